Source: an optimization exercise on an open RTL-to-GDS flow (aim: small area and a short achievable clock period). Production flows keep margins and buffers that such runs may drop. Where RTL was checked, it was by simulation tests only, not by an equivalence proof against the original. Order is by start time. A run may have started before the one above it ended, and the first run may already hold edits. Some runs may be left out. An edit can pass the tests and still lose a function that they never use. For runs 4 to 7, 13 and 14, only the layout was checked, not whether the RTL still works.

## flow/design.v

```verilog
module alu
    ( input wire[7:0] a
    , input wire[7:0] b
    , output wire[7:0] y
    );
assign y = a + b;
endmodule
module id
    ( input wire reset
    , input wire[4:0] pc
    , input wire[7:0] inst
    , input wire[7:0] resreg
    , input wire[7:0] val_i
    , output reg[7:0] val1
    , output reg[7:0] val2
    , output reg wmem
    , output reg[4:0] wmemaddr
    , output reg wresreg
    , output reg wpc
    , output reg[4:0] pc_o
    , output reg rmem
    , output reg[4:0] rmemaddr
    );
always @(*) begin
    if (reset == 1) begin
        val1 <= 0;
        val2 <= 0;
        wmem <= 0;
        wmemaddr <= 0;
        wresreg <= 0;
        wpc <= 0;
        pc_o <= 0;
        rmem <= 0;
        rmemaddr <= 0;
    end else if (inst[7] == 0) begin
        case (inst[6:4])
            3'b001: begin  
                val1 <= 0;
                val2 <= {4'b0000, inst[3:0]};
                wmem <= 0;
                wmemaddr <= 0;
                wresreg <= 1;
                wpc <= 0;
                pc_o <= 0;
                rmem <= 0;
                rmemaddr <= 0;
            end
            3'b010: begin  
                val1 <= resreg;
                val2 <= {4'b0000, inst[3:0]};
                wmem <= 0;
                wmemaddr <= 0;
                wresreg <= 1;
                wpc <= 0;
                pc_o <= 0;
                rmem <= 0;
                rmemaddr <= 0;   
            end
            default: begin  
                val1 <= 0;
                val2 <= 0;
                wmem <= 0;
                wmemaddr <= 0;
                wresreg <= 0;
                wpc <= 0;
                pc_o <= 0;
                rmem <= 0;
                rmemaddr <= 0;    
            end
        endcase
    end else begin
        case (inst[6:5])
            2'b00: begin  
                val1 <= resreg;
                val2 <= val_i;
                wmem <= 0;
                wmemaddr <= 0;
                wresreg <= 1;
                wpc <= 0;
                pc_o <= 0;
                rmem <= 1;
                rmemaddr <= inst[4:0];
            end
            2'b01: begin
                val1 <= 0;
                val2 <= val_i;
                wmem <= 0;
                wmemaddr <= 0;
                wresreg <= 1;
                wpc <= 0;
                pc_o <= 0;
                rmem <= 1;
                rmemaddr <= inst[4:0]; 
            end
            2'b10: begin
                val1 <= 0;
                val2 <= resreg;
                wmem <= 1;
                wmemaddr <= inst[4:0];
                wresreg <= 0;
                wpc <= 0;
                pc_o <= 0;
                rmem <= 0;
                rmemaddr <= 0; 
            end
            2'b11: begin
                val1 <= 0;
                val2 <= 0;
                wmem <= 0;
                wmemaddr <= 0;
                wresreg <= 0;
                wpc <= 1;
                pc_o <= inst[4:0];
                rmem <= 0;
                rmemaddr <= 0; 
            end
            default: begin
                val1 <= 0;
                val2 <= 0;
                wmem <= 0;
                wmemaddr <= 0;
                wresreg <= 0;
                wpc <= 0;
                pc_o <= 0;
                rmem <= 0;
                rmemaddr <= 0;  
            end
        endcase
    end
end
endmodule
module pc
    ( input wire clock
    , input wire reset
    , input wire load
    , input wire[4:0] pc_i
    , output wire rmem
    , output wire[4:0] pc
    );
reg[7:0] q;
assign rmem = !reset;
assign pc = q;
always @(posedge clock) begin
    if (reset == 1) begin
        q <= 0;
    end else if (load == 1) begin
        q <= pc_i;
    end else begin
        q <= q + 1;
    end
end
endmodule
module pc_reg
    ( input wire clock
    , input wire reset
    , input wire[4:0] pc_i
    , input wire rmem_i
    , output wire[4:0] pc_o
    , output wire rmem_o
    );
reg[4:0] pc_q;
reg rmem_q;
assign pc_o = reset == 1 ? 0 : pc_q;
assign rmem_o = reset == 1 ? 0 : rmem_q;
always @(posedge clock) begin
    if (reset == 1) begin
        pc_q <= 0;
        rmem_q <= 0;
    end else begin
        pc_q <= pc_i;
        rmem_q <= rmem_i;
    end
end
endmodule
module ram
    ( input wire clock
    , input wire re1
    , input wire[4:0] raddr1
    , input wire re2
    , input wire[4:0] raddr2
    , input wire we
    , input wire[4:0] waddr
    , input wire[7:0] wdata
    , input wire pwe
    , input wire[4:0] paddr
    , input wire[7:0] pdata
    , output wire[7:0] rdata1
    , output wire[7:0] rdata2
    );
reg[7:0] data[0:31];
assign rdata1 = re1 == 0 ? 0 : data[raddr1];
assign rdata2 = re2 == 0 ? 0 : data[raddr2];
always @(posedge clock) begin
    if (we == 1) begin
        data[waddr] = wdata;
    end else if (pwe == 1) begin
        data[paddr] = pdata;
    end
end
endmodule
module reg8 
    ( input wire clock
    , input wire reset
    , input wire load
    , input wire[7:0] data
    , output wire[7:0] y
    );
reg[7:0] value;
assign y = reset == 1 ? 0 : value;
always @(posedge clock) begin
    if (reset == 1) begin
        value <= 0;
    end else if (load == 1) begin
        value <= data;
    end
end
endmodule
module addmachine
    ( input wire clock
    , input wire reset
    , input wire prog_we
    , input wire[4:0] prog_addr
    , input wire[7:0] prog_data
    , output wire[7:0] res
    );
wire[4:0] pc_o;
wire pc_rmem_o;
wire[4:0] pc_reg_o;
wire pc_reg_rmem_o;
wire[7:0] id_val1_o;
wire[7:0] id_val2_o;
wire id_wmem_o;
wire[4:0] id_wmemaddr_o;
wire id_wresreg_o;
wire id_wpc_o;
wire[4:0] id_pc_o;
wire id_rmem_o;
wire[4:0] id_rmemaddr_o;
wire[7:0] ram_rdata1_o;
wire[7:0] ram_rdata2_o;
wire[7:0] resreg_o;
wire[7:0] alu_o;
pc pc0 (
    .clock(clock),
    .reset(reset),
    .load(id_wpc_o),
    .pc_i(id_pc_o),
    .rmem(pc_rmem_o),
    .pc(pc_o)
);
pc_reg pc_reg0 (
    .clock(clock),
    .reset(reset),
    .pc_i(pc_o),
    .rmem_i(pc_rmem_o),
    .pc_o(pc_reg_o),
    .rmem_o(pc_reg_rmem_o)
);
ram ram0 (
    .clock(clock),
    .re1(pc_reg_rmem_o),
    .raddr1(pc_reg_o),
    .re2(id_rmem_o),
    .raddr2(id_rmemaddr_o),
    .we(id_wmem_o),
    .waddr(id_wmemaddr_o),
    .wdata(resreg_o),
    .pwe(reset & prog_we),
    .paddr(prog_addr),
    .pdata(prog_data),
    .rdata1(ram_rdata1_o),
    .rdata2(ram_rdata2_o)
);
id id0 (
    .reset(reset),
    .pc(pc_reg_o),
    .inst(ram_rdata1_o),
    .resreg(resreg_o),
    .val_i(ram_rdata2_o),
    .val1(id_val1_o),
    .val2(id_val2_o),
    .wmem(id_wmem_o),
    .wmemaddr(id_wmemaddr_o),
    .wresreg(id_wresreg_o),
    .wpc(id_wpc_o),
    .pc_o(id_pc_o),
    .rmem(id_rmem_o),
    .rmemaddr(id_rmemaddr_o)
);
reg8 resreg (
    .clock(clock),
    .reset(reset),
    .load(id_wresreg_o),
    .data(alu_o),
    .y(resreg_o)
);
alu alu0 (
    .a(id_val1_o),
    .b(id_val2_o),
    .y(alu_o)
);
assign res = resreg_o;
endmodule
```

## flow/run.sh

```bash
#!/bin/bash
# synth_recipe.tcl (not shown) runs the flow's synth.tcl, then flattens the netlist and writes it again
# the make line also repeats each setting of config.mk as NAME=value (left out here)
make -C /OpenROAD-flow-scripts/flow DESIGN_CONFIG=/design/flow/config.mk WORK_HOME=/design/flow/orfs CLKGATE_MAP_FILE= SYNTH_SCRIPT=/design/flow/synth_recipe.tcl finish
```

## flow/config.mk

```make
export PLATFORM = sky130hd
export DESIGN_NAME = addmachine
export DESIGN_NICKNAME = addmachine
export VERILOG_FILES = /design/flow/design.v
export SDC_FILE = /design/flow/constraint.sdc
export NUM_CORES = 4
export LEC_CHECK = 0
export CAP_MARGIN = 20
export CORE_MARGIN = 2
export CORE_UTILIZATION = 30
export PLACE_DENSITY = 0.5
export SETUP_SLACK_MARGIN = 0.3
export SLEW_MARGIN = 20
```

## flow/constraint.sdc

```tcl
create_clock -name core_clock -period 6.0 [get_ports {clock}]
set_input_delay 1.2000 -clock core_clock [delete_from_list [all_inputs] [get_ports {clock}]]
set_output_delay 1.2000 -clock core_clock [all_outputs]
set_load 0.01 [all_outputs]
```

==> impl_metrics.env, run 1 <==
export IMPL_cts_hold_buf=0
export IMPL_final_core_util_pct=38.8
export IMPL_grt_first_pass_wirelength_um=82600
export IMPL_path_buf_inv=4
export IMPL_synthSimpleGateAreaFrac_pct=12.5
export IMPL_synth_cells_most_frequent="edfxtp_1, nand2_1, mux2i_1"
export IMPL_synthXorXnorAreaFrac_pct=0.613
export IMPL_required_ns=6.51
export IMPL_synthTopCellsByArea="edfxtp_1, mux2i_1, nand2_1"
export IMPL_slew_violations=0
export IMPL_wl_per_cell_um=28.0
export IMPL_grt_pass1_vias=11500
export IMPL_synth_top_area_share_pct=53.8
export IMPL_vias=11900
export IMPL_ys_async_sr_fraction_pct=0
export IMPL_post_place_ws_ns=-0.522
export IMPL_path_max_fanout=18
export IMPL_cp_top_family="compound AO/OA/AOI/OAI gates"
export IMPL_final_hold_violation_count=0
export IMPL_ys_ff_latch=275
export IMPL_fin_cells=2068
export IMPL_cts_tree="built"
export IMPL_crit_path_top_delay_cell="a222oi_1"
export IMPL_tightest_slew_ns=1.02
export IMPL_synth_cells=1206
export IMPL_rsz0062_at_grt="no"
export IMPL_period_needed_ns=5.54
export IMPL_syn_to_final_growth_pct=26.9
export IMPL_setup_worst_path_class="primary input to flop"
export IMPL_synth_main_ff_cell="edfxtp_1"
export IMPL_core_area_um2=46800
export IMPL_synth_distinct_cells=88
export IMPL_htree_num_levels=1
export IMPL_placed_area_um2=16800
export IMPL_layout_setup_ws_ns=0.455
export IMPL_start_util_pct=30.6
export IMPL_numClockSinks=275
export IMPL_relSlewSlack_pct=31.8
export IMPL_max_freq_mhz=180
export IMPL_fin_nets=1460
export IMPL_wirelength_um=57900
export IMPL_synthesis_area_um2=14300
export IMPL_critPathCaptureType="flop"
export IMPL_clk_latency_ns=0.58
export IMPL_synth_compound_area_share_pct=16.1
export IMPL_drive_above_1_share_pct=28.4
export IMPL_rows=79
export IMPL_dr_pass1_iters=7
export IMPL_fin_worst_skew_ns=0.0211
export IMPL_max_stage_delay_ns=0.46
export IMPL_clockRootBuffer="clkbuf_16"
export IMPL_dp_cells=1997
export IMPL_clock_path_buffers=3
export IMPL_dieArea_um2=49400
export IMPL_antenna_found_initial=2
export IMPL_final_area_um2=18100
export IMPL_dp_hpwl_um=42500
export IMPL_gp_congestion=1.00
export IMPL_cts_clk_slew_worst_paths_ns=0.06
export IMPL_vias_per_cell=5.76
export IMPL_synth_edff_count=256
export IMPL_yosys_area_top_type="edfxtp_1"
export IMPL_worst_setup_path_start_kind="primary input"
export IMPL_dieWidth_um=222
export IMPL_drv_cap=0
export IMPL_hold_class="flop to flop"
export IMPL_grt_usage_pct=22.9
export IMPL_io_pins=24
export IMPL_synth_most_common_cell="edfxtp_1"
export IMPL_drc=0
export IMPL_grt_overflow=0
export IMPL_cts_inserted_buffers=30
export IMPL_synth_top_family_by_area="compound AO/OA/AOI/OAI gates"
export IMPL_path_cells="buf_8 > or3b_4 > buf_4 > o22a_1 > a211oi_2 > a41oi_2 > nand2_2 > buf_4 > nor2_1 > a222oi_1 > mux2i_1 > buf_4 > o211ai_1 > a211oi_2 > ha_1 > a21o_1 > a21o_1 > a21o_1 > a21oi_2 > o21bai_1 > a21oi_1 > xor2_1 > or3_1 > nand3_1"
export IMPL_avgSynthCellArea_um2=11.8
export IMPL_finalSetupViolCount=0
export IMPL_yosysSeqAreaShare_pct=56.5
export IMPL_fin_crit_sh_pct=92.4
export IMPL_muxShareOfSynthArea_pct=8.88
export IMPL_synthAdderAreaFrac_pct=0.841
export IMPL_die_h_um=222
export IMPL_ys_warn_count=5
export IMPL_drtIter0Drc=1726
export IMPL_grt_max_degree=33
export IMPL_crit_arrival_ns=6.06
export IMPL_ant_nets=0
export IMPL_port_buffers=23
export IMPL_outcome="complete, no violations"
-- cell usage in the layout (no fill, tap or decap), types with 17 or more instances in the layout --
master	instances
edfxtp_1	256
buf_4	243
nand2_1	136
mux2i_1	82
nor2_1	81
nand3_1	72
a221oi_1	36
o22ai_1	32
clkbuf_16	31
inv_1	29
a21oi_1	27
o21ai_0	26
clkdlybuf4s50_1	22
mux2_2	17
-- what timing repair did --
action,CTS,global route
gates cloned,0,1
setup buffers,1,11
setup endpoints to repair,2,2
gates resized for setup,8,44
endpoints found under the hold margin,0,0
pin swaps,1,11
-- state kept, by name, indices dropped and copies added, names as in the netlist --
signal	count
resreg.value	8
pc_reg0.rmem_q	1
pc0.q	5
pc_reg0.pc_q	5
ram0.data	256
-- metal layers --
metal	part of all wire (%)	routed length [µm]	GRT usage, %	up-vias
met4	3.3	1940	7.41	0
met5	0	0	0	-
met2	44	25500	34.9	644
met1	45	25800	33.3	5985
li1	-	-	-	5191
met3	8.1	4720	3.45	85
-- layout make-up --
cell class / count / area [µm²]
diodes: 2 / 5.00
clock buffers: 42 / 857
clock inverters: 14 / 124
fillers: 4547 / 28600
inverters: 30 / 113
multi-input cells: 815 / 5800
flip-flops and latches: 275 / 8080
well taps: 607 / 759
repair buffers: 283 / 2390
-- cells by family after synthesis --
logic type               count (synthesis)
AO/OA/AOI/OAI                          301
XOR/XNOR                                10
adder cells (fa/ha/maj)                  9
buffers and inverters                  117
flip-flops                             275
multiplexers                           112
AND/OR/NAND/NOR                        382
-- through the flow --
step / TNS [ns] / hold slack [ns]
after floorplan: 0 / 0.459
after global placement: -1.23 / 0.469
after detailed placement: -1.18 / 0.475
after CTS: 0 / 0.483
after global routing: 0 / 0.509
final: 0 / 0.481
-- path summary, 6_finish.rpt --
check	start	end	slack, ns	cells after the start
max	reset	resreg.value[7]	0.46	24
min	pc0.q[1]	pc_reg0.pc_q[1]	0.48	1
max reg2reg	pc_reg0.pc_q[0]	resreg.value[7]	0.59	24
min reg2reg	pc0.q[1]	pc_reg0.pc_q[1]	0.48	1
Power of run 1 is not shown: the default activity estimate is doubtful for this run.
==> inputs of run 2 (changes only) <==
==> flow/design.v (replaced) <==
module addmachine
    ( input wire clock
    , input wire reset
    , input wire prog_we
    , input wire[4:0] prog_addr
    , input wire[7:0] prog_data
    , output wire[7:0] res
    );
reg [7:0] acc;    
reg [7:0] ir;     
reg [4:0] pc;     
wire is_loadi = ir[7:4] == 4'b0001;
wire is_addi  = ir[7:4] == 4'b0010;
wire is_add   = ir[7:5] == 3'b100;
wire is_load  = ir[7:5] == 3'b101;
wire is_store = ir[7:5] == 3'b110;
wire is_jump  = ir[7:5] == 3'b111;
wire [4:0] waddr = reset ? prog_addr : ir[4:0];
wire [7:0] wdata = reset ? prog_data : acc;
wire       we    = reset ? prog_we : is_store;
wire [7:0] rd [0:31];
genvar i;
generate
    for (i = 0; i < 32; i = i + 1) begin : m
        reg [7:0] b;
        always @(posedge clock)
            if (we && waddr == i)
                b <= wdata;
        assign rd[i] = b;
    end
endgenerate
wire [7:0] opnd  = rd[ir[4:0]];
wire [7:0] fetch = (is_store && ir[4:0] == pc) ? acc : rd[pc];
always @(posedge clock) begin
    if (reset) begin
        ir <= 8'd0;
        pc <= 5'd0;
        acc <= 8'd0;
    end else begin
        ir <= fetch;
        pc <= is_jump ? ir[4:0] : pc + 5'd1;
        if (is_loadi)
            acc <= {4'b0000, ir[3:0]};
        else if (is_addi)
            acc <= acc + {4'b0000, ir[3:0]};
        else if (is_add)
            acc <= acc + opnd;
        else if (is_load)
            acc <= opnd;
    end
end
assign res = reset ? 8'd0 : acc;
endmodule
==> run 2 against run 1 <==
- still clean on timing, DRC and antenna
- fmax is 2.8% higher
- synthesized cell count is 3.4% lower
- cell count is 11% lower
- first-iteration DRC count is 26% higher
- worst hold slack better by 0.11 ns
- core utilization is 3.3 points lower
==> impl_metrics.env, run 2 <==
export IMPL_outcome="complete, no violations"
export IMPL_synth_distinct_cells=77
export IMPL_gp_congestion=1.07
export IMPL_min_path_cells=2
export IMPL_postCtsSetupBuffers=0
export IMPL_r2r_start="ir[2]"
export IMPL_grt_usage_pct=36.2
export IMPL_critPathCaptureType="flop"
export IMPL_port_buffers=23
export IMPL_critical_path_startpoint="ir[2]"
export IMPL_grt_max_degree=55
export IMPL_cp_endpoint="acc[6]"
export IMPL_numClockSinks=277
export IMPL_synth_cells=1165
export IMPL_setup_worst_path_class="flop to flop"
export IMPL_maxUsedRoutingLayer="met5"
export IMPL_largest_reg_flops=256
export IMPL_nFillCells=4459
export IMPL_clock_path_buffers=3
export IMPL_rows=78
export IMPL_grt_overflow=0
export IMPL_hold_class="flop to flop"
export IMPL_reg2reg_slack_ns=0.60
export IMPL_synth_edff_count=256
export IMPL_wl_per_cell_um=47.7
export IMPL_synth_main_ff_cell="edfxtp_1"
export IMPL_ys_ff_latch=277
export IMPL_multi_input_area_um2=5510
export IMPL_finalSetupViolCount=0
export IMPL_worst_setup_path_start_kind="flop"
export IMPL_drv_cap=0
export IMPL_cts_resized=0
export IMPL_synth_top_area_share_pct=55.2
export IMPL_dieWidth_um=220
export IMPL_finalSetupTns_ns=0
export IMPL_ys_async_sr_fraction_pct=0
export IMPL_fin_nets=1245
export IMPL_io_pins=24
export IMPL_core_area_um2=45600
export IMPL_dp_hpwl_um=66400
export IMPL_path_max_fanout=23
export IMPL_final_common_cell="edfxtp_1"
export IMPL_timing_rr_end="acc[6]"
export IMPL_fin_crit_sh_pct=89.9
export IMPL_drtIter0Drc=2168
export IMPL_max_freq_mhz=185
export IMPL_vias=12400
export IMPL_fin_worst_skew_ns=0.0288
export IMPL_ant_nets=0
export IMPL_vias_per_cell=6.78
export IMPL_yosys_area_top_type="edfxtp_1"
export IMPL_slew_violations=0
export IMPL_min_from="acc[3]"
export IMPL_tightest_slew_ns=1.19
export IMPL_grt_pass1_vias=11700
export IMPL_dr_pass1_iters=6
export IMPL_avgSynthCellArea_um2=12.0
export IMPL_ys_warn_count=1
export IMPL_drc=0
export IMPL_synth_most_common_cell="edfxtp_1"
export IMPL_dieArea_um2=48200
export IMPL_clockRootBuffer="clkbuf_16"
export IMPL_layout_common_cells="edfxtp_1, nor2_1, a22oi_1, nand2_1, buf_4"
export IMPL_die_h_um=220
export IMPL_start_util_pct=30.6
export IMPL_final_core_util_pct=35.5
export IMPL_period_needed_ns=5.40
export IMPL_relSlewSlack_pct=20.4
export IMPL_synthesis_area_um2=13900
export IMPL_wirelength_um=87400
export IMPL_grt_first_pass_wirelength_um=114000
export IMPL_cts_tree="built"
export IMPL_htree_num_levels=1
export IMPL_synthTopCellsByArea="edfxtp_1, a22oi_1, dfxtp_1"
export IMPL_clk_latency_ns=0.60
export IMPL_cts_clk_slew_worst_paths_ns=0.06
export IMPL_synth_cells_most_frequent="edfxtp_1, nor2_1, a22oi_1"
export IMPL_yosysSeqAreaShare_pct=58.2
export IMPL_antenna_found_initial=7
export IMPL_drt_met1_wl_um=34800
export IMPL_cts_hold_buf=0
export IMPL_regArea_um2=8110
export IMPL_required_ns=6.48
export IMPL_cts_inserted_buffers=31
export IMPL_rsz0062_at_grt="no"
export IMPL_crit_arrival_ns=5.87
export IMPL_syn_to_final_growth_pct=16.1
export IMPL_wl_met2_um=37300
export IMPL_drive_above_1_share_pct=14.8
export IMPL_route_met3_wl_um=8810
export IMPL_r2r_cells=16
export IMPL_final_hold_violation_count=0
## run 2: worst min path at each step
stage,to
final,ir[3]
after global routing,ir[3]
after CTS,ir[3]
after detailed placement,ir[3]
after global placement,pc[0]
after floorplan,ir[7]
## run 2: area by class of cell
class / instances / share of cell area (%)
clock inverters: 23 / 1.79
diodes: 1 / 0.0155
clock buffers: 33 / 4.84
flip-flops and latches: 277 / 50.2
multi-input cells: 803 / 34.1
repair buffers: 82 / 4.13
inverters: 15 / 0.348
well taps: 600 / 4.64
## run 2: cell families (layout without fill, tap and decap cells)
logic type	after synthesis	count (layout)	synth area share (%)
AND/OR/NAND/NOR	391	391	14.4
AO/OA/AOI/OAI	331	331	18.0
flip-flops	277	277	58.2
buffers and inverters	85	153	2.92
multiplexers	46	46	3.69
adder cells (fa/ha/maj)	19	19	1.81
XOR/XNOR	16	16	1.01
other	0	1	0
## run 2: metal layers
metal  up-vias  track usage [%]
met4        10             20.7
met1      6359             47.7
met2      1013             54.6
met5         -                0
met3       267             8.49
li1       4778                -
## run 2: worst max-delay path: stages, from the launching register on
cell and delay [ns]:
dfxtp_1 1.07, buf_4 0.39, nor3b_4 0.62, and2_1 0.54, a222oi_1 0.20, and3_1 0.26, a31oi_1 0.54, ha_1 0.30
inv_1 0.07, fa_1 0.43, nor2b_1 0.12, o21ai_0 0.08, nand2b_1 0.12, a31oi_1 0.12, xnor2_1 0.14, a22oi_1 0.18
a21oi_1 0.09
## run 2: metrics by stage
stage,std cells,worst slack [ns],area [µm²],hold slack [ns]
6_report,1834,0.604,16200,0.589
4_1_cts,1832,0.930,16100,0.595
5_1_grt,1833,0.619,16200,0.625
3_3_place_gp,1776,0.876,15100,0.574
3_5_place_dp,1776,0.961,15100,0.584
2_1_floorplan,1165,2.61,13900,0.511
Power of run 2 is not shown: the default activity estimate is doubtful for this run.
==> inputs of run 3 (changes only) <==
==> flow/config.mk (replaced) <==
export PLATFORM = sky130hd
export DESIGN_NAME = addmachine
export DESIGN_NICKNAME = addmachine
export VERILOG_FILES = /design/flow/design.v
export SDC_FILE = /design/flow/constraint.sdc
export NUM_CORES = 4
export LEC_CHECK = 0
export ABC_CLOCK_PERIOD_IN_PS = 3000
export CAP_MARGIN = 20
export CORE_MARGIN = 2
export CORE_UTILIZATION = 50
export PLACE_DENSITY = 0.6
export SETUP_SLACK_MARGIN = 3.0
export SLEW_MARGIN = 20
==> run 3 against run 2 <==
- synthesized cell count unchanged
- register-to-register slack improved by 1.5 ns
- fmax grew 40%
- critical path depth unchanged
- critical path type unchanged
- largest cell class unchanged
==> impl_metrics.env, run 3 <==
export IMPL_yosys_area_top_type="edfxtp_1"
export IMPL_synth_most_common_cell="edfxtp_1"
export IMPL_grt_first_pass_wirelength_um=103000
export IMPL_timing_rr_end="acc[7]"
export IMPL_finalSetupViolCount=0
export IMPL_numClockSinks=277
export IMPL_period_needed_ns=3.87
export IMPL_rsz0062_at_grt="yes"
export IMPL_htree_num_levels=1
export IMPL_core_area_um2=27600
export IMPL_fin_nets=1296
export IMPL_gp_congestion=1.19
export IMPL_synth_edff_count=256
export IMPL_r2r_cells=16
export IMPL_slew_violations=0
export IMPL_r2r_start="ir[0]"
export IMPL_setup_worst_path_class="flop to flop"
export IMPL_clockRootBuffer="clkbuf_16"
export IMPL_whs_endpoint="pc[0]"
export IMPL_grt_usage_pct=53.1
export IMPL_ys_async_sr_fraction_pct=0
export IMPL_fin_worst_skew_ns=0.0377
export IMPL_dieArea_um2=29200
export IMPL_max_freq_mhz=259
export IMPL_critPathCaptureType="flop"
export IMPL_ys_ff_latch=277
export IMPL_clk_latency_ns=0.60
export IMPL_synthTopCellsByArea="edfxtp_1, a22oi_1, dfxtp_1"
export IMPL_nFillCells=2176
export IMPL_required_ns=6.52
export IMPL_ys_warn_count=1
export IMPL_largest_reg_flops=256
export IMPL_crit_arrival_ns=4.38
export IMPL_final_hold_violation_count=0
export IMPL_relSlewSlack_pct=17.7
export IMPL_fin_crit_sh_pct=64.4
export IMPL_vias_per_cell=8.25
export IMPL_synth_cells=1165
export IMPL_antenna_found_initial=7
export IMPL_min_from="pc[0]"
export IMPL_dieWidth_um=171
export IMPL_start_util_pct=50.4
export IMPL_clock_path_buffers=3
export IMPL_yosysSeqAreaShare_pct=58.2
export IMPL_avgSynthCellArea_um2=12.0
export IMPL_cts_clk_slew_worst_paths_ns=0.07
export IMPL_hold_class="flop to flop"
export IMPL_finalSetupTns_ns=0
export IMPL_vias=13800
export IMPL_io_pins=24
export IMPL_syn_to_final_growth_pct=22.7
export IMPL_tightest_slew_ns=1.23
export IMPL_layout_common_cells="edfxtp_1, buf_4, nor2_1, a22oi_1, nand2_1"
export IMPL_grt_max_degree=34
export IMPL_wirelength_um=78700
export IMPL_port_buffers=23
export IMPL_drc=0
export IMPL_outcome="complete, no violations"
export IMPL_dp_hpwl_um=54400
export IMPL_synth_distinct_cells=77
export IMPL_rows=61
export IMPL_synth_top_area_share_pct=55.2
export IMPL_drv_cap=0
export IMPL_cts_inserted_buffers=29
export IMPL_drtIter0Drc=3226
export IMPL_drive_above_1_share_pct=25.9
export IMPL_synthesis_area_um2=13900
export IMPL_cts_hold_buf=0
export IMPL_wl_per_cell_um=47.2
export IMPL_synth_main_ff_cell="edfxtp_1"
export IMPL_worst_setup_path_start_kind="flop"
export IMPL_dr_pass1_iters=9
export IMPL_die_h_um=171
export IMPL_path_max_fanout=6
export IMPL_final_common_cell="edfxtp_1"
export IMPL_cts_tree="built"
export IMPL_reg2reg_slack_ns=2.13
export IMPL_grt_pass1_vias=12300
export IMPL_synth_cells_most_frequent="edfxtp_1, nor2_1, a22oi_1"
export IMPL_ant_nets=0
export IMPL_min_path_cells=1
export IMPL_grt_overflow=0
## run 3: cell count changes in the layout (fill, tap and decap cells not counted), sizes merged
cell,previous run,this run
clkinvlp,0,1
inv,18,15
clkinv,14,12
bufbuf,0,1
dlygate4sd2,0,1
diode,1,7
clkdlybuf4s50,22,14
buf,60,114
clkdlybuf4s15,0,1
clkbuf,33,40
bufinv,6,4
## run 3: cell families (layout without fill, tap and decap cells)
group                      after synthesis  count (layout)  synth area share [%]
buffers and inverters                   85             203                  2.92
and+or+nand+nor                        391             391                  14.4
muxes                                   46              46                  3.69
adders and majority gates               19              19                  1.81
DFF                                    277             277                  58.2
xor gates and xnor gates                16              16                  1.01
AOI/OAI and AO/OA                      331             331                  18.0
other                                    0               7                     0
## run 3: area by class of cell
| type | count | area [µm²] | share of cell area, % |
|---|---|---|---|
| Clock inverter | 17 | 204 | 1.19 |
| Multi-Input combinational cell | 803 | 6160 | 36.1 |
| Clock buffer | 36 | 772 | 4.52 |
| Inverter | 15 | 56.3 | 0.329 |
| Sequential cell | 277 | 8140 | 47.6 |
| Timing Repair Buffer | 135 | 1270 | 7.42 |
| Antenna cell | 7 | 17.5 | 0.102 |
| Tap cell | 378 | 473 | 2.77 |
## run 3: repair_timing
action,CTS,global route
pin swaps,27,32
gates cloned,1,2
setup endpoints to repair,174,105
gates resized for setup,132,86
setup buffers,36,19
## run 3: routing by layer
metal	track usage (%)	routed length [µm]	vias up
met4	38.4	8990	8
met2	72.3	29900	1754
met5	2.96	120	-
met3	28.2	14000	593
met1	63.5	25700	6519
li1	-	-	4883
## run 3: critical path, cell delays in order (launching register included)
cell and delay [ns]:
dfxtp_4 0.43, buf_12 0.14, buf_4 0.12, mux2i_2 0.46, nor3_1 0.22, a21oi_1 0.18, nand4_1 0.11, or3_4 0.44
o21a_1 0.17, ha_4 0.26, nand3_1 0.09, o211ai_1 0.14, o41ai_2 0.26, xor2_1 0.17, nor2_1 0.06, or4b_1 0.47
nand3_1 0.08
## run 3: how the worst max path moves through the flow
stage,start,end,slack [ns],cells past startpoint
floorplan,ir[0],acc[7],2.69,15
global placement,ir[3],acc[7],1.24,13
detailed placement,ir[4],acc[7],1.40,14
CTS,ir[0],acc[7],2.11,14
global route,ir[0],acc[7],2.14,14
finish,ir[0],acc[7],2.13,16
## run 3: stage by stage
step	utilization, %	hold WS [ns]	instance area [µm²]	std cells	setup WS, ns
finish	61.9	0.521	17100	1668	2.13
detailed placement	53.4	0.587	14700	1550	1.40
global placement	53.3	0.579	14700	1550	1.24
global route	61.8	0.564	17100	1663	2.14
CTS	59.7	0.610	16500	1640	2.11
floorplan	-	0.511	14000	1165	2.69
Power of run 3 is not shown: the default activity estimate is doubtful for this run.
==> inputs of run 4 (changes only) <==
--- a/flow/design.v
+++ b/flow/design.v
@@ -1,3 +1,36 @@
+module ao3n
+    ( input wire a0, input wire s0
+    , input wire a1, input wire s1
+    , input wire a2, input wire s2
+    , output wire yn
+    );
+assign yn = ~((a0 & s0) | (a1 & s1) | (a2 & s2));
+endmodule
+module rdbit
+    ( input wire[31:0] a
+    , input wire[31:0] s
+    , output wire y
+    );
+wire [10:0] t;
+genvar i;
+generate
+    for (i = 0; i < 10; i = i + 1) begin : g
+        ao3n u (.a0(a[3*i]), .s0(s[3*i]), .a1(a[3*i+1]), .s1(s[3*i+1]),
+                .a2(a[3*i+2]), .s2(s[3*i+2]), .yn(t[i]));
+    end
+endgenerate
+assign t[10] = ~((a[30] & s[30]) | (a[31] & s[31]));
+assign y = ~&t;
+endmodule
+module wbit
+    ( input wire q
+    , input wire d
+    , input wire we
+    , input wire hold
+    , output wire y
+    );
+assign y = (we & d) | (hold & q);
+endmodule
 module addmachine
     ( input wire clock
     , input wire reset
@@ -15,22 +48,40 @@
 wire is_load  = ir[7:5] == 3'b101;
 wire is_store = ir[7:5] == 3'b110;
 wire is_jump  = ir[7:5] == 3'b111;
-wire [4:0] waddr = reset ? prog_addr : ir[4:0];
+reg [31:0] sel_op, sel_f;
+integer k;
+always @(*)
+    for (k = 0; k < 32; k = k + 1) begin
+        sel_op[k] = ir[4:0] == k;
+        sel_f[k]  = pc == k;
+    end
 wire [7:0] wdata = reset ? prog_data : acc;
-wire       we    = reset ? prog_we : is_store;
-wire [7:0] rd [0:31];
-genvar i;
+reg [31:0] we;
+always @(*)
+    for (k = 0; k < 32; k = k + 1)
+        we[k] = reset ? (prog_we && prog_addr == k) : (is_store && sel_op[k]);
+reg [7:0] mem [0:31];
+wire [7:0] opnd, fetch_m;
+genvar i, j;
 generate
     for (i = 0; i < 32; i = i + 1) begin : m
-        reg [7:0] b;
+        wire [7:0] nxt;
+        for (j = 0; j < 8; j = j + 1) begin : b
+            wbit w (.q(mem[i][j]), .d(wdata[j]), .we(we[i]), .hold(~we[i]), .y(nxt[j]));
+        end
         always @(posedge clock)
-            if (we && waddr == i)
-                b <= wdata;
-        assign rd[i] = b;
+            mem[i] <= nxt;
+    end
+    for (j = 0; j < 8; j = j + 1) begin : r
+        wire [31:0] col;
+        for (i = 0; i < 32; i = i + 1) begin : c
+            assign col[i] = mem[i][j];
+        end
+        rdbit rop (.a(col), .s(sel_op), .y(opnd[j]));
+        rdbit rf  (.a(col), .s(sel_f),  .y(fetch_m[j]));
     end
 endgenerate
-wire [7:0] opnd  = rd[ir[4:0]];
-wire [7:0] fetch = (is_store && ir[4:0] == pc) ? acc : rd[pc];
+wire [7:0] fetch = (is_store && ir[4:0] == pc) ? acc : fetch_m;
 always @(posedge clock) begin
     if (reset) begin
         ir <= 8'd0;
--- a/flow/config.mk
+++ b/flow/config.mk
@@ -12,3 +12,5 @@
 export PLACE_DENSITY = 0.6
 export SETUP_SLACK_MARGIN = 3.0
 export SLEW_MARGIN = 20
+export SYNTH_HIERARCHICAL = 1
+export SYNTH_MINIMUM_KEEP_SIZE = 0
==> run 4 against run 3 <==
- critical path depth down 3
- non-clock buffer count down 55
- setup slack better by 0.093 ns
- critical path type unchanged
==> impl_metrics.env, run 4 <==
export IMPL_outcome="complete, no violations"
export IMPL_grt_pass1_vias=11400
export IMPL_synthesis_area_um2=12400
export IMPL_dr_pass1_iters=17
export IMPL_cpMostUsedCell="nor2_2"
export IMPL_max_stage_delay_ns=0.61
export IMPL_rsz0062_at_grt="yes"
export IMPL_drc=0
export IMPL_tightest_slew_ns=1.17
export IMPL_rows=57
export IMPL_ys_ff_latch=277
export IMPL_drv_cap=0
export IMPL_finalSetupTns_ns=0
export IMPL_grt_overflow=0
export IMPL_synth_edff_count=0
export IMPL_cts_inserted_buffers=29
export IMPL_grt_first_pass_wirelength_um=73100
export IMPL_ys_async_sr_fraction_pct=0
export IMPL_grt_max_degree=46
export IMPL_ant_nets=0
export IMPL_avgSynthCellArea_um2=10.5
export IMPL_cts_tree="built"
export IMPL_synth_distinct_cells=60
export IMPL_path_cells="buf_4 > nor2_2 > nand2_2 > nor2_2 > a222oi_1 > nand4_1 > or4_4 > ha_4 > a211oi_4 > o2111ai_2 > nand2_1 > and4b_1 > or4_1"
export IMPL_critPathCaptureType="flop"
export IMPL_die_h_um=162
export IMPL_synthTopCellsByArea="dfxtp_1, a22o_1, a222oi_1"
export IMPL_syn_to_final_growth_pct=20.5
export IMPL_clockRootBuffer="clkbuf_16"
export IMPL_hold_class="flop to flop"
export IMPL_grt_usage_pct=36.6
export IMPL_cp_top_family="simple AND/OR/NAND/NOR gates"
export IMPL_crit_path_top_delay_cell="or4_4"
export IMPL_dp_cells=1518
export IMPL_final_hold_violation_count=0
export IMPL_synth_main_ff_cell="dfxtp_1"
export IMPL_ys_warn_count=9
export IMPL_finalSetupViolCount=0
export IMPL_drive_above_1_share_pct=18.1
export IMPL_wirelength_um=49200
export IMPL_start_util_pct=51.0
export IMPL_fin_nets=1305
export IMPL_largest_reg_flops=256
export IMPL_required_ns=6.43
export IMPL_fin_crit_sh_pct=62.9
export IMPL_nFillCells=2051
export IMPL_io_pins=24
export IMPL_cts_clk_slew_worst_paths_ns=0.06
export IMPL_wl_per_cell_um=30.5
export IMPL_fin_worst_skew_ns=0.0127
export IMPL_max_freq_mhz=265
export IMPL_synth_top_area_share_pct=44.7
export IMPL_synth_cells=1184
export IMPL_diodes=0
export IMPL_vias=12400
export IMPL_final_common_cell="a22o_1"
export IMPL_drtIter0Drc=2465
export IMPL_period_needed_ns=3.77
export IMPL_setup_worst_path_class="flop to flop"
export IMPL_dp_hpwl_um=33600
export IMPL_dieWidth_um=162
export IMPL_synth_cells_most_frequent="a22o_1, dfxtp_1, a222oi_1"
export IMPL_htree_num_levels=1
export IMPL_dieArea_um2=26100
export IMPL_port_buffers=23
export IMPL_worst_setup_path_start_kind="flop"
export IMPL_core_area_um2=24300
export IMPL_slew_violations=0
export IMPL_gp_congestion=1.02
export IMPL_vias_per_cell=7.69
export IMPL_path_max_fanout=8
export IMPL_relSlewSlack_pct=21.6
export IMPL_clock_path_buffers=3
export IMPL_clk_latency_ns=0.56
export IMPL_layout_common_cells="a22o_1, dfxtp_1, a222oi_1, nor2_1, buf_4"
export IMPL_yosysSeqAreaShare_pct=44.7
export IMPL_crit_arrival_ns=4.20
export IMPL_numClockSinks=277
export IMPL_path_buf_inv=1
export IMPL_yosys_area_top_type="dfxtp_1"
export IMPL_antenna_found_initial=0
export IMPL_fin_cells=1617
run 4: changes by cell type after synthesis, sizes merged, moves of 20 or more:
cell / change
a22o: +256
dfxtp: +256
edfxtp: -256
a222oi: +150
a22oi: -79
nor2: -38
buf: -35
a32oi: -30
nand3: -28
and3: -24
o21ai: -21
mux2: -20
run 4: cell families (layout without fill, tap and decap cells):
| family | Yosys count | count (layout) | share of synthesized area [%] |
|---|---|---|---|
| xor gates and xnor gates | 14 | 14 | 0.989 |
| buffers and inverters | 56 | 164 | 1.79 |
| muxes | 10 | 10 | 0.807 |
| DFF | 277 | 277 | 44.7 |
| adders and majority gates | 19 | 19 | 2.04 |
| AOI/OAI and AO/OA | 537 | 537 | 38.0 |
| and+or+nand+nor | 271 | 272 | 11.7 |
run 4: final cells by class:
class / instances / area (µm²) / area share, %
Tap cell: 324 / 405 / 2.71
Sequential cell: 277 / 5570 / 37.3
Multi-Input combinational cell: 852 / 7160 / 47.9
Timing Repair Buffer: 80 / 707 / 4.73
Clock inverter: 16 / 174 / 1.16
Clock buffer: 38 / 810 / 5.42
Inverter: 30 / 118 / 0.787
run 4: per-module statistics from Yosys (local to each module, per instance):
| module | copies in the design | flip-flops and latches | cells |
|---|---|---|---|
| wbit | 256 | 0 | 1 |
| ao3n | 160 | 0 | 1 |
| rdbit | 16 | 0 | 5 |
| addmachine | 1 | 277 | 688 |
run 4: final timing paths:
path	start	endpoint	slack, ns	depth (start not counted)
min	mem[8][0]	mem[8][0]	0.51	1
max	ir[3]	acc[7]	2.23	13
min reg2reg	mem[8][0]	mem[8][0]	0.51	1
max reg2reg	ir[3]	acc[7]	2.23	13
run 4: metrics by stage:
| step | utilization (%) | hold WS [ns] | instance area [µm²] | setup WS [ns] |
|---|---|---|---|---|
| floorplan | - | 0.461 | 12600 | 2.71 |
| global placement | 54.1 | 0.481 | 13100 | 1.58 |
| finish | 61.5 | 0.506 | 14900 | 2.23 |
| CTS | 60.5 | 0.503 | 14700 | 2.40 |
| detailed placement | 54.1 | 0.484 | 13200 | 1.81 |
| global route | 61.5 | 0.520 | 14900 | 2.19 |
run 4: layer usage:
layer  wire, µm  global-route usage (%)  vias to the layer above  part of all wire, %
met2      20200                    53.6                      934                   41
li1           -                       -                     5301                    -
met5          0                       0                        -                    0
met4       2620                    15.4                        0                  5.3
met1      20800                    53.6                     6020                   42
met3       5600                    5.57                      172                   11
run 4: timing repair:
action / in CTS / in global routing
hold buffers: 0 / 0
pin swaps: 36 / 38
setup endpoints to repair: 181 / 79
gates cloned: 1 / 0
buffers inserted: 29 / 15
resized for setup: 106 / 31
Power of run 4 is not shown: the default activity estimate is doubtful for this run.
==> inputs of run 5 (changes only) <==
==> flow/design.v (replaced) <==
module ao3n
    ( input wire a0, input wire s0
    , input wire a1, input wire s1
    , input wire a2, input wire s2
    , output wire yn
    );
assign yn = ~((a0 & s0) | (a1 & s1) | (a2 & s2));
endmodule
module rdbit
    ( input wire[31:0] a
    , input wire[31:0] s
    , output wire y
    );
wire [10:0] t;
genvar i;
generate
    for (i = 0; i < 10; i = i + 1) begin : g
        ao3n u (.a0(a[3*i]), .s0(s[3*i]), .a1(a[3*i+1]), .s1(s[3*i+1]),
                .a2(a[3*i+2]), .s2(s[3*i+2]), .yn(t[i]));
    end
endgenerate
assign t[10] = ~((a[30] & s[30]) | (a[31] & s[31]));
assign y = ~&t;
endmodule
module wbit
    ( input wire q
    , input wire d
    , input wire we
    , input wire hold
    , output wire y
    );
assign y = (we & d) | (hold & q);
endmodule
module addmachine
    ( input wire clock
    , input wire reset
    , input wire prog_we
    , input wire[4:0] prog_addr
    , input wire[7:0] prog_data
    , output wire[7:0] res
    );
reg [7:0] acc;
reg [7:0] ex;
reg [7:0] opr;
reg [7:0] fi;
reg       fwd;
reg       jmp;
reg [4:0] fa1;
wire is_loadi = ex[7:4] == 4'b0001;
wire is_addi  = ex[7:4] == 4'b0010;
wire is_load  = ex[7:5] == 3'b101;
wire is_store = ex[7:5] == 3'b110;
wire rd_mem   = ex[7:6] == 2'b10;            
wire keep_acc = ~(is_loadi | is_load);       
wire [7:0] wdata = reset ? prog_data : acc;
wire [4:0] waddr = reset ? prog_addr : ex[4:0];
wire       wen   = reset ? prog_we : is_store;
reg [31:0] we;
integer k;
always @(*)
    for (k = 0; k < 32; k = k + 1)
        we[k] = wen && waddr == k;
wire [7:0] nx    = fwd ? acc : fi;
wire [4:0] oaddr = nx[4:0];
wire [4:0] faddr = jmp ? ex[4:0] : fa1;
wire       fwd_o = is_store && ex[4:0] == oaddr;
wire       fwd_f = is_store && ex[4:0] == fa1;
reg [31:0] sel_op, sel_f;
always @(*)
    for (k = 0; k < 32; k = k + 1) begin
        sel_op[k] = oaddr == k;
        sel_f[k]  = faddr == k;
    end
reg [7:0] mem [0:31];
wire [7:0] mem0_nxt;
wire [7:0] rd_o, rd_f;
genvar i, j;
generate
    for (i = 0; i < 32; i = i + 1) begin : m
        wire [7:0] nxt;
        for (j = 0; j < 8; j = j + 1) begin : b
            wbit w (.q(mem[i][j]), .d(wdata[j]), .we(we[i]), .hold(~we[i]), .y(nxt[j]));
        end
        always @(posedge clock)
            mem[i] <= nxt;
    end
    for (j = 0; j < 8; j = j + 1) begin : r
        wire [31:0] col;
        for (i = 0; i < 32; i = i + 1) begin : c
            assign col[i] = mem[i][j];
        end
        rdbit rop (.a(col), .s(sel_op), .y(rd_o[j]));
        rdbit rf  (.a(col), .s(sel_f),  .y(rd_f[j]));
    end
endgenerate
assign mem0_nxt = m[0].nxt;
wire [7:0] imm = (is_loadi | is_addi) ? {4'b0000, ex[3:0]} : 8'd0;
wire [7:0] opv = rd_mem ? opr : 8'd0;
wire [7:0] sum = (keep_acc ? acc : 8'd0) + (opv | imm);
wire [7:0] fi_nxt = fwd_f ? acc : rd_f;
always @(posedge clock) begin
    opr <= fwd_o ? acc : rd_o;
    if (reset) begin
        ex  <= 8'd0;
        acc <= 8'd0;
        fi  <= mem0_nxt;
        fwd <= 1'b0;
        jmp <= 1'b0;
        fa1 <= 5'd1;
    end else begin
        ex  <= nx;
        acc <= sum;
        fi  <= fi_nxt;
        fwd <= nx[7:5] == 3'b110 && nx[4:0] == faddr;
        jmp <= nx[7:5] == 3'b111;
        fa1 <= faddr + 5'd1;
    end
end
assign res = reset ? 8'd0 : acc;
endmodule
==> flow/config.mk (replaced) <==
export PLATFORM = sky130hd
export DESIGN_NAME = addmachine
export DESIGN_NICKNAME = addmachine
export VERILOG_FILES = /design/flow/design.v
export SDC_FILE = /design/flow/constraint.sdc
export NUM_CORES = 4
export LEC_CHECK = 0
export ABC_CLOCK_PERIOD_IN_PS = 2800
export CAP_MARGIN = 20
export CORE_MARGIN = 2
export CORE_UTILIZATION = 35
export CTS_BUF_LIST = sky130_fd_sc_hd__clkbuf_4 sky130_fd_sc_hd__clkbuf_8
export PLACE_DENSITY = 0.5
export SETUP_SLACK_MARGIN = 3.2
export SLEW_MARGIN = 20
export SYNTH_HIERARCHICAL = 1
export SYNTH_MINIMUM_KEEP_SIZE = 0
==> run 5 against run 4 <==
- non-clock buffer count is the same
- synthesized area increased by 3.1%
- flip-flop and latch count increased by 18
- sequential share of layout area is 0.062 points higher
- cell count up 14%
- worst hold slack worse by 0.0086 ns
- critical path depth is 1 lower
- first-iteration DRC count fell by 6.4%
- final area increased by 6.3%
- core utilization shrank 18 points
- die area is 46% higher
- largest cell class unchanged
- highest routed layer unchanged
==> impl_metrics.env, run 5 <==
export IMPL_outcome="complete, no violations"
export IMPL_cts_clk_slew_worst_paths_ns=0.06
export IMPL_wl_per_cell_um=28.8
export IMPL_synth_edff_count=0
export IMPL_drv_cap=0
export IMPL_slew_violations=0
export IMPL_wirelength_um=53100
export IMPL_synth_cells_most_frequent="dfxtp_1, a22o_1, a222oi_1"
export IMPL_period_needed_ns=3.18
export IMPL_syn_to_final_growth_pct=24.2
export IMPL_io_pins=24
export IMPL_dieArea_um2=38100
export IMPL_start_util_pct=35.3
export IMPL_reg2reg_slack_ns=2.82
export IMPL_path_max_fanout=8
export IMPL_clockRootBuffer="clkbuf_8"
export IMPL_post_place_ws_ns=1.94
export IMPL_timing_rr_end="fi[3]"
export IMPL_grt_pass1_vias=11600
export IMPL_numClockSinks=295
export IMPL_final_hold_violation_count=0
export IMPL_hold_class="flop to flop"
export IMPL_finalSetupViolCount=0
export IMPL_rows=70
export IMPL_dp_cells=1695
export IMPL_cts_inserted_buffers=52
export IMPL_grt_overflow=0
export IMPL_drc=0
export IMPL_largest_reg_flops=256
export IMPL_ant_nets=0
export IMPL_synthesis_area_um2=12800
export IMPL_drtIter0Drc=2307
export IMPL_grt_usage_pct=27.0
export IMPL_grt_max_degree=33
export IMPL_core_area_um2=36300
export IMPL_dr_pass1_iters=14
export IMPL_whs_ns=0.497
export IMPL_critical_path_startpoint="jmp"
export IMPL_setup_worst_path_class="flop to flop"
export IMPL_r2r_start="jmp"
export IMPL_relSlewSlack_pct=28.4
export IMPL_grt_first_pass_wirelength_um=77200
export IMPL_cts_tree="built"
export IMPL_cp_endpoint="fi[3]"
export IMPL_fin_crit_sh_pct=53.0
export IMPL_yosysSeqAreaShare_pct=46.2
export IMPL_critPathCaptureType="flop"
export IMPL_final_common_cell="dfxtp_1"
export IMPL_finalSetupTns_ns=0
export IMPL_synth_most_common_cell="dfxtp_1"
export IMPL_dieWidth_um=195
export IMPL_diodes=0
export IMPL_vias_per_cell=6.71
export IMPL_synth_distinct_cells=44
export IMPL_synth_main_ff_cell="dfxtp_1"
export IMPL_fin_worst_skew_ns=0.0324
export IMPL_r2r_cells=12
export IMPL_antenna_found_initial=0
export IMPL_synth_cells=1222
export IMPL_avgSynthCellArea_um2=10.5
export IMPL_fin_nets=1362
export IMPL_yosys_area_top_type="dfxtp_1"
export IMPL_nFillCells=3468
export IMPL_cts_hold_buf=0
export IMPL_gp_congestion=0.969
export IMPL_drive_above_1_share_pct=22.9
export IMPL_tightest_slew_ns=1.07
export IMPL_required_ns=6.51
export IMPL_synthTopCellsByArea="dfxtp_1, a22o_1, a222oi_1"
export IMPL_worst_setup_path_start_kind="flop"
export IMPL_layout_setup_ws_ns=2.82
export IMPL_dp_hpwl_um=35300
export IMPL_regArea_um2=5930
export IMPL_vias=12400
export IMPL_ys_ff_latch=295
export IMPL_port_buffers=23
export IMPL_crit_arrival_ns=3.69
export IMPL_ys_warn_count=9
export IMPL_ys_async_sr_fraction_pct=0
export IMPL_synth_top_area_share_pct=46.2
export IMPL_clk_latency_ns=0.64
export IMPL_layout_common_cells="dfxtp_1, a22o_1, a222oi_1, nor2_1, nand2_1"
export IMPL_multi_input_area_um2=7370
export IMPL_die_h_um=195
export IMPL_htree_num_levels=2
export IMPL_rsz0062_at_grt="yes"
export IMPL_clock_path_buffers=3
export IMPL_fin_cells=1841
export IMPL_max_freq_mhz=315
run 5: cell types whose count changed after synthesis, sizes merged, moves of 13 or more:
cell / before / now
inv: 29 / 10
dfxtp: 277 / 295
mux2i: 10 / 23
nand2: 53 / 92
nor2: 83 / 133
o22ai: 25 / 0
run 5: how the worst min path moves through the flow:
stage / startpoint / to / slack [ns] / cells after the start
2_1_floorplan: fi[6] / ex[6] / 0.46 / 2
3_3_place_gp: mem[3][7] / mem[3][7] / 0.48 / 1
3_5_place_dp: mem[21][6] / mem[21][6] / 0.48 / 1
4_1_cts: fi[6] / ex[6] / 0.50 / 2
5_1_grt: mem[1][5] / mem[1][5] / 0.51 / 1
6_report: fi[6] / ex[6] / 0.50 / 2
run 5: modules after synthesis (local to each module, per instance):
| module | flops+latches | cells |
|---|---|---|
| rdbit | 0 | 5 |
| addmachine | 295 | 726 |
| ao3n | 0 | 1 |
| wbit | 0 | 1 |
run 5: final cells by class:
class                      count  share of cell area, %
tap                          468                   3.69
inverter                      10                  0.252
clock buffer                  80                   6.26
clock inverter                15                   1.13
multi-input combinational    893                   46.4
sequential                   295                   37.3
timing repair buffer          80                   4.94
run 5: routing by layer:
metal	global-route usage, %	share of wire, %
met1	37.9	44
met2	39.8	43
met4	10.7	3.8
met3	6.27	9.7
met5	0	0
run 5: cells by family (layout without fill, tap and decap cells):
group                      Yosys count  after routing  share of synthesized area (%)
xor gates and xnor gates            20             20                           1.37
muxes                               33             33                           3.17
DFF                                295            295                           46.2
buffers and inverters               34            185                           1.12
adders and majority gates           14             14                           1.43
AOI/OAI and AO/OA                  487            487                           34.0
and+or+nand+nor                    339            339                           12.8
run 5: what timing repair did:
action,CTS,global route
endpoints found under the setup margin,282,114
pin swaps,68,54
hold endpoints to repair,0,0
cloned,1,1
resized for setup,176,36
buffers inserted,34,15
run 5: through the flow:
stage / utilization, % / area [µm²]
after global placement: 37.5 / 13600
after floorplan: - / 12900
after global routing: 43.8 / 15900
after CTS: 43.1 / 15600
after detailed placement: 37.5 / 13600
final: 43.8 / 15900
run 5: worst max-delay path: stages (launching register included):
cell and delay, ns:
dfxtp_4 0.40, mux2i_4 0.21, buf_4 0.15, buf_4 0.17
ha_4 0.19, nand2_4 0.11, buf_4 0.12, nor2_2 0.07
a222oi_1 0.55, nand4_1 0.36, or4_4 0.49, mux2i_1 0.15
o21ai_1 0.07
Power of run 5 is not shown: the default activity estimate is doubtful for this run.
==> inputs of run 6 (changes only) <==
==> flow/design.v (replaced) <==
module ao3n
    ( input wire a0, input wire s0
    , input wire a1, input wire s1
    , input wire a2, input wire s2
    , output wire yn
    );
assign yn = ~((a0 & s0) | (a1 & s1) | (a2 & s2));
endmodule
module wbit
    ( input wire q
    , input wire d
    , input wire we
    , input wire hold
    , output wire y
    );
assign y = (we & d) | (hold & q);
endmodule
module predec #(parameter W = 2)
    ( input wire[W-1:0] a
    , input wire en
    , output reg[(1<<W)-1:0] p
    , output reg[(1<<W)-1:0] pn
    );
integer k;
always @(*)
    for (k = 0; k < (1 << W); k = k + 1) begin
        p[k]  = en && a == k;
        pn[k] = !(en && a == k);
    end
endmodule
module nor2m (input wire a, input wire b, output wire y);
assign y = ~(a | b);
endmodule
module nand2m (input wire a, input wire b, output wire y);
assign y = ~(a & b);
endmodule
module dec5
    ( input wire[4:0] a
    , input wire en
    , output reg[31:0] y
    );
integer k;
always @(*)
    for (k = 0; k < 32; k = k + 1)
        y[k] = en && a == k;
endmodule
module dec5c
    ( input wire[4:0] a
    , input wire en
    , output wire[31:0] y
    , output wire[31:0] yn
    );
wire [3:0] lo, lon;
wire [7:0] hi, hin;
predec #(.W(2)) pl (.a(a[1:0]), .en(en), .p(lo), .pn(lon));
predec #(.W(3)) ph (.a(a[4:2]), .en(1'b1), .p(hi), .pn(hin));
genvar k;
generate
    for (k = 0; k < 32; k = k + 1) begin : g
        nor2m  u (.a(lon[k % 4]), .b(hin[k / 4]), .y(y[k]));
        nand2m v (.a(lo[k % 4]), .b(hi[k / 4]), .y(yn[k]));
    end
endgenerate
endmodule
module or11n
    ( input wire[10:0] tn
    , output wire y
    );
assign y = ~&tn;
endmodule
module addmachine
    ( input wire clock
    , input wire reset
    , input wire prog_we
    , input wire[4:0] prog_addr
    , input wire[7:0] prog_data
    , output wire[7:0] res
    );
reg [7:0] acc;
reg [7:0] ex;
reg [7:0] opr;
reg       opf;
reg [7:0] fi;
reg       fwd;
reg [4:0] fad;
wire is_loadi = ex[7:4] == 4'b0001;
wire is_addi  = ex[7:4] == 4'b0010;
wire is_load  = ex[7:5] == 3'b101;
wire is_store = ex[7:5] == 3'b110;
wire rd_mem   = ex[7:6] == 2'b10;            
wire keep_acc = ~(is_loadi | is_load);       
wire [7:0] wdata = reset ? prog_data : acc;
wire [4:0] waddr = reset ? prog_addr : ex[4:0];
wire       wen   = reset ? prog_we : is_store;
wire [31:0] we, hold;
dec5c dw (.a(waddr), .en(wen), .y(we), .yn(hold));
wire [7:0] nx    = fwd ? acc : fi;
wire [4:0] oaddr = nx[4:0];
wire       fwd_o = is_store && ex[4:0] == oaddr;
wire       fwd_f = is_store && ex[4:0] == fad;
wire [31:0] sel_op, sel_f;
dec5 dop (.a(oaddr), .en(1'b1), .y(sel_op));
dec5 df  (.a(fad), .en(!reset), .y(sel_f));
reg [7:0] mem [0:31];
wire [7:0] mem0_nxt;
wire [7:0] opr_nxt, fi_nxt;
genvar i, j;
generate
    for (i = 0; i < 32; i = i + 1) begin : m
        wire [7:0] nxt;
        for (j = 0; j < 8; j = j + 1) begin : b
            wbit w (.q(mem[i][j]), .d(wdata[j]), .we(we[i]), .hold(hold[i]), .y(nxt[j]));
        end
        always @(posedge clock)
            mem[i] <= nxt;
    end
    for (j = 0; j < 8; j = j + 1) begin : r
        wire [10:0] to, tf;
        for (i = 0; i < 10; i = i + 1) begin : g
            ao3n uo (.a0(mem[3*i][j]), .s0(sel_op[3*i]), .a1(mem[3*i+1][j]), .s1(sel_op[3*i+1]),
                     .a2(mem[3*i+2][j]), .s2(sel_op[3*i+2]), .yn(to[i]));
            ao3n uf (.a0(mem[3*i][j]), .s0(sel_f[3*i]), .a1(mem[3*i+1][j]), .s1(sel_f[3*i+1]),
                     .a2(mem[3*i+2][j]), .s2(sel_f[3*i+2]), .yn(tf[i]));
        end
        assign to[10] = ~((mem[30][j] & sel_op[30]) | (mem[31][j] & sel_op[31]));
        assign tf[10] = ~((mem[30][j] & sel_f[30]) | (mem[31][j] & sel_f[31])
                          | (reset & mem0_nxt[j]));
        or11n co (.tn(to), .y(opr_nxt[j]));
        or11n cf (.tn(tf), .y(fi_nxt[j]));
    end
endgenerate
assign mem0_nxt = m[0].nxt;
wire [7:0] imm = (is_loadi | is_addi) ? {4'b0000, ex[3:0]} : 8'd0;
wire [7:0] opv = rd_mem ? (opf ? acc : opr) : 8'd0;
wire [7:0] sum = (keep_acc ? acc : 8'd0) + (opv | imm);
always @(posedge clock) begin
    opr <= opr_nxt;
    opf <= fwd_o;
    fi  <= fi_nxt;
    if (reset) begin
        ex  <= 8'd0;
        acc <= 8'd0;
        fwd <= 1'b0;
        fad <= 5'd1;
    end else begin
        ex  <= nx;
        acc <= sum;
        fwd <= (nx[7:5] == 3'b110 && nx[4:0] == fad) || fwd_f;
        fad <= nx[7:5] == 3'b111 ? nx[4:0] : fad + 5'd1;
    end
end
assign res = reset ? 8'd0 : acc;
endmodule
==> flow/flow/run.sh (new file) <==
#!/bin/bash
# The standard layout, with two changes: the ports get plain buf_2 buffers
# (which timing repair may resize), and clock tree synthesis adds no dummy
# loads and clusters more flip-flops per leaf buffer.
set -euo pipefail
export BUFFER_PORTS_ARGS="-buffer_cell sky130_fd_sc_hd__buf_2"
export CTS_ARGS="-sink_clustering_enable -repair_clock_nets -buf_list {sky130_fd_sc_hd__clkbuf_4 sky130_fd_sc_hd__clkbuf_8} -sink_clustering_size 14 -sink_clustering_max_diameter 60 -dont_use_dummy_load"
bash standard.sh > standard.log 2>&1
==> flow/standard.sh (new file) <==
#!/bin/bash
# synth_recipe.tcl (not shown) runs the flow's synth.tcl, then flattens the netlist and writes it again
# the make line also repeats each setting of config.mk as NAME=value (left out here)
make -C /OpenROAD-flow-scripts/flow DESIGN_CONFIG=/design/flow/config.mk WORK_HOME=/design/flow/orfs CLKGATE_MAP_FILE= SYNTH_SCRIPT=/design/flow/synth_recipe.tcl "${@:-finish}"
--- a/flow/config.mk
+++ b/flow/config.mk
@@ -7,11 +7,13 @@
 export LEC_CHECK = 0
 export ABC_CLOCK_PERIOD_IN_PS = 2800
 export CAP_MARGIN = 20
+export CELL_PAD_IN_SITES_DETAIL_PLACEMENT = 1
+export CELL_PAD_IN_SITES_GLOBAL_PLACEMENT = 2
 export CORE_MARGIN = 2
-export CORE_UTILIZATION = 35
-export CTS_BUF_LIST = sky130_fd_sc_hd__clkbuf_4 sky130_fd_sc_hd__clkbuf_8
+export CORE_UTILIZATION = 30
 export PLACE_DENSITY = 0.5
 export SETUP_SLACK_MARGIN = 3.2
 export SLEW_MARGIN = 20
 export SYNTH_HIERARCHICAL = 1
 export SYNTH_MINIMUM_KEEP_SIZE = 0
+export TNS_END_PERCENT = 5
removed: flow/run.sh
==> run 6 against run 5 <==
- critical path depth fell by 5
- via count decreased by 2.2%
- highest routed layer is now met5
- non-clock buffer count increased by 1
- fmax grew 3.7%
- flip-flop and latch count did not move
- final area is 8.4% lower
- setup slack improved by 0.11 ns
- count of clock-buffer cells in the layout decreased by 46
- synthesized cell count down 4.7%
- sequential share of layout area is 3.3 points higher
==> impl_metrics.env, run 6 <==
export IMPL_cts_tree="built"
export IMPL_clock_path_buffers=3
export IMPL_dieArea_um2=43400
export IMPL_gp_congestion=0.946
export IMPL_numClockSinks=295
export IMPL_syn_to_final_growth_pct=16.2
export IMPL_synth_main_ff_cell="dfxtp_1"
export IMPL_cts_clk_slew_worst_paths_ns=0.07
export IMPL_setup_worst_path_class="primary input to flop"
export IMPL_required_ns=6.49
export IMPL_grt_max_degree=33
export IMPL_synthTopCellsByArea="dfxtp_1, a22o_1, a222oi_1"
export IMPL_crit_cells=7
export IMPL_clk_latency_ns=0.62
export IMPL_synth_cells_most_frequent="dfxtp_1, a22o_1, a222oi_1"
export IMPL_path_buf_inv=3
export IMPL_synth_most_common_cell="dfxtp_1"
export IMPL_port_buffers=23
export IMPL_drc=0
export IMPL_grt_pass1_vias=11500
export IMPL_period_needed_ns=3.06
export IMPL_ant_nets=0
export IMPL_avgSynthCellArea_um2=10.8
export IMPL_cts_hold_buf=0
export IMPL_synth_edff_count=0
export IMPL_grt_usage_pct=28.4
export IMPL_ys_warn_count=12
export IMPL_whs_endpoint="mem[1][7]"
export IMPL_critPathCaptureType="flop"
export IMPL_tightest_slew_ns=0.927
export IMPL_crit_arrival_ns=3.55
export IMPL_dp_cells=1717
export IMPL_grt_first_pass_wirelength_um=89800
export IMPL_io_pins=24
export IMPL_reg2reg_slack_ns=3.05
export IMPL_wl_per_cell_um=34.8
export IMPL_fin_nets=1294
export IMPL_antenna_found_initial=3
export IMPL_vias=12100
export IMPL_r2r_cells=7
export IMPL_vias_per_cell=6.71
export IMPL_slew_violations=0
export IMPL_clockRootBuffer="clkbuf_8"
export IMPL_cp_top_family="simple AND/OR/NAND/NOR gates"
export IMPL_final_common_cell="dfxtp_1"
export IMPL_dp_hpwl_um=43700
export IMPL_fin_crit_sh_pct=51.1
export IMPL_drtIter0Drc=1935
export IMPL_min_path_cells=1
export IMPL_synth_top_area_share_pct=47.2
export IMPL_ys_ff_latch=295
export IMPL_yosysSeqAreaShare_pct=47.2
export IMPL_fin_cells=1800
export IMPL_nFillCells=4513
export IMPL_dieWidth_um=208
export IMPL_finalSetupViolCount=0
export IMPL_htree_num_levels=2
export IMPL_rows=74
export IMPL_start_util_pct=30.5
export IMPL_cts_inserted_buffers=34
export IMPL_dr_pass1_iters=14
export IMPL_max_stage_delay_ns=0.84
export IMPL_final_core_util_pct=35.5
export IMPL_worst_setup_path_start_kind="primary input"
export IMPL_rsz0062_at_grt="yes"
export IMPL_largest_reg_flops=256
export IMPL_path_max_fanout=8
export IMPL_max_freq_mhz=326
export IMPL_die_h_um=208
export IMPL_ys_async_sr_fraction_pct=0
export IMPL_yosys_area_top_type="dfxtp_1"
export IMPL_synth_cells=1164
export IMPL_relSlewSlack_pct=37.9
export IMPL_final_hold_violation_count=0
export IMPL_outcome="complete, no violations"
export IMPL_drive_above_1_share_pct=14.9
export IMPL_synth_distinct_cells=58
export IMPL_drv_cap=0
export IMPL_path_cells="buf_16 > buf_6 > mux2_4 > buf_4 > nand3_1 > nor2_1 > a22o_1"
export IMPL_finalSetupTns_ns=0
export IMPL_min_from="mem[1][7]"
export IMPL_synthesis_area_um2=12500
export IMPL_hold_class="flop to flop"
export IMPL_grt_overflow=0
export IMPL_wirelength_um=62600
export IMPL_layout_common_cells="dfxtp_1, a22o_1, a222oi_1, nor2_1, buf_4"
export IMPL_r2r_start="acc[1]"
export IMPL_fin_worst_skew_ns=0.0801
export IMPL_core_area_um2=41000
export IMPL_timing_rr_end="opr[7]"
export IMPL_crit_path_top_delay_cell="nor2_1"
==> run 6: cell count changes in the layout (fill, tap and decap cells not counted), moves of 14 or more <==
| cell | change |
|---|---|
| nand2_1 | -39 |
| clkbuf_8 | -29 |
| buf_2 | +22 |
| clkbuf_4 | -17 |
| a22o_1 | -16 |
| nor2_2 | -16 |
| nor2_4 | -16 |
| or4_4 | -16 |
| conb_1 | +15 |
| clkdlybuf4s50_1 | -14 |
| nor2_1 | +14 |
==> run 6: worst max path at each step <==
stage	slack (ns)	start	endpoint
detailed placement	1.50	reset	fi[5]
floorplan	2.66	reset	fi[0]
global placement	1.45	reset	fi[0]
finish	2.94	reset	mem[27][0]
global route	2.99	reset	res[4]
CTS	3.03	reset	res[4]
==> run 6: per-module statistics from Yosys, one instance, submodules excluded, excerpt <==
module / cells inside / times used
wbit: 1 / 256
or11n: 4 / 16
nand2m: 1 / 32
addmachine: 497 / 1
dec5: 47 / 2
ao3n: 1 / 160
dec5c: 1 / 1
nor2m: 1 / 32
==> run 6: area by class of cell <==
type / count / area, µm² / area share [%]
antenna: 1 / 2.50 / 0.0172
clock buffer: 34 / 468 / 3.22
inverter: 8 / 33.8 / 0.232
multi-input combinational: 849 / 6800 / 46.7
sequential: 295 / 5910 / 40.6
tap: 532 / 666 / 4.57
timing repair buffer: 81 / 672 / 4.62
==> run 6: logic make-up (layout without fill, tap and decap cells) <==
kind of cell,Yosys count,after routing,share of synthesized area [%]
DFF,295,295,47.2
AOI/OAI and AO/OA,472,472,34.1
adders and majority gates,9,9,0.960
muxes,24,24,2.00
other,2,16,0.0600
buffers and inverters,33,123,1.07
xor gates and xnor gates,19,19,1.33
and+or+nand+nor,310,310,13.3
==> run 6: metal layers <==
metal	vias up	GRT usage [%]	part of all wire, %
li1	5190	-	-
met1	6166	40.4	46
met2	615	44.0	43
met3	113	4.02	7.2
met4	2	9.30	3.2
met5	-	0	0.021
==> run 6: per-stage QoR <==
step	setup slack (ns)	hold slack (ns)	area (µm²)
detailed placement	1.50	0.486	13400
floorplan	2.66	0.461	12700
global placement	1.45	0.478	13400
finish	2.94	0.506	14600
global route	2.99	0.517	14500
CTS	3.03	0.505	14500
==> run 6: timing repair <==
| action | 4_1_cts | 5_1_grt |
|---|---|---|
| gates resized for setup | 67 | 9 |
| gates cloned | 3 | 0 |
| pin swaps | 24 | 2 |
| setup endpoints to repair | 282 | 151 |
| setup buffers | 42 | 3 |
Power of run 6 is not shown: the default activity estimate is doubtful for this run.
==> inputs of run 7 (changes only) <==
--- a/flow/config.mk
+++ b/flow/config.mk
@@ -12,8 +12,8 @@
 export CORE_MARGIN = 2
 export CORE_UTILIZATION = 30
 export PLACE_DENSITY = 0.5
-export SETUP_SLACK_MARGIN = 3.2
+export SETUP_SLACK_MARGIN = 3.4
 export SLEW_MARGIN = 20
 export SYNTH_HIERARCHICAL = 1
 export SYNTH_MINIMUM_KEEP_SIZE = 0
-export TNS_END_PERCENT = 5
+export TNS_END_PERCENT = 20
==> run 7 against run 6 <==
- highest routed layer unchanged
- synthesized area unchanged
- global-route usage increased by 0.47 points
- count of clock-buffer cells in the layout increased by 1
- register-to-register slack about the same
==> impl_metrics.env, run 7 <==
export IMPL_worst_setup_path_start_kind="primary input"
export IMPL_final_common_cell="dfxtp_1"
export IMPL_cts_tree="built"
export IMPL_vias=12300
export IMPL_gp_congestion=0.902
export IMPL_ys_async_sr_fraction_pct=0
export IMPL_finalSetupTns_ns=0
export IMPL_finalSetupViolCount=0
export IMPL_synthTopCellsByArea="dfxtp_1, a22o_1, a222oi_1"
export IMPL_vias_per_cell=6.75
export IMPL_drive_above_1_share_pct=18.6
export IMPL_clk_latency_ns=0.63
export IMPL_dp_hpwl_um=44100
export IMPL_die_h_um=208
export IMPL_drc=0
export IMPL_slew_violations=0
export IMPL_largest_reg_flops=256
export IMPL_setup_worst_path_class="primary input to flop"
export IMPL_numClockSinks=295
export IMPL_rsz0062_at_grt="yes"
export IMPL_drv_cap=0
export IMPL_ys_ff_latch=295
export IMPL_cts_inserted_buffers=35
export IMPL_cts_clk_slew_worst_paths_ns=0.09
export IMPL_period_needed_ns=3.06
export IMPL_fin_worst_skew_ns=0.0629
export IMPL_grt_pass1_vias=11800
export IMPL_yosysSeqAreaShare_pct=47.2
export IMPL_htree_num_levels=2
export IMPL_wirelength_um=63600
export IMPL_start_util_pct=30.5
export IMPL_port_buffers=23
export IMPL_synth_cells=1164
export IMPL_synth_most_common_cell="dfxtp_1"
export IMPL_antenna_found_initial=3
export IMPL_ys_warn_count=12
export IMPL_synth_top_area_share_pct=47.2
export IMPL_critPathCaptureType="flop"
export IMPL_synth_edff_count=0
export IMPL_outcome="complete, no violations"
export IMPL_synth_main_ff_cell="dfxtp_1"
export IMPL_yosys_area_top_type="dfxtp_1"
export IMPL_grt_usage_pct=28.8
export IMPL_synthesis_area_um2=12500
export IMPL_crit_arrival_ns=3.53
export IMPL_ant_nets=0
export IMPL_layout_common_cells="dfxtp_1, a22o_1, a222oi_1, nor2_1, buf_4"
export IMPL_fin_crit_sh_pct=51.0
export IMPL_dieArea_um2=43400
export IMPL_grt_overflow=0
export IMPL_required_ns=6.47
export IMPL_rows=74
export IMPL_nFillCells=4531
export IMPL_relSlewSlack_pct=37.2
export IMPL_io_pins=24
export IMPL_avgSynthCellArea_um2=10.8
export IMPL_core_area_um2=41000
export IMPL_max_freq_mhz=327
export IMPL_final_hold_violation_count=0
export IMPL_synth_cells_most_frequent="dfxtp_1, a22o_1, a222oi_1"
export IMPL_wl_per_cell_um=35.1
export IMPL_grt_max_degree=33
export IMPL_syn_to_final_growth_pct=20.2
export IMPL_path_max_fanout=8
export IMPL_hold_class="flop to flop"
export IMPL_dr_pass1_iters=14
export IMPL_clockRootBuffer="clkbuf_8"
export IMPL_dieWidth_um=208
export IMPL_synth_distinct_cells=58
export IMPL_fin_nets=1308
export IMPL_drtIter0Drc=1957
export IMPL_clock_path_buffers=3
export IMPL_tightest_slew_ns=0.938
export IMPL_grt_first_pass_wirelength_um=91500
[run 7: cell type report]
class	count	area (µm²)	share of cell area, %
diodes	1	2.50	0.0166
clock buffers	35	482	3.20
inverters	8	40.0	0.266
multi-input cells	849	7050	46.9
flip-flops and latches	295	5910	39.3
well taps	532	666	4.42
repair buffers	94	893	5.94
[run 7: per-stage QoR]
| stage | cells | worst slack, ns | hold slack, ns | instance area [µm²] | utilization [%] |
|---|---|---|---|---|---|
| 3_3_place_gp | 1716 | 1.25 | 0.481 | 13400 | 32.7 |
| 4_1_cts | 1801 | 2.98 | 0.504 | 14800 | 36.2 |
| 3_5_place_dp | 1716 | 1.28 | 0.484 | 13400 | 32.7 |
| 5_1_grt | 1813 | 2.93 | 0.529 | 15000 | 36.7 |
| 6_report | 1814 | 2.94 | 0.505 | 15000 | 36.7 |
| 2_1_floorplan | 1177 | 2.66 | 0.461 | 12700 | - |
[run 7: logic make-up after synthesis]
family | Yosys count | synth area share [%]
muxes | 24 | 2.00
and+or+nand+nor | 310 | 13.3
xor gates and xnor gates | 19 | 1.33
AOI/OAI and AO/OA | 472 | 34.1
buffers and inverters | 33 | 1.07
DFF | 295 | 47.2
other | 2 | 0.0600
adders and majority gates | 9 | 0.960
[run 7: per-layer routing]
layer	vias up	global-route usage (%)	wire, µm
met3	106	5.03	4310
met2	564	46.5	28800
li1	5218	-	-
met1	6363	39.5	28700
met4	2	8.09	1850
met5	-	0	13
[run 7: worst max-delay path: stages]
cell and delay (ns):
buf_16 0.14, mux2_4 0.36, nor4b_4 0.34, nand2_2 0.16, a22o_1 0.24, a222oi_1 0.39, nand3_2 0.28, or3_1 0.40
[run 7: timing repair]
item	4_1_cts	5_1_grt
hold buffers	0	0
setup buffers	46	12
gates resized for setup	110	29
setup endpoints to repair	284	177
gates cloned	4	0
pin swaps	54	28
[run 7: worst paths after layout]
check             start    endpoint  slack, ns  cells after the start
max               reset       fi[5]       2.94                      8
min          mem[24][2]  mem[24][2]       0.51                      1
max reg2reg         fwd      opr[3]       3.05                      8
min reg2reg  mem[24][2]  mem[24][2]       0.51                      1
[run 7: modules after synthesis, one instance, submodules excluded, a selection]
module,flops+latches,times used,area [µm²]
ao3n,0,160,10.0
nor2m,0,32,3.75
dec5c,0,1,3.75
dec5,0,2,234
or11n,0,16,23.8
addmachine,295,1,7330
wbit,0,256,8.76
nand2m,0,32,3.75
Power of run 7 is not shown: the default activity estimate is doubtful for this run.
==> inputs of run 8 (changes only) <==
--- a/flow/design.v
+++ b/flow/design.v
@@ -15,17 +15,29 @@
     );
 assign y = (we & d) | (hold & q);
 endmodule
-module predec #(parameter W = 2)
-    ( input wire[W-1:0] a
+module predec2
+    ( input wire[1:0] a
     , input wire en
-    , output reg[(1<<W)-1:0] p
-    , output reg[(1<<W)-1:0] pn
+    , output reg[3:0] p
+    , output reg[3:0] pn
     );
 integer k;
 always @(*)
-    for (k = 0; k < (1 << W); k = k + 1) begin
+    for (k = 0; k < 4; k = k + 1) begin
         p[k]  = en && a == k;
         pn[k] = !(en && a == k);
+    end
+endmodule
+module predec3
+    ( input wire[2:0] a
+    , output reg[7:0] p
+    , output reg[7:0] pn
+    );
+integer k;
+always @(*)
+    for (k = 0; k < 8; k = k + 1) begin
+        p[k]  = a == k;
+        pn[k] = a != k;
     end
 endmodule
 module nor2m (input wire a, input wire b, output wire y);
@@ -35,6 +47,15 @@
 assign y = ~(a & b);
 endmodule
 module dec5
+    ( input wire[4:0] a
+    , output reg[31:0] y
+    );
+integer k;
+always @(*)
+    for (k = 0; k < 32; k = k + 1)
+        y[k] = a == k;
+endmodule
+module dec5e
     ( input wire[4:0] a
     , input wire en
     , output reg[31:0] y
@@ -52,8 +73,8 @@
     );
 wire [3:0] lo, lon;
 wire [7:0] hi, hin;
-predec #(.W(2)) pl (.a(a[1:0]), .en(en), .p(lo), .pn(lon));
-predec #(.W(3)) ph (.a(a[4:2]), .en(1'b1), .p(hi), .pn(hin));
+predec2 pl (.a(a[1:0]), .en(en), .p(lo), .pn(lon));
+predec3 ph (.a(a[4:2]), .p(hi), .pn(hin));
 genvar k;
 generate
     for (k = 0; k < 32; k = k + 1) begin : g
@@ -99,8 +120,8 @@
 wire       fwd_o = is_store && ex[4:0] == oaddr;
 wire       fwd_f = is_store && ex[4:0] == fad;
 wire [31:0] sel_op, sel_f;
-dec5 dop (.a(oaddr), .en(1'b1), .y(sel_op));
-dec5 df  (.a(fad), .en(!reset), .y(sel_f));
+dec5  dop (.a(oaddr), .y(sel_op));
+dec5e df  (.a(fad), .en(!reset), .y(sel_f));
 reg [7:0] mem [0:31];
 wire [7:0] mem0_nxt;
 wire [7:0] opr_nxt, fi_nxt;
--- a/flow/config.mk
+++ b/flow/config.mk
@@ -12,8 +12,8 @@
 export CORE_MARGIN = 2
 export CORE_UTILIZATION = 30
 export PLACE_DENSITY = 0.5
-export SETUP_SLACK_MARGIN = 3.4
+export SETUP_SLACK_MARGIN = 3.2
 export SLEW_MARGIN = 20
 export SYNTH_HIERARCHICAL = 1
 export SYNTH_MINIMUM_KEEP_SIZE = 0
-export TNS_END_PERCENT = 20
+export TNS_END_PERCENT = 5
==> run 8 against run 7 <==
- via count fell by 3.4%
- clock skew fell by 0.015 ns
- count of clock-buffer cells in the layout did not move
- cell count fell by 1.3%
- global-route usage fell by 1.5 points
- sequential share of layout area rose by 1.1 points
- highest routed layer unchanged
- fmax rose by 3.2%
==> impl_metrics.env, run 8 <==
export IMPL_clockRootBuffer="clkbuf_8"
export IMPL_dieArea_um2=43200
export IMPL_path_max_fanout=8
export IMPL_grt_first_pass_wirelength_um=86700
export IMPL_setup_worst_path_class="primary input to flop"
export IMPL_synthesis_area_um2=12500
export IMPL_worst_setup_path_start_kind="primary input"
export IMPL_path_cells="buf_16 > buf_12 > mux2_4 > nand3b_1 > nor2_1 > a22o_1"
export IMPL_vias=11800
export IMPL_min_from="mem[1][2]"
export IMPL_drc=0
export IMPL_core_area_um2=40900
export IMPL_dr_pass1_iters=12
export IMPL_outcome="complete, no violations"
export IMPL_clk_latency_ns=0.61
export IMPL_post_place_ws_ns=1.43
export IMPL_synth_main_ff_cell="dfxtp_1"
export IMPL_ys_warn_count=13
export IMPL_finalSetupViolCount=0
export IMPL_wirelength_um=60700
export IMPL_synth_most_common_cell="dfxtp_1"
export IMPL_r2r_cells=5
export IMPL_synth_top_area_share_pct=47.4
export IMPL_hold_class="flop to flop"
export IMPL_start_util_pct=30.5
export IMPL_synthTopCellsByArea="dfxtp_1, a22o_1, a222oi_1"
export IMPL_route_met3_wl_um=4280
export IMPL_synth_distinct_cells=56
export IMPL_syn_to_final_growth_pct=17.4
export IMPL_numClockSinks=295
export IMPL_regArea_um2=5910
export IMPL_period_needed_ns=2.97
export IMPL_yosysSeqAreaShare_pct=47.4
export IMPL_yosys_area_top_type="dfxtp_1"
export IMPL_finalSetupTns_ns=0
export IMPL_io_pins=24
export IMPL_htree_num_levels=2
export IMPL_multi_input_area_um2=6790
export IMPL_dp_hpwl_um=42200
export IMPL_avgSynthCellArea_um2=10.7
export IMPL_relSlewSlack_pct=35.3
export IMPL_whs_ns=0.505
export IMPL_ys_ff_latch=295
export IMPL_critPathCaptureType="flop"
export IMPL_clock_path_buffers=3
export IMPL_cts_tree="built"
export IMPL_dieWidth_um=208
export IMPL_gp_congestion=0.847
export IMPL_layout_common_cells="dfxtp_1, a22o_1, a222oi_1, nor2_1, buf_4"
export IMPL_ys_async_sr_fraction_pct=0
export IMPL_timing_rr_end="fi[6]"
export IMPL_required_ns=6.56
export IMPL_cts_inserted_buffers=35
export IMPL_drt_met1_wl_um=27500
export IMPL_tightest_slew_ns=0.967
export IMPL_cts_clk_slew_worst_paths_ns=0.08
export IMPL_ant_nets=0
export IMPL_fin_worst_skew_ns=0.0477
export IMPL_largest_reg_flops=256
export IMPL_fin_crit_sh_pct=49.5
export IMPL_min_path_cells=1
export IMPL_antenna_found_initial=3
export IMPL_grt_max_degree=33
export IMPL_vias_per_cell=6.61
export IMPL_nFillCells=4521
export IMPL_layout_setup_ws_ns=3.03
export IMPL_grt_usage_pct=27.3
export IMPL_fin_cells=1790
export IMPL_fin_nets=1283
export IMPL_rsz0062_at_grt="yes"
export IMPL_grt_overflow=0
export IMPL_wl_met2_um=26500
export IMPL_r2r_start="fad[0]"
export IMPL_drtIter0Drc=1728
export IMPL_dp_cells=1701
export IMPL_crit_arrival_ns=3.52
export IMPL_cts_hold_buf=0
export IMPL_whs_endpoint="mem[1][2]"
export IMPL_maxUsedRoutingLayer="met5"
export IMPL_synth_cells_most_frequent="dfxtp_1, a22o_1, a222oi_1"
export IMPL_reg2reg_slack_ns=3.08
export IMPL_die_h_um=208
export IMPL_max_stage_delay_ns=0.83
export IMPL_drive_above_1_share_pct=17.4
export IMPL_drv_cap=0
export IMPL_max_freq_mhz=337
export IMPL_rows=74
export IMPL_wl_per_cell_um=33.9
export IMPL_final_common_cell="dfxtp_1"
export IMPL_final_hold_violation_count=0
export IMPL_grt_pass1_vias=11300
export IMPL_port_buffers=23
export IMPL_crit_path_top_delay_cell="nor2_1"
export IMPL_slew_violations=0
export IMPL_synth_cells=1161
export IMPL_synth_edff_count=0
[run 8: cell count changes in the layout (fill, tap and decap cells not counted), sizes merged, moves of 6 or more]
cell	before	now
nand4bb	9	3
nand4b	9	3
nand3b	5	11
or3b	1	7
buf	92	82
conb	15	0
[run 8: modules after synthesis, one instance, submodules excluded, a selection]
| module | cells inside | area [µm²] | flops+latches | copies in the design |
|---|---|---|---|---|
| or11n | 4 | 23.8 | 0 | 16 |
| wbit | 1 | 8.76 | 0 | 256 |
| dec5 | 47 | 221 | 0 | 1 |
| dec5e | 47 | 234 | 0 | 1 |
| predec2 | 8 | 63.8 | 0 | 1 |
| predec3 | 19 | 158 | 0 | 1 |
| addmachine | 496 | 7330 | 295 | 1 |
| nand2m | 1 | 3.75 | 0 | 32 |
| nor2m | 1 | 3.75 | 0 | 32 |
| ao3n | 1 | 10.0 | 0 | 160 |
[run 8: how the worst max path moves through the flow]
stage          start         end  slack, ns  cells past startpoint
2_1_floorplan  reset       fi[0]       2.79                     10
3_5_place_dp   reset       fi[3]       1.43                      9
4_1_cts        reset       fi[3]       3.13                      9
5_1_grt        reset       fi[3]       2.99                      9
6_report       reset  mem[13][2]       3.03                      6
3_3_place_gp   reset       fi[3]       1.54                      9
[run 8: critical path, delay by kind of cell]
| kind | cells | cell delay (ns) |
|---|---|---|
| AO/OA/AOI/OAI | 1 | 0.25 |
| buffers and inverters | 2 | 0.26 |
| AND/OR/NAND/NOR | 2 | 1.44 |
| multiplexers | 1 | 0.35 |
[run 8: routing by layer]
| metal | vias to the layer above | track usage, % |
|---|---|---|
| met1 | 6033 | 38.1 |
| met5 | - | 0 |
| met2 | 524 | 41.9 |
| met4 | 2 | 10.7 |
| li1 | 5153 | - |
| met3 | 119 | 4.92 |
[run 8: kinds of logic (layout without fill, tap and decap cells)]
kind of cell,Yosys count,count (layout),synth area share (%)
other,0,2,0
and+or+nand+nor,310,310,13.1
DFF,295,295,47.4
muxes,24,24,2.01
AOI/OAI and AO/OA,472,472,34.2
xor gates and xnor gates,19,19,1.33
buffers and inverters,32,127,1.07
adders and majority gates,9,9,0.963
[run 8: what timing repair did]
action                                  in CTS  in global routing
resized for setup                          102                  9
gates cloned                                 3                  0
endpoints found under the setup margin     282                196
setup buffers                               40                  9
pin swaps                                   48                  9
[run 8: area by class of cell]
type / instances / area share, %
timing repair buffer: 84 / 5.10
antenna: 2 / 0.0342
clock buffer: 35 / 3.29
sequential: 295 / 40.4
multi-input combinational: 834 / 46.4
inverter: 8 / 0.265
tap: 532 / 4.55
[run 8: stage by stage]
step / cell area [µm²] / util (%)
finish: 14600 / 35.8
global route: 14600 / 35.8
CTS: 14500 / 35.5
detailed placement: 13300 / 32.4
global placement: 13300 / 32.4
floorplan: 12600 / -
Power of run 8 is not shown: the default activity estimate is doubtful for this run.
==> inputs of run 9 (changes only) <==
--- a/flow/config.mk
+++ b/flow/config.mk
@@ -10,8 +10,8 @@
 export CELL_PAD_IN_SITES_DETAIL_PLACEMENT = 1
 export CELL_PAD_IN_SITES_GLOBAL_PLACEMENT = 2
 export CORE_MARGIN = 2
-export CORE_UTILIZATION = 30
-export PLACE_DENSITY = 0.5
+export CORE_UTILIZATION = 45
+export PLACE_DENSITY = 0.65
 export SETUP_SLACK_MARGIN = 3.2
 export SLEW_MARGIN = 20
 export SYNTH_HIERARCHICAL = 1
==> run 9 against run 8 <==
- first-iteration DRC count increased by 33%
- still clean on timing, DRC and antenna
- routed wire length decreased by 13%
- core utilization increased by 16 points
- register-to-register slack got worse by 0.07 ns
- largest cell class unchanged
- count of clock-buffer cells in the layout decreased by 7
==> impl_metrics.env, run 9 <==
export IMPL_outcome="complete, no violations"
export IMPL_fin_worst_skew_ns=0.0665
export IMPL_finalSetupViolCount=0
export IMPL_dr_pass1_iters=13
export IMPL_clock_path_buffers=3
export IMPL_max_stage_delay_ns=0.79
export IMPL_gp_congestion=0.966
export IMPL_syn_to_final_growth_pct=11.7
export IMPL_grt_pass1_vias=11400
export IMPL_cts_hold_buf=0
export IMPL_path_cells="buf_12 > bufbuf_16 > o21ai_4 > buf_4 > nand3b_1 > nor2_1 > a22o_1"
export IMPL_slew_violations=0
export IMPL_rsz0062_at_grt="yes"
export IMPL_synth_distinct_cells=56
export IMPL_crit_path_top_delay_cell="nor2_1"
export IMPL_setup_worst_path_class="primary input to flop"
export IMPL_layout_common_cells="dfxtp_1, a22o_1, a222oi_1, nor2_1, nand2_1"
export IMPL_post_place_ws_ns=1.69
export IMPL_required_ns=6.56
export IMPL_final_core_util_pct=51.4
export IMPL_wl_per_cell_um=33.1
export IMPL_port_buffers=23
export IMPL_drc=0
export IMPL_synthTopCellsByArea="dfxtp_1, a22o_1, a222oi_1"
export IMPL_vias_per_cell=7.50
export IMPL_htree_num_levels=1
export IMPL_start_util_pct=46.0
export IMPL_worst_setup_path_start_kind="primary input"
export IMPL_rows=60
export IMPL_dieWidth_um=170
export IMPL_ys_ff_latch=295
export IMPL_whs_ns=0.509
export IMPL_synth_cells_most_frequent="dfxtp_1, a22o_1, a222oi_1"
export IMPL_drv_cap=0
export IMPL_vias=12000
export IMPL_io_pins=24
export IMPL_drive_above_1_share_pct=10.9
export IMPL_crit_arrival_ns=3.59
export IMPL_dp_hpwl_um=35800
export IMPL_drtIter0Drc=2291
export IMPL_clk_latency_ns=0.62
export IMPL_path_max_fanout=13
export IMPL_fin_nets=1248
export IMPL_layout_setup_ws_ns=2.98
export IMPL_yosysSeqAreaShare_pct=47.4
export IMPL_ys_async_sr_fraction_pct=0
export IMPL_relSlewSlack_pct=43.0
export IMPL_yosys_area_top_type="dfxtp_1"
export IMPL_final_common_cell="dfxtp_1"
export IMPL_synth_edff_count=0
export IMPL_ys_warn_count=13
export IMPL_period_needed_ns=3.02
export IMPL_grt_first_pass_wirelength_um=77300
export IMPL_wirelength_um=52800
export IMPL_antenna_found_initial=3
export IMPL_synthesis_area_um2=12500
export IMPL_dieArea_um2=29100
export IMPL_final_hold_violation_count=0
export IMPL_critPathCaptureType="flop"
export IMPL_synth_most_common_cell="dfxtp_1"
export IMPL_avgSynthCellArea_um2=10.7
export IMPL_die_h_um=170
export IMPL_reg2reg_slack_ns=3.01
export IMPL_grt_usage_pct=35.8
export IMPL_clockRootBuffer="clkbuf_8"
export IMPL_tightest_slew_ns=0.852
export IMPL_fin_crit_sh_pct=50.4
export IMPL_synth_cells=1161
export IMPL_cts_inserted_buffers=28
export IMPL_cts_clk_slew_worst_paths_ns=0.09
export IMPL_ant_nets=0
export IMPL_hold_class="flop to flop"
export IMPL_core_area_um2=27100
export IMPL_largest_reg_flops=256
export IMPL_synth_top_area_share_pct=47.4
export IMPL_cts_tree="built"
export IMPL_grt_overflow=0
export IMPL_synth_main_ff_cell="dfxtp_1"
export IMPL_numClockSinks=295
export IMPL_grt_max_degree=33
export IMPL_finalSetupTns_ns=0
export IMPL_nFillCells=2938
export IMPL_max_freq_mhz=331
==> run 9: routing by layer <==
layer	track usage [%]	share of wire, %	vias up
met4	15.4	4.8	4
met1	50.4	42	5963
met3	6.47	10	151
met5	0	0.051	-
met2	53.8	43	748
li1	-	-	5094
==> run 9: logic make-up after synthesis <==
group,synth area share [%]
AO/OA/AOI/OAI,34.2
buffers and inverters,1.07
AND/OR/NAND/NOR,13.1
XOR/XNOR,1.33
multiplexers,2.01
adder cells (fa/ha/maj),0.963
flip-flops,47.4
==> run 9: final cells by class <==
type / count / area (µm²) / area share, %
sequential: 295 / 5910 / 42.4
inverter: 8 / 33.8 / 0.243
timing repair buffer: 56 / 477 / 3.42
antenna: 1 / 2.50 / 0.0180
tap: 372 / 465 / 3.34
multi-input combinational: 834 / 6650 / 47.8
clock buffer: 28 / 385 / 2.77
==> run 9: final timing paths <==
kind                  start         end  cells past startpoint
hold / removal    mem[3][1]   mem[3][1]                      1
setup / recovery      reset  mem[22][6]                      7
setup reg to reg     fad[0]       fi[1]                      5
hold reg to reg   mem[3][1]   mem[3][1]                      1
==> run 9: modules after synthesis (local to each module, per instance), a selection <==
module	times used	flip-flops and latches
ao3n	160	0
nor2m	32	0
nand2m	32	0
dec5e	1	0
or11n	16	0
dec5	1	0
==> run 9: repair_timing <==
action	in CTS	in global routing
pin swaps	20	8
gates resized for setup	42	5
buffers inserted	17	4
gates cloned	3	0
endpoints found under the setup margin	282	175
==> run 9: worst max-delay path: cells and delay by family <==
kind | cells | cell delay [ns]
AO/OA/AOI/OAI | 2 | 0.43
buffers and inverters | 3 | 0.55
AND/OR/NAND/NOR | 2 | 1.38
==> run 9: metrics by stage <==
step / std cells / cell area [µm²]
2_1_floorplan: 1161 / 12600
3_3_place_gp: 1541 / 13100
3_5_place_dp: 1541 / 13100
4_1_cts: 1589 / 13900
5_1_grt: 1593 / 13900
6_report: 1594 / 13900
Power of run 9 is not shown: the default activity estimate is doubtful for this run.
==> inputs of run 10 (changes only) <==
--- a/flow/design.v
+++ b/flow/design.v
@@ -55,16 +55,6 @@
     for (k = 0; k < 32; k = k + 1)
         y[k] = a == k;
 endmodule
-module dec5e
-    ( input wire[4:0] a
-    , input wire en
-    , output reg[31:0] y
-    );
-integer k;
-always @(*)
-    for (k = 0; k < 32; k = k + 1)
-        y[k] = en && a == k;
-endmodule
 module dec5c
     ( input wire[4:0] a
     , input wire en
@@ -102,7 +92,7 @@
 reg [7:0] opr;
 reg       opf;
 reg [7:0] fi;
-reg       fwd;
+reg       nfi, nacc, nm0;
 reg [4:0] fad;
 wire is_loadi = ex[7:4] == 4'b0001;
 wire is_addi  = ex[7:4] == 4'b0010;
@@ -115,15 +105,14 @@
 wire       wen   = reset ? prog_we : is_store;
 wire [31:0] we, hold;
 dec5c dw (.a(waddr), .en(wen), .y(we), .yn(hold));
-wire [7:0] nx    = fwd ? acc : fi;
+wire [7:0] nx    = ({8{nfi}} & fi) | ({8{nacc}} & acc) | ({8{nm0}} & mem[0]);
 wire [4:0] oaddr = nx[4:0];
 wire       fwd_o = is_store && ex[4:0] == oaddr;
 wire       fwd_f = is_store && ex[4:0] == fad;
 wire [31:0] sel_op, sel_f;
-dec5  dop (.a(oaddr), .y(sel_op));
-dec5e df  (.a(fad), .en(!reset), .y(sel_f));
+dec5 dop (.a(oaddr), .y(sel_op));
+dec5 df  (.a(fad), .y(sel_f));
 reg [7:0] mem [0:31];
-wire [7:0] mem0_nxt;
 wire [7:0] opr_nxt, fi_nxt;
 genvar i, j;
 generate
@@ -144,13 +133,11 @@
                      .a2(mem[3*i+2][j]), .s2(sel_f[3*i+2]), .yn(tf[i]));
         end
         assign to[10] = ~((mem[30][j] & sel_op[30]) | (mem[31][j] & sel_op[31]));
-        assign tf[10] = ~((mem[30][j] & sel_f[30]) | (mem[31][j] & sel_f[31])
-                          | (reset & mem0_nxt[j]));
+        assign tf[10] = ~((mem[30][j] & sel_f[30]) | (mem[31][j] & sel_f[31]));
         or11n co (.tn(to), .y(opr_nxt[j]));
         or11n cf (.tn(tf), .y(fi_nxt[j]));
     end
 endgenerate
-assign mem0_nxt = m[0].nxt;
 wire [7:0] imm = (is_loadi | is_addi) ? {4'b0000, ex[3:0]} : 8'd0;
 wire [7:0] opv = rd_mem ? (opf ? acc : opr) : 8'd0;
 wire [7:0] sum = (keep_acc ? acc : 8'd0) + (opv | imm);
@@ -159,15 +146,19 @@
     opf <= fwd_o;
     fi  <= fi_nxt;
     if (reset) begin
-        ex  <= 8'd0;
-        acc <= 8'd0;
-        fwd <= 1'b0;
-        fad <= 5'd1;
+        ex   <= 8'd0;
+        acc  <= 8'd0;
+        nfi  <= 1'b0;
+        nacc <= 1'b0;
+        nm0  <= 1'b1;
+        fad  <= 5'd1;
     end else begin
-        ex  <= nx;
-        acc <= sum;
-        fwd <= (nx[7:5] == 3'b110 && nx[4:0] == fad) || fwd_f;
-        fad <= nx[7:5] == 3'b111 ? nx[4:0] : fad + 5'd1;
+        ex   <= nx;
+        acc  <= sum;
+        nacc <= (nx[7:5] == 3'b110 && nx[4:0] == fad) || fwd_f;
+        nfi  <= !((nx[7:5] == 3'b110 && nx[4:0] == fad) || fwd_f);
+        nm0  <= 1'b0;
+        fad  <= nx[7:5] == 3'b111 ? nx[4:0] : fad + 5'd1;
     end
 end
 assign res = reset ? 8'd0 : acc;
--- a/flow/config.mk
+++ b/flow/config.mk
@@ -10,8 +10,8 @@
 export CELL_PAD_IN_SITES_DETAIL_PLACEMENT = 1
 export CELL_PAD_IN_SITES_GLOBAL_PLACEMENT = 2
 export CORE_MARGIN = 2
-export CORE_UTILIZATION = 45
-export PLACE_DENSITY = 0.65
+export CORE_UTILIZATION = 30
+export PLACE_DENSITY = 0.5
 export SETUP_SLACK_MARGIN = 3.2
 export SLEW_MARGIN = 20
 export SYNTH_HIERARCHICAL = 1
==> run 10 against run 9 <==
- synthesized cell count up 0.17%
- register-to-register slack worse by 0.13 ns
- still clean on timing, DRC and antenna
- die area is 48% higher
- fmax decreased by 3.0%
- flip-flop and latch count up 2
- critical path depth is 2 lower
- core utilization down 16 points
- sequential share of layout area is 0.89 points lower
- first-iteration DRC count is 20% lower
- setup slack got worse by 0.093 ns
- non-clock buffer count rose by 9
- cell count up 11%
==> impl_metrics.env, run 10 <==
export IMPL_outcome="complete, no violations"
export IMPL_setup_worst_path_class="flop to flop"
export IMPL_fin_worst_skew_ns=0.0643
export IMPL_path_buf_inv=0
export IMPL_layout_common_cells="dfxtp_1, a22o_1, a222oi_1, nor2_1, nand2_1"
export IMPL_tightest_slew_ns=1.04
export IMPL_slew_violations=0
export IMPL_crit_arrival_ns=3.55
export IMPL_vias_per_cell=6.58
export IMPL_dr_pass1_iters=13
export IMPL_crit_path_top_delay_cell="a222oi_1"
export IMPL_critPathCaptureType="flop"
export IMPL_largest_reg_flops=256
export IMPL_avgSynthCellArea_um2=10.7
export IMPL_drtIter0Drc=1823
export IMPL_grt_first_pass_wirelength_um=86900
export IMPL_final_hold_violation_count=0
export IMPL_yosysSeqAreaShare_pct=47.8
export IMPL_crit_cells=5
export IMPL_synth_edff_count=0
export IMPL_fin_nets=1266
export IMPL_yosys_area_top_type="dfxtp_1"
export IMPL_dieWidth_um=208
export IMPL_grt_overflow=0
export IMPL_vias=11700
export IMPL_drc=0
export IMPL_core_area_um2=40900
export IMPL_period_needed_ns=3.12
export IMPL_numClockSinks=297
export IMPL_synthTopCellsByArea="dfxtp_1, a22o_1, a222oi_1"
export IMPL_synth_top_area_share_pct=47.8
export IMPL_cts_clk_slew_worst_paths_ns=0.06
export IMPL_max_freq_mhz=321
export IMPL_port_buffers=23
export IMPL_drive_above_1_share_pct=15.7
export IMPL_synth_main_ff_cell="dfxtp_1"
export IMPL_syn_to_final_growth_pct=15.2
export IMPL_antenna_found_initial=5
export IMPL_io_pins=24
export IMPL_path_max_fanout=9
export IMPL_ys_warn_count=12
export IMPL_die_h_um=208
export IMPL_clock_path_buffers=3
export IMPL_clockRootBuffer="clkbuf_8"
export IMPL_clk_latency_ns=0.62
export IMPL_max_stage_delay_ns=0.69
export IMPL_cts_tree="built"
export IMPL_finalSetupViolCount=0
export IMPL_cts_inserted_buffers=35
export IMPL_worst_setup_path_start_kind="flop"
export IMPL_fin_crit_sh_pct=51.9
export IMPL_synth_cells_most_frequent="dfxtp_1, a22o_1, a222oi_1"
export IMPL_cp_top_family="simple AND/OR/NAND/NOR gates"
export IMPL_wl_per_cell_um=34.0
export IMPL_start_util_pct=30.4
export IMPL_ant_nets=0
export IMPL_required_ns=6.44
export IMPL_relSlewSlack_pct=30.7
export IMPL_synth_distinct_cells=45
export IMPL_cts_hold_buf=0
export IMPL_grt_pass1_vias=11400
export IMPL_drv_cap=0
export IMPL_synthesis_area_um2=12400
export IMPL_grt_max_degree=33
export IMPL_dp_hpwl_um=42300
export IMPL_dieArea_um2=43100
export IMPL_gp_congestion=0.858
export IMPL_finalSetupTns_ns=0
export IMPL_grt_usage_pct=27.4
export IMPL_min_path_cells=1
export IMPL_ys_ff_latch=297
export IMPL_synth_most_common_cell="dfxtp_1"
export IMPL_final_common_cell="dfxtp_1"
export IMPL_rows=74
export IMPL_path_cells="nand2b_1 > nor2_1 > a222oi_1 > nand4_1 > or3_1"
export IMPL_hold_class="flop to flop"
export IMPL_htree_num_levels=2
export IMPL_wirelength_um=60200
export IMPL_r2r_cells=5
export IMPL_rsz0062_at_grt="yes"
export IMPL_ys_async_sr_fraction_pct=0
export IMPL_synth_cells=1163
==> run 10: cell count changes after synthesis, moves of 4 or more <==
cell | previous run | this run
and2_1 | 1 | 8
mux2i_1 | 16 | 7
a22oi_1 | 8 | 16
and3_1 | 9 | 1
o21ai_0 | 7 | 12
nor2_1 | 115 | 119
==> run 10: worst paths after layout <==
path	startpoint	end	slack (ns)
worst max-delay path	fad[2]	fi[3]	2.88
worst min register to register	mem[13][5]	mem[13][5]	0.50
worst max register to register	fad[2]	fi[3]	2.88
worst min-delay path	mem[13][5]	mem[13][5]	0.50
==> run 10: layout make-up <==
class                   count  area, µm²
flip-flops and latches    297       5960
well taps                 532        666
repair buffers             65        532
diodes                      1       2.50
inverters                  10       37.5
clock buffers              35        482
multi-input cells         832       6660
fillers                  4542      26600
==> run 10: layer usage <==
metal  GRT usage (%)  vias up  share of wire [%]
met1            38.1     5959                 45
met4            9.61        4                3.5
met5               0        -              0.038
li1                -     5094                  -
met2            43.1      497                 45
met3            3.95      108                6.5
==> run 10: logic make-up (layout without fill, tap and decap cells) <==
kind of cell,Yosys count,after routing,share of synthesized area (%)
adders and majority gates,9,9,0.965
DFF,297,297,47.8
buffers and inverters,34,110,1.25
muxes,13,13,1.11
xor gates and xnor gates,20,20,1.41
AOI/OAI and AO/OA,477,477,34.4
and+or+nand+nor,313,313,13.0
other,0,1,0
==> run 10: Yosys stat by module (local to each module, per instance), excerpt <==
module      times used  cells inside  flip-flops and latches
predec2              1             8                       0
nand2m              32             1                       0
nor2m               32             1                       0
wbit               256             1                       0
ao3n               160             1                       0
or11n               16             4                       0
dec5                 2            47                       0
predec3              1            19                       0
addmachine           1           498                     297
==> run 10: timing repair <==
action                     4_1_cts  5_1_grt
gates resized for setup         47        9
hold endpoints to repair         0        0
pin swaps                       22       12
cloned                           3        0
setup endpoints to repair      151       99
setup buffers                   25        2
==> run 10: through the flow <==
step	worst slack (ns)	hold WS, ns	utilization (%)	std cells	cell area (µm²)
global placement	2.17	0.480	32.7	1706	13400
floorplan	3.00	0.461	-	1163	12700
global route	2.91	0.522	35.0	1771	14300
detailed placement	2.13	0.483	32.7	1706	13400
finish	2.88	0.502	35.0	1772	14300
CTS	3.03	0.501	34.9	1769	14300
==> run 10: worst reg2reg max path, stage by stage (launching register included) <==
cell,delay (ns)
dfxtp_1,0.56
nand2b_1,0.52
nor2_1,0.31
a222oi_1,0.69
nand4_1,0.38
or3_1,0.51
Power of run 10 is not shown: the default activity estimate is doubtful for this run.
==> inputs of run 11 (changes only) <==
--- a/flow/config.mk
+++ b/flow/config.mk
@@ -10,8 +10,8 @@
 export CELL_PAD_IN_SITES_DETAIL_PLACEMENT = 1
 export CELL_PAD_IN_SITES_GLOBAL_PLACEMENT = 2
 export CORE_MARGIN = 2
-export CORE_UTILIZATION = 30
-export PLACE_DENSITY = 0.5
+export CORE_UTILIZATION = 45
+export PLACE_DENSITY = 0.65
 export SETUP_SLACK_MARGIN = 3.2
 export SLEW_MARGIN = 20
 export SYNTH_HIERARCHICAL = 1
==> run 11 against run 10 <==
- worst hold slack improved by 0.0086 ns
- final area decreased by 2.0%
- via count increased by 4.2%
- synthesized cell count unchanged
- synthesized area unchanged
- flip-flop and latch count unchanged
- critical endpoint is now opr[7]
- clock skew decreased by 0.012 ns
- routed wire length decreased by 9.3%
- non-clock buffer count increased by 1
- highest routed layer is now met4
==> impl_metrics.env, run 11 <==
export IMPL_outcome="complete, no violations"
export IMPL_rsz0062_at_grt="yes"
export IMPL_synth_cells=1163
export IMPL_slew_violations=0
export IMPL_antenna_found_initial=1
export IMPL_final_common_cell="dfxtp_1"
export IMPL_synthesis_area_um2=12400
export IMPL_timing_rr_end="opr[7]"
export IMPL_ant_nets=0
export IMPL_largest_reg_flops=256
export IMPL_required_ns=6.53
export IMPL_fin_crit_sh_pct=50.1
export IMPL_yosysSeqAreaShare_pct=47.8
export IMPL_ys_warn_count=12
export IMPL_grt_max_degree=33
export IMPL_dp_hpwl_um=37900
export IMPL_avgSynthCellArea_um2=10.7
export IMPL_r2r_cells=8
export IMPL_wl_met2_um=23900
export IMPL_whs_ns=0.510
export IMPL_critical_path_startpoint="nacc"
export IMPL_port_buffers=23
export IMPL_grt_overflow=0
export IMPL_reg2reg_slack_ns=3.00
export IMPL_layout_common_cells="dfxtp_1, a22o_1, a222oi_1, nor2_1, nand2_1"
export IMPL_synth_edff_count=0
export IMPL_wl_per_cell_um=34.7
export IMPL_crit_arrival_ns=3.54
export IMPL_synth_main_ff_cell="dfxtp_1"
export IMPL_final_core_util_pct=52.0
export IMPL_setup_worst_path_class="flop to flop"
export IMPL_finalSetupViolCount=0
export IMPL_min_from="mem[10][2]"
export IMPL_numClockSinks=297
export IMPL_cts_clk_slew_worst_paths_ns=0.09
export IMPL_die_h_um=170
export IMPL_synth_cells_most_frequent="dfxtp_1, a22o_1, a222oi_1"
export IMPL_drv_cap=0
export IMPL_hold_class="flop to flop"
export IMPL_dr_pass1_iters=11
export IMPL_clock_path_buffers=3
export IMPL_cts_hold_buf=0
export IMPL_cp_endpoint="opr[7]"
export IMPL_r2r_start="nacc"
export IMPL_grt_first_pass_wirelength_um=79600
export IMPL_synthTopCellsByArea="dfxtp_1, a22o_1, a222oi_1"
export IMPL_muxShareOfSynthArea_pct=1.11
export IMPL_start_util_pct=46.0
export IMPL_syn_to_final_growth_pct=12.9
export IMPL_finalSetupTns_ns=0
export IMPL_drc=0
export IMPL_wirelength_um=54600
export IMPL_rows=60
export IMPL_period_needed_ns=3.00
export IMPL_synth_top_family_by_area="compound AO/OA/AOI/OAI gates"
export IMPL_max_freq_mhz=333
export IMPL_route_met3_wl_um=5220
export IMPL_synthXorXnorAreaFrac_pct=1.41
export IMPL_worst_setup_path_start_kind="flop"
export IMPL_vias_per_cell=7.71
export IMPL_fin_nets=1261
export IMPL_synth_top_area_share_pct=47.8
export IMPL_path_max_fanout=8
export IMPL_drtIter0Drc=2453
export IMPL_critPathCaptureType="flop"
export IMPL_drt_met1_wl_um=22800
export IMPL_dieWidth_um=170
export IMPL_synth_most_common_cell="dfxtp_1"
export IMPL_final_hold_violation_count=0
export IMPL_cts_inserted_buffers=29
export IMPL_cts_tree="built"
export IMPL_synth_distinct_cells=45
export IMPL_drive_above_1_share_pct=15.4
export IMPL_grt_usage_pct=37.0
export IMPL_core_area_um2=27000
export IMPL_clockRootBuffer="clkbuf_8"
export IMPL_fin_worst_skew_ns=0.0519
export IMPL_clk_latency_ns=0.62
export IMPL_synthSimpleGateAreaFrac_pct=13.0
export IMPL_ys_async_sr_fraction_pct=0
export IMPL_maxUsedRoutingLayer="met4"
export IMPL_relSlewSlack_pct=27.9
export IMPL_gp_congestion=1.08
export IMPL_synthAdderAreaFrac_pct=0.965
export IMPL_io_pins=24
export IMPL_dieArea_um2=29000
export IMPL_synth_compound_area_share_pct=34.4
export IMPL_ys_ff_latch=297
export IMPL_vias=12100
export IMPL_yosys_area_top_type="dfxtp_1"
export IMPL_htree_num_levels=1
export IMPL_grt_pass1_vias=11500
export IMPL_tightest_slew_ns=1.07
run 11: cell counts after synthesis:
Identical to the previous run, type by type.
run 11: worst min-delay path by stage:
stage | to | cells after the start | slack, ns
6_report | mem[10][2] | 1 | 0.51
5_1_grt | mem[13][4] | 1 | 0.54
4_1_cts | mem[14][4] | 1 | 0.51
3_5_place_dp | mem[5][2] | 1 | 0.48
3_3_place_gp | mem[10][4] | 1 | 0.48
2_1_floorplan | mem[12][0] | 1 | 0.46
run 11: layout make-up:
cell class / count / area (µm²)
fillers: 2888 / 13000
flip-flops and latches: 297 / 5960
repair buffers: 66 / 541
clock buffers: 29 / 399
multi-input cells: 832 / 6690
well taps: 341 / 427
diodes: 1 / 2.50
inverters: 10 / 37.5
run 11: critical path, stage by stage (launching register included):
cell	delay, ns
dfxtp_4	0.38
a222oi_1	0.47
inv_1	0.20
buf_4	0.20
nand3b_1	0.27
nor2_1	0.71
a222oi_1	0.23
nand3_1	0.31
or3_1	0.17
run 11: per-stage QoR:
stage                     cells  cell area [µm²]  setup slack [ns]
after floorplan            1163            12700              3.00
after global placement     1515            13100              2.35
after detailed placement   1515            13100              2.30
after CTS                  1567            13900              3.07
after global routing       1575            14000              3.03
final                      1576            14000              3.00
run 11: cells by family (layout without fill, tap and decap cells):
kind of cell / Yosys count / after routing
and+or+nand+nor: 313 / 313
DFF: 297 / 297
muxes: 13 / 13
xor gates and xnor gates: 20 / 20
AOI/OAI and AO/OA: 477 / 477
buffers and inverters: 34 / 105
adders and majority gates: 9 / 9
other: 0 / 1
run 11: per-module statistics from Yosys, one instance, submodules excluded, excerpt:
| module | copies in the design | flops+latches | area (µm²) | cells |
|---|---|---|---|---|
| nand2m | 32 | 0 | 3.75 | 1 |
| dec5 | 2 | 0 | 221 | 47 |
| predec3 | 1 | 0 | 158 | 19 |
| addmachine | 1 | 297 | 7310 | 498 |
| nor2m | 32 | 0 | 3.75 | 1 |
| or11n | 16 | 0 | 23.8 | 4 |
| ao3n | 160 | 0 | 10.0 | 1 |
| predec2 | 1 | 0 | 63.8 | 8 |
| wbit | 256 | 0 | 8.76 | 1 |
run 11: metal layers:
| metal | vias up | GRT usage, % |
|---|---|---|
| met5 | - | 0 |
| met1 | 6136 | 50.4 |
| li1 | 5082 | - |
| met3 | 162 | 7.26 |
| met4 | 0 | 15.8 |
| met2 | 766 | 57.1 |
run 11: timing repair:
| item | in CTS | in global routing |
|---|---|---|
| setup endpoints to repair | 154 | 84 |
| cloned | 2 | 0 |
| pin swaps | 10 | 18 |
| resized for setup | 35 | 33 |
| buffers inserted | 21 | 8 |
Power of run 11 is not shown: the default activity estimate is doubtful for this run.
==> inputs of run 12 (changes only) <==
--- a/flow/config.mk
+++ b/flow/config.mk
@@ -12,8 +12,8 @@
 export CORE_MARGIN = 2
 export CORE_UTILIZATION = 45
 export PLACE_DENSITY = 0.65
-export SETUP_SLACK_MARGIN = 3.2
+export SETUP_SLACK_MARGIN = 3.05
 export SLEW_MARGIN = 20
 export SYNTH_HIERARCHICAL = 1
 export SYNTH_MINIMUM_KEEP_SIZE = 0
-export TNS_END_PERCENT = 5
+export TNS_END_PERCENT = 100
==> run 12 against run 11 <==
- synthesized area stayed put
- core utilization is 0.54 points lower
- clock skew hardly changed
- setup slack better by 0.046 ns
- critical endpoint is now opr[4]
- highest routed layer unchanged
==> impl_metrics.env, run 12 <==
export IMPL_layout_setup_ws_ns=3.04
export IMPL_dieWidth_um=170
export IMPL_layout_common_cells="dfxtp_1, a22o_1, a222oi_1, nor2_1, nand2_1"
export IMPL_yosysSeqAreaShare_pct=47.8
export IMPL_reg2reg_slack_ns=3.04
export IMPL_rsz0062_at_grt="yes"
export IMPL_synth_edff_count=0
export IMPL_avgSynthCellArea_um2=10.7
export IMPL_synth_cells_most_frequent="dfxtp_1, a22o_1, a222oi_1"
export IMPL_clk_latency_ns=0.63
export IMPL_grt_overflow=0
export IMPL_cpMostUsedCell="a222oi_1"
export IMPL_vias_per_cell=7.66
export IMPL_path_cells="a222oi_1 > buf_4 > inv_1 > or2_2 > nor2_1 > a222oi_1 > nand4_1 > or3_1"
export IMPL_required_ns=6.47
export IMPL_synth_main_ff_cell="dfxtp_1"
export IMPL_outcome="complete, no violations"
export IMPL_drv_cap=0
export IMPL_min_from="mem[10][2]"
export IMPL_path_max_fanout=8
export IMPL_post_place_ws_ns=2.30
export IMPL_slew_violations=0
export IMPL_period_needed_ns=2.96
export IMPL_relSlewSlack_pct=28.5
export IMPL_final_area_um2=13900
export IMPL_synth_cells=1163
export IMPL_setup_worst_path_class="flop to flop"
export IMPL_cp_top_family="simple AND/OR/NAND/NOR gates"
export IMPL_clockRootBuffer="clkbuf_8"
export IMPL_r2r_cells=8
export IMPL_cts_clk_slew_worst_paths_ns=0.09
export IMPL_ys_ff_latch=297
export IMPL_drc=0
export IMPL_finalSetupTns_ns=0
export IMPL_cts_hold_buf=0
export IMPL_ys_async_sr_fraction_pct=0
export IMPL_cts_inserted_buffers=29
export IMPL_port_buffers=23
export IMPL_final_hold_violation_count=0
export IMPL_max_freq_mhz=338
export IMPL_critPathCaptureType="flop"
export IMPL_final_common_cell="dfxtp_1"
export IMPL_io_pins=24
export IMPL_cts_tree="built"
export IMPL_fin_worst_skew_ns=0.0523
export IMPL_grt_max_degree=33
export IMPL_syn_to_final_growth_pct=11.7
export IMPL_htree_num_levels=1
export IMPL_vias=12000
export IMPL_rows=60
export IMPL_dp_hpwl_um=37900
export IMPL_critical_path_startpoint="acc[2]"
export IMPL_grt_first_pass_wirelength_um=79500
export IMPL_fin_nets=1250
export IMPL_wirelength_um=54200
export IMPL_hold_class="flop to flop"
export IMPL_core_area_um2=27000
export IMPL_path_buf_inv=2
export IMPL_synth_distinct_cells=45
export IMPL_dieArea_um2=29000
export IMPL_synth_top_area_share_pct=47.8
export IMPL_whs_endpoint="mem[10][2]"
export IMPL_crit_arrival_ns=3.43
export IMPL_tightest_slew_ns=1.06
export IMPL_start_util_pct=46.0
export IMPL_drtIter0Drc=2632
export IMPL_ant_nets=0
export IMPL_largest_reg_flops=256
export IMPL_synth_most_common_cell="dfxtp_1"
export IMPL_ys_warn_count=12
export IMPL_antenna_found_initial=1
export IMPL_dr_pass1_iters=14
export IMPL_worst_setup_path_start_kind="flop"
export IMPL_synthesis_area_um2=12400
export IMPL_gp_congestion=1.08
export IMPL_drive_above_1_share_pct=13.3
export IMPL_die_h_um=170
export IMPL_grt_usage_pct=36.8
export IMPL_timing_rr_end="opr[4]"
export IMPL_synthTopCellsByArea="dfxtp_1, a22o_1, a222oi_1"
export IMPL_clock_path_buffers=3
export IMPL_min_path_cells=1
export IMPL_crit_path_top_delay_cell="a222oi_1"
export IMPL_fin_crit_sh_pct=49.3
export IMPL_r2r_start="acc[2]"
export IMPL_grt_pass1_vias=11400
export IMPL_max_stage_delay_ns=0.66
export IMPL_numClockSinks=297
export IMPL_yosys_area_top_type="dfxtp_1"
export IMPL_finalSetupViolCount=0
export IMPL_wl_per_cell_um=34.6
export IMPL_placed_area_um2=13100
run 12: changes by cell type in the layout (fill, tap and decap cells not counted), moves of 2 or more:
cell,before,now
buf_2,19,17
buf_4,39,29
dfxtp_4,2,0
nor2_1,70,83
nor2_2,31,20
nor2_4,18,16
run 12: per-layer routing:
| layer | global-route usage [%] | part of all wire [%] | routed length [µm] |
|---|---|---|---|
| met2 | 57.3 | 44 | 23900 |
| met3 | 6.07 | 9.2 | 4960 |
| met4 | 14.9 | 4.5 | 2450 |
| met1 | 50.8 | 42 | 22800 |
| met5 | 0 | 0 | 0 |
run 12: layout make-up:
type	count	area, µm²
antenna	1	2.50
clock buffer	29	399
fill	2897	13100
inverter	10	37.5
multi-input combinational	832	6620
sequential	297	5950
tap	341	427
timing repair buffer	55	467
run 12: worst reg2reg max path, stage by stage, from the launching register on:
cell and delay, ns:
dfxtp_1 0.47, a222oi_1 0.16, buf_4 0.19, inv_1 0.15
or2_2 0.27, nor2_1 0.20, a222oi_1 0.66, nand4_1 0.31
or3_1 0.44
run 12: cells by family after synthesis:
group,Yosys count,synth area share (%)
AO/OA/AOI/OAI,477,34.4
buffers and inverters,34,1.25
multiplexers,13,1.11
adder cells (fa/ha/maj),9,0.965
flip-flops,297,47.8
XOR/XNOR,20,1.41
AND/OR/NAND/NOR,313,13.0
run 12: per-stage QoR:
step	hold WS [ns]	instances	utilization [%]
6_report	0.512	1565	51.4
5_1_grt	0.535	1564	51.4
4_1_cts	0.507	1557	51.1
3_5_place_dp	0.483	1515	48.7
3_3_place_gp	0.479	1515	48.7
2_1_floorplan	0.461	1163	-
run 12: worst max path at each step:
stage,to,slack [ns],cells past startpoint
2_1_floorplan,mem[10][0],3.00,6
3_3_place_gp,mem[5][3],2.35,5
3_5_place_dp,mem[1][7],2.30,5
4_1_cts,opr[7],3.01,7
5_1_grt,res[0],3.04,4
6_report,opr[4],3.04,8
run 12: Yosys stat by module (local to each module, per instance), excerpt:
module	copies in the design	flip-flops and latches	cell area (µm²)	cells inside
addmachine	1	297	7310	498
dec5	2	0	221	47
predec3	1	0	158	19
predec2	1	0	63.8	8
or11n	16	0	23.8	4
ao3n	160	0	10.0	1
wbit	256	0	8.76	1
nand2m	32	0	3.75	1
nor2m	32	0	3.75	1
run 12: what timing repair did:
| item | in CTS | in global routing |
|---|---|---|
| cloned | 2 | 0 |
| setup endpoints to repair | 88 | 17 |
| hold endpoints to repair | 0 | 0 |
| pin swaps | 6 | 11 |
| setup buffers | 11 | 7 |
| gates resized for setup | 28 | 17 |
Power of run 12 is not shown: the default activity estimate is doubtful for this run.
==> inputs of run 13 (changes only) <==
--- a/flow/design.v
+++ b/flow/design.v
@@ -79,6 +79,9 @@
     );
 assign y = ~&tn;
 endmodule
+module resgate (input wire a, input wire r, input wire b, output wire y);
+assign y = a & ~r & ~b;
+endmodule
 module addmachine
     ( input wire clock
     , input wire reset
@@ -92,12 +95,12 @@
 reg [7:0] opr;
 reg       opf;
 reg [7:0] fi;
-reg       nfi, nacc, nm0;
+reg       nfi, nacc, bub;
 reg [4:0] fad;
 wire is_loadi = ex[7:4] == 4'b0001;
 wire is_addi  = ex[7:4] == 4'b0010;
 wire is_load  = ex[7:5] == 3'b101;
-wire is_store = ex[7:5] == 3'b110;
+wire is_store = ex[7:5] == 3'b110 && !bub;
 wire rd_mem   = ex[7:6] == 2'b10;            
 wire keep_acc = ~(is_loadi | is_load);       
 wire [7:0] wdata = reset ? prog_data : acc;
@@ -105,7 +108,7 @@
 wire       wen   = reset ? prog_we : is_store;
 wire [31:0] we, hold;
 dec5c dw (.a(waddr), .en(wen), .y(we), .yn(hold));
-wire [7:0] nx    = ({8{nfi}} & fi) | ({8{nacc}} & acc) | ({8{nm0}} & mem[0]);
+wire [7:0] nx    = ({8{nfi}} & fi) | ({8{nacc}} & acc) | ({8{bub}} & mem[0]);
 wire [4:0] oaddr = nx[4:0];
 wire       fwd_o = is_store && ex[4:0] == oaddr;
 wire       fwd_f = is_store && ex[4:0] == fad;
@@ -145,21 +148,23 @@
     opr <= opr_nxt;
     opf <= fwd_o;
     fi  <= fi_nxt;
+    ex  <= nx;
+    acc <= bub ? 8'd0 : sum;
+    bub <= reset;
     if (reset) begin
-        ex   <= 8'd0;
-        acc  <= 8'd0;
         nfi  <= 1'b0;
         nacc <= 1'b0;
-        nm0  <= 1'b1;
         fad  <= 5'd1;
     end else begin
-        ex   <= nx;
-        acc  <= sum;
         nacc <= (nx[7:5] == 3'b110 && nx[4:0] == fad) || fwd_f;
         nfi  <= !((nx[7:5] == 3'b110 && nx[4:0] == fad) || fwd_f);
-        nm0  <= 1'b0;
         fad  <= nx[7:5] == 3'b111 ? nx[4:0] : fad + 5'd1;
     end
 end
-assign res = reset ? 8'd0 : acc;
+genvar q;
+generate
+    for (q = 0; q < 8; q = q + 1) begin : o
+        resgate g (.a(acc[q]), .r(reset), .b(bub), .y(res[q]));
+    end
+endgenerate
 endmodule
--- a/flow/config.mk
+++ b/flow/config.mk
@@ -12,8 +12,8 @@
 export CORE_MARGIN = 2
 export CORE_UTILIZATION = 45
 export PLACE_DENSITY = 0.65
-export SETUP_SLACK_MARGIN = 3.05
+export SETUP_SLACK_MARGIN = 3.2
 export SLEW_MARGIN = 20
 export SYNTH_HIERARCHICAL = 1
 export SYNTH_MINIMUM_KEEP_SIZE = 0
-export TNS_END_PERCENT = 100
+export TNS_END_PERCENT = 5
==> run 13 against run 12 <==
- routed wire length fell by 3.6%
- sequential share of layout area rose by 0.18 points
- largest cell class unchanged
- count of clock-buffer cells in the layout did not move
- die area rose by 0.45%
- clock skew fell by 0.0088 ns
- worst hold slack got worse by 0.0064 ns
- first-iteration DRC count fell by 23%
==> impl_metrics.env, run 13 <==
export IMPL_fin_crit_sh_pct=49.4
export IMPL_tightest_slew_ns=1.15
export IMPL_clockRootBuffer="clkbuf_8"
export IMPL_slew_violations=0
export IMPL_io_pins=24
export IMPL_outcome="complete, no violations"
export IMPL_path_buf_inv=2
export IMPL_numClockSinks=297
export IMPL_synth_top_area_share_pct=47.6
export IMPL_clk_latency_ns=0.61
export IMPL_crit_path_top_delay_cell="a222oi_1"
export IMPL_ys_async_sr_fraction_pct=0
export IMPL_required_ns=6.50
export IMPL_cts_hold_buf=0
export IMPL_grt_max_degree=33
export IMPL_finalSetupViolCount=0
export IMPL_finalSetupTns_ns=0
export IMPL_antenna_found_initial=0
export IMPL_synth_edff_count=0
export IMPL_drc=0
export IMPL_relSlewSlack_pct=23.1
export IMPL_max_freq_mhz=337
export IMPL_rows=61
export IMPL_critPathCaptureType="flop"
export IMPL_grt_usage_pct=35.2
export IMPL_ant_nets=0
export IMPL_hold_class="flop to flop"
export IMPL_cp_top_family="simple AND/OR/NAND/NOR gates"
export IMPL_cts_clk_slew_worst_paths_ns=0.09
export IMPL_start_util_pct=45.4
export IMPL_critical_path_startpoint="acc[1]"
export IMPL_grt_pass1_vias=11300
export IMPL_regArea_um2=5960
export IMPL_wl_per_cell_um=32.9
export IMPL_dp_hpwl_um=36400
export IMPL_yosys_area_top_type="dfxtp_1"
export IMPL_wirelength_um=52200
export IMPL_synthesis_area_um2=12500
export IMPL_gp_congestion=0.991
export IMPL_ys_warn_count=12
export IMPL_synth_distinct_cells=48
export IMPL_synthTopCellsByArea="dfxtp_1, a22o_1, a222oi_1"
export IMPL_synth_most_common_cell="dfxtp_1"
export IMPL_synth_main_ff_cell="dfxtp_1"
export IMPL_min_from="mem[13][4]"
export IMPL_nFillCells=2969
export IMPL_avgSynthCellArea_um2=10.8
export IMPL_worst_setup_path_start_kind="flop"
export IMPL_dieWidth_um=171
export IMPL_max_stage_delay_ns=0.61
export IMPL_period_needed_ns=2.96
export IMPL_port_buffers=23
export IMPL_fin_worst_skew_ns=0.0435
export IMPL_grt_overflow=0
export IMPL_vias=11900
export IMPL_grt_first_pass_wirelength_um=76000
export IMPL_cpMostUsedCell="a222oi_1"
export IMPL_vias_per_cell=7.47
export IMPL_yosysSeqAreaShare_pct=47.6
export IMPL_multi_input_area_um2=6660
export IMPL_cts_tree="built"
export IMPL_drtIter0Drc=2035
export IMPL_diodes=0
export IMPL_drv_cap=0
export IMPL_synth_cells_most_frequent="dfxtp_1, a22o_1, a222oi_1"
export IMPL_rsz0062_at_grt="yes"
export IMPL_path_cells="a222oi_1 > buf_4 > inv_1 > nand3_2 > nor2_2 > a222oi_1 > nand4_1 > or3_4"
export IMPL_synth_cells=1156
export IMPL_dieArea_um2=29100
export IMPL_largest_reg_flops=256
export IMPL_fin_nets=1236
export IMPL_ys_ff_latch=297
export IMPL_syn_to_final_growth_pct=10.9
export IMPL_die_h_um=171
export IMPL_dr_pass1_iters=11
export IMPL_final_hold_violation_count=0
export IMPL_layout_common_cells="dfxtp_1, a22o_1, a222oi_1, nor2_1, nor2_2"
export IMPL_drive_above_1_share_pct=15.1
export IMPL_cts_inserted_buffers=29
export IMPL_final_common_cell="dfxtp_1"
export IMPL_whs_ns=0.506
export IMPL_r2r_start="acc[1]"
export IMPL_core_area_um2=27600
export IMPL_htree_num_levels=1
export IMPL_crit_arrival_ns=3.46
export IMPL_path_max_fanout=9
export IMPL_clock_path_buffers=3
export IMPL_setup_worst_path_class="flop to flop"
run 13: cell families (layout without fill, tap and decap cells):
group	Yosys count	in the layout	share of synthesized area (%)
compound gates	469	469	33.8
simple gates	305	305	13.2
flops	297	297	47.6
buf+inv	35	88	1.21
mux	21	21	1.81
xor+xnor	20	20	1.40
fa+ha+maj	9	9	0.961
run 13: path summary, 6_finish.rpt:
| kind | endpoint | slack [ns] | depth (start not counted) |
|---|---|---|---|
| setup reg to reg | opr[4] | 3.04 | 8 |
| hold / removal | mem[13][4] | 0.51 | 1 |
| hold reg to reg | mem[13][4] | 0.51 | 1 |
| setup / recovery | opr[4] | 3.04 | 8 |
run 13: per-layer routing:
layer  vias up  wire, µm  global-route usage [%]  part of all wire [%]
met4         0      2710                    15.4                   5.2
li1       5037         -                       -                     -
met1      5989     22000                    47.6                    42
met2       667     22900                    54.8                    44
met3       157      4610                    6.52                   8.8
met5         -         0                       0                     0
run 13: layout make-up:
class                           count  area share, %
Multi-Input combinational cell    824           48.1
Sequential cell                   297           43.0
Tap cell                          378           3.41
Clock buffer                       29           2.88
Timing Repair Buffer               45           2.25
Inverter                           13          0.379
Timing Repair inverter              1         0.0361
run 13: what timing repair did:
item,CTS,global route
endpoints found under the setup margin,273,280
gates resized for setup,56,25
pin swaps,32,3
cloned,1,0
buffers inserted,18,0
run 13: through the flow:
step / util [%] / area [µm²] / std cells / setup slack (ns)
3_3_place_gp: 47.3 / 13000 / 1538 / 2.16
4_1_cts: 49.9 / 13800 / 1586 / 3.11
3_5_place_dp: 47.3 / 13000 / 1538 / 2.10
2_1_floorplan: - / 12500 / 1156 / 3.18
5_1_grt: 50.3 / 13900 / 1587 / 3.04
6_report: 50.3 / 13900 / 1587 / 3.04
run 13: modules after synthesis, one instance, submodules excluded, a selection:
module,cells,area [µm²],flops+latches
addmachine,483,7270,297
nor2m,1,3.75,0
predec3,19,158,0
predec2,8,63.8,0
or11n,4,23.8,0
nand2m,1,3.75,0
dec5,47,221,0
resgate,1,12.5,0
wbit,1,8.76,0
ao3n,1,10.0,0
Power of run 13 is not shown: the default activity estimate is doubtful for this run.
==> inputs of run 14 (changes only) <==
--- a/flow/config.mk
+++ b/flow/config.mk
@@ -12,8 +12,8 @@
 export CORE_MARGIN = 2
 export CORE_UTILIZATION = 45
 export PLACE_DENSITY = 0.65
-export SETUP_SLACK_MARGIN = 3.2
+export SETUP_SLACK_MARGIN = 3.05
 export SLEW_MARGIN = 20
 export SYNTH_HIERARCHICAL = 1
 export SYNTH_MINIMUM_KEEP_SIZE = 0
-export TNS_END_PERCENT = 5
+export TNS_END_PERCENT = 100
==> run 14 against run 13 <==
- core utilization down 0.16 points
- critical path depth did not move
- die area is the same
- critical path type unchanged
- global-route usage shrank 0.67 points
- count of clock-buffer cells in the layout stayed put
- worst hold slack improved by 0.0034 ns
- first-iteration DRC count grew 5.6%
- routed wire length decreased by 0.98%
- sequential share of layout area increased by 0.15 points
==> impl_metrics.env, run 14 <==
export IMPL_whs_endpoint="mem[21][1]"
export IMPL_crit_arrival_ns=3.53
export IMPL_dieArea_um2=29100
export IMPL_rsz0062_at_grt="yes"
export IMPL_fin_nets=1237
export IMPL_ant_nets=0
export IMPL_path_cells="a222oi_1 > buf_4 > clkinvlp_4 > or3b_4 > nor2_2 > a222oi_1 > nand4_1 > or3_1"
export IMPL_setup_worst_path_class="flop to flop"
export IMPL_final_hold_violation_count=0
export IMPL_yosysSeqAreaShare_pct=47.6
export IMPL_max_freq_mhz=321
export IMPL_synth_edff_count=0
export IMPL_htree_num_levels=1
export IMPL_relSlewSlack_pct=26.3
export IMPL_clock_path_buffers=3
export IMPL_core_area_um2=27600
export IMPL_drtIter0Drc=2148
export IMPL_rows=61
export IMPL_finalSetupViolCount=0
export IMPL_ys_async_sr_fraction_pct=0
export IMPL_grt_max_degree=33
export IMPL_fin_crit_sh_pct=51.8
export IMPL_dr_pass1_iters=17
export IMPL_synth_distinct_cells=48
export IMPL_grt_pass1_vias=10800
export IMPL_port_buffers=23
export IMPL_crit_path_top_delay_cell="a222oi_1"
export IMPL_synth_cells=1156
export IMPL_max_stage_delay_ns=0.51
export IMPL_cpMostUsedCell="a222oi_1"
export IMPL_slew_violations=0
export IMPL_synthTopCellsByArea="dfxtp_1, a22o_1, a222oi_1"
export IMPL_worst_setup_path_start_kind="flop"
export IMPL_met2_usage_pct=54.6
export IMPL_grt_usage_pct=34.5
export IMPL_ys_warn_count=12
export IMPL_vias_per_cell=7.30
export IMPL_busiest_layer="met2"
export IMPL_cts_inserted_buffers=29
export IMPL_synth_main_ff_cell="dfxtp_1"
export IMPL_required_ns=6.42
export IMPL_largest_reg_flops=256
export IMPL_wirelength_um=51700
export IMPL_outcome="complete, no violations"
export IMPL_layout_common_cells="dfxtp_1, a22o_1, a222oi_1, nor2_1, nand2_1"
export IMPL_synthesis_area_um2=12500
export IMPL_syn_to_final_growth_pct=10.5
export IMPL_start_util_pct=45.4
export IMPL_timing_rr_end="opr[0]"
export IMPL_r2r_cells=8
export IMPL_die_h_um=171
export IMPL_clockRootBuffer="clkbuf_8"
export IMPL_synth_cells_most_frequent="dfxtp_1, a22o_1, a222oi_1"
export IMPL_grtUsageMet3_pct=5.14
export IMPL_finalSetupTns_ns=0
export IMPL_io_pins=24
export IMPL_path_max_fanout=8
export IMPL_period_needed_ns=3.11
export IMPL_ys_ff_latch=297
export IMPL_final_common_cell="dfxtp_1"
export IMPL_drc=0
export IMPL_dieWidth_um=171
export IMPL_cts_clk_slew_worst_paths_ns=0.06
export IMPL_hold_class="flop to flop"
export IMPL_gp_congestion=0.971
export IMPL_drv_cap=0
export IMPL_critPathCaptureType="flop"
export IMPL_grt_first_pass_wirelength_um=75100
export IMPL_wl_per_cell_um=32.6
export IMPL_avgSynthCellArea_um2=10.8
export IMPL_numClockSinks=297
export IMPL_reg2reg_slack_ns=2.89
export IMPL_tightest_slew_ns=1.11
export IMPL_min_from="mem[21][1]"
export IMPL_diodes=0
export IMPL_cts_hold_buf=0
export IMPL_fin_worst_skew_ns=0.0796
export IMPL_grt_use_met1_pct=47.5
export IMPL_clk_latency_ns=0.62
export IMPL_grt_overflow=0
export IMPL_dp_hpwl_um=36100
export IMPL_vias=11600
export IMPL_cts_tree="built"
export IMPL_yosys_area_top_type="dfxtp_1"
export IMPL_synth_top_area_share_pct=47.6
export IMPL_synth_most_common_cell="dfxtp_1"
export IMPL_antenna_found_initial=0
export IMPL_r2r_start="nacc"
export IMPL_min_path_cells=1
export IMPL_drive_above_1_share_pct=14.0
==> run 14: kinds of logic after synthesis <==
family / after synthesis / synth area share (%)
DFF: 297 / 47.6
adders and majority gates: 9 / 0.961
AOI/OAI and AO/OA: 469 / 33.8
and+or+nand+nor: 305 / 13.2
buffers and inverters: 35 / 1.21
muxes: 21 / 1.81
xor gates and xnor gates: 20 / 1.40
==> run 14: cell type report <==
class / count / area (µm²)
clock buffers: 29 / 399
fillers: 2984 / 13700
inverters: 13 / 56.3
multi-input cells: 824 / 6580
flip-flops and latches: 297 / 5960
well taps: 378 / 473
repair buffers: 46 / 340
repair inverters: 1 / 5.00
==> run 14: what timing repair did <==
item,CTS,global route
setup endpoints to repair,272,88
cloned,0,2
resized for setup,35,36
setup buffers,16,5
pin swaps,12,25
==> run 14: worst max-delay path by stage <==
stage	startpoint	endpoint	slack [ns]	cells after the start
after floorplan	reset	mem[0][0]	3.08	6
after detailed placement	reset	mem[15][7]	1.97	5
final	nacc	opr[0]	2.89	8
after CTS	acc[0]	opr[5]	3.05	8
after global placement	reset	mem[15][6]	2.09	5
after global routing	bub	opr[5]	2.90	8
==> run 14: worst max-delay path: cells and delay by family, from the launching register on <==
| family | cells | cell delay, ns |
|---|---|---|
| compound gates | 2 | 0.90 |
| buf+inv | 2 | 0.38 |
| flops | 1 | 0.36 |
| simple gates | 4 | 1.28 |
==> run 14: Yosys stat by module, one instance, submodules excluded, excerpt <==
| module | area, µm² | times used |
|---|---|---|
| addmachine | 7270 | 1 |
| ao3n | 10.0 | 160 |
| dec5 | 221 | 2 |
| nand2m | 3.75 | 32 |
| nor2m | 3.75 | 32 |
| or11n | 23.8 | 16 |
| predec2 | 63.8 | 1 |
| predec3 | 158 | 1 |
| resgate | 12.5 | 8 |
| wbit | 8.76 | 256 |
==> run 14: metrics by stage <==
step                      hold slack [ns]  utilization [%]  instance area, µm²  worst slack (ns)  cells
after floorplan                     0.458                -               12500              3.08   1156
after global placement              0.475             47.2               13000              2.09   1536
after detailed placement            0.481             47.2               13000              1.97   1536
after CTS                           0.505             49.4               13600              3.05   1581
after global routing                0.521             50.1               13800              2.90   1588
final                               0.509             50.1               13800              2.89   1588
==> run 14: layer usage <==
| metal | vias up | wire length [µm] |
|---|---|---|
| met5 | - | 0 |
| met4 | 0 | 2380 |
| met3 | 125 | 4270 |
| met2 | 638 | 23300 |
| met1 | 5800 | 21800 |
| li1 | 5032 | - |
Power of run 14 is not shown: the default activity estimate is doubtful for this run.
==> inputs of run 15 (changes only) <==
--- a/flow/design.v
+++ b/flow/design.v
@@ -73,11 +73,24 @@
     end
 endgenerate
 endmodule
+module and4m (input wire a, input wire b, input wire c, input wire d, output wire y);
+assign y = a & b & c & d;
+endmodule
+module and3m (input wire a, input wire b, input wire c, output wire y);
+assign y = a & b & c;
+endmodule
+module nand3m (input wire a, input wire b, input wire c, output wire y);
+assign y = ~(a & b & c);
+endmodule
 module or11n
     ( input wire[10:0] tn
     , output wire y
     );
-assign y = ~&tn;
+wire p0, p1, p2;
+and4m  g0 (.a(tn[0]), .b(tn[1]), .c(tn[2]), .d(tn[3]), .y(p0));
+and4m  g1 (.a(tn[4]), .b(tn[5]), .c(tn[6]), .d(tn[7]), .y(p1));
+and3m  g2 (.a(tn[8]), .b(tn[9]), .c(tn[10]), .y(p2));
+nand3m g3 (.a(p0), .b(p1), .c(p2), .y(y));
 endmodule
 module resgate (input wire a, input wire r, input wire b, output wire y);
 assign y = a & ~r & ~b;
--- a/flow/config.mk
+++ b/flow/config.mk
@@ -12,7 +12,7 @@
 export CORE_MARGIN = 2
 export CORE_UTILIZATION = 45
 export PLACE_DENSITY = 0.65
-export SETUP_SLACK_MARGIN = 3.05
+export SETUP_SLACK_MARGIN = 3.1
 export SLEW_MARGIN = 20
 export SYNTH_HIERARCHICAL = 1
 export SYNTH_MINIMUM_KEEP_SIZE = 0
==> run 15 against run 14 <==
- highest routed layer is now met5
- count of clock-buffer cells in the layout grew 1
- setup slack better by 0.24 ns
- critical endpoint is now res[0]
- critical path depth decreased by 5
- cell count is 0.44% lower
==> impl_metrics.env, run 15 <==
export IMPL_dr_pass1_iters=12
export IMPL_max_freq_mhz=348
export IMPL_grt_usage_pct=34.1
export IMPL_setup_worst_path_class="primary input to output port"
export IMPL_antenna_found_initial=3
export IMPL_cts_tree="built"
export IMPL_nFillCells=3025
export IMPL_htree_num_levels=1
export IMPL_ys_async_sr_fraction_pct=0
export IMPL_layout_common_cells="dfxtp_1, a22o_1, a222oi_1, nor2_1, nand2_1"
export IMPL_post_place_ws_ns=2.07
export IMPL_critPathCaptureType="output port"
export IMPL_vias=11700
export IMPL_synth_most_common_cell="dfxtp_1"
export IMPL_crit_arrival_ns=1.67
export IMPL_fin_crit_sh_pct=47.9
export IMPL_syn_to_final_growth_pct=8.82
export IMPL_rows=61
export IMPL_ant_nets=0
export IMPL_drc=0
export IMPL_clockRootBuffer="clkbuf_8"
export IMPL_diodes=0
export IMPL_fin_nets=1230
export IMPL_grt_overflow=0
export IMPL_cts_clk_slew_worst_paths_ns=0.06
export IMPL_final_hold_violation_count=0
export IMPL_grt_max_degree=33
export IMPL_hold_class="flop to flop"
export IMPL_synthTopCellsByArea="dfxtp_1, a22o_1, a222oi_1"
export IMPL_largest_reg_flops=256
export IMPL_io_pins=24
export IMPL_layout_setup_ws_ns=3.13
export IMPL_start_util_pct=45.6
export IMPL_outcome="complete, no violations"
export IMPL_die_h_um=172
export IMPL_avgSynthCellArea_um2=10.9
export IMPL_wirelength_um=51400
export IMPL_required_ns=4.80
export IMPL_cts_inserted_buffers=30
export IMPL_drtIter0Drc=2024
export IMPL_gp_congestion=0.921
export IMPL_ys_ff_latch=297
export IMPL_rsz0062_at_grt="no"
export IMPL_drive_above_1_share_pct=12.9
export IMPL_port_buffers=23
export IMPL_finalSetupViolCount=0
export IMPL_numClockSinks=297
export IMPL_yosysSeqAreaShare_pct=47.1
export IMPL_synth_cells_most_frequent="dfxtp_1, a22o_1, a222oi_1"
export IMPL_worst_setup_path_start_kind="primary input"
export IMPL_final_common_cell="dfxtp_1"
export IMPL_period_needed_ns=2.87
export IMPL_wl_per_cell_um=32.5
export IMPL_grt_first_pass_wirelength_um=73900
export IMPL_synthesis_area_um2=12600
export IMPL_clk_latency_ns=0.62
export IMPL_slew_violations=0
export IMPL_core_area_um2=27700
export IMPL_ys_warn_count=12
export IMPL_dieArea_um2=29400
export IMPL_finalSetupTns_ns=0
export IMPL_synth_main_ff_cell="dfxtp_1"
export IMPL_tightest_slew_ns=1.15
export IMPL_yosys_area_top_type="dfxtp_1"
export IMPL_path_max_fanout=31
export IMPL_relSlewSlack_pct=23.5
export IMPL_grt_pass1_vias=10900
export IMPL_synth_distinct_cells=55
export IMPL_clock_path_buffers=3
export IMPL_final_core_util_pct=49.6
export IMPL_drv_cap=0
export IMPL_synth_cells=1158
export IMPL_synth_edff_count=0
export IMPL_fin_worst_skew_ns=0.0437
export IMPL_dp_hpwl_um=35000
export IMPL_vias_per_cell=7.42
export IMPL_whs_ns=0.508
export IMPL_dieWidth_um=172
export IMPL_synth_top_area_share_pct=47.1
[run 15: kinds of logic (layout without fill, tap and decap cells)]
group	Yosys count	count (layout)	synth area share (%)
compound gates	470	470	33.5
simple gates	307	307	13.8
fa+ha+maj	9	9	0.951
xor+xnor	20	20	1.45
flops	297	297	47.1
buf+inv	34	79	1.42
mux	21	21	1.79
[run 15: Yosys stat by module, one instance, submodules excluded, a selection]
module | copies in the design | cells
ao3n | 160 | 1
dec5 | 2 | 47
predec2 | 1 | 8
and3m | 16 | 1
predec3 | 1 | 19
wbit | 256 | 1
nor2m | 32 | 1
addmachine | 1 | 485
nand2m | 32 | 1
and4m | 32 | 1
resgate | 8 | 1
nand3m | 16 | 1
[run 15: per-layer routing]
layer	vias to the layer above	routed length, µm	global-route usage (%)
met4	6	1920	11.5
li1	5030	-	-
met1	5876	22700	49.5
met2	704	21000	48.0
met5	-	61	0
met3	119	5700	9.92
[run 15: final timing paths]
kind	cells after the start	endpoint	slack, ns	start
hold reg to reg	1	mem[19][2]	0.51	mem[19][2]
hold / removal	1	mem[19][2]	0.51	mem[19][2]
setup reg to reg	8	opr[7]	3.15	nfi
setup / recovery	3	res[0]	3.13	reset
[run 15: layout make-up]
class	count	area, µm²	share of cell area (%)
multi-input combinational	827	6630	48.2
inverter	12	45.0	0.328
clock buffer	30	413	3.00
tap	378	473	3.44
sequential	297	5950	43.3
timing repair buffer	37	235	1.71
[run 15: worst max-delay path, cell delays in order]
cell     delay, ns
buf_12        0.15
nor3b_2       0.17
buf_2         0.15
[run 15: what timing repair did]
action,4_1_cts,5_1_grt
resized for setup,30,15
setup buffers,6,3
pin swaps,3,9
setup endpoints to repair,272,88
hold buffers,0,0
[run 15: per-stage QoR]
| step | cell area [µm²] | std cells |
|---|---|---|
| 6_report | 13700 | 1581 |
| 5_1_grt | 13700 | 1581 |
| 4_1_cts | 13700 | 1578 |
| 3_5_place_dp | 13100 | 1542 |
| 3_3_place_gp | 13100 | 1542 |
| 2_1_floorplan | 12700 | 1158 |
Power of run 15 is not shown: the default activity estimate is doubtful for this run.
==> inputs of run 16 (changes only) <==
--- a/flow/design.v
+++ b/flow/design.v
@@ -46,14 +46,38 @@
 module nand2m (input wire a, input wire b, output wire y);
 assign y = ~(a & b);
 endmodule
+module predec2n
+    ( input wire[1:0] a
+    , output reg[3:0] pn
+    );
+integer k;
+always @(*)
+    for (k = 0; k < 4; k = k + 1)
+        pn[k] = a != k;
+endmodule
+module predec3n
+    ( input wire[2:0] a
+    , output reg[7:0] pn
+    );
+integer k;
+always @(*)
+    for (k = 0; k < 8; k = k + 1)
+        pn[k] = a != k;
+endmodule
 module dec5
     ( input wire[4:0] a
-    , output reg[31:0] y
-    );
-integer k;
-always @(*)
-    for (k = 0; k < 32; k = k + 1)
-        y[k] = a == k;
+    , output wire[31:0] y
+    );
+wire [3:0] lon;
+wire [7:0] hin;
+predec2n pl (.a(a[1:0]), .pn(lon));
+predec3n ph (.a(a[4:2]), .pn(hin));
+genvar k;
+generate
+    for (k = 0; k < 32; k = k + 1) begin : g
+        nor2m u (.a(lon[k % 4]), .b(hin[k / 4]), .y(y[k]));
+    end
+endgenerate
 endmodule
 module dec5c
     ( input wire[4:0] a
==> run 16 against run 15 <==
- core utilization increased by 0.65 points
- clock skew is 0.0095 ns higher
- critical endpoint is now opr[2]
- synthesized cell count down 0.52%
- fmax down 1.1%
- worst hold slack worse by 0.0034 ns
==> impl_metrics.env, run 16 <==
export IMPL_outcome="complete, no violations"
export IMPL_final_hold_violation_count=0
export IMPL_critPathCaptureType="flop"
export IMPL_fin_nets=1231
export IMPL_cts_tree="built"
export IMPL_grt_max_degree=33
export IMPL_period_needed_ns=2.91
export IMPL_die_h_um=171
export IMPL_vias_per_cell=7.49
export IMPL_synth_main_ff_cell="dfxtp_1"
export IMPL_rows=61
export IMPL_grt_usage_pct=34.8
export IMPL_dr_pass1_iters=14
export IMPL_largest_reg_flops=256
export IMPL_fin_crit_sh_pct=48.4
export IMPL_synth_cells=1152
export IMPL_hold_class="flop to flop"
export IMPL_worst_setup_path_start_kind="flop"
export IMPL_setup_worst_path_class="flop to flop"
export IMPL_ys_ff_latch=297
export IMPL_grt_first_pass_wirelength_um=75700
export IMPL_crit_arrival_ns=3.37
export IMPL_vias=11900
export IMPL_clock_path_buffers=3
export IMPL_drt_met1_wl_um=22400
export IMPL_slew_violations=0
export IMPL_ys_async_sr_fraction_pct=0
export IMPL_dp_hpwl_um=35000
export IMPL_antenna_found_initial=0
export IMPL_drive_above_1_share_pct=13.3
export IMPL_ys_warn_count=13
export IMPL_rsz0062_at_grt="no"
export IMPL_syn_to_final_growth_pct=10.6
export IMPL_ant_nets=0
export IMPL_maxUsedRoutingLayer="met4"
export IMPL_required_ns=6.46
export IMPL_finalSetupViolCount=0
export IMPL_max_freq_mhz=344
export IMPL_synth_distinct_cells=50
export IMPL_r2r_cells=9
export IMPL_reg2reg_slack_ns=3.09
export IMPL_cts_clk_slew_worst_paths_ns=0.09
export IMPL_drv_cap=0
export IMPL_nFillCells=2976
export IMPL_htree_num_levels=1
export IMPL_numClockSinks=297
export IMPL_start_util_pct=45.4
export IMPL_grt_overflow=0
export IMPL_timing_rr_end="opr[2]"
export IMPL_yosysSeqAreaShare_pct=47.4
export IMPL_synthTopCellsByArea="dfxtp_1, a22o_1, a222oi_1"
export IMPL_whs_ns=0.505
export IMPL_tightest_slew_ns=1.15
export IMPL_r2r_start="bub"
export IMPL_synthesis_area_um2=12600
export IMPL_finalSetupTns_ns=0
export IMPL_synth_most_common_cell="dfxtp_1"
export IMPL_drc=0
export IMPL_clockRootBuffer="clkbuf_8"
export IMPL_drtIter0Drc=1858
export IMPL_synth_top_area_share_pct=47.4
export IMPL_cp_endpoint="opr[2]"
export IMPL_grt_pass1_vias=11300
export IMPL_route_met3_wl_um=4540
export IMPL_avgSynthCellArea_um2=10.9
export IMPL_clk_latency_ns=0.62
export IMPL_dieArea_um2=29300
export IMPL_synth_cells_most_frequent="dfxtp_1, a22o_1, a222oi_1"
export IMPL_gp_congestion=0.940
export IMPL_cts_inserted_buffers=30
export IMPL_relSlewSlack_pct=23.3
export IMPL_diodes=0
export IMPL_critical_path_startpoint="bub"
export IMPL_fin_worst_skew_ns=0.0533
export IMPL_layout_common_cells="dfxtp_1, a22o_1, a222oi_1, nor2_1, nand2_1"
export IMPL_yosys_area_top_type="dfxtp_1"
export IMPL_final_common_cell="dfxtp_1"
export IMPL_synth_edff_count=0
export IMPL_wl_per_cell_um=32.8
export IMPL_cts_hold_buf=0
export IMPL_path_max_fanout=27
export IMPL_wirelength_um=51900
export IMPL_port_buffers=23
export IMPL_core_area_um2=27600
export IMPL_dieWidth_um=171
export IMPL_wl_met2_um=22800
export IMPL_io_pins=24
run 16: cell count changes after synthesis, moves of 2 or more:
cell and change:
o21ai_1 -5, buf_6 -3, clkbuf_1 -6, or3b_1 +6
or3b_4 -6, buf_2 +2, o21ai_0 +5, buf_1 +2
run 16: critical path: stages, from the launching register on:
cell and delay [ns]:
dfxtp_1 0.33, buf_12 0.17, a222oi_1 0.30, buf_4 0.19, inv_1 0.21, or3b_4 0.42, nor2_4 0.10, a222oi_1 0.51
and4_1 0.37, nand3_1 0.17
run 16: logic make-up after synthesis:
logic type | share of synthesized area (%)
xor gates and xnor gates | 1.40
buffers and inverters | 1.01
adders and majority gates | 0.957
AOI/OAI and AO/OA | 33.7
and+or+nand+nor | 13.8
muxes | 1.80
DFF | 47.4
run 16: final cells by class:
class / count / area, µm² / area share (%)
clock buffer: 30 / 413 / 2.97
inverter: 12 / 48.8 / 0.351
tap: 378 / 473 / 3.41
multi-input combinational: 827 / 6720 / 48.4
timing repair inverter: 1 / 7.51 / 0.0541
sequential: 297 / 5950 / 42.8
timing repair buffer: 37 / 273 / 1.96
run 16: metrics by stage:
stage	utilization [%]	instances	setup WS [ns]	cell area [µm²]
floorplan	-	1152	3.18	12600
global placement	47.5	1541	2.07	13100
detailed placement	47.5	1541	2.05	13100
CTS	49.5	1578	3.07	13700
global route	50.3	1582	3.07	13900
finish	50.3	1582	3.09	13900
run 16: how the worst min path moves through the flow:
stage | from | depth (start not counted) | slack (ns) | endpoint
2_1_floorplan | fi[7] | 2 | 0.42 | ex[7]
3_3_place_gp | mem[9][6] | 1 | 0.48 | mem[9][6]
3_5_place_dp | mem[3][7] | 1 | 0.48 | mem[3][7]
4_1_cts | mem[6][6] | 1 | 0.50 | mem[6][6]
5_1_grt | mem[10][1] | 1 | 0.52 | mem[10][1]
6_report | mem[6][6] | 1 | 0.50 | mem[6][6]
run 16: routing by layer:
layer | vias to the layer above | track usage (%)
met3 | 157 | 6.38
li1 | 5032 | -
met1 | 5996 | 48.8
met5 | - | 0
met2 | 672 | 53.6
met4 | 0 | 12.4
run 16: repair_timing:
action / 4_1_cts / 5_1_grt
setup endpoints to repair: 273 / 16
setup buffers: 7 / 2
gates cloned: 0 / 2
hold endpoints to repair: 0 / 0
pin swaps: 4 / 9
resized for setup: 33 / 48
run 16: per-module statistics from Yosys, one instance, submodules excluded, a selection:
module / cells inside / area [µm²]
addmachine: 485 / 7280
and3m: 1 / 6.26
and4m: 1 / 8.76
ao3n: 1 / 10.0
nand2m: 1 / 3.75
nand3m: 1 / 5.00
nor2m: 1 / 3.75
predec2: 8 / 63.8
predec2n: 4 / 22.5
predec3: 19 / 158
predec3n: 8 / 60.1
resgate: 1 / 12.5
wbit: 1 / 8.76
Power of run 16 is not shown: the default activity estimate is doubtful for this run.
==> inputs of run 17 (changes only) <==
--- a/flow/config.mk
+++ b/flow/config.mk
@@ -12,7 +12,7 @@
 export CORE_MARGIN = 2
 export CORE_UTILIZATION = 45
 export PLACE_DENSITY = 0.65
-export SETUP_SLACK_MARGIN = 3.1
+export SETUP_SLACK_MARGIN = 3.25
 export SLEW_MARGIN = 20
 export SYNTH_HIERARCHICAL = 1
 export SYNTH_MINIMUM_KEEP_SIZE = 0
==> run 17 against run 16 <==
- still clean
- worst hold slack improved by 0.0042 ns
- routed wire length rose by 1.3%
- synthesized area did not move
- via count rose by 1.2%
- sequential share of layout area fell by 0.73 points
- critical path depth fell by 6
- count of clock-buffer cells in the layout did not move
==> impl_metrics.env, run 17 <==
export IMPL_grt_first_pass_wirelength_um=75300
export IMPL_grt_overflow=0
export IMPL_ys_warn_count=13
export IMPL_fin_worst_skew_ns=0.0504
export IMPL_fin_nets=1245
export IMPL_start_util_pct=45.4
export IMPL_yosys_area_top_type="dfxtp_1"
export IMPL_finalSetupViolCount=0
export IMPL_grt_pass1_vias=11100
export IMPL_cts_inserted_buffers=30
export IMPL_path_cells="buf_16 > nor3b_4 > buf_2"
export IMPL_outcome="complete, no violations"
export IMPL_setup_worst_path_class="primary input to output port"
export IMPL_rows=61
export IMPL_largest_reg_flops=256
export IMPL_dieWidth_um=171
export IMPL_tightest_slew_ns=1.14
export IMPL_vias_per_cell=7.52
export IMPL_drtIter0Drc=2214
export IMPL_layout_setup_ws_ns=3.15
export IMPL_ant_nets=0
export IMPL_synth_cells=1152
export IMPL_critical_path_startpoint="reset"
export IMPL_ys_ff_latch=297
export IMPL_synthesis_area_um2=12600
export IMPL_synth_distinct_cells=50
export IMPL_finalSetupTns_ns=0
export IMPL_final_common_cell="dfxtp_1"
export IMPL_synth_edff_count=0
export IMPL_htree_num_levels=1
export IMPL_ys_async_sr_fraction_pct=0
export IMPL_syn_to_final_growth_pct=12.6
export IMPL_cts_clk_slew_worst_paths_ns=0.08
export IMPL_crit_arrival_ns=1.65
export IMPL_wirelength_um=52600
export IMPL_path_max_fanout=6
export IMPL_crit_path_top_delay_cell="nor3b_4"
export IMPL_die_h_um=171
export IMPL_post_place_ws_ns=1.95
export IMPL_whs_ns=0.509
export IMPL_rsz0062_at_grt="yes"
export IMPL_grt_max_degree=33
export IMPL_placed_area_um2=13100
export IMPL_synth_top_area_share_pct=47.4
export IMPL_gp_congestion=0.927
export IMPL_cts_hold_buf=0
export IMPL_antenna_found_initial=1
export IMPL_drc=0
export IMPL_cts_tree="built"
export IMPL_yosysSeqAreaShare_pct=47.4
export IMPL_port_buffers=23
export IMPL_clockRootBuffer="clkbuf_8"
export IMPL_synth_main_ff_cell="dfxtp_1"
export IMPL_diodes=0
export IMPL_grt_usage_pct=34.6
export IMPL_max_stage_delay_ns=0.17
export IMPL_period_needed_ns=2.85
export IMPL_synthTopCellsByArea="dfxtp_1, a22o_1, a222oi_1"
export IMPL_layout_common_cells="dfxtp_1, a22o_1, a222oi_1, nor2_1, nand2_1"
export IMPL_relSlewSlack_pct=23.9
export IMPL_min_from="mem[6][6]"
export IMPL_max_freq_mhz=351
export IMPL_drv_cap=0
export IMPL_hold_class="flop to flop"
export IMPL_slew_violations=0
export IMPL_required_ns=4.80
export IMPL_dieArea_um2=29300
export IMPL_regArea_um2=5950
export IMPL_worst_setup_path_start_kind="primary input"
export IMPL_fin_crit_sh_pct=47.4
export IMPL_dr_pass1_iters=10
export IMPL_r2r_start="bub"
export IMPL_numClockSinks=297
export IMPL_final_hold_violation_count=0
export IMPL_avgSynthCellArea_um2=10.9
export IMPL_final_area_um2=14100
export IMPL_clk_latency_ns=0.62
export IMPL_wl_per_cell_um=33.0
export IMPL_clock_path_buffers=3
export IMPL_drive_above_1_share_pct=15.9
export IMPL_io_pins=24
export IMPL_synth_most_common_cell="dfxtp_1"
export IMPL_critPathCaptureType="output port"
export IMPL_core_area_um2=27600
export IMPL_vias=12000
export IMPL_dp_hpwl_um=34900
export IMPL_multi_input_area_um2=6810
export IMPL_synth_cells_most_frequent="dfxtp_1, a22o_1, a222oi_1"
export IMPL_nFillCells=2970
-- run 17: critical path, delay by kind of cell --
| kind | cells | cell delay [ns] |
|---|---|---|
| buffers and inverters | 2 | 0.27 |
| AND/OR/NAND/NOR | 1 | 0.17 |
-- run 17: area by class of cell --
| cell class | instances | area share, % |
|---|---|---|
| clock buffers | 30 | 2.92 |
| inverters | 12 | 0.345 |
| multi-input cells | 827 | 48.1 |
| flip-flops and latches | 297 | 42.1 |
| repair buffers | 52 | 3.16 |
| well taps | 378 | 3.34 |
-- run 17: final timing paths --
path | to | slack, ns | depth (start not counted)
hold reg to reg | mem[6][6] | 0.51 | 1
setup / recovery | res[0] | 3.15 | 3
setup reg to reg | opr[4] | 3.17 | 10
hold / removal | mem[6][6] | 0.51 | 1
-- run 17: Yosys stat by module, one instance, submodules excluded, a selection --
module	area, µm²	cells inside	times used	flops+latches
addmachine	7280	485	1	297
and3m	6.26	1	16	0
and4m	8.76	1	32	0
ao3n	10.0	1	160	0
nand2m	3.75	1	32	0
nor2m	3.75	1	96	0
predec2	63.8	8	1	0
predec2n	22.5	4	2	0
predec3	158	19	1	0
predec3n	60.1	8	2	0
resgate	12.5	1	8	0
wbit	8.76	1	256	0
-- run 17: cells by family (layout without fill, tap and decap cells) --
| family | Yosys count | after routing | synth area share (%) |
|---|---|---|---|
| buffers and inverters | 28 | 94 | 1.01 |
| muxes | 21 | 21 | 1.80 |
| DFF | 297 | 297 | 47.4 |
| and+or+nand+nor | 307 | 307 | 13.8 |
| xor gates and xnor gates | 20 | 20 | 1.40 |
| AOI/OAI and AO/OA | 470 | 470 | 33.7 |
| adders and majority gates | 9 | 9 | 0.957 |
-- run 17: metal layers --
layer,vias to the layer above,part of all wire (%),routed length (µm),global-route usage (%)
met2,741,44,23300,53.4
met4,0,4.4,2340,13.7
met3,141,8.7,4560,5.20
met1,6055,43,22400,48.7
li1,5060,-,-,-
met5,-,0,0,0
-- run 17: per-stage QoR --
step / std cells / utilization, %
after floorplan: 1152 / -
after global placement: 1538 / 47.5
after detailed placement: 1538 / 47.5
after CTS: 1588 / 50.3
after global routing: 1596 / 51.2
final: 1596 / 51.2
-- run 17: timing repair --
action                                  4_1_cts  5_1_grt
setup buffers                                18        7
resized for setup                            50       54
endpoints found under the setup margin      273       62
cloned                                        2        1
pin swaps                                    17       17
Power of run 17 is not shown: the default activity estimate is doubtful for this run.
==> inputs of run 18 (changes only) <==
--- a/flow/design.v
+++ b/flow/design.v
@@ -46,38 +46,14 @@
 module nand2m (input wire a, input wire b, output wire y);
 assign y = ~(a & b);
 endmodule
-module predec2n
-    ( input wire[1:0] a
-    , output reg[3:0] pn
+module dec5
+    ( input wire[4:0] a
+    , output reg[31:0] y
     );
 integer k;
 always @(*)
-    for (k = 0; k < 4; k = k + 1)
-        pn[k] = a != k;
-endmodule
-module predec3n
-    ( input wire[2:0] a
-    , output reg[7:0] pn
-    );
-integer k;
-always @(*)
-    for (k = 0; k < 8; k = k + 1)
-        pn[k] = a != k;
-endmodule
-module dec5
-    ( input wire[4:0] a
-    , output wire[31:0] y
-    );
-wire [3:0] lon;
-wire [7:0] hin;
-predec2n pl (.a(a[1:0]), .pn(lon));
-predec3n ph (.a(a[4:2]), .pn(hin));
-genvar k;
-generate
-    for (k = 0; k < 32; k = k + 1) begin : g
-        nor2m u (.a(lon[k % 4]), .b(hin[k / 4]), .y(y[k]));
-    end
-endgenerate
+    for (k = 0; k < 32; k = k + 1)
+        y[k] = a == k;
 endmodule
 module dec5c
     ( input wire[4:0] a
--- a/flow/config.mk
+++ b/flow/config.mk
@@ -10,9 +10,9 @@
 export CELL_PAD_IN_SITES_DETAIL_PLACEMENT = 1
 export CELL_PAD_IN_SITES_GLOBAL_PLACEMENT = 2
 export CORE_MARGIN = 2
-export CORE_UTILIZATION = 45
-export PLACE_DENSITY = 0.65
-export SETUP_SLACK_MARGIN = 3.25
+export CORE_UTILIZATION = 55
+export PLACE_DENSITY = 0.75
+export SETUP_SLACK_MARGIN = 3.1
 export SLEW_MARGIN = 20
 export SYNTH_HIERARCHICAL = 1
 export SYNTH_MINIMUM_KEEP_SIZE = 0
==> run 18 against run 17 <==
- still clean
- via count rose by 1.7%
- first-iteration DRC count up 12%
- count of clock-buffer cells in the layout fell by 1
- core utilization grew 10 points
- routed wire length down 3.0%
- fmax shrank 2.6%
- sequential share of layout area grew 0.68 points
- cell count decreased by 6.2%
- register-to-register slack got worse by 0.09 ns
- final area decreased by 1.7%
- largest cell class unchanged
- highest routed layer unchanged
==> impl_metrics.env, run 18 <==
export IMPL_port_buffers=23
export IMPL_crit_path_top_delay_cell="a222oi_1"
export IMPL_numClockSinks=297
export IMPL_vias_per_cell=8.15
export IMPL_path_cells="buf_6 > a222oi_1 > buf_4 > inv_1 > nand2b_2 > nor2_2 > a222oi_1 > and3_1 > nand3_1"
export IMPL_cts_clk_slew_worst_paths_ns=0.09
export IMPL_avgSynthCellArea_um2=10.9
export IMPL_synth_cells=1158
export IMPL_synthTopCellsByArea="dfxtp_1, a22o_1, a222oi_1"
export IMPL_max_freq_mhz=342
export IMPL_cts_tree="built"
export IMPL_drv_cap=0
export IMPL_tightest_slew_ns=1.10
export IMPL_cp_top_family="simple AND/OR/NAND/NOR gates"
export IMPL_clock_path_buffers=3
export IMPL_period_needed_ns=2.92
export IMPL_synth_top_area_share_pct=47.1
export IMPL_clockRootBuffer="clkbuf_8"
export IMPL_grt_max_degree=33
export IMPL_wl_per_cell_um=34.1
export IMPL_hold_class="flop to flop"
export IMPL_final_hold_violation_count=0
export IMPL_vias=12200
export IMPL_largest_reg_flops=256
export IMPL_clk_latency_ns=0.62
export IMPL_rows=55
export IMPL_dieArea_um2=24200
export IMPL_drc=0
export IMPL_layout_common_cells="dfxtp_1, a22o_1, a222oi_1, nor2_1, nor2_2"
export IMPL_setup_worst_path_class="flop to flop"
export IMPL_io_pins=24
export IMPL_required_ns=6.46
export IMPL_path_buf_inv=3
export IMPL_core_area_um2=22600
export IMPL_cpMostUsedCell="a222oi_1"
export IMPL_max_stage_delay_ns=0.57
export IMPL_grt_usage_pct=40.6
export IMPL_yosys_area_top_type="dfxtp_1"
export IMPL_fin_cells=1497
export IMPL_fin_crit_sh_pct=48.7
export IMPL_grt_overflow=0
export IMPL_grt_first_pass_wirelength_um=74600
export IMPL_path_max_fanout=27
export IMPL_grt_pass1_vias=11600
export IMPL_gp_congestion=1.03
export IMPL_fin_nets=1239
export IMPL_nFillCells=2381
export IMPL_cts_inserted_buffers=29
export IMPL_die_h_um=156
export IMPL_htree_num_levels=1
export IMPL_yosysSeqAreaShare_pct=47.1
export IMPL_synth_edff_count=0
export IMPL_synth_main_ff_cell="dfxtp_1"
export IMPL_dr_pass1_iters=14
export IMPL_drtIter0Drc=2489
export IMPL_synthesis_area_um2=12600
export IMPL_critPathCaptureType="flop"
export IMPL_synth_cells_most_frequent="dfxtp_1, a22o_1, a222oi_1"
export IMPL_worst_setup_path_start_kind="flop"
export IMPL_rsz0062_at_grt="yes"
export IMPL_start_util_pct=55.9
export IMPL_outcome="complete, no violations"
export IMPL_relSlewSlack_pct=26.4
export IMPL_synth_distinct_cells=55
export IMPL_drive_above_1_share_pct=15.4
export IMPL_syn_to_final_growth_pct=10.1
export IMPL_crit_arrival_ns=3.38
export IMPL_synth_most_common_cell="dfxtp_1"
export IMPL_wirelength_um=51000
export IMPL_antenna_found_initial=0
export IMPL_final_common_cell="dfxtp_1"
export IMPL_slew_violations=0
export IMPL_dp_cells=1445
export IMPL_finalSetupTns_ns=0
export IMPL_ys_async_sr_fraction_pct=0
export IMPL_diodes=0
export IMPL_ys_ff_latch=297
export IMPL_ys_warn_count=12
export IMPL_finalSetupViolCount=0
export IMPL_fin_worst_skew_ns=0.0760
export IMPL_ant_nets=0
export IMPL_dieWidth_um=156
export IMPL_dp_hpwl_um=34100
[run 18: changes by cell type after synthesis, moves of 2 or more]
cell / previous run / this run
or3b_1: 11 / 5
clkbuf_1: 6 / 12
o21ai_1: 1 / 6
or3b_4: 0 / 6
buf_6: 1 / 4
buf_1: 4 / 2
buf_2: 2 / 0
o21ai_0: 11 / 6
[run 18: kinds of logic after synthesis]
family	count (synthesis)	share of synthesized area, %
AOI/OAI and AO/OA	470	33.5
adders and majority gates	9	0.951
and+or+nand+nor	307	13.8
DFF	297	47.1
xor gates and xnor gates	20	1.45
buffers and inverters	34	1.42
muxes	21	1.79
[run 18: per-module statistics from Yosys (local to each module, per instance), a selection]
module | times used | cells | cell area [µm²]
addmachine | 1 | 485 | 7320
and3m | 16 | 1 | 6.26
and4m | 32 | 1 | 8.76
ao3n | 160 | 1 | 10.0
dec5 | 2 | 47 | 221
nand2m | 32 | 1 | 3.75
nand3m | 16 | 1 | 5.00
nor2m | 32 | 1 | 3.75
predec2 | 1 | 8 | 63.8
predec3 | 1 | 19 | 158
resgate | 8 | 1 | 12.5
wbit | 256 | 1 | 8.76
[run 18: per-layer routing]
layer	routed length (µm)	part of all wire (%)	GRT usage, %
met1	20200	40	57.3
met2	21800	43	60.8
met3	6490	13	8.77
met4	2500	4.9	16.0
met5	0	0	0
[run 18: worst paths after layout]
check	start	end	slack [ns]	cells past startpoint
setup / recovery	bub	opr[2]	3.08	9
hold / removal	mem[31][0]	mem[31][0]	0.51	1
setup reg to reg	bub	opr[2]	3.08	9
hold reg to reg	mem[31][0]	mem[31][0]	0.51	1
[run 18: metrics by stage]
step / instance area (µm²) / hold slack [ns] / setup slack (ns) / utilization, %
2_1_floorplan: 12700 / 0.426 / 3.18 / -
3_3_place_gp: 13000 / 0.475 / 2.15 / 57.6
3_5_place_dp: 13000 / 0.484 / 2.07 / 57.6
4_1_cts: 13600 / 0.505 / 3.09 / 60.2
5_1_grt: 13900 / 0.527 / 3.04 / 61.6
6_report: 13900 / 0.505 / 3.08 / 61.6
[run 18: layout make-up]
cell class                 instances  area [µm²]  share of cell area (%)
tap                              285         357                    2.57
inverter                          12        48.8                   0.351
sequential                       297        5950                    42.8
clock buffer                      29         399                    2.87
multi-input combinational        827        6790                    48.8
timing repair buffer              47         364                    2.62
[run 18: timing repair]
action | CTS | global route
setup endpoints to repair | 272 | 131
resized for setup | 37 | 51
hold buffers | 0 | 0
cloned | 0 | 1
pin swaps | 9 | 13
buffers inserted | 12 | 10
Power of run 18 is not shown: the default activity estimate is doubtful for this run.
==> inputs of run 19 (changes only) <==
==> flow/flow/run.sh (replaced) <==
#!/bin/bash
# The standard layout, with two changes: the ports get plain buf_2 buffers
# (which timing repair may resize), and clock tree synthesis adds no dummy
# loads and clusters more flip-flops per leaf buffer.
set -euo pipefail
export BUFFER_PORTS_ARGS="-buffer_cell sky130_fd_sc_hd__buf_2"
export CTS_ARGS="-sink_clustering_enable -repair_clock_nets -buf_list {sky130_fd_sc_hd__clkbuf_8 sky130_fd_sc_hd__clkbuf_16} -sink_clustering_size 24 -sink_clustering_max_diameter 50 -dont_use_dummy_load"
bash standard.sh > standard.log 2>&1
--- a/flow/config.mk
+++ b/flow/config.mk
@@ -10,8 +10,8 @@
 export CELL_PAD_IN_SITES_DETAIL_PLACEMENT = 1
 export CELL_PAD_IN_SITES_GLOBAL_PLACEMENT = 2
 export CORE_MARGIN = 2
-export CORE_UTILIZATION = 55
-export PLACE_DENSITY = 0.75
+export CORE_UTILIZATION = 45
+export PLACE_DENSITY = 0.65
 export SETUP_SLACK_MARGIN = 3.1
 export SLEW_MARGIN = 20
 export SYNTH_HIERARCHICAL = 1
==> run 19 against run 18 <==
- still clean
- clock skew is 0.028 ns lower
- register-to-register slack better by 0.02 ns
- non-clock buffer count is 10 lower
- die area is 22% higher
- synthesized area did not move
- via count fell by 3.1%
- worst hold slack got worse by 0.0084 ns
- critical path type unchanged
- critical endpoint is now opr[5]
- highest routed layer unchanged
==> impl_metrics.env, run 19 <==
export IMPL_outcome="complete, no violations"
export IMPL_grt_pass1_vias=10900
export IMPL_final_common_cell="dfxtp_1"
export IMPL_whs_ns=0.497
export IMPL_vias=11800
export IMPL_synth_cells_most_frequent="dfxtp_1, a22o_1, a222oi_1"
export IMPL_port_buffers=23
export IMPL_synthTopCellsByArea="dfxtp_1, a22o_1, a222oi_1"
export IMPL_r2r_cells=8
export IMPL_r2r_start="nacc"
export IMPL_cts_inserted_buffers=36
export IMPL_finalSetupTns_ns=0
export IMPL_dr_pass1_iters=9
export IMPL_clockRootBuffer="clkbuf_16"
export IMPL_relSlewSlack_pct=21.6
export IMPL_synth_cells=1158
export IMPL_fin_nets=1236
export IMPL_cts_hold_buf=0
export IMPL_yosysSeqAreaShare_pct=47.1
export IMPL_cts_clk_slew_worst_paths_ns=0.05
export IMPL_path_max_fanout=9
export IMPL_dp_hpwl_um=35000
export IMPL_rows=61
export IMPL_reg2reg_slack_ns=3.10
export IMPL_layout_common_cells="dfxtp_1, a22o_1, a222oi_1, nor2_1, nand2_1"
export IMPL_crit_arrival_ns=3.28
export IMPL_core_area_um2=27700
export IMPL_setup_worst_path_class="flop to flop"
export IMPL_whs_endpoint="mem[3][1]"
export IMPL_synth_most_common_cell="dfxtp_1"
export IMPL_period_needed_ns=2.90
export IMPL_nFillCells=2963
export IMPL_io_pins=24
export IMPL_die_h_um=172
export IMPL_largest_reg_flops=256
export IMPL_grt_first_pass_wirelength_um=74400
export IMPL_dieArea_um2=29400
export IMPL_wl_per_cell_um=32.7
export IMPL_drc=0
export IMPL_ys_async_sr_fraction_pct=0
export IMPL_grt_overflow=0
export IMPL_regArea_um2=5950
export IMPL_required_ns=6.38
export IMPL_vias_per_cell=7.45
export IMPL_hold_class="flop to flop"
export IMPL_diodes=0
export IMPL_synth_top_area_share_pct=47.1
export IMPL_timing_rr_end="opr[5]"
export IMPL_ys_warn_count=12
export IMPL_fin_crit_sh_pct=48.4
export IMPL_ant_nets=0
export IMPL_final_hold_violation_count=0
export IMPL_synth_distinct_cells=55
export IMPL_clock_path_buffers=3
export IMPL_min_from="mem[3][1]"
export IMPL_synth_edff_count=0
export IMPL_rsz0062_at_grt="no"
export IMPL_worst_setup_path_start_kind="flop"
export IMPL_numClockSinks=297
export IMPL_cts_tree="built"
export IMPL_synth_main_ff_cell="dfxtp_1"
export IMPL_grt_max_degree=33
export IMPL_tightest_slew_ns=1.18
export IMPL_start_util_pct=45.6
export IMPL_synthesis_area_um2=12600
export IMPL_max_freq_mhz=344
export IMPL_antenna_found_initial=0
export IMPL_htree_num_levels=2
export IMPL_syn_to_final_growth_pct=12.8
export IMPL_min_path_cells=1
export IMPL_wirelength_um=52000
export IMPL_critical_path_startpoint="nacc"
export IMPL_clk_latency_ns=0.54
export IMPL_critPathCaptureType="flop"
export IMPL_ys_ff_latch=297
export IMPL_dieWidth_um=172
export IMPL_drtIter0Drc=2080
export IMPL_drv_cap=0
export IMPL_multi_input_area_um2=6630
export IMPL_drive_above_1_share_pct=13.3
export IMPL_fin_worst_skew_ns=0.0480
export IMPL_slew_violations=0
export IMPL_grt_usage_pct=34.5
export IMPL_yosys_area_top_type="dfxtp_1"
export IMPL_finalSetupViolCount=0
export IMPL_avgSynthCellArea_um2=10.9
export IMPL_gp_congestion=0.921
==> run 19: cell count changes in the layout (fill, tap and decap cells not counted), sizes merged <==
cell      previous run  this run
buf                 46        37
clkbuf              30        36
clkinvlp             1         0
inv                 11        12
==> run 19: cell families after synthesis <==
| logic type | share of synthesized area [%] |
|---|---|
| AO/OA/AOI/OAI | 33.5 |
| XOR/XNOR | 1.45 |
| adder cells (fa/ha/maj) | 0.951 |
| buffers and inverters | 1.42 |
| flip-flops | 47.1 |
| multiplexers | 1.79 |
| AND/OR/NAND/NOR | 13.8 |
==> run 19: how the worst max path moves through the flow <==
stage               slack, ns  depth (start not counted)    endpoint
detailed placement       2.07                          5  mem[18][1]
finish                   3.10                          8      opr[5]
floorplan                3.18                          5   mem[0][0]
CTS                      3.10                          8      opr[0]
global placement         2.14                          5   mem[6][6]
global route             3.09                          8      opr[2]
==> run 19: timing repair <==
| action | 4_1_cts | 5_1_grt |
|---|---|---|
| pin swaps | 2 | 9 |
| resized for setup | 31 | 13 |
| hold endpoints to repair | 0 | 0 |
| endpoints found under the setup margin | 272 | 86 |
| setup buffers | 6 | 3 |
==> run 19: area by class of cell <==
class                           instances  share of cell area (%)
Multi-Input combinational cell        827                    46.5
Timing Repair Buffer                   37                    1.74
Tap cell                              378                    3.32
Inverter                               12                   0.316
Sequential cell                       297                    41.8
Clock buffer                           36                    6.33
==> run 19: worst max-delay path, cell delays in order, from the launching register on <==
cell	delay, ns
dfxtp_1	0.41
a222oi_1	0.37
buf_4	0.22
inv_1	0.16
nand3b_1	0.36
nor2_1	0.23
a222oi_1	0.52
and4_1	0.39
nand3_1	0.11
==> run 19: through the flow <==
step	setup WS, ns	utilization, %	cell area [µm²]	std cells
2_1_floorplan	3.18	-	12700	1158
3_3_place_gp	2.14	47.4	13100	1542
3_5_place_dp	2.07	47.4	13100	1542
4_1_cts	3.10	51.2	14200	1584
5_1_grt	3.09	51.4	14200	1587
6_report	3.10	51.4	14200	1587
==> run 19: modules after synthesis, one instance, submodules excluded, a selection <==
module,copies in the design,area (µm²),cells,flops+latches
and3m,16,6.26,1,0
and4m,32,8.76,1,0
resgate,8,12.5,1,0
ao3n,160,10.0,1,0
nand3m,16,5.00,1,0
predec3,1,158,19,0
dec5,2,221,47,0
addmachine,1,7320,485,297
==> run 19: layer usage <==
layer | vias up | wire length, µm | track usage [%]
met1 | 5953 | 23000 | 50.6
met3 | 111 | 5670 | 8.47
li1 | 5048 | - | -
met5 | - | 0 | 0
met4 | 0 | 1940 | 12.5
met2 | 713 | 21400 | 48.5
Power of run 19 is not shown: the default activity estimate is doubtful for this run.
==> inputs of run 20 (changes only) <==
==> flow/flow/run.sh (replaced) <==
#!/bin/bash
# The standard layout, with two changes: the ports get plain buf_2 buffers
# (which timing repair may resize), and clock tree synthesis adds no dummy
# loads and clusters more flip-flops per leaf buffer.
set -euo pipefail
export BUFFER_PORTS_ARGS="-buffer_cell sky130_fd_sc_hd__buf_2"
export CTS_ARGS="-sink_clustering_enable -repair_clock_nets -buf_list {sky130_fd_sc_hd__clkbuf_4 sky130_fd_sc_hd__clkbuf_8} -sink_clustering_size 14 -sink_clustering_max_diameter 60 -dont_use_dummy_load"
bash standard.sh > standard.log 2>&1
--- a/flow/config.mk
+++ b/flow/config.mk
@@ -12,7 +12,7 @@
 export CORE_MARGIN = 2
 export CORE_UTILIZATION = 45
 export PLACE_DENSITY = 0.65
-export SETUP_SLACK_MARGIN = 3.1
+export SETUP_SLACK_MARGIN = 3.25
 export SLEW_MARGIN = 20
 export SYNTH_HIERARCHICAL = 1
 export SYNTH_MINIMUM_KEEP_SIZE = 0
==> run 20 against run 19 <==
- still clean
- synthesized cell count did not move
- sequential share of layout area rose by 0.42 points
- count of clock-buffer cells in the layout fell by 8
- global-route usage rose by 0.25 points
- worst hold slack improved by 0.010 ns
- synthesized area did not move
- non-clock buffer count rose by 11
- final area fell by 0.89%
- fmax fell by 2.3%
- first-iteration DRC count fell by 3.5%
- flip-flop and latch count did not move
- highest routed layer unchanged
==> impl_metrics.env, run 20 <==
export IMPL_synthTopCellsByArea="dfxtp_1, a22o_1, a222oi_1"
export IMPL_grt_first_pass_wirelength_um=75900
export IMPL_crit_arrival_ns=3.41
export IMPL_drtIter0Drc=2008
export IMPL_path_max_fanout=14
export IMPL_synth_cells=1158
export IMPL_drv_cap=0
export IMPL_layout_common_cells="dfxtp_1, a22o_1, a222oi_1, nor2_1, nor2_2"
export IMPL_io_pins=24
export IMPL_fin_crit_sh_pct=49.5
export IMPL_synth_cells_most_frequent="dfxtp_1, a22o_1, a222oi_1"
export IMPL_relSlewSlack_pct=23.1
export IMPL_grt_usage_pct=34.7
export IMPL_finalSetupTns_ns=0
export IMPL_vias=11800
export IMPL_min_path_cells=1
export IMPL_critPathCaptureType="flop"
export IMPL_largest_reg_flops=256
export IMPL_vias_per_cell=7.43
export IMPL_cts_inserted_buffers=28
export IMPL_ys_ff_latch=297
export IMPL_slew_violations=0
export IMPL_synth_edff_count=0
export IMPL_max_freq_mhz=336
export IMPL_die_h_um=172
export IMPL_cts_tree="built"
export IMPL_antenna_found_initial=0
export IMPL_grt_overflow=0
export IMPL_dieWidth_um=172
export IMPL_setup_worst_path_class="flop to flop"
export IMPL_grt_pass1_vias=11100
export IMPL_reg2reg_slack_ns=3.03
export IMPL_core_area_um2=27700
export IMPL_fin_worst_skew_ns=0.0254
export IMPL_crit_path_top_delay_cell="a222oi_1"
export IMPL_start_util_pct=45.6
export IMPL_dr_pass1_iters=10
export IMPL_grt_max_degree=33
export IMPL_tightest_slew_ns=1.15
export IMPL_final_common_cell="dfxtp_1"
export IMPL_wl_per_cell_um=32.9
export IMPL_diodes=0
export IMPL_final_hold_violation_count=0
export IMPL_dp_hpwl_um=35600
export IMPL_r2r_start="bub"
export IMPL_finalSetupViolCount=0
export IMPL_synthesis_area_um2=12600
export IMPL_synth_main_ff_cell="dfxtp_1"
export IMPL_avgSynthCellArea_um2=10.9
export IMPL_yosysSeqAreaShare_pct=47.1
export IMPL_path_cells="buf_12 > a222oi_1 > inv_2 > or3b_4 > nor2_4 > a222oi_1 > and4_2 > nand3_1"
export IMPL_drive_above_1_share_pct=17.0
export IMPL_dieArea_um2=29400
export IMPL_whs_endpoint="mem[28][4]"
export IMPL_synth_most_common_cell="dfxtp_1"
export IMPL_ant_nets=0
export IMPL_hold_class="flop to flop"
export IMPL_nFillCells=2977
export IMPL_outcome="complete, no violations"
export IMPL_worst_setup_path_start_kind="flop"
export IMPL_port_buffers=23
export IMPL_rows=61
export IMPL_cpMostUsedCell="a222oi_1"
export IMPL_drc=0
export IMPL_wirelength_um=52300
export IMPL_regArea_um2=5950
export IMPL_multi_input_area_um2=6820
export IMPL_numClockSinks=297
export IMPL_timing_rr_end="opr[2]"
export IMPL_period_needed_ns=2.97
export IMPL_ys_warn_count=12
export IMPL_clockRootBuffer="clkbuf_8"
export IMPL_r2r_cells=8
export IMPL_gp_congestion=0.951
export IMPL_rsz0062_at_grt="yes"
export IMPL_required_ns=6.44
export IMPL_clk_latency_ns=0.59
export IMPL_min_from="mem[28][4]"
export IMPL_fin_nets=1240
export IMPL_clock_path_buffers=3
export IMPL_whs_ns=0.507
export IMPL_cts_hold_buf=0
export IMPL_max_stage_delay_ns=0.58
export IMPL_synth_top_area_share_pct=47.1
export IMPL_htree_num_levels=1
export IMPL_cts_clk_slew_worst_paths_ns=0.10
export IMPL_synth_distinct_cells=55
export IMPL_syn_to_final_growth_pct=11.8
export IMPL_yosys_area_top_type="dfxtp_1"
export IMPL_ys_async_sr_fraction_pct=0
[run 20: cell types whose count changed in the layout (fill, tap and decap cells not counted), moves of 6 or more]
cell	before	now
nor2_4	0	13
buf_4	13	19
nor2_1	70	50
clkbuf_16	36	1
clkbuf_8	0	28
nor2_2	41	48
[run 20: cells by family after synthesis]
family,count (synthesis),share of synthesized area (%)
fa+ha+maj,9,0.951
mux,21,1.79
flops,297,47.1
buf+inv,34,1.42
xor+xnor,20,1.45
simple gates,307,13.8
compound gates,470,33.5
[run 20: layout make-up]
cell class	count	area share, %
Inverter	12	0.337
Multi-Input combinational cell	827	48.3
Timing Repair Buffer	48	3.01
Sequential cell	297	42.2
Tap cell	378	3.35
Clock buffer	28	2.73
Timing Repair inverter	1	0.0532
[run 20: per-module statistics from Yosys, one instance, submodules excluded, excerpt]
module      times used  cells inside
nor2m               32             1
ao3n               160             1
addmachine           1           485
dec5                 2            47
predec3              1            19
wbit               256             1
[run 20: what timing repair did]
| item | 4_1_cts | 5_1_grt |
|---|---|---|
| endpoints found under the hold margin | 0 | 0 |
| pin swaps | 21 | 12 |
| gates resized for setup | 81 | 27 |
| buffers inserted | 15 | 5 |
| cloned | 2 | 2 |
| endpoints found under the setup margin | 267 | 50 |
[run 20: worst max-delay path by stage]
stage / from / end / cells after the start
floorplan: reset / mem[1][0] / 5
global placement: reset / mem[23][0] / 6
detailed placement: reset / mem[23][7] / 6
CTS: reset / res[5] / 3
global route: bub / opr[0] / 9
finish: bub / opr[2] / 8
[run 20: metrics by stage]
stage	utilization [%]	setup WS [ns]	instances	area, µm²
final	50.9	3.03	1591	14100
after detailed placement	47.4	2.02	1539	13100
after global routing	50.9	3.08	1591	14100
after CTS	50.4	3.16	1584	14000
after global placement	47.4	2.12	1539	13100
after floorplan	-	3.19	1158	12700
[run 20: critical path: cells and delay by family (launching register included)]
family                 cells  cell delay, ns
AO/OA/AOI/OAI              2            1.07
AND/OR/NAND/NOR            4            1.05
flip-flops                 1            0.36
buffers and inverters      2            0.35
[run 20: routing by layer]
layer  vias to the layer above  track usage, %  share of wire (%)
met1                      5977            49.3                 44
met5                         -               0                  0
met3                       118            6.01                8.9
li1                       5053               -                  -
met4                         0            10.4                3.6
met2                       672            54.0                 44
Power of run 20 is not shown: the default activity estimate is doubtful for this run.
==> inputs of run 21 (changes only) <==
--- a/flow/config.mk
+++ b/flow/config.mk
@@ -12,7 +12,7 @@
 export CORE_MARGIN = 2
 export CORE_UTILIZATION = 45
 export PLACE_DENSITY = 0.65
-export SETUP_SLACK_MARGIN = 3.25
+export SETUP_SLACK_MARGIN = 3.15
 export SLEW_MARGIN = 20
 export SYNTH_HIERARCHICAL = 1
 export SYNTH_MINIMUM_KEEP_SIZE = 0
==> run 21 against run 20 <==
- non-clock buffer count down 8
- flip-flop and latch count unchanged
- critical endpoint is now opr[3]
- global-route usage down 0.45 points
- highest routed layer is now met5
- first-iteration DRC count up 3.2%
- die area unchanged
- routed wire length down 0.94%
- register-to-register slack better by 0.12 ns
- critical path type unchanged
- fmax up 4.1%
- sequential share of layout area up 0.79 points
- final area down 1.9%
- worst hold slack worse by 0.00068 ns
==> impl_metrics.env, run 21 <==
export IMPL_outcome="complete, no violations"
export IMPL_dp_cells=1542
export IMPL_synth_compound_area_share_pct=33.5
export IMPL_ys_async_sr_fraction_pct=0
export IMPL_final_hold_violation_count=0
export IMPL_clockRootBuffer="clkbuf_8"
export IMPL_synthTopCellsByArea="dfxtp_1, a22o_1, a222oi_1"
export IMPL_critPathCaptureType="flop"
export IMPL_synthesis_area_um2=12600
export IMPL_path_cells="a222oi_1 > buf_4 > inv_1 > or3b_4 > nor2_2 > a222oi_1 > and4_1 > nand3_1"
export IMPL_layout_common_cells="dfxtp_1, a22o_1, a222oi_1, nor2_1, nor2_2"
export IMPL_synthAdderAreaFrac_pct=0.951
export IMPL_antenna_found_initial=3
export IMPL_whs_endpoint="mem[4][1]"
export IMPL_slew_violations=0
export IMPL_synth_cells=1158
export IMPL_muxShareOfSynthArea_pct=1.79
export IMPL_r2r_start="nfi"
export IMPL_synth_most_common_cell="dfxtp_1"
export IMPL_max_stage_delay_ns=0.65
export IMPL_port_buffers=23
export IMPL_fin_cells=1584
export IMPL_nFillCells=3012
export IMPL_grt_usage_pct=34.3
export IMPL_dr_pass1_iters=10
export IMPL_cts_inserted_buffers=30
export IMPL_yosys_area_top_type="dfxtp_1"
export IMPL_yosysSeqAreaShare_pct=47.1
export IMPL_fin_nets=1233
export IMPL_drive_above_1_share_pct=13.8
export IMPL_grt_max_degree=33
export IMPL_r2r_cells=8
export IMPL_finalSetupTns_ns=0
export IMPL_die_h_um=172
export IMPL_grt_first_pass_wirelength_um=74200
export IMPL_synth_distinct_cells=55
export IMPL_min_from="mem[4][1]"
export IMPL_hold_class="flop to flop"
export IMPL_timing_rr_end="opr[3]"
export IMPL_path_max_fanout=9
export IMPL_synth_top_family_by_area="compound AO/OA/AOI/OAI gates"
export IMPL_crit_arrival_ns=3.33
export IMPL_synth_main_ff_cell="dfxtp_1"
export IMPL_diodes=0
export IMPL_vias_per_cell=7.44
export IMPL_rsz0062_at_grt="yes"
export IMPL_core_area_um2=27700
export IMPL_ant_nets=0
export IMPL_ys_ff_latch=297
export IMPL_drtIter0Drc=2073
export IMPL_synth_edff_count=0
export IMPL_cts_hold_buf=0
export IMPL_grt_pass1_vias=10900
export IMPL_crit_path_top_delay_cell="a222oi_1"
export IMPL_fin_crit_sh_pct=47.6
export IMPL_drc=0
export IMPL_cts_tree="built"
export IMPL_setup_worst_path_class="flop to flop"
export IMPL_cts_clk_slew_worst_paths_ns=0.08
export IMPL_final_common_cell="dfxtp_1"
export IMPL_finalSetupViolCount=0
export IMPL_avgSynthCellArea_um2=10.9
export IMPL_syn_to_final_growth_pct=9.65
export IMPL_tightest_slew_ns=1.16
export IMPL_wl_per_cell_um=32.7
export IMPL_drv_cap=0
export IMPL_dieArea_um2=29400
export IMPL_rows=61
export IMPL_synth_top_area_share_pct=47.1
export IMPL_largest_reg_flops=256
export IMPL_numClockSinks=297
export IMPL_worst_setup_path_start_kind="flop"
export IMPL_vias=11800
export IMPL_synthSimpleGateAreaFrac_pct=13.8
export IMPL_clock_path_buffers=3
export IMPL_io_pins=24
export IMPL_clk_latency_ns=0.62
export IMPL_grt_overflow=0
export IMPL_relSlewSlack_pct=22.5
export IMPL_required_ns=6.47
export IMPL_whs_ns=0.506
export IMPL_placed_area_um2=13100
export IMPL_min_path_cells=1
export IMPL_period_needed_ns=2.85
export IMPL_dp_hpwl_um=35000
export IMPL_fin_worst_skew_ns=0.0475
export IMPL_start_util_pct=45.6
export IMPL_reg2reg_slack_ns=3.15
export IMPL_htree_num_levels=1
export IMPL_synth_cells_most_frequent="dfxtp_1, a22o_1, a222oi_1"
export IMPL_max_freq_mhz=350
export IMPL_gp_congestion=0.921
export IMPL_dieWidth_um=172
export IMPL_final_area_um2=13800
export IMPL_cpMostUsedCell="a222oi_1"
export IMPL_ys_warn_count=12
export IMPL_wirelength_um=51800
export IMPL_synthXorXnorAreaFrac_pct=1.45
## run 21: cell counts after synthesis
Identical to the previous run, type by type.
## run 21: final cells by class
type	count	area (µm²)	area share [%]
Multi-Input combinational cell	827	6650	48.1
Sequential cell	297	5950	43.0
Tap cell	378	473	3.42
Clock buffer	30	413	2.98
Timing Repair Buffer	40	312	2.25
Inverter	12	45.0	0.325
## run 21: logic make-up (layout without fill, tap and decap cells)
family | after synthesis | in the layout
XOR/XNOR | 20 | 20
adder cells (fa/ha/maj) | 9 | 9
multiplexers | 21 | 21
buffers and inverters | 34 | 82
flip-flops | 297 | 297
AND/OR/NAND/NOR | 307 | 307
AO/OA/AOI/OAI | 470 | 470
## run 21: what timing repair did
item                                    in CTS  in global routing
setup buffers                                6                  4
endpoints found under the setup margin     272                 98
cloned                                       1                  1
gates resized for setup                     35                 22
hold endpoints to repair                     0                  0
pin swaps                                    7                  6
## run 21: worst max-delay path by stage
stage | startpoint | slack (ns) | cells after the start | to
2_1_floorplan | reset | 3.18 | 5 | mem[0][0]
3_3_place_gp | reset | 2.14 | 5 | mem[6][6]
3_5_place_dp | reset | 2.07 | 5 | mem[18][1]
6_report | nfi | 3.15 | 8 | opr[3]
5_1_grt | ex[4] | 3.11 | 12 | acc[6]
4_1_cts | reset | 3.15 | 3 | res[0]
## run 21: worst max-delay path, delay by kind of cell (launching register included)
family / cells / cell delay [ns]
compound gates: 2 / 1.07
buf+inv: 2 / 0.37
flops: 1 / 0.41
simple gates: 4 / 0.89
## run 21: per-module statistics from Yosys (local to each module, per instance), excerpt
module | flops+latches | copies in the design | cells inside
addmachine | 297 | 1 | 485
nor2m | 0 | 32 | 1
ao3n | 0 | 160 | 1
and3m | 0 | 16 | 1
and4m | 0 | 32 | 1
resgate | 0 | 8 | 1
predec2 | 0 | 1 | 8
nand3m | 0 | 16 | 1
## run 21: metal layers
layer  up-vias  GRT usage, %  routed length [µm]  share of wire [%]
met5         -             0                  62               0.12
met4         6          11.5                1810                3.5
met3       113          9.92                5830                 11
met2       719          48.2               21500                 41
met1      5915          49.7               22700                 44
li1       5038             -                   -                  -
## run 21: stage by stage
stage	util, %	setup WS, ns
2_1_floorplan	-	3.18
3_3_place_gp	47.4	2.14
3_5_place_dp	47.4	2.07
4_1_cts	49.6	3.15
5_1_grt	50.0	3.11
6_report	50.0	3.15
Power of run 21 is not shown: the default activity estimate is doubtful for this run.
==> inputs of run 22 (changes only) <==
==> flow/flow/run.sh (replaced) <==
#!/bin/bash
# The standard layout, with two changes: the ports get plain buf_2 buffers
# (which timing repair may resize), and clock tree synthesis adds no dummy
# loads and clusters more flip-flops per leaf buffer.
set -euo pipefail
export BUFFER_PORTS_ARGS="-buffer_cell sky130_fd_sc_hd__buf_2"
export CTS_ARGS="-sink_clustering_enable -repair_clock_nets -buf_list {sky130_fd_sc_hd__clkbuf_4} -sink_clustering_size 10 -sink_clustering_max_diameter 40 -dont_use_dummy_load"
bash standard.sh > standard.log 2>&1
--- a/flow/config.mk
+++ b/flow/config.mk
@@ -12,7 +12,7 @@
 export CORE_MARGIN = 2
 export CORE_UTILIZATION = 45
 export PLACE_DENSITY = 0.65
-export SETUP_SLACK_MARGIN = 3.15
+export SETUP_SLACK_MARGIN = 3.1
 export SLEW_MARGIN = 20
 export SYNTH_HIERARCHICAL = 1
 export SYNTH_MINIMUM_KEEP_SIZE = 0
==> run 22 against run 21 <==
- still clean on timing, DRC and antenna
- global-route usage shrank 0.074 points
- synthesized cell count is the same
- synthesized area is the same
- final area shrank 1.2%
- die area is the same
==> impl_metrics.env, run 22 <==
export IMPL_outcome="complete, no violations"
export IMPL_yosysSeqAreaShare_pct=47.1
export IMPL_crit_path_top_delay_cell="a222oi_1"
export IMPL_grt_usage_pct=34.2
export IMPL_layout_common_cells="dfxtp_1, a22o_1, a222oi_1, nor2_1, clkbuf_4"
export IMPL_min_path_cells=1
export IMPL_wl_met2_um=21100
export IMPL_gp_congestion=0.921
export IMPL_critPathCaptureType="flop"
export IMPL_die_h_um=172
export IMPL_htree_num_levels=2
export IMPL_synth_most_common_cell="dfxtp_1"
export IMPL_cts_inserted_buffers=48
export IMPL_synthesis_area_um2=12600
export IMPL_cts_tree="built"
export IMPL_core_area_um2=27700
export IMPL_synth_cells=1158
export IMPL_synth_edff_count=0
export IMPL_ant_nets=0
export IMPL_dr_pass1_iters=12
export IMPL_fin_cells=1600
export IMPL_avgSynthCellArea_um2=10.9
export IMPL_ys_warn_count=12
export IMPL_ys_async_sr_fraction_pct=0
export IMPL_dp_cells=1542
export IMPL_finalSetupTns_ns=0
export IMPL_period_needed_ns=2.89
export IMPL_dp_hpwl_um=35000
export IMPL_max_stage_delay_ns=0.52
export IMPL_rows=61
export IMPL_clock_path_buffers=3
export IMPL_required_ns=6.56
export IMPL_path_max_fanout=9
export IMPL_grt_first_pass_wirelength_um=73900
export IMPL_crit_arrival_ns=3.45
export IMPL_worst_setup_path_start_kind="flop"
export IMPL_grt_overflow=0
export IMPL_fin_crit_sh_pct=48.2
export IMPL_clockRootBuffer="clkbuf_4"
export IMPL_drive_above_1_share_pct=13.6
export IMPL_drt_met1_wl_um=22500
export IMPL_cts_hold_buf=0
export IMPL_io_pins=24
export IMPL_vias=11900
export IMPL_fin_nets=1248
export IMPL_maxUsedRoutingLayer="met5"
export IMPL_wirelength_um=51300
export IMPL_cp_top_family="simple AND/OR/NAND/NOR gates"
export IMPL_crit_cells=8
export IMPL_final_common_cell="dfxtp_1"
export IMPL_drtIter0Drc=2139
export IMPL_wl_per_cell_um=32.1
export IMPL_nFillCells=3051
export IMPL_synthTopCellsByArea="dfxtp_1, a22o_1, a222oi_1"
export IMPL_path_buf_inv=2
export IMPL_setup_worst_path_class="flop to flop"
export IMPL_slew_violations=0
export IMPL_synth_cells_most_frequent="dfxtp_1, a22o_1, a222oi_1"
export IMPL_synth_top_area_share_pct=47.1
export IMPL_relSlewSlack_pct=20.6
export IMPL_final_hold_violation_count=0
export IMPL_hold_class="flop to flop"
export IMPL_syn_to_final_growth_pct=8.30
export IMPL_synth_distinct_cells=55
export IMPL_cpMostUsedCell="a222oi_1"
export IMPL_ys_ff_latch=297
export IMPL_finalSetupViolCount=0
export IMPL_route_met3_wl_um=5830
export IMPL_synth_main_ff_cell="dfxtp_1"
export IMPL_largest_reg_flops=256
export IMPL_fin_worst_skew_ns=0.0781
export IMPL_start_util_pct=45.6
export IMPL_drc=0
export IMPL_grt_max_degree=33
export IMPL_yosys_area_top_type="dfxtp_1"
export IMPL_vias_per_cell=7.42
export IMPL_dieWidth_um=172
export IMPL_r2r_cells=8
export IMPL_max_freq_mhz=346
export IMPL_port_buffers=23
export IMPL_numClockSinks=297
export IMPL_antenna_found_initial=2
export IMPL_drv_cap=0
export IMPL_grt_pass1_vias=10900
export IMPL_rsz0062_at_grt="yes"
export IMPL_tightest_slew_ns=1.19
export IMPL_cts_clk_slew_worst_paths_ns=0.09
export IMPL_path_cells="a222oi_1 > buf_4 > inv_1 > nand3b_1 > nor2_1 > a222oi_1 > and4_1 > nand3_1"
export IMPL_clk_latency_ns=0.70
export IMPL_dieArea_um2=29400
-- run 22: cell types whose count changed in the layout (fill, tap and decap cells not counted), moves of 13 or more --
cell and change:
nor2_1 +14, clkbuf_4 +48, nor2_2 -13, clkbuf_8 -30
-- run 22: cell type report --
class                           count  area [µm²]  area share [%]
Tap cell                          378         473            3.46
Multi-Input combinational cell    827        6610            48.3
Clock buffer                       48         360            2.63
Antenna cell                        1        2.50          0.0183
Timing Repair Buffer               37         239            1.75
Inverter                           12        45.0           0.329
Sequential cell                   297        5950            43.5
-- run 22: kinds of logic (layout without fill, tap and decap cells) --
family / after synthesis / after routing / synth area share, %
buffers and inverters: 34 / 97 / 1.42
muxes: 21 / 21 / 1.79
xor gates and xnor gates: 20 / 20 / 1.45
AOI/OAI and AO/OA: 470 / 470 / 33.5
DFF: 297 / 297 / 47.1
and+or+nand+nor: 307 / 307 / 13.8
other: 0 / 1 / 0
adders and majority gates: 9 / 9 / 0.951
-- run 22: what timing repair did --
item | 4_1_cts | 5_1_grt
endpoints found under the setup margin | 259 | 145
setup buffers | 5 | 4
pin swaps | 4 | 6
gates resized for setup | 18 | 20
-- run 22: stage by stage --
| step | util (%) | hold WS, ns | setup WS (ns) | cell area [µm²] |
|---|---|---|---|---|
| 6_report | 49.4 | 0.504 | 3.11 | 13700 |
| 5_1_grt | 49.4 | 0.520 | 3.08 | 13700 |
| 4_1_cts | 49.1 | 0.498 | 3.03 | 13600 |
| 3_5_place_dp | 47.4 | 0.481 | 2.07 | 13100 |
| 3_3_place_gp | 47.4 | 0.475 | 2.14 | 13100 |
| 2_1_floorplan | - | 0.426 | 3.18 | 12700 |
-- run 22: per-layer routing --
layer  GRT usage (%)  vias to the layer above
met2            48.3                      744
met4            12.1                        2
met3            9.04                      107
met1            49.8                     5932
li1                -                     5080
met5               0                        -
-- run 22: worst paths after layout --
| kind | start | endpoint | slack (ns) |
|---|---|---|---|
| worst max-delay path | nacc | opr[5] | 3.11 |
| worst min-delay path | mem[3][5] | mem[3][5] | 0.50 |
| worst max register to register | nacc | opr[5] | 3.11 |
| worst min register to register | mem[3][5] | mem[3][5] | 0.50 |
-- run 22: modules after synthesis, one instance, submodules excluded, a selection --
module      flops+latches  cells inside  times used
resgate                 0             1           8
nand3m                  0             1          16
nor2m                   0             1          32
wbit                    0             1         256
nand2m                  0             1          32
and3m                   0             1          16
ao3n                    0             1         160
predec3                 0            19           1
addmachine            297           485           1
predec2                 0             8           1
Power of run 22 is not shown: the default activity estimate is doubtful for this run.
==> inputs of run 23 (changes only) <==
--- a/flow/design.v
+++ b/flow/design.v
@@ -46,14 +46,38 @@
 module nand2m (input wire a, input wire b, output wire y);
 assign y = ~(a & b);
 endmodule
+module predec2n
+    ( input wire[1:0] a
+    , output reg[3:0] pn
+    );
+integer k;
+always @(*)
+    for (k = 0; k < 4; k = k + 1)
+        pn[k] = a != k;
+endmodule
+module predec3n
+    ( input wire[2:0] a
+    , output reg[7:0] pn
+    );
+integer k;
+always @(*)
+    for (k = 0; k < 8; k = k + 1)
+        pn[k] = a != k;
+endmodule
 module dec5
     ( input wire[4:0] a
-    , output reg[31:0] y
-    );
-integer k;
-always @(*)
-    for (k = 0; k < 32; k = k + 1)
-        y[k] = a == k;
+    , output wire[31:0] y
+    );
+wire [3:0] lon;
+wire [7:0] hin;
+predec2n pl (.a(a[1:0]), .pn(lon));
+predec3n ph (.a(a[4:2]), .pn(hin));
+genvar k;
+generate
+    for (k = 0; k < 32; k = k + 1) begin : g
+        nor2m u (.a(lon[k % 4]), .b(hin[k / 4]), .y(y[k]));
+    end
+endgenerate
 endmodule
 module dec5c
     ( input wire[4:0] a
==> flow/flow/run.sh (replaced) <==
#!/bin/bash
# The standard layout, with two changes: the ports get plain buf_2 buffers
# (which timing repair may resize), and clock tree synthesis adds no dummy
# loads and clusters more flip-flops per leaf buffer.
set -euo pipefail
export BUFFER_PORTS_ARGS="-buffer_cell sky130_fd_sc_hd__buf_2"
export CTS_ARGS="-sink_clustering_enable -repair_clock_nets -buf_list {sky130_fd_sc_hd__clkbuf_4 sky130_fd_sc_hd__clkbuf_8} -sink_clustering_size 14 -sink_clustering_max_diameter 60 -dont_use_dummy_load"
bash standard.sh > standard.log 2>&1
--- a/flow/config.mk
+++ b/flow/config.mk
@@ -12,7 +12,7 @@
 export CORE_MARGIN = 2
 export CORE_UTILIZATION = 45
 export PLACE_DENSITY = 0.65
-export SETUP_SLACK_MARGIN = 3.1
+export SETUP_SLACK_MARGIN = 3.2
 export SLEW_MARGIN = 20
 export SYNTH_HIERARCHICAL = 1
 export SYNTH_MINIMUM_KEEP_SIZE = 0
==> run 23 against run 22 <==
- count of clock-buffer cells in the layout is 18 lower
- critical path type is now primary input to output port
- register-to-register slack better by 0.13 ns
- still clean on timing, DRC and antenna
- clock skew is 0.022 ns lower
- critical endpoint is now res[5]
- setup slack worse by 0.0023 ns
- fmax hardly changed
- largest cell class unchanged
- cell count is 0.69% lower
==> impl_metrics.env, run 23 <==
export IMPL_drtIter0Drc=2022
export IMPL_period_needed_ns=2.89
export IMPL_io_pins=24
export IMPL_layout_common_cells="dfxtp_1, a22o_1, a222oi_1, nor2_1, nor2_2"
export IMPL_final_common_cell="dfxtp_1"
export IMPL_drv_cap=0
export IMPL_clock_path_buffers=3
export IMPL_synth_top_area_share_pct=47.4
export IMPL_cts_tree="built"
export IMPL_grt_first_pass_wirelength_um=74900
export IMPL_vias_per_cell=7.42
export IMPL_core_area_um2=27600
export IMPL_slew_violations=0
export IMPL_reg2reg_slack_ns=3.24
export IMPL_synth_cells_most_frequent="dfxtp_1, a22o_1, a222oi_1"
export IMPL_fin_crit_sh_pct=48.2
export IMPL_fin_nets=1238
export IMPL_rows=61
export IMPL_cp_top_family="buffers and inverters"
export IMPL_finalSetupTns_ns=0
export IMPL_max_freq_mhz=346
export IMPL_hold_class="flop to flop"
export IMPL_die_h_um=171
export IMPL_dieArea_um2=29300
export IMPL_crit_arrival_ns=1.69
export IMPL_crit_path_top_delay_cell="nor3b_4"
export IMPL_avgSynthCellArea_um2=10.9
export IMPL_grt_usage_pct=34.6
export IMPL_fin_worst_skew_ns=0.0557
export IMPL_gp_congestion=0.941
export IMPL_outcome="complete, no violations"
export IMPL_start_util_pct=45.4
export IMPL_ys_ff_latch=297
export IMPL_relSlewSlack_pct=23.6
export IMPL_drive_above_1_share_pct=14.8
export IMPL_worst_setup_path_start_kind="primary input"
export IMPL_cts_clk_slew_worst_paths_ns=0.09
export IMPL_max_stage_delay_ns=0.21
export IMPL_antenna_found_initial=0
export IMPL_port_buffers=23
export IMPL_largest_reg_flops=256
export IMPL_ant_nets=0
export IMPL_diodes=0
export IMPL_final_hold_violation_count=0
export IMPL_regArea_um2=5950
export IMPL_synthesis_area_um2=12600
export IMPL_synth_main_ff_cell="dfxtp_1"
export IMPL_synthTopCellsByArea="dfxtp_1, a22o_1, a222oi_1"
export IMPL_clk_latency_ns=0.62
export IMPL_grt_overflow=0
export IMPL_path_buf_inv=2
export IMPL_drc=0
export IMPL_multi_input_area_um2=6710
export IMPL_vias=11800
export IMPL_final_core_util_pct=50.5
export IMPL_numClockSinks=297
export IMPL_nFillCells=3014
export IMPL_path_cells="buf_16 > nor3b_4 > buf_2"
export IMPL_dr_pass1_iters=15
export IMPL_wl_per_cell_um=32.6
export IMPL_dp_hpwl_um=35000
export IMPL_synth_distinct_cells=50
export IMPL_synth_edff_count=0
export IMPL_grt_max_degree=33
export IMPL_grt_pass1_vias=11100
export IMPL_finalSetupViolCount=0
export IMPL_path_max_fanout=5
export IMPL_min_from="mem[30][7]"
export IMPL_tightest_slew_ns=1.15
export IMPL_wirelength_um=51900
export IMPL_required_ns=4.80
export IMPL_dieWidth_um=171
export IMPL_critPathCaptureType="output port"
export IMPL_synth_cells=1152
export IMPL_cts_inserted_buffers=30
export IMPL_setup_worst_path_class="primary input to output port"
export IMPL_ys_async_sr_fraction_pct=0
export IMPL_yosysSeqAreaShare_pct=47.4
export IMPL_rsz0062_at_grt="yes"
export IMPL_clockRootBuffer="clkbuf_8"
export IMPL_synth_most_common_cell="dfxtp_1"
export IMPL_yosys_area_top_type="dfxtp_1"
export IMPL_ys_warn_count=13
export IMPL_r2r_start="acc[4]"
export IMPL_htree_num_levels=1
export IMPL_critical_path_startpoint="reset"
export IMPL_syn_to_final_growth_pct=11.1
-- run 23: changes by cell type in the layout (fill, tap and decap cells not counted), moves of 4 or more --
cell      delta
or3b_1       +5
buf_4        +5
nor2_4       +4
clkbuf_8    +30
or3b_4       -5
nor2_1      -20
nor2_2      +16
clkbuf_4    -48
-- run 23: repair_timing --
item | in CTS | in global routing
resized for setup | 35 | 46
endpoints found under the setup margin | 273 | 103
pin swaps | 15 | 7
setup buffers | 15 | 4
endpoints found under the hold margin | 0 | 0
hold buffers | 0 | 0
cloned | 2 | 0
-- run 23: per-stage QoR --
stage	setup slack (ns)	instances	instance area [µm²]	hold slack (ns)
global placement	2.15	1538	13100	0.476
finish	3.11	1589	14000	0.505
detailed placement	2.10	1538	13100	0.484
CTS	3.12	1585	13800	0.506
floorplan	3.18	1152	12600	0.420
global route	3.08	1589	14000	0.524
-- run 23: metal layers --
metal,share of wire [%],up-vias,GRT usage (%)
met1,42,5947,46.3
met5,0,-,0
met3,8.3,159,6.55
li1,-,5057,-
met2,44,625,53.4
met4,5.6,0,17.2
-- run 23: area by class of cell --
type / count / area share [%]
clock buffers: 30 / 2.96
inverters: 12 / 0.323
well taps: 378 / 3.39
flip-flops and latches: 297 / 42.6
repair buffers: 45 / 2.61
multi-input cells: 827 / 48.1
-- run 23: path summary, 6_finish.rpt --
path                     end  cells after the start
setup / recovery      res[5]                      3
hold / removal    mem[30][7]                      1
setup reg to reg      opr[0]                      8
hold reg to reg   mem[30][7]                      1
-- run 23: worst reg2reg max path: stages (launching register included) --
cell and delay, ns:
dfxtp_1 0.39, a222oi_1 0.38, buf_4 0.19, inv_1 0.15
nand3b_1 0.32, nor2_2 0.17, a222oi_1 0.58, and4_2 0.38
nand3_1 0.10
-- run 23: logic make-up after synthesis --
| group | share of synthesized area (%) |
|---|---|
| XOR/XNOR | 1.40 |
| AND/OR/NAND/NOR | 13.8 |
| AO/OA/AOI/OAI | 33.7 |
| multiplexers | 1.80 |
| buffers and inverters | 1.01 |
| flip-flops | 47.4 |
| adder cells (fa/ha/maj) | 0.957 |
-- run 23: modules after synthesis, one instance, submodules excluded, a selection --
module    cell area, µm²  flops+latches  times used
and4m               8.76              0          32
nand3m              5.00              0          16
predec2n            22.5              0           2
and3m               6.26              0          16
predec3              158              0           1
ao3n                10.0              0         160
predec3n            60.1              0           2
Power of run 23 is not shown: the default activity estimate is doubtful for this run.
==> inputs of run 24 (changes only) <==
--- a/flow/design.v
+++ b/flow/design.v
@@ -46,38 +46,14 @@
 module nand2m (input wire a, input wire b, output wire y);
 assign y = ~(a & b);
 endmodule
-module predec2n
-    ( input wire[1:0] a
-    , output reg[3:0] pn
+module dec5
+    ( input wire[4:0] a
+    , output reg[31:0] y
     );
 integer k;
 always @(*)
-    for (k = 0; k < 4; k = k + 1)
-        pn[k] = a != k;
-endmodule
-module predec3n
-    ( input wire[2:0] a
-    , output reg[7:0] pn
-    );
-integer k;
-always @(*)
-    for (k = 0; k < 8; k = k + 1)
-        pn[k] = a != k;
-endmodule
-module dec5
-    ( input wire[4:0] a
-    , output wire[31:0] y
-    );
-wire [3:0] lon;
-wire [7:0] hin;
-predec2n pl (.a(a[1:0]), .pn(lon));
-predec3n ph (.a(a[4:2]), .pn(hin));
-genvar k;
-generate
-    for (k = 0; k < 32; k = k + 1) begin : g
-        nor2m u (.a(lon[k % 4]), .b(hin[k / 4]), .y(y[k]));
-    end
-endgenerate
+    for (k = 0; k < 32; k = k + 1)
+        y[k] = a == k;
 endmodule
 module dec5c
     ( input wire[4:0] a
--- a/flow/config.mk
+++ b/flow/config.mk
@@ -11,8 +11,8 @@
 export CELL_PAD_IN_SITES_GLOBAL_PLACEMENT = 2
 export CORE_MARGIN = 2
 export CORE_UTILIZATION = 45
-export PLACE_DENSITY = 0.65
-export SETUP_SLACK_MARGIN = 3.2
+export PLACE_DENSITY = 0.6
+export SETUP_SLACK_MARGIN = 3.1
 export SLEW_MARGIN = 20
 export SYNTH_HIERARCHICAL = 1
 export SYNTH_MINIMUM_KEEP_SIZE = 0
==> run 24 against run 23 <==
- setup slack improved by 0.021 ns
- first-iteration DRC count about the same
- die area increased by 0.56%
- flip-flop and latch count unchanged
- via count shrank 0.45%
- global-route usage fell by 0.46 points
- core utilization fell by 0.91 points
- synthesized area grew 0.58%
- worst hold slack better by 0.0029 ns
- clock skew is 0.012 ns lower
- count of clock-buffer cells in the layout did not move
==> impl_metrics.env, run 24 <==
export IMPL_critPathCaptureType="output port"
export IMPL_cts_inserted_buffers=30
export IMPL_final_common_cell="dfxtp_1"
export IMPL_max_freq_mhz=348
export IMPL_largest_reg_flops=256
export IMPL_drive_above_1_share_pct=12.9
export IMPL_drc=0
export IMPL_fin_crit_sh_pct=47.9
export IMPL_ys_async_sr_fraction_pct=0
export IMPL_start_util_pct=45.6
export IMPL_vias=11700
export IMPL_dp_cells=1542
export IMPL_vias_per_cell=7.42
export IMPL_yosysSeqAreaShare_pct=47.1
export IMPL_dr_pass1_iters=12
export IMPL_max_stage_delay_ns=0.17
export IMPL_ys_ff_latch=297
export IMPL_drv_cap=0
export IMPL_port_buffers=23
export IMPL_synth_main_ff_cell="dfxtp_1"
export IMPL_path_max_fanout=31
export IMPL_path_buf_inv=2
export IMPL_final_hold_violation_count=0
export IMPL_synthesis_area_um2=12600
export IMPL_cts_tree="built"
export IMPL_rows=61
export IMPL_ant_nets=0
export IMPL_grt_max_degree=33
export IMPL_wl_per_cell_um=32.5
export IMPL_synth_cells_most_frequent="dfxtp_1, a22o_1, a222oi_1"
export IMPL_synthTopCellsByArea="dfxtp_1, a22o_1, a222oi_1"
export IMPL_crit_arrival_ns=1.67
export IMPL_synth_cells=1158
export IMPL_rsz0062_at_grt="no"
export IMPL_die_h_um=172
export IMPL_relSlewSlack_pct=23.5
export IMPL_dieArea_um2=29400
export IMPL_outcome="complete, no violations"
export IMPL_ys_warn_count=12
export IMPL_tightest_slew_ns=1.15
export IMPL_dieWidth_um=172
export IMPL_dp_hpwl_um=35000
export IMPL_grt_overflow=0
export IMPL_fin_cells=1581
export IMPL_cts_clk_slew_worst_paths_ns=0.06
export IMPL_cp_top_family="buffers and inverters"
export IMPL_yosys_area_top_type="dfxtp_1"
export IMPL_layout_common_cells="dfxtp_1, a22o_1, a222oi_1, nor2_1, nand2_1"
export IMPL_synth_distinct_cells=55
export IMPL_hold_class="flop to flop"
export IMPL_period_needed_ns=2.87
export IMPL_avgSynthCellArea_um2=10.9
export IMPL_crit_path_top_delay_cell="nor3b_2"
export IMPL_synth_edff_count=0
export IMPL_clockRootBuffer="clkbuf_8"
export IMPL_antenna_found_initial=3
export IMPL_finalSetupViolCount=0
export IMPL_finalSetupTns_ns=0
export IMPL_maxUsedRoutingLayer="met5"
export IMPL_synth_most_common_cell="dfxtp_1"
export IMPL_numClockSinks=297
export IMPL_clk_latency_ns=0.62
export IMPL_diodes=0
export IMPL_grt_pass1_vias=10900
export IMPL_path_cells="buf_12 > nor3b_2 > buf_2"
export IMPL_syn_to_final_growth_pct=8.82
export IMPL_grt_first_pass_wirelength_um=73900
export IMPL_worst_setup_path_start_kind="primary input"
export IMPL_fin_nets=1230
export IMPL_route_met3_wl_um=5700
export IMPL_core_area_um2=27700
export IMPL_clock_path_buffers=3
export IMPL_fin_worst_skew_ns=0.0437
export IMPL_wirelength_um=51400
export IMPL_required_ns=4.80
export IMPL_synth_top_area_share_pct=47.1
export IMPL_drtIter0Drc=2024
export IMPL_htree_num_levels=1
export IMPL_drt_met1_wl_um=22700
export IMPL_grt_usage_pct=34.1
export IMPL_setup_worst_path_class="primary input to output port"
export IMPL_slew_violations=0
export IMPL_io_pins=24
export IMPL_gp_congestion=0.921
export IMPL_wl_met2_um=21000
-- run 24: cell types whose count changed after synthesis, moves of 2 or more --
cell      previous run  this run
clkbuf_1             6        12
or3b_1              11         5
or3b_4               0         6
o21ai_0             11         6
o21ai_1              1         6
buf_6                1         4
buf_1                4         2
buf_2                2         0
-- run 24: final cells by class --
cell class | instances | area, µm²
Timing Repair Buffer | 37 | 235
Clock buffer | 30 | 413
Multi-Input combinational cell | 827 | 6630
Tap cell | 378 | 473
Fill cell | 3025 | 14000
Inverter | 12 | 45.0
Sequential cell | 297 | 5950
-- run 24: per-layer routing --
layer | track usage (%) | vias to the layer above
met3 | 9.92 | 119
met5 | 0 | -
met2 | 48.0 | 704
li1 | - | 5030
met4 | 11.5 | 6
met1 | 49.5 | 5876
-- run 24: per-stage QoR --
stage          utilization (%)  setup WS, ns  hold WS [ns]  instance area (µm²)
4_1_cts                   49.4          3.11         0.489                13700
3_3_place_gp              47.4          2.14         0.475                13100
6_report                  49.6          3.13         0.508                13700
5_1_grt                   49.6          3.10         0.523                13700
3_5_place_dp              47.4          2.07         0.481                13100
2_1_floorplan                -          3.18         0.426                12700
-- run 24: Yosys stat by module, one instance, submodules excluded, a selection --
module	cells	flops+latches	area [µm²]	copies in the design
dec5	47	0	221	2
and3m	1	0	6.26	16
resgate	1	0	12.5	8
ao3n	1	0	10.0	160
wbit	1	0	8.76	256
nand3m	1	0	5.00	16
nand2m	1	0	3.75	32
nor2m	1	0	3.75	32
and4m	1	0	8.76	32
predec3	19	0	158	1
addmachine	485	297	7320	1
predec2	8	0	63.8	1
-- run 24: repair_timing --
action | in CTS | in global routing
setup buffers | 6 | 3
hold buffers | 0 | 0
gates resized for setup | 30 | 15
endpoints found under the setup margin | 272 | 88
pin swaps | 3 | 9
hold endpoints to repair | 0 | 0
gates cloned | 0 | 0
-- run 24: final timing paths --
kind / slack [ns] / depth (start not counted) / from / end
worst max-delay path: 3.13 / 3 / reset / res[0]
worst min-delay path: 0.51 / 1 / mem[19][2] / mem[19][2]
worst max register to register: 3.15 / 8 / nfi / opr[7]
worst min register to register: 0.51 / 1 / mem[19][2] / mem[19][2]
-- run 24: cell families after synthesis --
kind of cell / Yosys count / synth area share [%]
xor+xnor: 20 / 1.45
buf+inv: 34 / 1.42
simple gates: 307 / 13.8
flops: 297 / 47.1
compound gates: 470 / 33.5
mux: 21 / 1.79
fa+ha+maj: 9 / 0.951
Power of run 24 is not shown: the default activity estimate is doubtful for this run.
==> inputs of run 25 (changes only) <==
--- a/flow/config.mk
+++ b/flow/config.mk
@@ -11,7 +11,8 @@
 export CELL_PAD_IN_SITES_GLOBAL_PLACEMENT = 2
 export CORE_MARGIN = 2
 export CORE_UTILIZATION = 45
-export PLACE_DENSITY = 0.6
+export GPL_TIMING_DRIVEN = 0
+export PLACE_DENSITY = 0.65
 export SETUP_SLACK_MARGIN = 3.1
 export SLEW_MARGIN = 20
 export SYNTH_HIERARCHICAL = 1
==> run 25 against run 24 <==
- routed wire length decreased by 3.1%
- cell count increased by 2.0%
- synthesized area stayed put
- critical path depth is 5 higher
- non-clock buffer count rose by 26
- synthesized cell count unchanged
- global-route usage shrank 1.2 points
- still clean
- first-iteration DRC count is 24% lower
- final area increased by 3.3%
- setup slack got worse by 0.22 ns
- core utilization up 1.6 points
- flip-flop and latch count unchanged
==> impl_metrics.env, run 25 <==
export IMPL_grt_pass1_vias=11000
export IMPL_r2r_start="bub"
export IMPL_dp_hpwl_um=34700
export IMPL_muxShareOfSynthArea_pct=1.79
export IMPL_critical_path_startpoint="bub"
export IMPL_worst_setup_path_start_kind="flop"
export IMPL_grt_usage_pct=32.9
export IMPL_io_pins=24
export IMPL_synthesis_area_um2=12600
export IMPL_start_util_pct=45.6
export IMPL_reg2reg_slack_ns=2.91
export IMPL_cts_hold_buf=0
export IMPL_drv_cap=0
export IMPL_slew_violations=0
export IMPL_clockRootBuffer="clkbuf_8"
export IMPL_synthXorXnorAreaFrac_pct=1.45
export IMPL_ant_nets=0
export IMPL_finalSetupViolCount=0
export IMPL_synth_top_family_by_area="compound AO/OA/AOI/OAI gates"
export IMPL_rsz0062_at_grt="yes"
export IMPL_grt_overflow=0
export IMPL_relSlewSlack_pct=32.7
export IMPL_drive_above_1_share_pct=16.4
export IMPL_cts_tree="built"
export IMPL_clock_path_buffers=3
export IMPL_cts_inserted_buffers=34
export IMPL_grt_first_pass_wirelength_um=71800
export IMPL_avgSynthCellArea_um2=10.9
export IMPL_hold_class="flop to flop"
export IMPL_required_ns=6.38
export IMPL_final_common_cell="dfxtp_1"
export IMPL_critPathCaptureType="flop"
export IMPL_nFillCells=3010
export IMPL_rows=61
export IMPL_yosysSeqAreaShare_pct=47.1
export IMPL_fin_crit_sh_pct=51.5
export IMPL_synth_main_ff_cell="dfxtp_1"
export IMPL_tightest_slew_ns=1.01
export IMPL_max_freq_mhz=324
export IMPL_synth_edff_count=0
export IMPL_largest_reg_flops=256
export IMPL_grt_max_degree=33
export IMPL_port_buffers=23
export IMPL_htree_num_levels=2
export IMPL_synthTopCellsByArea="dfxtp_1, a22o_1, a222oi_1"
export IMPL_ys_async_sr_fraction_pct=0
export IMPL_synth_cells=1158
export IMPL_diodes=0
export IMPL_fin_nets=1261
export IMPL_setup_worst_path_class="flop to flop"
export IMPL_multi_input_area_um2=6820
export IMPL_drtIter0Drc=1545
export IMPL_numClockSinks=297
export IMPL_timing_rr_end="opr[5]"
export IMPL_yosys_area_top_type="dfxtp_1"
export IMPL_final_core_util_pct=51.2
export IMPL_vias=11700
export IMPL_syn_to_final_growth_pct=12.4
export IMPL_synth_most_common_cell="dfxtp_1"
export IMPL_ys_warn_count=12
export IMPL_layout_common_cells="dfxtp_1, a22o_1, a222oi_1, nor2_1"
export IMPL_period_needed_ns=3.09
export IMPL_regArea_um2=5950
export IMPL_synthSimpleGateAreaFrac_pct=13.8
export IMPL_synth_cells_most_frequent="dfxtp_1, a22o_1, a222oi_1"
export IMPL_dieWidth_um=172
export IMPL_clk_latency_ns=0.56
export IMPL_drc=0
export IMPL_synthAdderAreaFrac_pct=0.951
export IMPL_gp_congestion=0.909
export IMPL_wirelength_um=49800
export IMPL_die_h_um=172
export IMPL_min_from="fi[6]"
export IMPL_outcome="complete, no violations"
export IMPL_final_hold_violation_count=0
export IMPL_wl_per_cell_um=30.9
export IMPL_dr_pass1_iters=9
export IMPL_r2r_cells=8
export IMPL_synth_compound_area_share_pct=33.5
export IMPL_antenna_found_initial=2
export IMPL_synth_top_area_share_pct=47.1
export IMPL_synth_distinct_cells=55
export IMPL_path_max_fanout=10
export IMPL_fin_worst_skew_ns=0.0646
export IMPL_dieArea_um2=29400
export IMPL_ys_ff_latch=297
export IMPL_cts_clk_slew_worst_paths_ns=0.09
export IMPL_crit_arrival_ns=3.47
export IMPL_cp_endpoint="opr[5]"
export IMPL_vias_per_cell=7.24
export IMPL_finalSetupTns_ns=0
export IMPL_core_area_um2=27700
-- run 25: cell types whose count changed in the layout (fill, tap and decap cells not counted), moves of 6 or more --
cell / change
nor2_1: -14
buf_6: +6
nor2_4: +20
nand2_2: +7
clkbuf_1: +9
nor2_2: -6
nand2_1: -7
-- run 25: final cells by class --
class | instances | area share [%]
timing repair buffer | 41 | 2.07
timing repair inverter | 1 | 0.0352
clock buffer | 34 | 3.30
buffer | 22 | 1.04
inverter | 12 | 0.317
multi-input combinational | 827 | 48.0
sequential | 297 | 41.9
tap | 378 | 3.33
-- run 25: cells by family (layout without fill, tap and decap cells) --
| logic type | Yosys count | after routing |
|---|---|---|
| AO/OA/AOI/OAI | 470 | 470 |
| adder cells (fa/ha/maj) | 9 | 9 |
| buffers and inverters | 34 | 110 |
| XOR/XNOR | 20 | 20 |
| AND/OR/NAND/NOR | 307 | 307 |
| flip-flops | 297 | 297 |
| multiplexers | 21 | 21 |
-- run 25: timing repair --
| item | 4_1_cts | 5_1_grt |
|---|---|---|
| setup buffers | 9 | 9 |
| endpoints found under the setup margin | 272 | 19 |
| resized for setup | 76 | 28 |
| pin swaps | 11 | 8 |
| cloned | 0 | 1 |
-- run 25: layer usage --
metal | global-route usage, % | share of wire (%) | up-vias
met5 | 0 | 0.046 | -
met4 | 9.03 | 2.5 | 4
met3 | 6.70 | 8.9 | 75
met2 | 49.9 | 44 | 550
met1 | 47.2 | 44 | 5970
li1 | - | - | 5079
-- run 25: critical path, stage by stage, from the launching register on --
cell and delay (ns):
dfxtp_4 0.39, buf_6 0.16, a222oi_1 0.56, inv_2 0.23, nand3b_1 0.39, nor2_2 0.18, a222oi_1 0.47, and4_1 0.35
nand3_1 0.19
-- run 25: worst min path at each step --
stage                        to  slack [ns]  cells after the start
after floorplan           ex[7]        0.43                      2
after global placement    ex[6]        0.44                      2
after detailed placement  ex[6]        0.45                      2
after CTS                 ex[6]        0.44                      2
after global routing      ex[6]        0.46                      2
final                     ex[6]        0.43                      2
-- run 25: modules after synthesis, one instance, submodules excluded, excerpt --
module | area (µm²) | cells
dec5 | 221 | 47
predec3 | 158 | 19
predec2 | 63.8 | 8
resgate | 12.5 | 1
ao3n | 10.0 | 1
and4m | 8.76 | 1
nand2m | 3.75 | 1
-- run 25: metrics by stage --
stage               instance area (µm²)  hold WS [ns]  cells  setup slack, ns
floorplan                         12700         0.426   1158             3.18
detailed placement                13200         0.453   1559             2.02
finish                            14200         0.427   1612             2.91
global route                      14200         0.458   1612             2.91
global placement                  13200         0.445   1559             2.05
CTS                               14000         0.435   1602             3.12
Power of run 25 is not shown: the default activity estimate is doubtful for this run.
==> inputs of run 26 (changes only) <==
--- a/flow/config.mk
+++ b/flow/config.mk
@@ -8,10 +8,9 @@
 export ABC_CLOCK_PERIOD_IN_PS = 2800
 export CAP_MARGIN = 20
 export CELL_PAD_IN_SITES_DETAIL_PLACEMENT = 1
-export CELL_PAD_IN_SITES_GLOBAL_PLACEMENT = 2
+export CELL_PAD_IN_SITES_GLOBAL_PLACEMENT = 1
 export CORE_MARGIN = 2
 export CORE_UTILIZATION = 45
-export GPL_TIMING_DRIVEN = 0
 export PLACE_DENSITY = 0.65
 export SETUP_SLACK_MARGIN = 3.1
 export SLEW_MARGIN = 20
==> run 26 against run 25 <==
- core utilization is 0.77 points lower
- non-clock buffer count is 18 lower
- cell count is 1.4% lower
- global-route usage is 2.1 points higher
- critical path type unchanged
- critical endpoint is now mem[22][5]
==> impl_metrics.env, run 26 <==
export IMPL_final_common_cell="dfxtp_1"
export IMPL_vias_per_cell=7.54
export IMPL_diodes=0
export IMPL_required_ns=6.52
export IMPL_min_path_cells=1
export IMPL_synth_distinct_cells=55
export IMPL_numClockSinks=297
export IMPL_synth_edff_count=0
export IMPL_hold_class="flop to flop"
export IMPL_drc=0
export IMPL_cts_hold_buf=0
export IMPL_finalSetupViolCount=0
export IMPL_critPathCaptureType="flop"
export IMPL_drv_cap=0
export IMPL_htree_num_levels=1
export IMPL_outcome="complete, no violations"
export IMPL_drtIter0Drc=2006
export IMPL_whs_endpoint="mem[28][5]"
export IMPL_synth_most_common_cell="dfxtp_1"
export IMPL_path_max_fanout=27
export IMPL_rsz0062_at_grt="yes"
export IMPL_synth_compound_area_share_pct=33.5
export IMPL_rows=61
export IMPL_synthAdderAreaFrac_pct=0.951
export IMPL_ys_async_sr_fraction_pct=0
export IMPL_min_from="mem[28][5]"
export IMPL_largest_reg_flops=256
export IMPL_finalSetupTns_ns=0
export IMPL_muxShareOfSynthArea_pct=1.79
export IMPL_layout_common_cells="dfxtp_1, a22o_1, a222oi_1, nor2_1, nand2_1"
export IMPL_grt_overflow=0
export IMPL_tightest_slew_ns=1.15
export IMPL_dp_hpwl_um=35400
export IMPL_slew_violations=0
export IMPL_nFillCells=2988
export IMPL_synth_top_area_share_pct=47.1
export IMPL_wl_per_cell_um=33.1
export IMPL_io_pins=24
export IMPL_antenna_found_initial=1
export IMPL_critical_path_startpoint="bub"
export IMPL_r2r_cells=6
export IMPL_wirelength_um=52600
export IMPL_period_needed_ns=2.98
export IMPL_max_freq_mhz=336
export IMPL_synthTopCellsByArea="dfxtp_1, a22o_1, a222oi_1"
export IMPL_clock_path_buffers=3
export IMPL_grt_first_pass_wirelength_um=76300
export IMPL_vias=12000
export IMPL_grt_pass1_vias=11300
export IMPL_cts_clk_slew_worst_paths_ns=0.10
export IMPL_synthesis_area_um2=12600
export IMPL_timing_rr_end="mem[22][5]"
export IMPL_yosysSeqAreaShare_pct=47.1
export IMPL_dr_pass1_iters=12
export IMPL_regArea_um2=5950
export IMPL_core_area_um2=27700
export IMPL_gp_congestion=0.953
export IMPL_avgSynthCellArea_um2=10.9
export IMPL_synth_main_ff_cell="dfxtp_1"
export IMPL_dieWidth_um=172
export IMPL_synth_cells_most_frequent="dfxtp_1, a22o_1, a222oi_1"
export IMPL_fin_crit_sh_pct=49.6
export IMPL_syn_to_final_growth_pct=10.7
export IMPL_synth_cells=1158
export IMPL_reg2reg_slack_ns=3.02
export IMPL_crit_arrival_ns=3.50
export IMPL_dieArea_um2=29400
export IMPL_worst_setup_path_start_kind="flop"
export IMPL_synth_top_family_by_area="compound AO/OA/AOI/OAI gates"
export IMPL_r2r_start="bub"
export IMPL_grt_max_degree=33
export IMPL_cts_inserted_buffers=30
export IMPL_ys_warn_count=12
export IMPL_drive_above_1_share_pct=14.7
export IMPL_die_h_um=172
export IMPL_fin_nets=1239
export IMPL_port_buffers=23
export IMPL_ant_nets=0
export IMPL_fin_worst_skew_ns=0.0439
export IMPL_clockRootBuffer="clkbuf_8"
export IMPL_yosys_area_top_type="dfxtp_1"
export IMPL_ys_ff_latch=297
export IMPL_setup_worst_path_class="flop to flop"
export IMPL_cts_tree="built"
export IMPL_synthXorXnorAreaFrac_pct=1.45
export IMPL_clk_latency_ns=0.61
export IMPL_multi_input_area_um2=6770
export IMPL_synthSimpleGateAreaFrac_pct=13.8
export IMPL_grt_usage_pct=35.0
export IMPL_start_util_pct=45.6
export IMPL_final_hold_violation_count=0
export IMPL_relSlewSlack_pct=23.5
[run 26: cell counts after synthesis]
Identical to the previous run, type by type.
[run 26: worst max-delay path by stage]
stage	slack, ns	endpoint
2_1_floorplan	3.18	mem[0][0]
3_3_place_gp	2.07	mem[8][7]
3_5_place_dp	2.01	mem[12][2]
4_1_cts	3.04	opr[4]
5_1_grt	2.95	mem[14][0]
6_report	3.02	mem[22][5]
[run 26: area by class of cell]
| class | instances | share of cell area (%) |
|---|---|---|
| sequential | 297 | 42.5 |
| clock buffer | 30 | 2.95 |
| timing repair inverter | 1 | 0.0358 |
| timing repair buffer | 45 | 2.34 |
| inverter | 12 | 0.349 |
| tap | 378 | 3.38 |
| multi-input combinational | 827 | 48.4 |
[run 26: cell families after synthesis]
family	after synthesis
and+or+nand+nor	307
xor gates and xnor gates	20
adders and majority gates	9
AOI/OAI and AO/OA	470
DFF	297
muxes	21
buffers and inverters	34
[run 26: layer usage]
metal	global-route usage, %	wire length, µm	vias up
li1	-	-	5046
met1	48.2	22200	6058
met2	53.2	22900	743
met3	7.85	5190	146
met4	13.7	2390	2
met5	0	16	-
[run 26: Yosys stat by module (local to each module, per instance), a selection]
module,times used,flip-flops and latches
addmachine,1,297
predec3,1,0
predec2,1,0
dec5,2,0
nand3m,16,0
nor2m,32,0
[run 26: what timing repair did]
action                     CTS  global route
buffers inserted            11             8
resized for setup           34            46
gates cloned                 0             2
setup endpoints to repair  272           183
pin swaps                    7            12
[run 26: per-stage QoR]
stage          std cells  util, %  instance area (µm²)  setup WS [ns]  hold slack [ns]
6_report            1590     50.5                14000           3.02            0.509
5_1_grt             1590     50.5                14000           2.95            0.519
4_1_cts             1580     49.5                13700           3.04            0.503
3_5_place_dp        1539     47.4                13100           2.01            0.484
3_3_place_gp        1539     47.4                13100           2.07            0.475
2_1_floorplan       1158        -                12700           3.18            0.426
[run 26: worst max-delay path: stages, from the launching register on]
cell and delay [ns]:
dfxtp_1 0.33, buf_8 0.18, nand4bb_1 0.28, o21ai_1 0.47, nand3b_1 0.61, nor2_1 0.75, a22o_1 0.25
Power of run 26 is not shown: the default activity estimate is doubtful for this run.
==> inputs of run 27 (changes only) <==
--- a/flow/config.mk
+++ b/flow/config.mk
@@ -8,9 +8,9 @@
 export ABC_CLOCK_PERIOD_IN_PS = 2800
 export CAP_MARGIN = 20
 export CELL_PAD_IN_SITES_DETAIL_PLACEMENT = 1
-export CELL_PAD_IN_SITES_GLOBAL_PLACEMENT = 1
+export CELL_PAD_IN_SITES_GLOBAL_PLACEMENT = 2
 export CORE_MARGIN = 2
-export CORE_UTILIZATION = 45
+export CORE_UTILIZATION = 40
 export PLACE_DENSITY = 0.65
 export SETUP_SLACK_MARGIN = 3.1
 export SLEW_MARGIN = 20
==> run 27 against run 26 <==
- non-clock buffer count shrank 3
- still clean
- critical path depth grew 2
- worst hold slack lost 0.0065 ns
- die area grew 12%
- cell count grew 1.5%
- sequential share of layout area shrank 0.13 points
- core utilization shrank 5.7 points
- global-route usage shrank 3.4 points
- synthesized cell count is the same
- register-to-register slack gained 0.09 ns
==> impl_metrics.env, run 27 <==
export IMPL_dp_hpwl_um=36500
export IMPL_rsz0062_at_grt="yes"
export IMPL_diodes=0
export IMPL_drtIter0Drc=2036
export IMPL_numClockSinks=297
export IMPL_largest_reg_flops=256
export IMPL_crit_arrival_ns=3.30
export IMPL_cts_tree="built"
export IMPL_layout_common_cells="dfxtp_1, a22o_1, a222oi_1, nor2_1, nor2_2"
export IMPL_crit_path_top_delay_cell="a222oi_1"
export IMPL_setup_worst_path_class="flop to flop"
export IMPL_yosysSeqAreaShare_pct=47.1
export IMPL_placed_area_um2=13200
export IMPL_synth_cells_most_frequent="dfxtp_1, a22o_1, a222oi_1"
export IMPL_synth_top_area_share_pct=47.1
export IMPL_ys_async_sr_fraction_pct=0
export IMPL_fin_crit_sh_pct=48.1
export IMPL_synth_cells=1158
export IMPL_rows=65
export IMPL_synth_edff_count=0
export IMPL_reg2reg_slack_ns=3.11
export IMPL_grt_first_pass_wirelength_um=78300
export IMPL_antenna_found_initial=1
export IMPL_outcome="complete, no violations"
export IMPL_finalSetupTns_ns=0
export IMPL_cts_clk_slew_worst_paths_ns=0.09
export IMPL_clk_latency_ns=0.55
export IMPL_finalSetupViolCount=0
export IMPL_die_h_um=182
export IMPL_syn_to_final_growth_pct=11.1
export IMPL_drt_met1_wl_um=23500
export IMPL_wl_met2_um=23400
export IMPL_required_ns=6.41
export IMPL_grt_max_degree=33
export IMPL_fin_nets=1239
export IMPL_yosys_area_top_type="dfxtp_1"
export IMPL_dieArea_um2=33000
export IMPL_final_hold_violation_count=0
export IMPL_grt_pass1_vias=11200
export IMPL_avgSynthCellArea_um2=10.9
export IMPL_multi_input_area_um2=6750
export IMPL_vias=11800
export IMPL_final_area_um2=14000
export IMPL_io_pins=24
export IMPL_htree_num_levels=2
export IMPL_worst_setup_path_start_kind="flop"
export IMPL_synth_distinct_cells=55
export IMPL_drive_above_1_share_pct=15.3
export IMPL_synthesis_area_um2=12600
export IMPL_wirelength_um=53500
export IMPL_cts_inserted_buffers=34
export IMPL_r2r_start="bub"
export IMPL_cts_hold_buf=0
export IMPL_wl_per_cell_um=33.1
export IMPL_clockRootBuffer="clkbuf_8"
export IMPL_vias_per_cell=7.32
export IMPL_hold_class="flop to flop"
export IMPL_clock_path_buffers=3
export IMPL_nFillCells=3418
export IMPL_grt_usage_pct=31.6
export IMPL_port_buffers=23
export IMPL_gp_congestion=0.970
export IMPL_tightest_slew_ns=1.15
export IMPL_dr_pass1_iters=11
export IMPL_timing_rr_end="opr[4]"
export IMPL_synthTopCellsByArea="dfxtp_1, a22o_1, a222oi_1"
export IMPL_whs_endpoint="mem[16][6]"
export IMPL_ys_ff_latch=297
export IMPL_r2r_cells=8
export IMPL_slew_violations=0
export IMPL_grt_overflow=0
export IMPL_route_met3_wl_um=4430
export IMPL_final_common_cell="dfxtp_1"
export IMPL_max_freq_mhz=347
export IMPL_ys_warn_count=12
export IMPL_core_area_um2=31300
export IMPL_regArea_um2=5950
export IMPL_max_stage_delay_ns=0.62
export IMPL_relSlewSlack_pct=23.3
export IMPL_maxUsedRoutingLayer="met5"
export IMPL_synth_main_ff_cell="dfxtp_1"
export IMPL_path_cells="buf_6 > a222oi_1 > inv_2 > or3b_4 > nor2_4 > a222oi_1 > and4_2 > nand3_1"
export IMPL_cpMostUsedCell="a222oi_1"
export IMPL_drc=0
export IMPL_drv_cap=0
export IMPL_dieWidth_um=182
export IMPL_critPathCaptureType="flop"
export IMPL_start_util_pct=40.3
export IMPL_path_max_fanout=27
export IMPL_min_from="mem[16][6]"
export IMPL_period_needed_ns=2.89
export IMPL_min_path_cells=1
export IMPL_synth_most_common_cell="dfxtp_1"
export IMPL_ant_nets=0
export IMPL_fin_worst_skew_ns=0.0532
==> run 27: critical path, delay by kind of cell, from the launching register on <==
| kind | cells | cell delay [ns] |
|---|---|---|
| AO/OA/AOI/OAI | 2 | 1.06 |
| buffers and inverters | 2 | 0.36 |
| flip-flops | 1 | 0.31 |
| AND/OR/NAND/NOR | 4 | 1.02 |
==> run 27: area by class of cell <==
type	instances	area share (%)
timing repair buffer	42	2.24
tap	402	3.59
clock buffer	34	3.34
sequential	297	42.4
multi-input combinational	827	48.1
inverter	12	0.321
==> run 27: worst max-delay path by stage <==
stage           from         end  slack, ns  depth (start not counted)
6_report         bub      opr[4]       3.11                          8
5_1_grt          bub      opr[4]       3.06                          8
4_1_cts          bub      opr[4]       3.10                          9
3_5_place_dp   reset  mem[16][5]       1.93                          6
3_3_place_gp   reset  mem[28][2]       1.97                          6
2_1_floorplan  reset   mem[0][0]       3.18                          5
==> run 27: timing repair <==
action | CTS | global route
setup buffers | 10 | 5
setup endpoints to repair | 272 | 86
pin swaps | 8 | 6
cloned | 0 | 1
gates resized for setup | 50 | 29
==> run 27: through the flow <==
stage	cells	util [%]	setup slack, ns	hold slack [ns]
finish	1614	44.8	3.11	0.502
global route	1614	44.8	3.06	0.527
CTS	1608	44.2	3.10	0.505
detailed placement	1564	42.0	1.93	0.481
global placement	1564	42.0	1.97	0.474
floorplan	1158	-	3.18	0.426
==> run 27: modules after synthesis, one instance, submodules excluded, excerpt <==
| module | cell area, µm² | flops+latches | cells |
|---|---|---|---|
| addmachine | 7320 | 297 | 485 |
| nand3m | 5.00 | 0 | 1 |
| predec2 | 63.8 | 0 | 8 |
| resgate | 12.5 | 0 | 1 |
| wbit | 8.76 | 0 | 1 |
| dec5 | 221 | 0 | 47 |
| ao3n | 10.0 | 0 | 1 |
| and4m | 8.76 | 0 | 1 |
| predec3 | 158 | 0 | 19 |
| and3m | 6.26 | 0 | 1 |
| nand2m | 3.75 | 0 | 1 |
| nor2m | 3.75 | 0 | 1 |
==> run 27: logic make-up (layout without fill, tap and decap cells) <==
family,Yosys count,in the layout,synth area share (%)
AOI/OAI and AO/OA,470,470,33.5
and+or+nand+nor,307,307,13.8
DFF,297,297,47.1
buffers and inverters,34,88,1.42
muxes,21,21,1.79
xor gates and xnor gates,20,20,1.45
adders and majority gates,9,9,0.951
==> run 27: metal layers <==
layer | up-vias | GRT usage (%)
li1 | 5042 | -
met1 | 6012 | 45.4
met2 | 646 | 47.7
met3 | 120 | 4.49
met4 | 2 | 12.3
met5 | - | 0
Power of run 27 is not shown: the default activity estimate is doubtful for this run.
==> inputs of run 28 (changes only) <==
==> flow/flow/run.sh (replaced) <==
#!/bin/bash
# The standard layout, with two changes: the ports get plain buf_2 buffers
# (which timing repair may resize), and clock tree synthesis adds no dummy
# loads and clusters more flip-flops per leaf buffer.
set -euo pipefail
export BUFFER_PORTS_ARGS="-buffer_cell sky130_fd_sc_hd__buf_2"
export CTS_ARGS="-sink_clustering_enable -repair_clock_nets -buf_list {sky130_fd_sc_hd__clkbuf_8} -sink_clustering_size 20 -sink_clustering_max_diameter 45 -dont_use_dummy_load"
bash standard.sh > standard.log 2>&1
--- a/flow/config.mk
+++ b/flow/config.mk
@@ -10,7 +10,7 @@
 export CELL_PAD_IN_SITES_DETAIL_PLACEMENT = 1
 export CELL_PAD_IN_SITES_GLOBAL_PLACEMENT = 2
 export CORE_MARGIN = 2
-export CORE_UTILIZATION = 40
+export CORE_UTILIZATION = 45
 export PLACE_DENSITY = 0.65
 export SETUP_SLACK_MARGIN = 3.1
 export SLEW_MARGIN = 20
==> run 28 against run 27 <==
- still clean on timing, DRC and antenna
- global-route usage rose by 2.8 points
- core utilization rose by 5.7 points
- first-iteration DRC count rose by 0.88%
- routed wire length fell by 2.6%
- synthesized area did not move
- critical path depth fell by 5
- flip-flop and latch count did not move
==> impl_metrics.env, run 28 <==
export IMPL_grt_usage_pct=34.4
export IMPL_drc=0
export IMPL_cts_inserted_buffers=43
export IMPL_numClockSinks=297
export IMPL_drive_above_1_share_pct=13.9
export IMPL_finalSetupTns_ns=0
export IMPL_wirelength_um=52100
export IMPL_final_common_cell="dfxtp_1"
export IMPL_grt_pass1_vias=10900
export IMPL_die_h_um=172
export IMPL_outcome="complete, no violations"
export IMPL_fin_worst_skew_ns=0.0480
export IMPL_synth_main_ff_cell="dfxtp_1"
export IMPL_critPathCaptureType="output port"
export IMPL_setup_worst_path_class="primary input to output port"
export IMPL_avgSynthCellArea_um2=10.9
export IMPL_ant_nets=0
export IMPL_layout_common_cells="dfxtp_1, a22o_1, a222oi_1, nor2_1, clkbuf_8"
export IMPL_final_hold_violation_count=0
export IMPL_synth_top_family_by_area="compound AO/OA/AOI/OAI gates"
export IMPL_syn_to_final_growth_pct=10.7
export IMPL_max_stage_delay_ns=0.19
export IMPL_crit_path_top_delay_cell="nor3b_2"
export IMPL_cts_tree="built"
export IMPL_grt_max_degree=33
export IMPL_fin_crit_sh_pct=47.9
export IMPL_clock_path_buffers=3
export IMPL_drtIter0Drc=2054
export IMPL_dieArea_um2=29400
export IMPL_antenna_found_initial=1
export IMPL_yosys_area_top_type="dfxtp_1"
export IMPL_max_freq_mhz=348
export IMPL_dp_hpwl_um=35000
export IMPL_ys_ff_latch=297
export IMPL_rows=61
export IMPL_synth_cells_most_frequent="dfxtp_1, a22o_1, a222oi_1"
export IMPL_vias=11800
export IMPL_synth_top_area_share_pct=47.1
export IMPL_synth_most_common_cell="dfxtp_1"
export IMPL_required_ns=4.80
export IMPL_htree_num_levels=2
export IMPL_synth_distinct_cells=55
export IMPL_io_pins=24
export IMPL_synthTopCellsByArea="dfxtp_1, a22o_1, a222oi_1"
export IMPL_period_needed_ns=2.87
export IMPL_path_cells="buf_16 > nor3b_2 > buf_2"
export IMPL_reg2reg_slack_ns=3.17
export IMPL_finalSetupViolCount=0
export IMPL_synthSimpleGateAreaFrac_pct=13.8
export IMPL_grt_overflow=0
export IMPL_slew_violations=0
export IMPL_cts_hold_buf=0
export IMPL_largest_reg_flops=256
export IMPL_worst_setup_path_start_kind="primary input"
export IMPL_clk_latency_ns=0.57
export IMPL_synthAdderAreaFrac_pct=0.951
export IMPL_dr_pass1_iters=11
export IMPL_synthXorXnorAreaFrac_pct=1.45
export IMPL_ys_async_sr_fraction_pct=0
export IMPL_core_area_um2=27700
export IMPL_gp_congestion=0.921
export IMPL_synth_compound_area_share_pct=33.5
export IMPL_rsz0062_at_grt="no"
export IMPL_cts_clk_slew_worst_paths_ns=0.05
export IMPL_fin_nets=1246
export IMPL_relSlewSlack_pct=21.6
export IMPL_drv_cap=0
export IMPL_synthesis_area_um2=12600
export IMPL_yosysSeqAreaShare_pct=47.1
export IMPL_synth_cells=1158
export IMPL_tightest_slew_ns=1.18
export IMPL_start_util_pct=45.6
export IMPL_port_buffers=23
export IMPL_clockRootBuffer="clkbuf_8"
export IMPL_dieWidth_um=172
export IMPL_synth_edff_count=0
export IMPL_crit_arrival_ns=1.67
export IMPL_nFillCells=3029
export IMPL_diodes=0
export IMPL_path_max_fanout=7
export IMPL_vias_per_cell=7.41
export IMPL_muxShareOfSynthArea_pct=1.79
export IMPL_wl_per_cell_um=32.6
export IMPL_hold_class="flop to flop"
export IMPL_grt_first_pass_wirelength_um=74300
export IMPL_ys_warn_count=12
==> run 28: cell counts after synthesis <==
Identical to the previous run, type by type.
==> run 28: through the flow <==
step / std cells / cell area, µm² / hold slack (ns) / setup slack, ns / utilization [%]
floorplan: 1158 / 12700 / 0.426 / 3.18 / -
global placement: 1542 / 13100 / 0.475 / 2.14 / 47.4
detailed placement: 1542 / 13100 / 0.481 / 2.07 / 47.4
CTS: 1590 / 13800 / 0.492 / 2.99 / 50.0
global route: 1597 / 14000 / 0.514 / 3.10 / 50.5
finish: 1597 / 14000 / 0.503 / 3.13 / 50.5
==> run 28: critical path: cells and delay by family <==
family	cells	cell delay, ns
buffers and inverters	2	0.28
and+or+nand+nor	1	0.19
==> run 28: logic make-up (layout without fill, tap and decap cells) <==
kind of cell,Yosys count,in the layout
XOR/XNOR,20,20
buffers and inverters,34,95
AND/OR/NAND/NOR,307,307
adder cells (fa/ha/maj),9,9
multiplexers,21,21
AO/OA/AOI/OAI,470,470
flip-flops,297,297
==> run 28: path summary, 6_finish.rpt <==
kind	startpoint	endpoint	depth (start not counted)
setup / recovery	reset	res[6]	3
hold / removal	mem[19][0]	mem[19][0]	1
setup reg to reg	nfi	opr[5]	8
hold reg to reg	mem[19][0]	mem[19][0]	1
==> run 28: cell type report <==
cell class / count / area (µm²) / area share [%]
clock buffers: 43 / 592 / 4.23
inverters: 12 / 45.0 / 0.322
multi-input cells: 827 / 6630 / 47.4
flip-flops and latches: 297 / 5950 / 42.5
well taps: 378 / 473 / 3.38
repair buffers: 40 / 300 / 2.15
==> run 28: timing repair <==
action / 4_1_cts / 5_1_grt
buffers inserted: 5 / 5
setup endpoints to repair: 272 / 163
resized for setup: 23 / 21
cloned: 0 / 2
pin swaps: 4 / 5
==> run 28: layer usage <==
layer / track usage [%] / vias to the layer above / share of wire [%]
li1: - / 5055 / -
met1: 49.7 / 5971 / 44
met2: 49.6 / 705 / 42
met3: 8.77 / 106 / 11
met4: 11.5 / 2 / 3.4
met5: 0 / - / 0.025
==> run 28: per-module statistics from Yosys, one instance, submodules excluded, excerpt <==
module	area [µm²]	flip-flops and latches
dec5	221	0
and3m	6.26	0
nand2m	3.75	0
nand3m	5.00	0
predec3	158	0
wbit	8.76	0
nor2m	3.75	0
resgate	12.5	0
and4m	8.76	0
addmachine	7320	297
predec2	63.8	0
ao3n	10.0	0
Power of run 28 is not shown: the default activity estimate is doubtful for this run.
==> inputs of run 29 (changes only) <==
--- a/flow/design.v
+++ b/flow/design.v
@@ -46,14 +46,38 @@
 module nand2m (input wire a, input wire b, output wire y);
 assign y = ~(a & b);
 endmodule
+module predec2n
+    ( input wire[1:0] a
+    , output reg[3:0] pn
+    );
+integer k;
+always @(*)
+    for (k = 0; k < 4; k = k + 1)
+        pn[k] = a != k;
+endmodule
+module predec3n
+    ( input wire[2:0] a
+    , output reg[7:0] pn
+    );
+integer k;
+always @(*)
+    for (k = 0; k < 8; k = k + 1)
+        pn[k] = a != k;
+endmodule
 module dec5
     ( input wire[4:0] a
-    , output reg[31:0] y
-    );
-integer k;
-always @(*)
-    for (k = 0; k < 32; k = k + 1)
-        y[k] = a == k;
+    , output wire[31:0] y
+    );
+wire [3:0] lon;
+wire [7:0] hin;
+predec2n pl (.a(a[1:0]), .pn(lon));
+predec3n ph (.a(a[4:2]), .pn(hin));
+genvar k;
+generate
+    for (k = 0; k < 32; k = k + 1) begin : g
+        nor2m u (.a(lon[k % 4]), .b(hin[k / 4]), .y(y[k]));
+    end
+endgenerate
 endmodule
 module dec5c
     ( input wire[4:0] a
==> flow/flow/run.sh (replaced) <==
#!/bin/bash
# The standard layout, with two changes: the ports get plain buf_2 buffers
# (which timing repair may resize), and clock tree synthesis adds no dummy
# loads and clusters more flip-flops per leaf buffer.
set -euo pipefail
export BUFFER_PORTS_ARGS="-buffer_cell sky130_fd_sc_hd__buf_2"
export CTS_ARGS="-sink_clustering_enable -repair_clock_nets -buf_list {sky130_fd_sc_hd__clkbuf_4 sky130_fd_sc_hd__clkbuf_8} -sink_clustering_size 14 -sink_clustering_max_diameter 60 -dont_use_dummy_load"
bash standard.sh > standard.log 2>&1
--- a/flow/config.mk
+++ b/flow/config.mk
@@ -10,9 +10,9 @@
 export CELL_PAD_IN_SITES_DETAIL_PLACEMENT = 1
 export CELL_PAD_IN_SITES_GLOBAL_PLACEMENT = 2
 export CORE_MARGIN = 2
-export CORE_UTILIZATION = 45
-export PLACE_DENSITY = 0.65
-export SETUP_SLACK_MARGIN = 3.1
+export CORE_UTILIZATION = 50
+export PLACE_DENSITY = 0.7
+export SETUP_SLACK_MARGIN = 3.2
 export SLEW_MARGIN = 20
 export SYNTH_HIERARCHICAL = 1
 export SYNTH_MINIMUM_KEEP_SIZE = 0
==> run 29 against run 28 <==
- still clean
- synthesized area fell by 0.57%
- fmax increased by 0.71%
- first-iteration DRC count increased by 6.7%
- global-route usage grew 3.2 points
- clock skew is 0.012 ns lower
- register-to-register slack better by 0.03 ns
- non-clock buffer count is 1 lower
- setup slack better by 0.020 ns
- core utilization up 6.1 points
- die area shrank 10%
- synthesized cell count down 0.52%
- critical path type unchanged
- largest cell class unchanged
==> impl_metrics.env, run 29 <==
export IMPL_regArea_um2=5950
export IMPL_diodes=0
export IMPL_grt_first_pass_wirelength_um=75200
export IMPL_cts_inserted_buffers=29
export IMPL_ys_ff_latch=297
export IMPL_avgSynthCellArea_um2=10.9
export IMPL_path_cells="buf_16 > nor3b_4 > buf_2"
export IMPL_cts_clk_slew_worst_paths_ns=0.07
export IMPL_antenna_found_initial=0
export IMPL_fin_worst_skew_ns=0.0359
export IMPL_crit_arrival_ns=1.65
export IMPL_synthesis_area_um2=12600
export IMPL_setup_worst_path_class="primary input to output port"
export IMPL_synth_cells=1152
export IMPL_start_util_pct=51.3
export IMPL_max_stage_delay_ns=0.17
export IMPL_vias_per_cell=7.84
export IMPL_yosys_area_top_type="dfxtp_1"
export IMPL_ys_async_sr_fraction_pct=0
export IMPL_clk_latency_ns=0.62
export IMPL_rsz0062_at_grt="yes"
export IMPL_fin_nets=1231
export IMPL_drv_cap=0
export IMPL_synth_top_area_share_pct=47.4
export IMPL_synth_most_common_cell="dfxtp_1"
export IMPL_final_hold_violation_count=0
export IMPL_synth_edff_count=0
export IMPL_dieWidth_um=162
export IMPL_cts_tree="built"
export IMPL_required_ns=4.80
export IMPL_fin_cells=1528
export IMPL_hold_class="flop to flop"
export IMPL_wl_per_cell_um=33.0
export IMPL_synth_main_ff_cell="dfxtp_1"
export IMPL_period_needed_ns=2.85
export IMPL_crit_path_top_delay_cell="nor3b_4"
export IMPL_dr_pass1_iters=14
export IMPL_tightest_slew_ns=1.11
export IMPL_finalSetupTns_ns=0
export IMPL_synth_cells_most_frequent="dfxtp_1, a22o_1, a222oi_1"
export IMPL_die_h_um=162
export IMPL_gp_congestion=0.947
export IMPL_ant_nets=0
export IMPL_synth_distinct_cells=50
export IMPL_worst_setup_path_start_kind="primary input"
export IMPL_grt_usage_pct=37.6
export IMPL_wirelength_um=50400
export IMPL_yosysSeqAreaShare_pct=47.4
export IMPL_relSlewSlack_pct=25.8
export IMPL_io_pins=24
export IMPL_clockRootBuffer="clkbuf_8"
export IMPL_nFillCells=2621
export IMPL_critPathCaptureType="output port"
export IMPL_vias=12000
export IMPL_drc=0
export IMPL_dp_cells=1484
export IMPL_grt_overflow=0
export IMPL_finalSetupViolCount=0
export IMPL_multi_input_area_um2=6740
export IMPL_grt_pass1_vias=11600
export IMPL_grt_max_degree=33
export IMPL_dp_hpwl_um=33800
export IMPL_drtIter0Drc=2192
export IMPL_synthTopCellsByArea="dfxtp_1, a22o_1, a222oi_1"
export IMPL_path_max_fanout=5
export IMPL_syn_to_final_growth_pct=10.3
export IMPL_clock_path_buffers=3
export IMPL_htree_num_levels=1
export IMPL_port_buffers=23
export IMPL_largest_reg_flops=256
export IMPL_outcome="complete, no violations"
export IMPL_drive_above_1_share_pct=13.8
export IMPL_numClockSinks=297
export IMPL_dieArea_um2=26400
export IMPL_layout_common_cells="dfxtp_1, a22o_1, a222oi_1, nor2_1, nand2_1"
export IMPL_max_freq_mhz=351
export IMPL_fin_crit_sh_pct=47.5
export IMPL_ys_warn_count=13
export IMPL_slew_violations=0
export IMPL_core_area_um2=24500
export IMPL_rows=57
export IMPL_final_common_cell="dfxtp_1"
[run 29: Yosys stat by module (local to each module, per instance), excerpt]
module      copies in the design  area (µm²)  flip-flops and latches
nand2m                        32        3.75                       0
predec3n                       2        60.1                       0
predec2                        1        63.8                       0
and4m                         32        8.76                       0
wbit                         256        8.76                       0
nand3m                        16        5.00                       0
addmachine                     1        7280                     297
predec3                        1         158                       0
predec2n                       2        22.5                       0
resgate                        8        12.5                       0
nor2m                         96        3.75                       0
ao3n                         160        10.0                       0
[run 29: area by class of cell]
cell class                      count  area share (%)
Timing Repair Buffer               39            2.21
Inverter                           12           0.325
Sequential cell                   297            43.0
Clock buffer                       29            2.88
Tap cell                          324            2.93
Multi-Input combinational cell    827            48.7
[run 29: per-layer routing]
metal	up-vias	share of wire, %	track usage [%]
met1	5976	40	51.0
met5	-	0	0
met4	0	5.2	15.9
met2	781	44	58.5
li1	5037	-	-
met3	183	11	7.44
[run 29: worst paths after layout]
check | startpoint | end | slack [ns] | cells past startpoint
min reg2reg | mem[11][1] | mem[11][1] | 0.51 | 1
max | reset | res[0] | 3.15 | 3
min | mem[11][1] | mem[11][1] | 0.51 | 1
max reg2reg | bub | opr[4] | 3.20 | 8
[run 29: kinds of logic after synthesis]
group,after synthesis,synth area share [%]
compound gates,470,33.7
simple gates,307,13.8
flops,297,47.4
buf+inv,28,1.01
mux,21,1.80
xor+xnor,20,1.40
fa+ha+maj,9,0.957
[run 29: worst max-delay path, delay by kind of cell]
kind / cells / cell delay [ns]
buf+inv: 2 / 0.28
simple gates: 1 / 0.17
[run 29: metrics by stage]
step	setup WS (ns)	hold slack (ns)	util (%)	instance area, µm²
CTS	3.14	0.505	56.3	13800
finish	3.15	0.509	56.6	13800
global placement	2.14	0.474	53.3	13000
floorplan	3.18	0.420	-	12600
detailed placement	2.00	0.483	53.3	13000
global route	3.12	0.529	56.6	13800
[run 29: timing repair]
action | in CTS | in global routing
setup buffers | 12 | 1
resized for setup | 57 | 25
hold buffers | 0 | 0
pin swaps | 15 | 6
cloned | 2 | 0
endpoints found under the setup margin | 273 | 140
Power of run 29 is not shown: the default activity estimate is doubtful for this run.
==> inputs of run 30 (changes only) <==
--- a/flow/config.mk
+++ b/flow/config.mk
@@ -12,7 +12,7 @@
 export CORE_MARGIN = 2
 export CORE_UTILIZATION = 50
 export PLACE_DENSITY = 0.7
-export SETUP_SLACK_MARGIN = 3.2
+export SETUP_SLACK_MARGIN = 3.3
 export SLEW_MARGIN = 20
 export SYNTH_HIERARCHICAL = 1
 export SYNTH_MINIMUM_KEEP_SIZE = 0
==> run 30 against run 29 <==
- via count decreased by 0.48%
- first-iteration DRC count is 9.5% lower
- setup slack lost 0.010 ns
- still clean on timing, DRC and antenna
- critical path type unchanged
- largest cell class unchanged
- synthesized area unchanged
- global-route usage decreased by 0.37 points
==> impl_metrics.env, run 30 <==
export IMPL_dieWidth_um=162
export IMPL_grt_usage_pct=37.2
export IMPL_final_hold_violation_count=0
export IMPL_synthesis_area_um2=12600
export IMPL_htree_num_levels=1
export IMPL_diodes=0
export IMPL_setup_worst_path_class="primary input to output port"
export IMPL_timing_rr_end="fi[7]"
export IMPL_port_buffers=23
export IMPL_drc=0
export IMPL_reg2reg_slack_ns=3.28
export IMPL_ys_async_sr_fraction_pct=0
export IMPL_max_stage_delay_ns=0.17
export IMPL_io_pins=24
export IMPL_numClockSinks=297
export IMPL_grt_max_degree=33
export IMPL_nFillCells=2577
export IMPL_path_max_fanout=6
export IMPL_synth_main_ff_cell="dfxtp_1"
export IMPL_grt_pass1_vias=11500
export IMPL_synth_distinct_cells=50
export IMPL_cts_inserted_buffers=29
export IMPL_rows=57
export IMPL_critPathCaptureType="output port"
export IMPL_cts_tree="built"
export IMPL_relSlewSlack_pct=23.2
export IMPL_grt_first_pass_wirelength_um=74600
export IMPL_tightest_slew_ns=1.15
export IMPL_min_from="mem[30][6]"
export IMPL_crit_arrival_ns=1.66
export IMPL_wirelength_um=50500
export IMPL_ys_warn_count=13
export IMPL_synth_cells_most_frequent="dfxtp_1, a22o_1, a222oi_1"
export IMPL_dr_pass1_iters=15
export IMPL_drv_cap=0
export IMPL_wl_per_cell_um=32.6
export IMPL_antenna_found_initial=0
export IMPL_outcome="complete, no violations"
export IMPL_slew_violations=0
export IMPL_fin_worst_skew_ns=0.0491
export IMPL_core_area_um2=24500
export IMPL_period_needed_ns=2.86
export IMPL_dp_hpwl_um=33700
export IMPL_drive_above_1_share_pct=17.1
export IMPL_syn_to_final_growth_pct=12.8
export IMPL_finalSetupViolCount=0
export IMPL_cts_clk_slew_worst_paths_ns=0.08
export IMPL_r2r_start="fad[0]"
export IMPL_clk_latency_ns=0.61
export IMPL_gp_congestion=0.949
export IMPL_synthTopCellsByArea="dfxtp_1, a22o_1, a222oi_1"
export IMPL_final_common_cell="dfxtp_1"
export IMPL_layout_common_cells="dfxtp_1, a22o_1, a222oi_1, nor2_1, nand2_1"
export IMPL_fin_cells=1548
export IMPL_rsz0062_at_grt="yes"
export IMPL_r2r_cells=5
export IMPL_critical_path_startpoint="reset"
export IMPL_cts_hold_buf=0
export IMPL_finalSetupTns_ns=0
export IMPL_required_ns=4.80
export IMPL_fin_crit_sh_pct=47.7
export IMPL_fin_nets=1251
export IMPL_worst_setup_path_start_kind="primary input"
export IMPL_synth_edff_count=0
export IMPL_clock_path_buffers=3
export IMPL_yosys_area_top_type="dfxtp_1"
export IMPL_synth_top_area_share_pct=47.4
export IMPL_dieArea_um2=26400
export IMPL_synth_most_common_cell="dfxtp_1"
export IMPL_max_freq_mhz=349
export IMPL_vias=11900
export IMPL_start_util_pct=51.3
export IMPL_drtIter0Drc=1983
export IMPL_min_path_cells=1
export IMPL_ant_nets=0
export IMPL_dp_cells=1484
export IMPL_synth_cells=1152
export IMPL_path_cells="buf_16 > nor3b_4 > buf_2"
export IMPL_yosysSeqAreaShare_pct=47.4
export IMPL_cp_endpoint="res[0]"
export IMPL_ys_ff_latch=297
export IMPL_crit_path_top_delay_cell="nor3b_4"
export IMPL_avgSynthCellArea_um2=10.9
export IMPL_grt_overflow=0
export IMPL_largest_reg_flops=256
export IMPL_vias_per_cell=7.70
export IMPL_hold_class="flop to flop"
export IMPL_die_h_um=162
export IMPL_clockRootBuffer="clkbuf_8"
-- run 30: how the worst min path moves through the flow --
| stage | end | slack (ns) |
|---|---|---|
| floorplan | ex[7] | 0.42 |
| global placement | mem[21][1] | 0.48 |
| detailed placement | mem[30][6] | 0.49 |
| CTS | mem[25][2] | 0.51 |
| global route | mem[3][0] | 0.52 |
| finish | mem[30][6] | 0.51 |
-- run 30: critical path, delay by kind of cell --
kind | cells | cell delay [ns]
simple gates | 1 | 0.17
buf+inv | 2 | 0.29
-- run 30: cell type report --
type | count | area (µm²) | area share, %
Multi-Input combinational cell | 827 | 6850 | 48.4
Timing Repair Buffer | 59 | 503 | 3.55
Sequential cell | 297 | 5960 | 42.0
Tap cell | 324 | 405 | 2.86
Clock buffer | 29 | 399 | 2.82
Inverter | 12 | 48.8 | 0.344
-- run 30: kinds of logic (layout without fill, tap and decap cells) --
group,Yosys count,in the layout,synth area share (%)
compound gates,470,470,33.7
simple gates,307,307,13.8
flops,297,297,47.4
buf+inv,28,100,1.01
mux,21,21,1.80
xor+xnor,20,20,1.40
fa+ha+maj,9,9,0.957
-- run 30: through the flow --
stage	util, %	instance area, µm²	setup slack (ns)	hold slack, ns
6_report	57.9	14200	3.14	0.509
5_1_grt	57.9	14200	3.12	0.523
4_1_cts	56.4	13800	3.16	0.509
3_5_place_dp	53.5	13100	2.12	0.486
3_3_place_gp	53.5	13100	2.21	0.476
2_1_floorplan	-	12600	3.21	0.420
-- run 30: metal layers --
metal / vias to the layer above / global-route usage, % / share of wire [%]
met1: 5895 / 49.9 / 41
met2: 780 / 57.8 / 44
met5: - / 0 / 0
met3: 176 / 7.89 / 10
met4: 0 / 16.7 / 5.4
li1: 5068 / - / -
-- run 30: what timing repair did --
item,4_1_cts,5_1_grt
setup buffers,12,20
gates resized for setup,55,58
gates cloned,2,1
setup endpoints to repair,275,163
pin swaps,15,23
-- run 30: per-module statistics from Yosys (local to each module, per instance), a selection --
module      flip-flops and latches  cells inside  copies in the design  cell area (µm²)
wbit                             0             1                   256             8.76
ao3n                             0             1                   160             10.0
resgate                          0             1                     8             12.5
addmachine                     297           485                     1             7280
predec2n                         0             4                     2             22.5
nand3m                           0             1                    16             5.00
and3m                            0             1                    16             6.26
predec3                          0            19                     1              158
and4m                            0             1                    32             8.76
predec2                          0             8                     1             63.8
Power of run 30 is not shown: the default activity estimate is doubtful for this run.

port drivers added, routing unchanged:
How much do the figures lean on ideal ports? The routed layouts below were timed once more, with nothing changed but the port constraints.
Step 1: set_driving_cell puts a clkbuf_16 on clock and a buf_2 on each other input, an assumption about the parent block.
Step 2, shift: input delay + t, output delay - t, t = (earliest + latest rising clock arrival at the registers) / 2. This alone moves slack from input paths to output paths.
Three values: ideal ports, drivers, drivers and shift; two values: the first two.
run | shift t [ns] | setup slack, ns | hold WS [ns]
run 1 | 0.627 | 0.455 / 0.460 / -0.168 | 0.481 / 0.481 / 0.481
run 2 | 0.641 | 0.604 / 0.604 / 0.604 | 0.589 / 0.589 / 0.589
run 3 | 0.631 | 2.135 / 2.135 / 2.135 | 0.521 / 0.521 / 0.521
run 4 | 0.611 | 2.227 / 2.227 / 2.156 | 0.506 / 0.506 / 0.506
run 5 | 0.674 | 2.822 / 2.822 / 2.394 | 0.497 / 0.497 / 0.497
run 6 | 0.638 | 2.936 / 2.863 / 2.225 | 0.506 / 0.506 / 0.506
run 7 | 0.647 | 2.938 / 2.767 / 2.120 | 0.505 / 0.505 / 0.505
run 8 | 0.647 | 3.032 / 2.912 / 2.265 | 0.505 / 0.505 / 0.505
run 9 | 0.631 | 2.977 / 2.976 / 2.345 | 0.509 / 0.509 / 0.509
run 10 | 0.639 | 2.884 / 2.884 / 2.341 | 0.502 / 0.502 / 0.502
run 11 | 0.646 | 2.997 / 2.985 / 2.399 | 0.510 / 0.510 / 0.510
run 12 | 0.655 | 3.042 / 2.984 / 2.392 | 0.512 / 0.512 / 0.512
run 13 | 0.640 | 3.035 / 3.035 / 2.660 | 0.506 / 0.506 / 0.506
run 14 | 0.634 | 2.889 / 2.889 / 2.570 | 0.509 / 0.509 / 0.509
run 15 | 0.648 | 3.127 / 3.078 / 2.520 | 0.508 / 0.508 / 0.508
run 16 | 0.643 | 3.094 / 3.050 / 2.630 | 0.505 / 0.505 / 0.505
run 17 | 0.648 | 3.154 / 3.032 / 2.486 | 0.509 / 0.509 / 0.509
run 18 | 0.631 | 3.079 / 3.053 / 2.431 | 0.505 / 0.505 / 0.505
run 19 | 0.570 | 3.097 / 3.078 / 2.633 | 0.497 / 0.497 / 0.497
run 20 | 0.633 | 3.027 / 3.027 / 2.516 | 0.507 / 0.507 / 0.507
run 21 | 0.647 | 3.146 / 3.049 / 2.444 | 0.506 / 0.506 / 0.506
run 22 | 0.716 | 3.109 / 3.069 / 2.429 | 0.504 / 0.504 / 0.504
run 23 | 0.646 | 3.106 / 2.995 / 2.490 | 0.505 / 0.505 / 0.505
run 24 | 0.648 | 3.127 / 3.078 / 2.520 | 0.508 / 0.508 / 0.508
run 25 | 0.573 | 2.909 / 2.909 / 2.579 | 0.427 / 0.427 / 0.427
run 26 | 0.642 | 3.024 / 3.018 / 2.386 | 0.509 / 0.509 / 0.509
run 27 | 0.578 | 3.114 / 3.016 / 2.468 | 0.502 / 0.502 / 0.502
run 28 | 0.597 | 3.128 / 3.012 / 2.491 | 0.503 / 0.503 / 0.503
run 29 | 0.648 | 3.148 / 3.023 / 2.445 | 0.509 / 0.509 / 0.509
run 30 | 0.633 | 3.138 / 3.009 / 2.491 | 0.509 / 0.509 / 0.509
With both steps, setup timing fails in run 1, where it was met with ideal ports. For run 7, which loses most, drivers alone change the setup slack by -0.171 ns; drivers and shift together by -0.818 ns.
